Background: an optimization exercise with open tools, aiming at small area and a short achievable clock period. Do not read the settings as production practice. RTL that was checked went through simulation tests only; none was proved equivalent to the original. Runs are listed by start time; runs that overlapped did not see each other's results, and the first one shown may already differ from the original design. Not every run is shown, and edits may drop behaviour that the tests do not exercise. The RTL of run 1 was laid out without a check of its function. Power figures rest on the tool's default switching activity, not on a simulated workload.

==> design/flow/design.v <==
`timescale 1ns / 1ps
module TNS_encoder_12(
    input wire [11 - 1 : 0] datain,     
    input wire clock,
    output reg [11:0] codeout
    );  
    wire [11:0] code_wire;
    reg [3:0] r_bit;     
    wire [11 - 1 : 0] r04_b;
    wire [10 - 1 : 0] r04_c;
    wire [9 - 1 : 0] r03;
    wire [8 - 1 : 0] r03_b;
    wire [7 - 1 : 0] r03_c;
    wire [6 - 1 : 0] r02;
    wire [5 - 1 : 0] r02_b;
    wire [4 - 1 : 0] r02_c;
    wire [3 - 1 : 0] r01;
    wire [2 - 1 : 0] r01_b;
    wire [1 - 1 : 0] r01_c;
    assign r04_b = (code_wire[11] == 0) ? (datain) : (datain - 1029);
    assign r04_c = (code_wire[10] == 0) ? (r04_b) : (r04_b - 686);
    assign r03 = (code_wire[9] == 0) ? (r04_c) : (r04_c - 343);
    assign r03_b = (code_wire[8] == 0) ? (r03) : (r03 - 147);
    assign r03_c = (code_wire[7] == 0) ? (r03_b) : (r03_b - 98);
    assign r02 = (code_wire[6] == 0) ? (r03_c) : (r03_c - 49);
    assign r02_b = (code_wire[5] == 0) ? (r02) : (r02 - 21);
    assign r02_c = (code_wire[4] == 0) ? (r02_b) : (r02_b - 14);
    assign r01 = (code_wire[3] == 0) ? (r02_c) : (r02_c - 7);
    assign r01_b = (code_wire[2] == 0) ? (r01) : (r01 - 3);
    assign r01_c = (code_wire[1] == 0) ? (r01_b) : (r01_b - 2);
    assign code_wire[11] = (datain < 1029) ? (0) : ( (datain >= (1029 + 343)) ? (1) : (r_bit[3]) );
    assign code_wire[10] = (r04_b < 686) ? (0) : (1);
    assign code_wire[9] = (r04_c < 343) ? (0) : (1);
    assign code_wire[8] = (r03 < 147) ? (0) : ( (r03 >= (147 + 49)) ? (1) : (r_bit[2]) );
    assign code_wire[7] = (r03_b < 98) ? (0) : (1);
    assign code_wire[6] = (r03_c < 49) ? (0) : (1);
    assign code_wire[5] = (r02 < 21) ? (0) : ( (r02 >= (21 + 7)) ? (1) : (r_bit[1]) );
    assign code_wire[4] = (r02_b < 14) ? (0) : (1);
    assign code_wire[3] = (r02_c < 7) ? (0) : (1);
    assign code_wire[2] = (r01 < 3) ? (0) : ( (r01 >= (3 + 1)) ? (1) : (r_bit[0]) );
    assign code_wire[1] = (r01_b < 2) ? (0) : (1);
    assign code_wire[0] = r01_c;
    always @(posedge clock) begin
      codeout <= code_wire;
      r_bit[3] <= code_wire[11];
      r_bit[2] <= code_wire[8];
      r_bit[1] <= code_wire[5];
      r_bit[0] <= code_wire[2];
    end
endmodule
module encoder_3c1s_18x18(datain, clock, codeout);
    input wire [219:0] datain;
    input wire clock;
    output wire [239:0] codeout;
    TNS_encoder_12 ecoder01( .datain(datain[10:0]), .clock(clock), .codeout(codeout[11:0]) );
    TNS_encoder_12 ecoder02( .datain(datain[21:11]), .clock(clock), .codeout(codeout[23:12]) );
    TNS_encoder_12 ecoder03( .datain(datain[32:22]), .clock(clock), .codeout(codeout[35:24]) );
    TNS_encoder_12 ecoder04( .datain(datain[43:33]), .clock(clock), .codeout(codeout[47:36]) );
    TNS_encoder_12 ecoder05( .datain(datain[54:44]), .clock(clock), .codeout(codeout[59:48]) );
    TNS_encoder_12 ecoder06( .datain(datain[65:55]), .clock(clock), .codeout(codeout[71:60]) );
    TNS_encoder_12 ecoder07( .datain(datain[76:66]), .clock(clock), .codeout(codeout[83:72]) );
    TNS_encoder_12 ecoder08( .datain(datain[87:77]), .clock(clock), .codeout(codeout[95:84]) );
    TNS_encoder_12 ecoder09( .datain(datain[98:88]), .clock(clock), .codeout(codeout[107:96]) );
    TNS_encoder_12 ecoder10( .datain(datain[109:99]), .clock(clock), .codeout(codeout[119:108]) );
    TNS_encoder_12 ecoder11( .datain(datain[120:110]), .clock(clock), .codeout(codeout[131:120]) );
    TNS_encoder_12 ecoder12( .datain(datain[131:121]), .clock(clock), .codeout(codeout[143:132]) );
    TNS_encoder_12 ecoder13( .datain(datain[142:132]), .clock(clock), .codeout(codeout[155:144]) );
    TNS_encoder_12 ecoder14( .datain(datain[153:143]), .clock(clock), .codeout(codeout[167:156]) );
    TNS_encoder_12 ecoder15( .datain(datain[164:154]), .clock(clock), .codeout(codeout[179:168]) );
    TNS_encoder_12 ecoder16( .datain(datain[175:165]), .clock(clock), .codeout(codeout[191:180]) );
    TNS_encoder_12 ecoder17( .datain(datain[186:176]), .clock(clock), .codeout(codeout[203:192]) );
    TNS_encoder_12 ecoder18( .datain(datain[197:187]), .clock(clock), .codeout(codeout[215:204]) );
    TNS_encoder_12 ecoder19( .datain(datain[208:198]), .clock(clock), .codeout(codeout[227:216]) );
    TNS_encoder_12 ecoder20( .datain(datain[219:209]), .clock(clock), .codeout(codeout[239:228]) );
endmodule
==> design/flow/run.sh <==
#!/bin/bash
# synth_recipe.tcl (not shown) runs the flow's synth.tcl, then flattens the netlist and writes it again
# the make line also repeats each setting of config.mk as NAME=value (left out here)
make -C /OpenROAD-flow-scripts/flow DESIGN_CONFIG=/design/flow/config.mk WORK_HOME=/design/flow/orfs CLKGATE_MAP_FILE= SYNTH_SCRIPT=/design/flow/synth_recipe.tcl finish
==> design/flow/config.mk <==
export PLATFORM = sky130hd
export DESIGN_NAME = encoder_3c1s_18x18
export DESIGN_NICKNAME = encoder_3c1s_18x18
export VERILOG_FILES = /design/flow/design.v
export SDC_FILE = /design/flow/constraint.sdc
export NUM_CORES = 4
export LEC_CHECK = 0
export CAP_MARGIN = 20
export CORE_MARGIN = 2
export CORE_UTILIZATION = 40
export SLEW_MARGIN = 20
==> design/flow/constraint.sdc <==
create_clock -name core_clock -period 12.0 [get_ports {clock}]
set_input_delay 2.4000 -clock core_clock [delete_from_list [all_inputs] [get_ports {clock}]]
set_output_delay 2.4000 -clock core_clock [all_outputs]
set_load 0.01 [all_outputs]
==> flow_summary.ini, run 1 <==
[clocking]
htreeDepth = 2
cts.sinks = 240
path_clk_slew_ns = 0.05
root_buffer = clkbuf_16
cts.path.max_buffers = 3
worstSkewPairLatency_ns = 0.63
cts_buffers = 41
cts_tree = done

[timing]
tightest_slew_ns = 1.17
max_freq_mhz = 85.8
slew_headroom_pct = 21.1
drv_slew = 0
finalHoldViolations = 0
setup_viol = 0
rsz0062_at_grt = yes
fin_worst_skew_ns = 0.0319
period_minus_slack_ns = 11.65
min_period_over_period_pct = 97.1

[worst_setup_path]
reg2regPathDepth = 44
worstPathArrival_ns = 12.13
cp_max_fo = 5
rr_endpoint = ecoder06.codeout[1]
slowest_stage = a2111o_1
cpPeakStageDelay_ns = 0.52
r2r_setup_slack_ns = 2.09
required_ns = 12.47
cpMostUsedCell = ha_1
worstSetupPathType = primary input to register
cp-end-kind = register
start_kind = primary input
rr_startpoint = ecoder06.codeout[11]

[synthesis]
synth_edf_count = 0
yosysWarnings = 1
ys.flop_type = dfxtp_1
synth_nets = 8921
ys_seq_area_share_pct = 8.02
synth-seq-cells = 240
synth_cell_types = 146
syn_area_um2 = 59900
syn_area_per_cell_um2 = 7.06
syn_inst = 8491
async_reset_ff_share_pct = 0

[cells_and_area]
final_util_pct = 58.6
final_cells = 12900
area_growth_pct = 46.0
layout.nets = 11300
final_cell_mix = buf_4 (2,123), nand2_1 (621), nor2_1 (576), a21oi_1 (442), o21ai_0 (426)
layout-drive-gt1-share_pct = 30.7
final_common_cell = buf_4

[placement]
hpwl_um = 169000
routabilityCongestion = 0.931
io_buffers = 460
dp.cells = 12700

[drt]
viasPerCell = 5.95
ant_nets = 0
wl_um = 210000
drcViolationCount = 0
num_vias = 76500
drtPass1Iterations = 6
drt_iter0_drc = 4668
routedWlPerCell_um = 16.4

[grt]
grt_usage_pct = 25.4
grt-ovfl-total = 0
grt_pass1_wl_um = 342000
grt_max_degree = 17
antenna_found_initial = 8
grt_pass1_vias = 71700

[floorplan]
die_y_um = 391
dieArea_um2 = 153000
die-width_um = 391
pin_count = 461
initial_core_util_pct = 40.2
rows = 142
core-area_um2 = 149000

[worst_hold_path]
holdCritStartpoint = ecoder14.codeout[2]
holdPathEnd = ecoder14.codeout[2]
hold_path_depth = 2
hold_path.class = register to register

[outcome]
outcome = finished clean

[run]
maxCapViolCount = 0
[layer usage]
metal | track usage (%) | up-vias | routed length, um
li1 | - | 38100 | -
met1 | 32.8 | 36300 | 95300
met2 | 44.4 | 1768 | 100000
met3 | 3.72 | 224 | 10500
met4 | 5.76 | 0 | 4180
met5 | 0 | - | 0
[what timing repair did]
item,CTS,global route
gates resized for setup,0,380
endpoints found under the setup margin,0,68
buffers inserted,0,122
hold buffers,0,0
[worst max-delay path, delay by kind of cell]
| family | cells | cell delay, ns |
|---|---|---|
| AO/OA/AOI/OAI | 19 | 4.64 |
| adder cells (fa/ha/maj) | 6 | 1.25 |
| AND/OR/NAND/NOR | 11 | 2.13 |
| buffers and inverters | 5 | 0.91 |
| XOR/XNOR | 2 | 0.28 |
| multiplexers | 2 | 0.48 |
[cells in the mapped netlist (156+ instances only)]
cell	n	area, um2
nand2_1	638	2390
nor2_1	604	2270
a21oi_1	489	2450
o21ai_0	478	2390
inv_1	420	1580
xnor2_1	378	3310
nor3_1	343	1720
nand3_1	303	1520
dfxtp_1	240	4800
mux2i_1	220	2200
ha_1	209	2620
o211ai_1	187	1400
a211oi_1	170	1280
or3_1	168	1050
o21a_1	160	1200
a31oi_1	158	988
mux2_2	156	1760
[area by class of cell]
type	instances	area (um2)
antenna	8	20.0
sequential	240	4800
fill	13900	61700
timing repair buffer	2593	20800
clock inverter	26	459
inverter	445	1690
tap	1944	2430
multi-input combinational	7553	56200
clock buffer	48	1090
[metrics by stage]
step	cell area, um2	TNS (ns)	worst slack [ns]	hold WS, ns
final	87500	0	0.347	0.497
after global routing	87500	-1.63	-0.166	0.519
after CTS	84800	0	0.140	0.500
after detailed placement	83300	-9.59	-0.493	0.482
after global placement	83300	-3.39	-0.372	0.474
after floorplan	62400	-1.47	-0.429	0.487
[kinds of logic after synthesis]
family	share of synthesized area (%)
buffers and inverters	4.63
AND/OR/NAND/NOR	27.9
multiplexers	6.73
flip-flops	8.02
XOR/XNOR	8.24
adder cells (fa/ha/maj)	4.36
AO/OA/AOI/OAI	40.1
[worst max path at each step]
stage	from	to	slack [ns]	cells after the start
floorplan	datain[15]	ecoder02.codeout[1]	-0.43	57
global placement	datain[55]	ecoder06.codeout[1]	-0.37	47
detailed placement	datain[15]	ecoder02.codeout[1]	-0.49	55
CTS	datain[55]	ecoder06.codeout[1]	0.14	47
global route	datain[79]	ecoder08.codeout[1]	-0.17	58
finish	datain[55]	ecoder06.codeout[1]	0.35	45
Power of run 1 is not shown: default switching activity piles up to over one toggle a cycle in this logic, so the estimate is an artifact.
==> inputs of run 2 (changes only) <==
==> design/flow/design.v (replaced) <==
module TNS_encoder_12(
    input wire [10:0] datain,
    input wire clock,
    output reg [11:0] codeout
    );
    wire [11:0] code_wire;
    TNS_core core(.datain(datain), .r_bit({codeout[11], codeout[8], codeout[5], codeout[2]}), .code_wire(code_wire));
    always @(posedge clock) codeout <= code_wire;
endmodule
module TNS_core(datain, r_bit, code_wire);
  input [10:0] datain;
  input [3:0] r_bit;
  output [11:0] code_wire;
  wire n_new_n100;
  wire n_new_n101;
  wire n_new_n102;
  wire n_new_n103;
  wire n_new_n104;
  wire n_new_n105;
  wire n_new_n106;
  wire n_new_n107;
  wire n_new_n108;
  wire n_new_n109;
  wire n_new_n110;
  wire n_new_n111;
  wire n_new_n112;
  wire n_new_n113;
  wire n_new_n114;
  wire n_new_n115;
  wire n_new_n116;
  wire n_new_n117;
  wire n_new_n118;
  wire n_new_n119;
  wire n_new_n120;
  wire n_new_n121;
  wire n_new_n122;
  wire n_new_n123;
  wire n_new_n124;
  wire n_new_n125;
  wire n_new_n126;
  wire n_new_n127;
  wire n_new_n128;
  wire n_new_n129;
  wire n_new_n130;
  wire n_new_n131;
  wire n_new_n132;
  wire n_new_n133;
  wire n_new_n134;
  wire n_new_n135;
  wire n_new_n136;
  wire n_new_n137;
  wire n_new_n138;
  wire n_new_n139;
  wire n_new_n140;
  wire n_new_n141;
  wire n_new_n142;
  wire n_new_n143;
  wire n_new_n144;
  wire n_new_n145;
  wire n_new_n146;
  wire n_new_n147;
  wire n_new_n148;
  wire n_new_n149;
  wire n_new_n150;
  wire n_new_n151;
  wire n_new_n152;
  wire n_new_n153;
  wire n_new_n154;
  wire n_new_n155;
  wire n_new_n156;
  wire n_new_n157;
  wire n_new_n158;
  wire n_new_n159;
  wire n_new_n160;
  wire n_new_n161;
  wire n_new_n162;
  wire n_new_n163;
  wire n_new_n164;
  wire n_new_n165;
  wire n_new_n166;
  wire n_new_n167;
  wire n_new_n168;
  wire n_new_n169;
  wire n_new_n170;
  wire n_new_n171;
  wire n_new_n172;
  wire n_new_n173;
  wire n_new_n174;
  wire n_new_n175;
  wire n_new_n176;
  wire n_new_n177;
  wire n_new_n178;
  wire n_new_n179;
  wire n_new_n180;
  wire n_new_n181;
  wire n_new_n182;
  wire n_new_n183;
  wire n_new_n184;
  wire n_new_n185;
  wire n_new_n186;
  wire n_new_n187;
  wire n_new_n188;
  wire n_new_n189;
  wire n_new_n190;
  wire n_new_n191;
  wire n_new_n192;
  wire n_new_n193;
  wire n_new_n194;
  wire n_new_n195;
  wire n_new_n196;
  wire n_new_n197;
  wire n_new_n198;
  wire n_new_n199;
  wire n_new_n201;
  wire n_new_n202;
  wire n_new_n203;
  wire n_new_n204;
  wire n_new_n205;
  wire n_new_n206;
  wire n_new_n207;
  wire n_new_n208;
  wire n_new_n209;
  wire n_new_n210;
  wire n_new_n211;
  wire n_new_n212;
  wire n_new_n213;
  wire n_new_n214;
  wire n_new_n216;
  wire n_new_n217;
  wire n_new_n218;
  wire n_new_n219;
  wire n_new_n220;
  wire n_new_n221;
  wire n_new_n222;
  wire n_new_n223;
  wire n_new_n224;
  wire n_new_n225;
  wire n_new_n226;
  wire n_new_n227;
  wire n_new_n228;
  wire n_new_n229;
  wire n_new_n230;
  wire n_new_n231;
  wire n_new_n233;
  wire n_new_n234;
  wire n_new_n235;
  wire n_new_n236;
  wire n_new_n237;
  wire n_new_n238;
  wire n_new_n239;
  wire n_new_n240;
  wire n_new_n241;
  wire n_new_n242;
  wire n_new_n243;
  wire n_new_n244;
  wire n_new_n245;
  wire n_new_n246;
  wire n_new_n247;
  wire n_new_n248;
  wire n_new_n249;
  wire n_new_n250;
  wire n_new_n251;
  wire n_new_n252;
  wire n_new_n253;
  wire n_new_n254;
  wire n_new_n255;
  wire n_new_n256;
  wire n_new_n257;
  wire n_new_n258;
  wire n_new_n259;
  wire n_new_n260;
  wire n_new_n261;
  wire n_new_n262;
  wire n_new_n263;
  wire n_new_n264;
  wire n_new_n265;
  wire n_new_n266;
  wire n_new_n267;
  wire n_new_n268;
  wire n_new_n269;
  wire n_new_n270;
  wire n_new_n271;
  wire n_new_n272;
  wire n_new_n273;
  wire n_new_n274;
  wire n_new_n275;
  wire n_new_n276;
  wire n_new_n277;
  wire n_new_n278;
  wire n_new_n279;
  wire n_new_n28;
  wire n_new_n280;
  wire n_new_n281;
  wire n_new_n282;
  wire n_new_n283;
  wire n_new_n284;
  wire n_new_n285;
  wire n_new_n286;
  wire n_new_n287;
  wire n_new_n288;
  wire n_new_n289;
  wire n_new_n29;
  wire n_new_n290;
  wire n_new_n291;
  wire n_new_n292;
  wire n_new_n293;
  wire n_new_n294;
  wire n_new_n295;
  wire n_new_n296;
  wire n_new_n297;
  wire n_new_n298;
  wire n_new_n299;
  wire n_new_n30;
  wire n_new_n300;
  wire n_new_n301;
  wire n_new_n302;
  wire n_new_n303;
  wire n_new_n304;
  wire n_new_n305;
  wire n_new_n306;
  wire n_new_n307;
  wire n_new_n308;
  wire n_new_n309;
  wire n_new_n31;
  wire n_new_n310;
  wire n_new_n311;
  wire n_new_n312;
  wire n_new_n313;
  wire n_new_n314;
  wire n_new_n315;
  wire n_new_n316;
  wire n_new_n317;
  wire n_new_n318;
  wire n_new_n319;
  wire n_new_n32;
  wire n_new_n320;
  wire n_new_n321;
  wire n_new_n322;
  wire n_new_n323;
  wire n_new_n324;
  wire n_new_n325;
  wire n_new_n326;
  wire n_new_n327;
  wire n_new_n328;
  wire n_new_n329;
  wire n_new_n33;
  wire n_new_n330;
  wire n_new_n331;
  wire n_new_n332;
  wire n_new_n333;
  wire n_new_n334;
  wire n_new_n335;
  wire n_new_n336;
  wire n_new_n337;
  wire n_new_n338;
  wire n_new_n339;
  wire n_new_n34;
  wire n_new_n340;
  wire n_new_n341;
  wire n_new_n342;
  wire n_new_n343;
  wire n_new_n344;
  wire n_new_n345;
  wire n_new_n346;
  wire n_new_n347;
  wire n_new_n348;
  wire n_new_n349;
  wire n_new_n35;
  wire n_new_n350;
  wire n_new_n351;
  wire n_new_n352;
  wire n_new_n353;
  wire n_new_n354;
  wire n_new_n355;
  wire n_new_n356;
  wire n_new_n357;
  wire n_new_n358;
  wire n_new_n359;
  wire n_new_n36;
  wire n_new_n360;
  wire n_new_n361;
  wire n_new_n362;
  wire n_new_n363;
  wire n_new_n364;
  wire n_new_n365;
  wire n_new_n366;
  wire n_new_n367;
  wire n_new_n368;
  wire n_new_n369;
  wire n_new_n37;
  wire n_new_n370;
  wire n_new_n371;
  wire n_new_n372;
  wire n_new_n373;
  wire n_new_n374;
  wire n_new_n375;
  wire n_new_n377;
  wire n_new_n378;
  wire n_new_n379;
  wire n_new_n38;
  wire n_new_n380;
  wire n_new_n381;
  wire n_new_n382;
  wire n_new_n383;
  wire n_new_n384;
  wire n_new_n385;
  wire n_new_n386;
  wire n_new_n387;
  wire n_new_n388;
  wire n_new_n389;
  wire n_new_n39;
  wire n_new_n390;
  wire n_new_n391;
  wire n_new_n392;
  wire n_new_n393;
  wire n_new_n394;
  wire n_new_n395;
  wire n_new_n396;
  wire n_new_n397;
  wire n_new_n398;
  wire n_new_n399;
  wire n_new_n40;
  wire n_new_n401;
  wire n_new_n402;
  wire n_new_n403;
  wire n_new_n404;
  wire n_new_n405;
  wire n_new_n406;
  wire n_new_n407;
  wire n_new_n408;
  wire n_new_n409;
  wire n_new_n41;
  wire n_new_n410;
  wire n_new_n411;
  wire n_new_n412;
  wire n_new_n414;
  wire n_new_n415;
  wire n_new_n416;
  wire n_new_n417;
  wire n_new_n418;
  wire n_new_n419;
  wire n_new_n42;
  wire n_new_n420;
  wire n_new_n421;
  wire n_new_n422;
  wire n_new_n423;
  wire n_new_n424;
  wire n_new_n425;
  wire n_new_n426;
  wire n_new_n427;
  wire n_new_n428;
  wire n_new_n429;
  wire n_new_n43;
  wire n_new_n430;
  wire n_new_n431;
  wire n_new_n432;
  wire n_new_n433;
  wire n_new_n434;
  wire n_new_n435;
  wire n_new_n436;
  wire n_new_n437;
  wire n_new_n438;
  wire n_new_n439;
  wire n_new_n44;
  wire n_new_n440;
  wire n_new_n441;
  wire n_new_n442;
  wire n_new_n443;
  wire n_new_n444;
  wire n_new_n445;
  wire n_new_n446;
  wire n_new_n447;
  wire n_new_n448;
  wire n_new_n449;
  wire n_new_n45;
  wire n_new_n450;
  wire n_new_n451;
  wire n_new_n452;
  wire n_new_n453;
  wire n_new_n454;
  wire n_new_n455;
  wire n_new_n456;
  wire n_new_n457;
  wire n_new_n458;
  wire n_new_n459;
  wire n_new_n46;
  wire n_new_n460;
  wire n_new_n461;
  wire n_new_n462;
  wire n_new_n463;
  wire n_new_n464;
  wire n_new_n465;
  wire n_new_n466;
  wire n_new_n467;
  wire n_new_n468;
  wire n_new_n469;
  wire n_new_n47;
  wire n_new_n470;
  wire n_new_n471;
  wire n_new_n472;
  wire n_new_n473;
  wire n_new_n474;
  wire n_new_n475;
  wire n_new_n476;
  wire n_new_n477;
  wire n_new_n478;
  wire n_new_n48;
  wire n_new_n480;
  wire n_new_n481;
  wire n_new_n482;
  wire n_new_n483;
  wire n_new_n484;
  wire n_new_n485;
  wire n_new_n486;
  wire n_new_n488;
  wire n_new_n489;
  wire n_new_n49;
  wire n_new_n490;
  wire n_new_n491;
  wire n_new_n492;
  wire n_new_n493;
  wire n_new_n495;
  wire n_new_n496;
  wire n_new_n497;
  wire n_new_n498;
  wire n_new_n499;
  wire n_new_n50;
  wire n_new_n500;
  wire n_new_n501;
  wire n_new_n502;
  wire n_new_n503;
  wire n_new_n504;
  wire n_new_n505;
  wire n_new_n506;
  wire n_new_n507;
  wire n_new_n508;
  wire n_new_n509;
  wire n_new_n51;
  wire n_new_n510;
  wire n_new_n511;
  wire n_new_n512;
  wire n_new_n513;
  wire n_new_n514;
  wire n_new_n515;
  wire n_new_n516;
  wire n_new_n517;
  wire n_new_n518;
  wire n_new_n519;
  wire n_new_n52;
  wire n_new_n520;
  wire n_new_n521;
  wire n_new_n522;
  wire n_new_n523;
  wire n_new_n524;
  wire n_new_n525;
  wire n_new_n526;
  wire n_new_n527;
  wire n_new_n528;
  wire n_new_n529;
  wire n_new_n53;
  wire n_new_n530;
  wire n_new_n531;
  wire n_new_n532;
  wire n_new_n533;
  wire n_new_n534;
  wire n_new_n535;
  wire n_new_n536;
  wire n_new_n538;
  wire n_new_n539;
  wire n_new_n54;
  wire n_new_n540;
  wire n_new_n541;
  wire n_new_n542;
  wire n_new_n543;
  wire n_new_n544;
  wire n_new_n545;
  wire n_new_n546;
  wire n_new_n547;
  wire n_new_n549;
  wire n_new_n55;
  wire n_new_n550;
  wire n_new_n551;
  wire n_new_n552;
  wire n_new_n553;
  wire n_new_n56;
  wire n_new_n57;
  wire n_new_n58;
  wire n_new_n59;
  wire n_new_n60;
  wire n_new_n61;
  wire n_new_n62;
  wire n_new_n63;
  wire n_new_n64;
  wire n_new_n65;
  wire n_new_n66;
  wire n_new_n67;
  wire n_new_n68;
  wire n_new_n69;
  wire n_new_n70;
  wire n_new_n71;
  wire n_new_n72;
  wire n_new_n73;
  wire n_new_n74;
  wire n_new_n75;
  wire n_new_n76;
  wire n_new_n77;
  wire n_new_n78;
  wire n_new_n79;
  wire n_new_n80;
  wire n_new_n81;
  wire n_new_n82;
  wire n_new_n83;
  wire n_new_n84;
  wire n_new_n85;
  wire n_new_n86;
  wire n_new_n87;
  wire n_new_n88;
  wire n_new_n89;
  wire n_new_n90;
  wire n_new_n91;
  wire n_new_n92;
  wire n_new_n93;
  wire n_new_n94;
  wire n_new_n95;
  wire n_new_n96;
  wire n_new_n97;
  wire n_new_n98;
  wire n_new_n99;
  assign n_new_n28 = (~datain[9] & datain[10]);
  assign n_new_n29 = (~datain[6] & n_new_n28);
  assign n_new_n30 = (datain[7] & n_new_n29);
  assign n_new_n31 = (~datain[5] & datain[6]);
  assign n_new_n32 = (~datain[7] & ~datain[10]);
  assign n_new_n33 = (datain[9] & ~n_new_n32);
  assign n_new_n34 = (n_new_n31 & n_new_n33);
  assign n_new_n35 = (~n_new_n30 & ~n_new_n34);
  assign n_new_n36 = (datain[8] & ~n_new_n35);
  assign n_new_n37 = (~datain[6] & datain[9]);
  assign n_new_n38 = (datain[6] & ~datain[9]);
  assign n_new_n39 = (~n_new_n37 & ~n_new_n38);
  assign n_new_n40 = (~datain[8] & ~datain[10]);
  assign n_new_n41 = (~datain[7] & n_new_n40);
  assign n_new_n42 = (datain[8] & ~n_new_n32);
  assign n_new_n43 = (~datain[5] & ~n_new_n42);
  assign n_new_n44 = (~n_new_n41 & ~n_new_n43);
  assign n_new_n45 = (~n_new_n39 & ~n_new_n44);
  assign n_new_n46 = (~n_new_n36 & ~n_new_n45);
  assign n_new_n47 = (datain[6] & datain[9]);
  assign n_new_n48 = (datain[8] & datain[10]);
  assign n_new_n49 = (datain[7] & n_new_n48);
  assign n_new_n50 = (~n_new_n41 & ~n_new_n49);
  assign n_new_n51 = (n_new_n47 & n_new_n50);
  assign n_new_n52 = (~datain[6] & ~datain[9]);
  assign n_new_n53 = (datain[7] & datain[10]);
  assign n_new_n54 = (~datain[8] & ~n_new_n53);
  assign n_new_n55 = (n_new_n52 & ~n_new_n54);
  assign n_new_n56 = (~n_new_n51 & ~n_new_n55);
  assign n_new_n57 = (datain[5] & ~n_new_n56);
  assign n_new_n58 = (n_new_n46 & ~n_new_n57);
  assign n_new_n59 = (datain[2] & datain[3]);
  assign n_new_n60 = (~datain[2] & ~datain[3]);
  assign n_new_n61 = (datain[0] & ~n_new_n60);
  assign n_new_n62 = (~n_new_n59 & ~n_new_n61);
  assign n_new_n63 = (datain[4] & n_new_n62);
  assign n_new_n64 = (~datain[4] & ~n_new_n62);
  assign n_new_n65 = (~n_new_n63 & ~n_new_n64);
  assign n_new_n66 = (datain[1] & n_new_n65);
  assign n_new_n67 = (datain[0] & datain[3]);
  assign n_new_n68 = (~datain[4] & n_new_n67);
  assign n_new_n69 = (~n_new_n63 & ~n_new_n68);
  assign n_new_n70 = (~datain[1] & ~n_new_n69);
  assign n_new_n71 = (~n_new_n66 & ~n_new_n70);
  assign n_new_n72 = (~datain[5] & ~datain[8]);
  assign n_new_n73 = (~n_new_n47 & n_new_n72);
  assign n_new_n74 = (~n_new_n52 & ~n_new_n73);
  assign n_new_n75 = (datain[7] & ~datain[10]);
  assign n_new_n76 = (~n_new_n74 & n_new_n75);
  assign n_new_n77 = (~datain[7] & datain[10]);
  assign n_new_n78 = (~n_new_n74 & n_new_n77);
  assign n_new_n79 = (~n_new_n76 & ~n_new_n78);
  assign n_new_n80 = (datain[9] & ~datain[10]);
  assign n_new_n81 = (datain[6] & n_new_n80);
  assign n_new_n82 = (~datain[7] & n_new_n81);
  assign n_new_n83 = (datain[5] & ~datain[6]);
  assign n_new_n84 = (~n_new_n31 & ~n_new_n83);
  assign n_new_n85 = (datain[9] & ~n_new_n84);
  assign n_new_n86 = (datain[5] & datain[6]);
  assign n_new_n87 = (datain[8] & datain[9]);
  assign n_new_n88 = (n_new_n86 & ~n_new_n87);
  assign n_new_n89 = (~n_new_n85 & ~n_new_n88);
  assign n_new_n90 = (n_new_n53 & ~n_new_n89);
  assign n_new_n91 = (~n_new_n82 & ~n_new_n90);
  assign n_new_n92 = (n_new_n79 & n_new_n91);
  assign n_new_n93 = (datain[5] & n_new_n32);
  assign n_new_n94 = (~datain[5] & n_new_n53);
  assign n_new_n95 = (~n_new_n93 & ~n_new_n94);
  assign n_new_n96 = (datain[8] & ~n_new_n52);
  assign n_new_n97 = (~n_new_n95 & n_new_n96);
  assign n_new_n98 = (n_new_n92 & ~n_new_n97);
  assign n_new_n99 = (n_new_n71 & n_new_n98);
  assign n_new_n100 = (~n_new_n71 & ~n_new_n98);
  assign n_new_n101 = (~datain[1] & ~datain[4]);
  assign n_new_n102 = (n_new_n67 & ~n_new_n101);
  assign n_new_n103 = (datain[1] & datain[4]);
  assign n_new_n104 = (~datain[0] & ~datain[3]);
  assign n_new_n105 = (n_new_n103 & n_new_n104);
  assign n_new_n106 = (~n_new_n102 & ~n_new_n105);
  assign n_new_n107 = (datain[2] & ~n_new_n106);
  assign n_new_n108 = (datain[2] & ~n_new_n101);
  assign n_new_n109 = (datain[0] & ~datain[3]);
  assign n_new_n110 = (~datain[0] & datain[3]);
  assign n_new_n111 = (~n_new_n109 & ~n_new_n110);
  assign n_new_n112 = (~n_new_n108 & ~n_new_n111);
  assign n_new_n113 = (~n_new_n107 & ~n_new_n112);
  assign n_new_n114 = (~n_new_n58 & ~n_new_n113);
  assign n_new_n115 = (~n_new_n100 & ~n_new_n114);
  assign n_new_n116 = (~n_new_n99 & ~n_new_n115);
  assign n_new_n117 = (n_new_n52 & ~n_new_n53);
  assign n_new_n118 = (~n_new_n32 & ~n_new_n117);
  assign n_new_n119 = (datain[8] & ~n_new_n118);
  assign n_new_n120 = (~datain[8] & datain[10]);
  assign n_new_n121 = (datain[7] & n_new_n120);
  assign n_new_n122 = (~n_new_n119 & ~n_new_n121);
  assign n_new_n123 = (~datain[5] & n_new_n122);
  assign n_new_n124 = (~datain[6] & datain[7]);
  assign n_new_n125 = (datain[6] & ~datain[7]);
  assign n_new_n126 = (~n_new_n124 & ~n_new_n125);
  assign n_new_n127 = (datain[10] & ~n_new_n126);
  assign n_new_n128 = (datain[9] & datain[10]);
  assign n_new_n129 = (datain[6] & datain[7]);
  assign n_new_n130 = (~n_new_n128 & n_new_n129);
  assign n_new_n131 = (~n_new_n127 & ~n_new_n130);
  assign n_new_n132 = (datain[8] & n_new_n131);
  assign n_new_n133 = (~datain[8] & n_new_n118);
  assign n_new_n134 = (~n_new_n132 & ~n_new_n133);
  assign n_new_n135 = (datain[5] & ~n_new_n134);
  assign n_new_n136 = (~n_new_n123 & ~n_new_n135);
  assign n_new_n137 = (~datain[6] & datain[8]);
  assign n_new_n138 = (datain[5] & n_new_n137);
  assign n_new_n139 = (datain[6] & ~datain[8]);
  assign n_new_n140 = (~datain[5] & n_new_n139);
  assign n_new_n141 = (~n_new_n138 & ~n_new_n140);
  assign n_new_n142 = (n_new_n33 & ~n_new_n141);
  assign n_new_n143 = (~n_new_n136 & ~n_new_n142);
  assign n_new_n144 = (~n_new_n103 & n_new_n104);
  assign n_new_n145 = (~n_new_n101 & ~n_new_n144);
  assign n_new_n146 = (datain[2] & ~n_new_n145);
  assign n_new_n147 = (~n_new_n102 & ~n_new_n103);
  assign n_new_n148 = (~datain[2] & ~n_new_n147);
  assign n_new_n149 = (~n_new_n146 & ~n_new_n148);
  assign n_new_n150 = (~n_new_n143 & ~n_new_n149);
  assign n_new_n151 = (n_new_n143 & n_new_n149);
  assign n_new_n152 = (~n_new_n150 & ~n_new_n151);
  assign n_new_n153 = (~n_new_n116 & ~n_new_n152);
  assign n_new_n154 = (n_new_n116 & n_new_n152);
  assign n_new_n155 = (~n_new_n153 & ~n_new_n154);
  assign n_new_n156 = (n_new_n58 & n_new_n113);
  assign n_new_n157 = (~n_new_n99 & ~n_new_n156);
  assign n_new_n158 = (~n_new_n100 & ~n_new_n157);
  assign n_new_n159 = (~n_new_n151 & ~n_new_n158);
  assign n_new_n160 = (~n_new_n150 & ~n_new_n159);
  assign n_new_n161 = (~n_new_n155 & ~n_new_n160);
  assign n_new_n162 = (n_new_n155 & n_new_n160);
  assign n_new_n163 = (~n_new_n161 & ~n_new_n162);
  assign n_new_n164 = (~n_new_n99 & ~n_new_n100);
  assign n_new_n165 = (~n_new_n113 & ~n_new_n164);
  assign n_new_n166 = (~n_new_n163 & n_new_n165);
  assign n_new_n167 = (n_new_n155 & ~n_new_n160);
  assign n_new_n168 = (n_new_n113 & ~n_new_n164);
  assign n_new_n169 = (n_new_n167 & n_new_n168);
  assign n_new_n170 = (~n_new_n166 & ~n_new_n169);
  assign n_new_n171 = (~n_new_n155 & n_new_n160);
  assign n_new_n172 = (n_new_n113 & n_new_n171);
  assign n_new_n173 = (n_new_n170 & ~n_new_n172);
  assign n_new_n174 = (n_new_n160 & ~n_new_n164);
  assign n_new_n175 = (n_new_n113 & n_new_n155);
  assign n_new_n176 = (n_new_n160 & n_new_n175);
  assign n_new_n177 = (~n_new_n174 & ~n_new_n176);
  assign n_new_n178 = (~n_new_n155 & ~n_new_n164);
  assign n_new_n179 = (~n_new_n113 & ~n_new_n160);
  assign n_new_n180 = (~n_new_n178 & ~n_new_n179);
  assign n_new_n181 = (n_new_n177 & n_new_n180);
  assign n_new_n182 = (r_bit[0] & n_new_n181);
  assign n_new_n183 = (n_new_n173 & ~n_new_n182);
  assign n_new_n184 = (n_new_n58 & ~n_new_n183);
  assign n_new_n185 = (~n_new_n113 & n_new_n164);
  assign n_new_n186 = (n_new_n167 & n_new_n185);
  assign n_new_n187 = (~n_new_n184 & ~n_new_n186);
  assign n_new_n188 = (~n_new_n167 & ~n_new_n178);
  assign n_new_n189 = (r_bit[0] & ~n_new_n188);
  assign n_new_n190 = (~n_new_n171 & ~n_new_n189);
  assign n_new_n191 = (~n_new_n113 & ~n_new_n190);
  assign n_new_n192 = (n_new_n113 & n_new_n160);
  assign n_new_n193 = (r_bit[0] & n_new_n192);
  assign n_new_n194 = (~n_new_n167 & ~n_new_n193);
  assign n_new_n195 = (n_new_n164 & ~n_new_n194);
  assign n_new_n196 = (~n_new_n163 & n_new_n168);
  assign n_new_n197 = (~n_new_n195 & ~n_new_n196);
  assign n_new_n198 = (~n_new_n191 & n_new_n197);
  assign n_new_n199 = (~n_new_n58 & ~n_new_n198);
  assign code_wire[0] = (n_new_n187 & ~n_new_n199);
  assign n_new_n201 = (~n_new_n164 & ~n_new_n179);
  assign n_new_n202 = (~n_new_n58 & ~n_new_n201);
  assign n_new_n203 = (n_new_n164 & ~n_new_n192);
  assign n_new_n204 = (~n_new_n202 & ~n_new_n203);
  assign n_new_n205 = (r_bit[0] & ~n_new_n204);
  assign n_new_n206 = (n_new_n113 & ~n_new_n167);
  assign n_new_n207 = (~n_new_n171 & ~n_new_n206);
  assign n_new_n208 = (n_new_n58 & ~n_new_n207);
  assign n_new_n209 = (~n_new_n172 & ~n_new_n208);
  assign n_new_n210 = (~n_new_n164 & n_new_n209);
  assign n_new_n211 = (~n_new_n58 & ~n_new_n192);
  assign n_new_n212 = (~n_new_n179 & ~n_new_n211);
  assign n_new_n213 = (n_new_n164 & n_new_n212);
  assign n_new_n214 = (~n_new_n210 & ~n_new_n213);
  assign code_wire[1] = (~n_new_n205 & ~n_new_n214);
  assign n_new_n216 = (n_new_n113 & n_new_n167);
  assign n_new_n217 = (~n_new_n113 & ~n_new_n155);
  assign n_new_n218 = (~n_new_n216 & ~n_new_n217);
  assign n_new_n219 = (~n_new_n58 & ~n_new_n218);
  assign n_new_n220 = (~n_new_n186 & ~n_new_n219);
  assign n_new_n221 = (n_new_n164 & ~n_new_n220);
  assign n_new_n222 = (n_new_n58 & ~n_new_n113);
  assign n_new_n223 = (~n_new_n58 & n_new_n113);
  assign n_new_n224 = (~n_new_n222 & ~n_new_n223);
  assign n_new_n225 = (r_bit[0] & ~n_new_n160);
  assign n_new_n226 = (n_new_n224 & ~n_new_n225);
  assign n_new_n227 = (~n_new_n114 & ~n_new_n164);
  assign n_new_n228 = (~r_bit[0] & n_new_n160);
  assign n_new_n229 = (~n_new_n227 & ~n_new_n228);
  assign n_new_n230 = (~n_new_n226 & n_new_n229);
  assign n_new_n231 = (~n_new_n155 & ~n_new_n230);
  assign code_wire[2] = (~n_new_n221 & ~n_new_n231);
  assign n_new_n233 = (~datain[7] & datain[9]);
  assign n_new_n234 = (~datain[10] & ~n_new_n233);
  assign n_new_n235 = (n_new_n72 & ~n_new_n234);
  assign n_new_n236 = (datain[7] & n_new_n80);
  assign n_new_n237 = (datain[7] & ~datain[9]);
  assign n_new_n238 = (datain[10] & ~n_new_n237);
  assign n_new_n239 = (datain[5] & ~n_new_n238);
  assign n_new_n240 = (~n_new_n236 & ~n_new_n239);
  assign n_new_n241 = (datain[8] & ~n_new_n240);
  assign n_new_n242 = (~n_new_n235 & ~n_new_n241);
  assign n_new_n243 = (~datain[6] & ~n_new_n242);
  assign n_new_n244 = (datain[8] & ~n_new_n128);
  assign n_new_n245 = (~datain[7] & ~n_new_n244);
  assign n_new_n246 = (~n_new_n120 & ~n_new_n245);
  assign n_new_n247 = (n_new_n86 & ~n_new_n246);
  assign n_new_n248 = (datain[7] & n_new_n40);
  assign n_new_n249 = (datain[8] & n_new_n128);
  assign n_new_n250 = (~n_new_n248 & ~n_new_n249);
  assign n_new_n251 = (~datain[9] & ~datain[10]);
  assign n_new_n252 = (~datain[8] & ~n_new_n251);
  assign n_new_n253 = (~datain[7] & ~n_new_n252);
  assign n_new_n254 = (n_new_n250 & ~n_new_n253);
  assign n_new_n255 = (n_new_n31 & ~n_new_n254);
  assign n_new_n256 = (~n_new_n247 & ~n_new_n255);
  assign n_new_n257 = (~datain[8] & n_new_n28);
  assign n_new_n258 = (~datain[7] & n_new_n257);
  assign n_new_n259 = (datain[5] & n_new_n258);
  assign n_new_n260 = (n_new_n256 & ~n_new_n259);
  assign n_new_n261 = (~n_new_n243 & n_new_n260);
  assign n_new_n262 = (datain[4] & ~n_new_n59);
  assign n_new_n263 = (datain[1] & n_new_n59);
  assign n_new_n264 = (~datain[4] & n_new_n263);
  assign n_new_n265 = (~n_new_n262 & ~n_new_n264);
  assign n_new_n266 = (~n_new_n261 & ~n_new_n265);
  assign n_new_n267 = (n_new_n261 & n_new_n265);
  assign n_new_n268 = (~n_new_n266 & ~n_new_n267);
  assign n_new_n269 = (datain[5] & ~datain[7]);
  assign n_new_n270 = (n_new_n29 & n_new_n269);
  assign n_new_n271 = (datain[7] & datain[8]);
  assign n_new_n272 = (~datain[6] & n_new_n271);
  assign n_new_n273 = (datain[7] & datain[9]);
  assign n_new_n274 = (~datain[7] & ~datain[9]);
  assign n_new_n275 = (~n_new_n273 & ~n_new_n274);
  assign n_new_n276 = (datain[6] & ~n_new_n275);
  assign n_new_n277 = (~n_new_n272 & ~n_new_n276);
  assign n_new_n278 = (datain[10] & ~n_new_n277);
  assign n_new_n279 = (datain[8] & ~datain[9]);
  assign n_new_n280 = (~datain[8] & n_new_n233);
  assign n_new_n281 = (~n_new_n279 & ~n_new_n280);
  assign n_new_n282 = (~datain[10] & ~n_new_n281);
  assign n_new_n283 = (~n_new_n278 & ~n_new_n282);
  assign n_new_n284 = (~datain[5] & ~n_new_n283);
  assign n_new_n285 = (datain[6] & n_new_n251);
  assign n_new_n286 = (datain[5] & datain[9]);
  assign n_new_n287 = (~datain[10] & ~n_new_n129);
  assign n_new_n288 = (n_new_n286 & ~n_new_n287);
  assign n_new_n289 = (~n_new_n285 & ~n_new_n288);
  assign n_new_n290 = (datain[8] & ~n_new_n289);
  assign n_new_n291 = (~datain[6] & ~datain[10]);
  assign n_new_n292 = (~n_new_n87 & n_new_n291);
  assign n_new_n293 = (datain[5] & n_new_n292);
  assign n_new_n294 = (~n_new_n257 & ~n_new_n293);
  assign n_new_n295 = (datain[7] & ~n_new_n294);
  assign n_new_n296 = (~n_new_n290 & ~n_new_n295);
  assign n_new_n297 = (~n_new_n284 & n_new_n296);
  assign n_new_n298 = (~n_new_n270 & n_new_n297);
  assign n_new_n299 = (datain[3] & ~n_new_n108);
  assign n_new_n300 = (datain[0] & ~n_new_n101);
  assign n_new_n301 = (~n_new_n103 & ~n_new_n300);
  assign n_new_n302 = (datain[2] & ~n_new_n301);
  assign n_new_n303 = (~datain[3] & n_new_n302);
  assign n_new_n304 = (~n_new_n299 & ~n_new_n303);
  assign n_new_n305 = (~n_new_n298 & ~n_new_n304);
  assign n_new_n306 = (n_new_n298 & n_new_n304);
  assign n_new_n307 = (~n_new_n160 & ~n_new_n306);
  assign n_new_n308 = (~n_new_n305 & ~n_new_n307);
  assign n_new_n309 = (~n_new_n268 & n_new_n308);
  assign n_new_n310 = (n_new_n268 & ~n_new_n308);
  assign n_new_n311 = (~r_bit[1] & ~n_new_n310);
  assign n_new_n312 = (~n_new_n309 & ~n_new_n311);
  assign n_new_n313 = (~n_new_n298 & n_new_n304);
  assign n_new_n314 = (n_new_n298 & ~n_new_n304);
  assign n_new_n315 = (~n_new_n313 & ~n_new_n314);
  assign n_new_n316 = (~n_new_n160 & ~n_new_n315);
  assign n_new_n317 = (n_new_n160 & n_new_n315);
  assign n_new_n318 = (~n_new_n316 & ~n_new_n317);
  assign n_new_n319 = (~n_new_n59 & n_new_n261);
  assign n_new_n320 = (datain[4] & ~n_new_n319);
  assign n_new_n321 = (~datain[5] & n_new_n87);
  assign n_new_n322 = (~datain[7] & n_new_n321);
  assign n_new_n323 = (~datain[9] & n_new_n125);
  assign n_new_n324 = (datain[7] & n_new_n128);
  assign n_new_n325 = (~n_new_n323 & ~n_new_n324);
  assign n_new_n326 = (~datain[8] & ~n_new_n325);
  assign n_new_n327 = (~datain[9] & n_new_n129);
  assign n_new_n328 = (~n_new_n120 & n_new_n327);
  assign n_new_n329 = (~n_new_n326 & ~n_new_n328);
  assign n_new_n330 = (datain[5] & ~n_new_n329);
  assign n_new_n331 = (~n_new_n322 & ~n_new_n330);
  assign n_new_n332 = (~datain[5] & datain[7]);
  assign n_new_n333 = (~datain[8] & ~datain[9]);
  assign n_new_n334 = (n_new_n332 & n_new_n333);
  assign n_new_n335 = (datain[8] & ~datain[10]);
  assign n_new_n336 = (datain[7] & ~n_new_n335);
  assign n_new_n337 = (~datain[5] & ~n_new_n336);
  assign n_new_n338 = (~datain[7] & n_new_n335);
  assign n_new_n339 = (~n_new_n337 & ~n_new_n338);
  assign n_new_n340 = (datain[9] & ~n_new_n339);
  assign n_new_n341 = (~n_new_n334 & ~n_new_n340);
  assign n_new_n342 = (datain[6] & n_new_n341);
  assign n_new_n343 = (~datain[5] & ~datain[7]);
  assign n_new_n344 = (n_new_n120 & n_new_n343);
  assign n_new_n345 = (~n_new_n269 & ~n_new_n332);
  assign n_new_n346 = (~n_new_n120 & ~n_new_n345);
  assign n_new_n347 = (~n_new_n344 & ~n_new_n346);
  assign n_new_n348 = (~datain[9] & ~n_new_n347);
  assign n_new_n349 = (~datain[5] & ~n_new_n120);
  assign n_new_n350 = (n_new_n273 & ~n_new_n349);
  assign n_new_n351 = (~n_new_n348 & ~n_new_n350);
  assign n_new_n352 = (~datain[6] & n_new_n351);
  assign n_new_n353 = (~n_new_n342 & ~n_new_n352);
  assign n_new_n354 = (n_new_n331 & ~n_new_n353);
  assign n_new_n355 = (~n_new_n261 & n_new_n263);
  assign n_new_n356 = (n_new_n354 & ~n_new_n355);
  assign n_new_n357 = (~n_new_n320 & n_new_n356);
  assign n_new_n358 = (n_new_n318 & n_new_n357);
  assign n_new_n359 = (~n_new_n318 & ~n_new_n354);
  assign n_new_n360 = (~n_new_n358 & ~n_new_n359);
  assign n_new_n361 = (~n_new_n312 & ~n_new_n360);
  assign n_new_n362 = (n_new_n268 & n_new_n354);
  assign n_new_n363 = (~n_new_n318 & n_new_n362);
  assign n_new_n364 = (~n_new_n308 & n_new_n363);
  assign n_new_n365 = (~n_new_n320 & ~n_new_n355);
  assign n_new_n366 = (n_new_n268 & ~n_new_n354);
  assign n_new_n367 = (~n_new_n365 & n_new_n366);
  assign n_new_n368 = (n_new_n318 & n_new_n367);
  assign n_new_n369 = (~n_new_n354 & n_new_n365);
  assign n_new_n370 = (~n_new_n318 & n_new_n369);
  assign n_new_n371 = (n_new_n354 & ~n_new_n365);
  assign n_new_n372 = (~n_new_n318 & n_new_n371);
  assign n_new_n373 = (~n_new_n370 & ~n_new_n372);
  assign n_new_n374 = (~n_new_n368 & n_new_n373);
  assign n_new_n375 = (~n_new_n364 & n_new_n374);
  assign code_wire[3] = ~((~n_new_n361 & n_new_n375));
  assign n_new_n377 = (n_new_n309 & n_new_n365);
  assign n_new_n378 = (n_new_n354 & n_new_n377);
  assign n_new_n379 = (~n_new_n354 & ~n_new_n365);
  assign n_new_n380 = (~n_new_n318 & n_new_n379);
  assign n_new_n381 = (~n_new_n358 & ~n_new_n380);
  assign n_new_n382 = (r_bit[1] & ~n_new_n381);
  assign n_new_n383 = (~n_new_n310 & n_new_n382);
  assign n_new_n384 = (~n_new_n364 & ~n_new_n383);
  assign n_new_n385 = (~n_new_n378 & n_new_n384);
  assign n_new_n386 = (n_new_n268 & ~n_new_n357);
  assign n_new_n387 = (n_new_n318 & n_new_n386);
  assign n_new_n388 = (n_new_n308 & n_new_n387);
  assign n_new_n389 = (~n_new_n268 & ~n_new_n357);
  assign n_new_n390 = (n_new_n318 & n_new_n389);
  assign n_new_n391 = (~n_new_n308 & n_new_n390);
  assign n_new_n392 = (~n_new_n388 & ~n_new_n391);
  assign n_new_n393 = (n_new_n268 & n_new_n365);
  assign n_new_n394 = (~n_new_n318 & n_new_n393);
  assign n_new_n395 = (~n_new_n308 & n_new_n394);
  assign n_new_n396 = (~n_new_n268 & ~n_new_n318);
  assign n_new_n397 = (n_new_n308 & n_new_n396);
  assign n_new_n398 = (~n_new_n395 & ~n_new_n397);
  assign n_new_n399 = (n_new_n392 & n_new_n398);
  assign code_wire[4] = (n_new_n385 & n_new_n399);
  assign n_new_n401 = (~n_new_n369 & ~n_new_n371);
  assign n_new_n402 = (n_new_n310 & ~n_new_n401);
  assign n_new_n403 = (~n_new_n357 & ~n_new_n380);
  assign n_new_n404 = (~r_bit[1] & ~n_new_n403);
  assign n_new_n405 = (~n_new_n318 & n_new_n357);
  assign n_new_n406 = (~n_new_n404 & ~n_new_n405);
  assign n_new_n407 = (~n_new_n310 & ~n_new_n406);
  assign n_new_n408 = (n_new_n309 & n_new_n401);
  assign n_new_n409 = (n_new_n318 & ~n_new_n401);
  assign n_new_n410 = (~n_new_n309 & n_new_n409);
  assign n_new_n411 = (~n_new_n408 & ~n_new_n410);
  assign n_new_n412 = (~n_new_n407 & n_new_n411);
  assign code_wire[5] = (~n_new_n402 & n_new_n412);
  assign n_new_n414 = (~n_new_n139 & n_new_n273);
  assign n_new_n415 = (~datain[6] & datain[10]);
  assign n_new_n416 = (~datain[8] & ~n_new_n415);
  assign n_new_n417 = (~datain[5] & ~n_new_n416);
  assign n_new_n418 = (~n_new_n137 & ~n_new_n417);
  assign n_new_n419 = (n_new_n274 & ~n_new_n418);
  assign n_new_n420 = (~n_new_n414 & ~n_new_n419);
  assign n_new_n421 = (datain[9] & n_new_n125);
  assign n_new_n422 = (~n_new_n37 & ~n_new_n327);
  assign n_new_n423 = (datain[5] & ~n_new_n422);
  assign n_new_n424 = (~n_new_n421 & ~n_new_n423);
  assign n_new_n425 = (~datain[8] & ~n_new_n424);
  assign n_new_n426 = (n_new_n420 & ~n_new_n425);
  assign n_new_n427 = (~datain[9] & n_new_n83);
  assign n_new_n428 = (datain[6] & n_new_n321);
  assign n_new_n429 = (~n_new_n427 & ~n_new_n428);
  assign n_new_n430 = (datain[7] & ~n_new_n429);
  assign n_new_n431 = (~datain[5] & n_new_n333);
  assign n_new_n432 = (~datain[8] & n_new_n80);
  assign n_new_n433 = (~datain[7] & ~n_new_n279);
  assign n_new_n434 = (~n_new_n432 & ~n_new_n433);
  assign n_new_n435 = (datain[5] & ~n_new_n434);
  assign n_new_n436 = (~n_new_n431 & ~n_new_n435);
  assign n_new_n437 = (datain[6] & n_new_n436);
  assign n_new_n438 = (datain[5] & ~n_new_n279);
  assign n_new_n439 = (~datain[8] & n_new_n128);
  assign n_new_n440 = (~datain[7] & ~n_new_n333);
  assign n_new_n441 = (~n_new_n439 & ~n_new_n440);
  assign n_new_n442 = (~datain[5] & n_new_n441);
  assign n_new_n443 = (~n_new_n438 & ~n_new_n442);
  assign n_new_n444 = (~datain[6] & ~n_new_n443);
  assign n_new_n445 = (~n_new_n437 & ~n_new_n444);
  assign n_new_n446 = (~n_new_n430 & ~n_new_n445);
  assign n_new_n447 = (n_new_n268 & ~n_new_n306);
  assign n_new_n448 = (~n_new_n150 & ~n_new_n447);
  assign n_new_n449 = (~n_new_n159 & n_new_n448);
  assign n_new_n450 = (~n_new_n268 & ~n_new_n305);
  assign n_new_n451 = (~n_new_n357 & ~n_new_n450);
  assign n_new_n452 = (~n_new_n449 & n_new_n451);
  assign n_new_n453 = (~n_new_n379 & ~n_new_n452);
  assign n_new_n454 = (n_new_n446 & n_new_n453);
  assign n_new_n455 = (~datain[9] & n_new_n269);
  assign n_new_n456 = (n_new_n273 & ~n_new_n291);
  assign n_new_n457 = (~datain[5] & n_new_n456);
  assign n_new_n458 = (~n_new_n455 & ~n_new_n457);
  assign n_new_n459 = (datain[5] & ~n_new_n124);
  assign n_new_n460 = (~n_new_n125 & ~n_new_n459);
  assign n_new_n461 = (~datain[8] & ~n_new_n460);
  assign n_new_n462 = (n_new_n458 & ~n_new_n461);
  assign n_new_n463 = (~datain[7] & n_new_n251);
  assign n_new_n464 = (datain[8] & ~n_new_n269);
  assign n_new_n465 = (~n_new_n463 & ~n_new_n464);
  assign n_new_n466 = (~datain[6] & ~n_new_n465);
  assign n_new_n467 = (n_new_n462 & ~n_new_n466);
  assign n_new_n468 = (r_bit[2] & n_new_n467);
  assign n_new_n469 = (~n_new_n446 & ~n_new_n453);
  assign n_new_n470 = (n_new_n468 & ~n_new_n469);
  assign n_new_n471 = (~n_new_n467 & n_new_n469);
  assign n_new_n472 = (~n_new_n470 & ~n_new_n471);
  assign n_new_n473 = (~n_new_n454 & n_new_n472);
  assign n_new_n474 = (n_new_n426 & ~n_new_n473);
  assign n_new_n475 = (n_new_n446 & ~n_new_n453);
  assign n_new_n476 = (~n_new_n446 & n_new_n453);
  assign n_new_n477 = (~n_new_n475 & ~n_new_n476);
  assign n_new_n478 = (~n_new_n426 & ~n_new_n477);
  assign code_wire[6] = (~n_new_n474 & ~n_new_n478);
  assign n_new_n480 = (~r_bit[2] & n_new_n426);
  assign n_new_n481 = (~n_new_n469 & n_new_n480);
  assign n_new_n482 = (~n_new_n454 & ~n_new_n481);
  assign n_new_n483 = (n_new_n467 & n_new_n482);
  assign n_new_n484 = (~n_new_n426 & ~n_new_n454);
  assign n_new_n485 = (~n_new_n469 & ~n_new_n484);
  assign n_new_n486 = (~n_new_n467 & n_new_n485);
  assign code_wire[7] = (~n_new_n483 & ~n_new_n486);
  assign n_new_n488 = (r_bit[2] & n_new_n426);
  assign n_new_n489 = (~n_new_n454 & n_new_n488);
  assign n_new_n490 = (~n_new_n469 & ~n_new_n489);
  assign n_new_n491 = (n_new_n467 & ~n_new_n490);
  assign n_new_n492 = (~n_new_n454 & n_new_n467);
  assign n_new_n493 = (~n_new_n426 & ~n_new_n492);
  assign code_wire[8] = ~((~n_new_n491 & ~n_new_n493));
  assign n_new_n495 = (~datain[8] & ~n_new_n129);
  assign n_new_n496 = (datain[9] & ~n_new_n495);
  assign n_new_n497 = (~datain[10] & ~n_new_n496);
  assign n_new_n498 = (r_bit[3] & ~n_new_n497);
  assign n_new_n499 = (~datain[6] & n_new_n128);
  assign n_new_n500 = (~n_new_n251 & ~n_new_n499);
  assign n_new_n501 = (~datain[8] & n_new_n500);
  assign n_new_n502 = (datain[7] & n_new_n28);
  assign n_new_n503 = (~n_new_n80 & ~n_new_n502);
  assign n_new_n504 = (datain[8] & n_new_n503);
  assign n_new_n505 = (~n_new_n501 & ~n_new_n504);
  assign n_new_n506 = (datain[5] & datain[8]);
  assign n_new_n507 = (n_new_n28 & n_new_n506);
  assign n_new_n508 = (~n_new_n248 & ~n_new_n507);
  assign n_new_n509 = (datain[6] & ~n_new_n508);
  assign n_new_n510 = (~n_new_n505 & ~n_new_n509);
  assign n_new_n511 = (~datain[6] & n_new_n333);
  assign n_new_n512 = (~n_new_n335 & ~n_new_n511);
  assign n_new_n513 = (~datain[5] & ~n_new_n512);
  assign n_new_n514 = (~datain[6] & n_new_n335);
  assign n_new_n515 = (~n_new_n439 & ~n_new_n514);
  assign n_new_n516 = (~n_new_n513 & n_new_n515);
  assign n_new_n517 = (~datain[7] & ~n_new_n516);
  assign n_new_n518 = (n_new_n510 & ~n_new_n517);
  assign n_new_n519 = (~n_new_n426 & n_new_n467);
  assign n_new_n520 = (~n_new_n453 & n_new_n519);
  assign n_new_n521 = (~n_new_n518 & n_new_n520);
  assign n_new_n522 = (~datain[7] & ~n_new_n86);
  assign n_new_n523 = (datain[8] & ~n_new_n522);
  assign n_new_n524 = (~datain[9] & ~n_new_n523);
  assign n_new_n525 = (datain[10] & ~n_new_n524);
  assign n_new_n526 = (~n_new_n520 & ~n_new_n525);
  assign n_new_n527 = (~n_new_n521 & ~n_new_n526);
  assign n_new_n528 = (n_new_n498 & ~n_new_n527);
  assign n_new_n529 = (n_new_n518 & n_new_n525);
  assign n_new_n530 = (n_new_n497 & n_new_n518);
  assign n_new_n531 = (~n_new_n525 & ~n_new_n530);
  assign n_new_n532 = (n_new_n520 & ~n_new_n531);
  assign n_new_n533 = (~n_new_n518 & ~n_new_n525);
  assign n_new_n534 = (~n_new_n520 & n_new_n533);
  assign n_new_n535 = (~n_new_n532 & ~n_new_n534);
  assign n_new_n536 = (~n_new_n529 & n_new_n535);
  assign code_wire[9] = (~n_new_n528 & n_new_n536);
  assign n_new_n538 = (~r_bit[3] & ~n_new_n527);
  assign n_new_n539 = (~n_new_n497 & n_new_n538);
  assign n_new_n540 = (~n_new_n497 & ~n_new_n525);
  assign n_new_n541 = (~n_new_n518 & n_new_n540);
  assign n_new_n542 = (~n_new_n520 & n_new_n541);
  assign n_new_n543 = (n_new_n520 & n_new_n525);
  assign n_new_n544 = (~n_new_n542 & ~n_new_n543);
  assign n_new_n545 = (n_new_n520 & n_new_n530);
  assign n_new_n546 = (~n_new_n529 & ~n_new_n545);
  assign n_new_n547 = (n_new_n544 & n_new_n546);
  assign code_wire[10] = ~((~n_new_n539 & n_new_n547));
  assign n_new_n549 = (~n_new_n518 & ~n_new_n520);
  assign n_new_n550 = (n_new_n518 & n_new_n520);
  assign n_new_n551 = (~r_bit[3] & ~n_new_n550);
  assign n_new_n552 = (~n_new_n549 & ~n_new_n551);
  assign n_new_n553 = (~n_new_n497 & n_new_n552);
  assign code_wire[11] = ~((~n_new_n525 & ~n_new_n553));
endmodule
module encoder_3c1s_18x18(datain, clock, codeout);
    input wire [219:0] datain;
    input wire clock;
    output wire [239:0] codeout;
    TNS_encoder_12 ecoder01( .datain(datain[10:0]), .clock(clock), .codeout(codeout[11:0]) );
    TNS_encoder_12 ecoder02( .datain(datain[21:11]), .clock(clock), .codeout(codeout[23:12]) );
    TNS_encoder_12 ecoder03( .datain(datain[32:22]), .clock(clock), .codeout(codeout[35:24]) );
    TNS_encoder_12 ecoder04( .datain(datain[43:33]), .clock(clock), .codeout(codeout[47:36]) );
    TNS_encoder_12 ecoder05( .datain(datain[54:44]), .clock(clock), .codeout(codeout[59:48]) );
    TNS_encoder_12 ecoder06( .datain(datain[65:55]), .clock(clock), .codeout(codeout[71:60]) );
    TNS_encoder_12 ecoder07( .datain(datain[76:66]), .clock(clock), .codeout(codeout[83:72]) );
    TNS_encoder_12 ecoder08( .datain(datain[87:77]), .clock(clock), .codeout(codeout[95:84]) );
    TNS_encoder_12 ecoder09( .datain(datain[98:88]), .clock(clock), .codeout(codeout[107:96]) );
    TNS_encoder_12 ecoder10( .datain(datain[109:99]), .clock(clock), .codeout(codeout[119:108]) );
    TNS_encoder_12 ecoder11( .datain(datain[120:110]), .clock(clock), .codeout(codeout[131:120]) );
    TNS_encoder_12 ecoder12( .datain(datain[131:121]), .clock(clock), .codeout(codeout[143:132]) );
    TNS_encoder_12 ecoder13( .datain(datain[142:132]), .clock(clock), .codeout(codeout[155:144]) );
    TNS_encoder_12 ecoder14( .datain(datain[153:143]), .clock(clock), .codeout(codeout[167:156]) );
    TNS_encoder_12 ecoder15( .datain(datain[164:154]), .clock(clock), .codeout(codeout[179:168]) );
    TNS_encoder_12 ecoder16( .datain(datain[175:165]), .clock(clock), .codeout(codeout[191:180]) );
    TNS_encoder_12 ecoder17( .datain(datain[186:176]), .clock(clock), .codeout(codeout[203:192]) );
    TNS_encoder_12 ecoder18( .datain(datain[197:187]), .clock(clock), .codeout(codeout[215:204]) );
    TNS_encoder_12 ecoder19( .datain(datain[208:198]), .clock(clock), .codeout(codeout[227:216]) );
    TNS_encoder_12 ecoder20( .datain(datain[219:209]), .clock(clock), .codeout(codeout[239:228]) );
endmodule
==> design/flow/flow/run.sh (new file) <==
#!/bin/bash
# Own layout flow: the standard synthesis, then the combinational logic between the
# registers is re-mapped with a stronger ABC script (registers, their names and cell types are
# kept as the standard synthesis made them), then the standard layout from floorplan on.
set -euo pipefail
W=$(pwd)
R=$W/orfs/results/$FLOW_PLATFORM/encoder_3c1s_18x18/base
YOSYS=yosys
[ -x "$FLOW_HOME/../tools/install/yosys/bin/yosys" ] && YOSYS=$FLOW_HOME/../tools/install/yosys/bin/yosys
LIB=$FLOW_HOME/platforms/$FLOW_PLATFORM/lib/sky130_fd_sc_hd__tt_025C_1v80.lib

bash standard.sh synth > std_synth.log 2>&1
cp $R/1_2_yosys.v $W/std_1_2_yosys.v

DU=""
for c in $(sed -n '/^export DONT_USE_CELLS/,/^$/p' $FLOW_HOME/platforms/$FLOW_PLATFORM/config.mk | grep -o 'sky130_fd_sc_hd__[a-z0-9_]*'); do
  DU="$DU -dont_use $c"
done
cat > $W/resyn.ys <<EOT
read_liberty -ignore_miss_func $LIB
blackbox sky130_fd_sc_hd__dfxtp_1
read_verilog $W/std_1_2_yosys.v
hierarchy -top $FLOW_TOP
flatten
opt -purge
abc -script $W/flow/resyn.abc -liberty $LIB $DU -D 12000
opt_clean -purge
hilomap -singleton -hicell sky130_fd_sc_hd__conb_1 HI -locell sky130_fd_sc_hd__conb_1 LO
splitnets
opt_clean -purge
rename -hide w:* x:* %d
stat -liberty $LIB
write_verilog -noattr -nohex -nodec $W/resyn_1_2_yosys.v
EOT
$YOSYS -s $W/resyn.ys > resyn.log 2>&1

# use the re-mapped netlist only if it keeps every register (name and cell type)
regs() { grep -E '^\s*sky130_fd_sc_hd__df' "$1" | awk '{print $1, $2}' | sort; }
if [ -s $W/resyn_1_2_yosys.v ] && [ "$(regs $W/std_1_2_yosys.v)" == "$(regs $W/resyn_1_2_yosys.v)" ]; then
  echo "using re-mapped netlist" > resyn_choice.log
  cp $W/resyn_1_2_yosys.v $R/1_2_yosys.v
  touch $R/1_2_yosys.v
else
  echo "registers differ; keeping the standard netlist" > resyn_choice.log
fi
bash standard.sh > layout.log 2>&1
==> design/flow/flow/resyn.abc (new file) <==
strash; dc2; dch -f; if -K 6 -a; mfs2; strash; dc2; dch -f; if -K 6 -a; mfs2; strash; dc2; dch -f; map; topo; stime -c; buffer -c; upsize -c; dnsize -c
==> design/flow/standard.sh (new file) <==
#!/bin/bash
# synth_recipe.tcl (not shown) runs the flow's synth.tcl, then flattens the netlist and writes it again
# the make line also repeats each setting of config.mk as NAME=value (left out here)
make -C /OpenROAD-flow-scripts/flow DESIGN_CONFIG=/design/flow/config.mk WORK_HOME=/design/flow/orfs CLKGATE_MAP_FILE= SYNTH_SCRIPT=/design/flow/synth_recipe.tcl "${@:-finish}"
removed: design/flow/run.sh
==> flow_summary.ini, run 2 <==
[timing]
worst_slack_ns = 6.69
period_minus_slack_ns = 5.31
slew_headroom_pct = 36.4
rsz0062_at_grt = no
max_freq_mhz = 188
drv_slew = 0
setup_viol = 0
fin_worst_skew_ns = 0.00780
tightest_slew_ns = 0.951
finalHoldViolations = 0
min_period_over_period_pct = 44.2
final.setup.tns_ns = 0

[cells_and_area]
layout-drive-gt1-share_pct = 6.77
final_cell_mix = nand2_1 (1,493), nor2_1 (822), inv_1 (674), o21ai_0 (492), a21oi_1 (490)
area_growth_pct = 19.6
fillCellCount = 9228
multi_input_area_um2 = 27600
layout.nets = 7012
final_common_cell = nand2_1
register_area_um2 = 4800
final_cells = 7999
final_util_pct = 48.4

[worst_setup_path]
cpMostUsedCell = nand3_1
worstPathArrival_ns = 5.81
cp_num_buf_inv = 2
cp_max_fo = 20
cp-startpoint = datain[127]
cp-end-kind = register
slowest_stage = clkdlybuf4s50_1
rr_startpoint = ecoder12.codeout[5]
crit_family = buffers and inverters
cpPeakStageDelay_ns = 1.01
start_kind = primary input
crit_chain = clkdlybuf4s50_1 > inv_1 > nand2_1 > nand3_1 > a21oi_1 > nor2_1 > nand2_1 > nand3_1 > nand3_1 > nand3_1 > nand3_2 > nand3_2 > nand2_2 > a41oi_2 > o211a_1
required_ns = 12.51
worstSetupPathType = primary input to register

[drt]
drt_iter0_drc = 4426
ant_nets = 0
drcViolationCount = 0
num_vias = 46900
wl_um = 126000
drtPass1Iterations = 8
routedWlPerCell_um = 15.7
viasPerCell = 5.86

[synthesis]
synth_nets = 6568
yosysWarnings = 1
syn_area_per_cell_um2 = 5.64
syn_inst = 6347
syn_area_um2 = 35800

[run]
maxCapViolCount = 0

[clocking]
cts.path.max_buffers = 3
root_buffer = clkbuf_16
path_clk_slew_ns = 0.06
htreeDepth = 2
cts.sinks = 240
cts_buffers = 37
ctsResizeCount = 0
postCtsSetupBuffers = 0
worstSkewPairLatency_ns = 0.61
ctsHoldBuffers = 0
cts_tree = done

[grt]
grt_usage_pct = 25.6
antenna_found_initial = 17
grt-ovfl-total = 0
grt_pass1_vias = 41100
grt_pass1_wl_um = 201000
grt_max_degree = 27

[floorplan]
core-area_um2 = 88500
die-width_um = 303
rows = 109
pin_count = 461
dieArea_um2 = 91900
initial_core_util_pct = 40.4
die_y_um = 303

[worst_hold_path]
hold_path.class = register to register
holdCritStartpoint = ecoder12.codeout[8]

[placement]
place_ws_ns = 6.10
dp.cells = 7917
hpwl_um = 97100
io_buffers = 460
routabilityCongestion = 0.984

[power]
p_leak_nw = 19.4
p_per_area_nw_per_um2 = 135
ir_drop_uv = 137

[outcome]
outcome = finished clean
-- run 2: worst reg2reg max path, cell delays in order (launching register included) --
cell and delay, ns:
dfxtp_1 0.33, inv_1 0.06, a31oi_1 0.24, o21ai_1 0.13
and3_1 0.17, o22ai_1 0.14, nand2_1 0.06
-- run 2: layout make-up --
class                      instances  share of cell area, %
antenna                           14                 0.0818
clock buffer                      46                   2.48
clock inverter                    22                  0.587
inverter                         777                   6.96
multi-input combinational       5274                   64.5
sequential                       240                   11.2
tap                             1165                   3.40
timing repair buffer             461                   10.8
-- run 2: path summary, 6_finish.rpt --
kind | end | slack [ns] | cells after the start
min reg2reg | ecoder12.codeout[8] | 0.53 | 2
max reg2reg | ecoder12.codeout[3] | 10.76 | 6
min | ecoder12.codeout[8] | 0.53 | 2
max | ecoder12.codeout[9] | 6.69 | 15
-- run 2: power by group --
group | internal [mW] | total [mW] | leakage [nW] | switching, mW
Sequential | 1.11 | 1.30 | 2.02 | 0.191
Clock | 0.719 | 1.19 | 0.632 | 0.475
Combinational | 1.34 | 3.27 | 16.8 | 1.93
-- run 2: per-stage QoR --
step	total power, mW	cell area, um2	hold slack (ns)
floorplan	3.25	35800	0.507
global placement	4.55	41500	0.504
detailed placement	4.55	41500	0.511
CTS	5.79	42800	0.527
global route	6.22	42800	0.551
finish	5.77	42800	0.527
-- run 2: layer usage --
metal | up-vias | GRT usage, % | part of all wire (%)
met5 | - | 0 | 0.061
met4 | 12 | 10.8 | 4.0
met3 | 312 | 5.58 | 9.0
met2 | 2122 | 41.1 | 45
met1 | 21000 | 33.1 | 42
li1 | 23500 | - | -
==> inputs of run 3 (changes only) <==
--- a/design/flow/flow/run.sh
+++ b/design/flow/flow/run.sh
@@ -45,2 +45,3 @@
 fi
+export BUFFER_PORTS_ARGS="-buffer_cell sky130_fd_sc_hd__buf_2"
 bash standard.sh > layout.log 2>&1
==> flow_summary.ini, run 3 <==
[outcome]
outcome = finished clean

[cells_and_area]
layout.nets = 7010
final_common_cell = nand2_1
area_growth_pct = 12.8
layout-drive-gt1-share_pct = 13.4
register_area_um2 = 4800
multi_input_area_um2 = 27600
final_cell_mix = nand2_1 (1,493), nor2_1 (822), inv_1 (674), o21ai_0 (492), a21oi_1 (490)
fillCellCount = 9438

[synthesis]
syn_inst = 6347
synth_nets = 6568
syn_area_per_cell_um2 = 5.64
yosysWarnings = 1
syn_area_um2 = 35800

[drt]
drtPass1Iterations = 7
viasPerCell = 5.86
num_vias = 46800
routedWlPerCell_um = 15.3
ant_nets = 0
drt_iter0_drc = 5098
drcViolationCount = 0
wl_um = 122000

[clocking]
path_clk_slew_ns = 0.06
postCtsSetupBuffers = 0
worstSkewPairLatency_ns = 0.60
root_buffer = clkbuf_16
cts.path.max_buffers = 3
cts.sinks = 240
ctsHoldBuffers = 0
ctsResizeCount = 0
cts_buffers = 35
cts_tree = done
htreeDepth = 2

[timing]
setup_viol = 0
worst_slack_ns = 7.39
final.setup.tns_ns = 0
rsz0062_at_grt = no
finalHoldViolations = 0
fin_worst_skew_ns = 0.0190
period_minus_slack_ns = 4.61
slew_headroom_pct = 47.7
max_freq_mhz = 217
min_period_over_period_pct = 38.4
tightest_slew_ns = 0.783
drv_slew = 0

[grt]
grt_pass1_wl_um = 196000
grt_usage_pct = 24.8
grt_max_degree = 27
antenna_found_initial = 27
grt_pass1_vias = 40800
grt-ovfl-total = 0

[power]
ir_drop_uv = 116
p_leak_nw = 19.4
p_per_area_nw_per_um2 = 131

[worst_setup_path]
rr_startpoint = ecoder12.codeout[5]
worstSetupPathType = primary input to register
required_ns = 12.47
r2r_setup_slack_ns = 10.75
rr_endpoint = ecoder12.codeout[3]
reg2regPathDepth = 6
cp_max_fo = 26
cp-end-kind = register
worstPathArrival_ns = 5.08
start_kind = primary input

[placement]
hpwl_um = 95000
place_ws_ns = 6.91
routabilityCongestion = 0.994
io_buffers = 460

[floorplan]
core-area_um2 = 88500
die_y_um = 303
rows = 109
dieArea_um2 = 91900
die-width_um = 303
pin_count = 461
initial_core_util_pct = 40.4

[worst_hold_path]
hold_path_depth = 2
hold_path.class = register to register
holdPathEnd = ecoder12.codeout[8]
holdCritStartpoint = ecoder12.codeout[8]

[run]
maxCapViolCount = 0
[run 3: cell type report]
type	instances	area share, %
sequential	240	11.9
tap	1165	3.61
inverter	777	7.38
antenna	19	0.118
timing repair buffer	461	5.72
clock buffer	42	2.33
multi-input combinational	5274	68.4
clock inverter	19	0.505
[run 3: worst max path at each step]
stage                 from             endpoint
6_report       datain[152]  ecoder14.codeout[9]
2_1_floorplan  datain[176]  ecoder17.codeout[6]
5_1_grt        datain[152]  ecoder14.codeout[9]
3_5_place_dp   datain[152]  ecoder14.codeout[9]
4_1_cts        datain[152]  ecoder14.codeout[9]
3_3_place_gp    datain[18]  ecoder02.codeout[6]
[run 3: worst max-delay path, cell delays in order]
cell and delay (ns):
buf_2 0.36, inv_1 0.21, a21oi_1 0.19, o21ai_0 0.15
nand3_1 0.20, nand2_1 0.11, a31oi_2 0.45, o22ai_1 0.24
o21ai_2 0.31, a41oi_1 0.20, a21oi_1 0.20, a21oi_1 0.05
[run 3: report_power, final]
part / switching, mW / internal, mW
Combinational: 1.91 / 1.02
Sequential: 0.185 / 1.11
Clock: 0.440 / 0.627
Total: 2.54 / 2.75
[run 3: routing by layer]
metal,global-route usage (%),share of wire [%],vias up
li1,-,-,23500
met1,31.9,43,21000
met2,40.3,45,2044
met3,4.82,8.5,342
met4,10.5,3.9,20
met5,0,0.098,-
[run 3: metrics by stage]
step / std cells / hold WS (ns) / total power, mW / instance area [um2] / utilization (%)
2_1_floorplan: 6347 / 0.507 / 3.25 / 35800 / -
3_3_place_gp: 7917 / 0.496 / 4.20 / 39200 / 44.2
3_5_place_dp: 7917 / 0.499 / 4.20 / 39200 / 44.2
4_1_cts: 7978 / 0.507 / 5.32 / 40300 / 45.5
5_1_grt: 7994 / 0.561 / 5.75 / 40300 / 45.6
6_report: 7997 / 0.508 / 5.29 / 40400 / 45.6
==> inputs of run 4 (changes only) <==
==> design/flow/design.v (replaced) <==
module TNS_encoder_12(
    input wire [10:0] datain,
    input wire clock,
    output reg [11:0] codeout
    );
    wire [11:0] code_wire;
    TNS_core core(.datain(datain), .r_bit({codeout[11], codeout[8], codeout[5], codeout[2]}), .code_wire(code_wire));
    always @(posedge clock) codeout <= code_wire;
endmodule
module TNS_core(datain, r_bit, code_wire);
  input [10:0] datain;
  input [3:0] r_bit;
  output [11:0] code_wire;
  wire n_new_n100;
  wire n_new_n101;
  wire n_new_n102;
  wire n_new_n103;
  wire n_new_n104;
  wire n_new_n105;
  wire n_new_n106;
  wire n_new_n107;
  wire n_new_n108;
  wire n_new_n109;
  wire n_new_n110;
  wire n_new_n111;
  wire n_new_n112;
  wire n_new_n113;
  wire n_new_n114;
  wire n_new_n115;
  wire n_new_n117;
  wire n_new_n118;
  wire n_new_n119;
  wire n_new_n121;
  wire n_new_n122;
  wire n_new_n124;
  wire n_new_n125;
  wire n_new_n126;
  wire n_new_n127;
  wire n_new_n128;
  wire n_new_n129;
  wire n_new_n130;
  wire n_new_n131;
  wire n_new_n132;
  wire n_new_n133;
  wire n_new_n134;
  wire n_new_n135;
  wire n_new_n136;
  wire n_new_n137;
  wire n_new_n138;
  wire n_new_n139;
  wire n_new_n140;
  wire n_new_n141;
  wire n_new_n142;
  wire n_new_n143;
  wire n_new_n144;
  wire n_new_n145;
  wire n_new_n146;
  wire n_new_n147;
  wire n_new_n148;
  wire n_new_n149;
  wire n_new_n150;
  wire n_new_n151;
  wire n_new_n152;
  wire n_new_n153;
  wire n_new_n154;
  wire n_new_n155;
  wire n_new_n156;
  wire n_new_n157;
  wire n_new_n158;
  wire n_new_n159;
  wire n_new_n160;
  wire n_new_n161;
  wire n_new_n162;
  wire n_new_n163;
  wire n_new_n164;
  wire n_new_n165;
  wire n_new_n166;
  wire n_new_n167;
  wire n_new_n168;
  wire n_new_n169;
  wire n_new_n170;
  wire n_new_n171;
  wire n_new_n172;
  wire n_new_n173;
  wire n_new_n174;
  wire n_new_n175;
  wire n_new_n176;
  wire n_new_n177;
  wire n_new_n178;
  wire n_new_n179;
  wire n_new_n180;
  wire n_new_n181;
  wire n_new_n182;
  wire n_new_n183;
  wire n_new_n184;
  wire n_new_n185;
  wire n_new_n186;
  wire n_new_n187;
  wire n_new_n188;
  wire n_new_n189;
  wire n_new_n190;
  wire n_new_n191;
  wire n_new_n192;
  wire n_new_n193;
  wire n_new_n194;
  wire n_new_n195;
  wire n_new_n196;
  wire n_new_n197;
  wire n_new_n198;
  wire n_new_n199;
  wire n_new_n200;
  wire n_new_n201;
  wire n_new_n202;
  wire n_new_n203;
  wire n_new_n204;
  wire n_new_n205;
  wire n_new_n206;
  wire n_new_n207;
  wire n_new_n208;
  wire n_new_n209;
  wire n_new_n210;
  wire n_new_n211;
  wire n_new_n212;
  wire n_new_n213;
  wire n_new_n214;
  wire n_new_n215;
  wire n_new_n216;
  wire n_new_n217;
  wire n_new_n218;
  wire n_new_n219;
  wire n_new_n220;
  wire n_new_n221;
  wire n_new_n222;
  wire n_new_n223;
  wire n_new_n225;
  wire n_new_n226;
  wire n_new_n227;
  wire n_new_n228;
  wire n_new_n229;
  wire n_new_n230;
  wire n_new_n232;
  wire n_new_n233;
  wire n_new_n235;
  wire n_new_n236;
  wire n_new_n237;
  wire n_new_n238;
  wire n_new_n239;
  wire n_new_n240;
  wire n_new_n241;
  wire n_new_n242;
  wire n_new_n243;
  wire n_new_n244;
  wire n_new_n245;
  wire n_new_n246;
  wire n_new_n247;
  wire n_new_n248;
  wire n_new_n249;
  wire n_new_n250;
  wire n_new_n251;
  wire n_new_n252;
  wire n_new_n253;
  wire n_new_n254;
  wire n_new_n255;
  wire n_new_n256;
  wire n_new_n257;
  wire n_new_n258;
  wire n_new_n259;
  wire n_new_n260;
  wire n_new_n261;
  wire n_new_n262;
  wire n_new_n263;
  wire n_new_n264;
  wire n_new_n265;
  wire n_new_n266;
  wire n_new_n267;
  wire n_new_n268;
  wire n_new_n269;
  wire n_new_n271;
  wire n_new_n272;
  wire n_new_n273;
  wire n_new_n274;
  wire n_new_n276;
  wire n_new_n277;
  wire n_new_n278;
  wire n_new_n28;
  wire n_new_n280;
  wire n_new_n281;
  wire n_new_n282;
  wire n_new_n283;
  wire n_new_n284;
  wire n_new_n285;
  wire n_new_n286;
  wire n_new_n287;
  wire n_new_n288;
  wire n_new_n29;
  wire n_new_n290;
  wire n_new_n291;
  wire n_new_n292;
  wire n_new_n293;
  wire n_new_n295;
  wire n_new_n30;
  wire n_new_n31;
  wire n_new_n32;
  wire n_new_n33;
  wire n_new_n34;
  wire n_new_n35;
  wire n_new_n36;
  wire n_new_n37;
  wire n_new_n38;
  wire n_new_n39;
  wire n_new_n40;
  wire n_new_n41;
  wire n_new_n42;
  wire n_new_n43;
  wire n_new_n44;
  wire n_new_n45;
  wire n_new_n46;
  wire n_new_n47;
  wire n_new_n48;
  wire n_new_n49;
  wire n_new_n50;
  wire n_new_n51;
  wire n_new_n52;
  wire n_new_n53;
  wire n_new_n54;
  wire n_new_n55;
  wire n_new_n56;
  wire n_new_n57;
  wire n_new_n58;
  wire n_new_n59;
  wire n_new_n60;
  wire n_new_n61;
  wire n_new_n62;
  wire n_new_n63;
  wire n_new_n64;
  wire n_new_n65;
  wire n_new_n66;
  wire n_new_n67;
  wire n_new_n68;
  wire n_new_n69;
  wire n_new_n70;
  wire n_new_n71;
  wire n_new_n72;
  wire n_new_n73;
  wire n_new_n74;
  wire n_new_n75;
  wire n_new_n76;
  wire n_new_n77;
  wire n_new_n78;
  wire n_new_n79;
  wire n_new_n80;
  wire n_new_n81;
  wire n_new_n82;
  wire n_new_n83;
  wire n_new_n84;
  wire n_new_n85;
  wire n_new_n86;
  wire n_new_n87;
  wire n_new_n88;
  wire n_new_n89;
  wire n_new_n90;
  wire n_new_n91;
  wire n_new_n92;
  wire n_new_n93;
  wire n_new_n94;
  wire n_new_n95;
  wire n_new_n96;
  wire n_new_n97;
  wire n_new_n98;
  wire n_new_n99;
  assign n_new_n28 = (datain[5] & datain[8]);
  assign n_new_n29 = (datain[7] & datain[10]);
  assign n_new_n30 = (~datain[7] & ~datain[10]);
  assign n_new_n31 = (~datain[6] & ~datain[9]);
  assign n_new_n32 = (~n_new_n30 & ~n_new_n31);
  assign n_new_n33 = (~n_new_n29 & ~n_new_n32);
  assign n_new_n34 = (~n_new_n28 & n_new_n33);
  assign n_new_n35 = (~datain[5] & ~datain[8]);
  assign n_new_n36 = (n_new_n31 & ~n_new_n35);
  assign n_new_n37 = (~n_new_n34 & n_new_n36);
  assign n_new_n38 = (datain[6] & datain[8]);
  assign n_new_n39 = (datain[5] & datain[7]);
  assign n_new_n40 = (datain[9] & ~n_new_n39);
  assign n_new_n41 = (n_new_n38 & n_new_n40);
  assign n_new_n42 = (datain[6] & datain[10]);
  assign n_new_n43 = (datain[5] & ~datain[8]);
  assign n_new_n44 = (n_new_n42 & ~n_new_n43);
  assign n_new_n45 = (~n_new_n41 & n_new_n44);
  assign n_new_n46 = (datain[6] & datain[9]);
  assign n_new_n47 = (~n_new_n30 & ~n_new_n35);
  assign n_new_n48 = (~n_new_n28 & ~n_new_n47);
  assign n_new_n49 = (n_new_n46 & ~n_new_n48);
  assign n_new_n50 = (~n_new_n45 & n_new_n49);
  assign n_new_n51 = (~n_new_n31 & ~n_new_n46);
  assign n_new_n52 = (n_new_n48 & n_new_n51);
  assign n_new_n53 = (~n_new_n50 & ~n_new_n52);
  assign n_new_n54 = (~n_new_n37 & n_new_n53);
  assign n_new_n55 = (~datain[1] & ~datain[4]);
  assign n_new_n56 = (datain[2] & ~n_new_n55);
  assign n_new_n57 = (~datain[3] & ~n_new_n56);
  assign n_new_n58 = (datain[1] & datain[4]);
  assign n_new_n59 = (~datain[0] & ~datain[3]);
  assign n_new_n60 = (~n_new_n58 & n_new_n59);
  assign n_new_n61 = (datain[3] & n_new_n56);
  assign n_new_n62 = (~n_new_n60 & ~n_new_n61);
  assign n_new_n63 = (~n_new_n57 & n_new_n62);
  assign n_new_n64 = (~datain[0] & ~n_new_n63);
  assign n_new_n65 = (datain[0] & ~n_new_n57);
  assign n_new_n66 = (~n_new_n61 & n_new_n65);
  assign n_new_n67 = (~n_new_n64 & ~n_new_n66);
  assign n_new_n68 = (~n_new_n54 & n_new_n67);
  assign n_new_n69 = (n_new_n54 & ~n_new_n67);
  assign n_new_n70 = (~n_new_n68 & ~n_new_n69);
  assign n_new_n71 = (datain[5] & datain[9]);
  assign n_new_n72 = (n_new_n38 & n_new_n71);
  assign n_new_n73 = (n_new_n29 & ~n_new_n72);
  assign n_new_n74 = (~n_new_n30 & ~n_new_n73);
  assign n_new_n75 = (~n_new_n31 & ~n_new_n52);
  assign n_new_n76 = (n_new_n74 & ~n_new_n75);
  assign n_new_n77 = (~n_new_n30 & n_new_n35);
  assign n_new_n78 = (~n_new_n76 & n_new_n77);
  assign n_new_n79 = (n_new_n29 & n_new_n46);
  assign n_new_n80 = (n_new_n28 & ~n_new_n79);
  assign n_new_n81 = (~n_new_n33 & n_new_n80);
  assign n_new_n82 = (n_new_n34 & ~n_new_n35);
  assign n_new_n83 = (~n_new_n81 & ~n_new_n82);
  assign n_new_n84 = (~n_new_n78 & n_new_n83);
  assign n_new_n85 = (n_new_n56 & ~n_new_n60);
  assign n_new_n86 = (~n_new_n61 & ~n_new_n65);
  assign n_new_n87 = (~n_new_n55 & ~n_new_n58);
  assign n_new_n88 = (~n_new_n86 & n_new_n87);
  assign n_new_n89 = (~datain[2] & ~n_new_n58);
  assign n_new_n90 = (~n_new_n88 & n_new_n89);
  assign n_new_n91 = (~n_new_n85 & ~n_new_n90);
  assign n_new_n92 = (n_new_n84 & ~n_new_n91);
  assign n_new_n93 = (~n_new_n74 & n_new_n75);
  assign n_new_n94 = (~n_new_n76 & ~n_new_n93);
  assign n_new_n95 = (n_new_n86 & ~n_new_n87);
  assign n_new_n96 = (~n_new_n88 & ~n_new_n95);
  assign n_new_n97 = (~n_new_n94 & n_new_n96);
  assign n_new_n98 = (~n_new_n84 & n_new_n91);
  assign n_new_n99 = (n_new_n94 & ~n_new_n96);
  assign n_new_n100 = (~n_new_n69 & ~n_new_n99);
  assign n_new_n101 = (~n_new_n98 & ~n_new_n100);
  assign n_new_n102 = (~n_new_n97 & n_new_n101);
  assign n_new_n103 = (~n_new_n68 & n_new_n92);
  assign n_new_n104 = (~n_new_n69 & ~n_new_n103);
  assign n_new_n105 = (~n_new_n99 & n_new_n104);
  assign n_new_n106 = (~n_new_n68 & n_new_n99);
  assign n_new_n107 = (r_bit[0] & ~n_new_n106);
  assign n_new_n108 = (~n_new_n97 & ~n_new_n107);
  assign n_new_n109 = (~n_new_n105 & n_new_n108);
  assign n_new_n110 = (~n_new_n102 & ~n_new_n109);
  assign n_new_n111 = (n_new_n92 & ~n_new_n110);
  assign n_new_n112 = (n_new_n98 & ~n_new_n109);
  assign n_new_n113 = (~n_new_n111 & ~n_new_n112);
  assign n_new_n114 = (n_new_n70 & ~n_new_n113);
  assign n_new_n115 = (~n_new_n70 & n_new_n113);
  assign code_wire[0] = ~((~n_new_n114 & ~n_new_n115));
  assign n_new_n117 = (n_new_n97 & ~n_new_n101);
  assign n_new_n118 = (n_new_n99 & ~n_new_n104);
  assign n_new_n119 = (~n_new_n110 & ~n_new_n118);
  assign code_wire[1] = ~((~n_new_n117 & ~n_new_n119));
  assign n_new_n121 = (~n_new_n92 & ~n_new_n102);
  assign n_new_n122 = (~n_new_n111 & ~n_new_n121);
  assign code_wire[2] = ~((~n_new_n112 & ~n_new_n122));
  assign n_new_n124 = (datain[7] & datain[8]);
  assign n_new_n125 = (datain[5] & ~datain[6]);
  assign n_new_n126 = (~datain[5] & datain[6]);
  assign n_new_n127 = (~n_new_n125 & ~n_new_n126);
  assign n_new_n128 = (~datain[7] & n_new_n127);
  assign n_new_n129 = (~n_new_n124 & ~n_new_n128);
  assign n_new_n130 = (~datain[9] & n_new_n129);
  assign n_new_n131 = (datain[6] & ~datain[9]);
  assign n_new_n132 = (~datain[5] & ~n_new_n131);
  assign n_new_n133 = (datain[7] & n_new_n132);
  assign n_new_n134 = (~n_new_n52 & n_new_n133);
  assign n_new_n135 = (~n_new_n130 & ~n_new_n134);
  assign n_new_n136 = (datain[10] & ~n_new_n135);
  assign n_new_n137 = (datain[8] & ~n_new_n40);
  assign n_new_n138 = (~n_new_n125 & n_new_n137);
  assign n_new_n139 = (datain[8] & datain[9]);
  assign n_new_n140 = (datain[7] & n_new_n125);
  assign n_new_n141 = (~n_new_n139 & n_new_n140);
  assign n_new_n142 = (~n_new_n138 & ~n_new_n141);
  assign n_new_n143 = (~datain[10] & ~n_new_n142);
  assign n_new_n144 = (~datain[10] & ~n_new_n35);
  assign n_new_n145 = (~n_new_n28 & ~n_new_n30);
  assign n_new_n146 = (datain[9] & ~n_new_n145);
  assign n_new_n147 = (~n_new_n144 & n_new_n146);
  assign n_new_n148 = (~n_new_n143 & ~n_new_n147);
  assign n_new_n149 = (~n_new_n136 & n_new_n148);
  assign n_new_n150 = (~n_new_n63 & n_new_n149);
  assign n_new_n151 = (n_new_n63 & ~n_new_n149);
  assign n_new_n152 = (~n_new_n150 & ~n_new_n151);
  assign n_new_n153 = (~n_new_n121 & ~n_new_n152);
  assign n_new_n154 = (~n_new_n61 & ~n_new_n151);
  assign n_new_n155 = (~datain[4] & n_new_n154);
  assign n_new_n156 = (datain[4] & ~n_new_n154);
  assign n_new_n157 = (~n_new_n155 & ~n_new_n156);
  assign n_new_n158 = (~datain[5] & ~datain[7]);
  assign n_new_n159 = (~datain[6] & ~datain[10]);
  assign n_new_n160 = (~n_new_n82 & n_new_n159);
  assign n_new_n161 = (n_new_n52 & n_new_n160);
  assign n_new_n162 = (datain[7] & ~datain[9]);
  assign n_new_n163 = (~datain[6] & ~datain[8]);
  assign n_new_n164 = (datain[10] & n_new_n163);
  assign n_new_n165 = (~n_new_n38 & ~n_new_n164);
  assign n_new_n166 = (~datain[7] & ~n_new_n165);
  assign n_new_n167 = (~n_new_n162 & ~n_new_n166);
  assign n_new_n168 = (n_new_n35 & ~n_new_n167);
  assign n_new_n169 = (~datain[7] & datain[9]);
  assign n_new_n170 = (~n_new_n39 & ~n_new_n169);
  assign n_new_n171 = (~n_new_n158 & ~n_new_n162);
  assign n_new_n172 = (n_new_n170 & n_new_n171);
  assign n_new_n173 = (n_new_n38 & ~n_new_n172);
  assign n_new_n174 = (~n_new_n28 & ~n_new_n141);
  assign n_new_n175 = (~n_new_n137 & ~n_new_n174);
  assign n_new_n176 = (~n_new_n173 & ~n_new_n175);
  assign n_new_n177 = (~n_new_n168 & n_new_n176);
  assign n_new_n178 = (~n_new_n161 & n_new_n177);
  assign n_new_n179 = (n_new_n158 & ~n_new_n178);
  assign n_new_n180 = (datain[8] & n_new_n160);
  assign n_new_n181 = (~n_new_n43 & ~n_new_n141);
  assign n_new_n182 = (~n_new_n129 & ~n_new_n181);
  assign n_new_n183 = (~datain[8] & ~n_new_n159);
  assign n_new_n184 = (n_new_n170 & n_new_n183);
  assign n_new_n185 = (~n_new_n42 & ~n_new_n184);
  assign n_new_n186 = (~n_new_n45 & ~n_new_n185);
  assign n_new_n187 = (~n_new_n182 & ~n_new_n186);
  assign n_new_n188 = (~n_new_n180 & n_new_n187);
  assign n_new_n189 = (~n_new_n179 & n_new_n188);
  assign n_new_n190 = (~n_new_n157 & ~n_new_n189);
  assign n_new_n191 = (n_new_n157 & n_new_n189);
  assign n_new_n192 = (~n_new_n190 & ~n_new_n191);
  assign n_new_n193 = (~n_new_n153 & ~n_new_n192);
  assign n_new_n194 = (n_new_n121 & n_new_n152);
  assign n_new_n195 = (~r_bit[1] & ~n_new_n194);
  assign n_new_n196 = (n_new_n193 & ~n_new_n195);
  assign n_new_n197 = (~n_new_n155 & ~n_new_n191);
  assign n_new_n198 = (datain[5] & ~n_new_n166);
  assign n_new_n199 = (~n_new_n168 & ~n_new_n198);
  assign n_new_n200 = (~datain[8] & n_new_n29);
  assign n_new_n201 = (~n_new_n126 & n_new_n200);
  assign n_new_n202 = (~n_new_n140 & ~n_new_n201);
  assign n_new_n203 = (~datain[9] & n_new_n202);
  assign n_new_n204 = (~n_new_n199 & n_new_n203);
  assign n_new_n205 = (datain[9] & ~n_new_n202);
  assign n_new_n206 = (~datain[10] & n_new_n41);
  assign n_new_n207 = (~n_new_n162 & ~n_new_n169);
  assign n_new_n208 = (n_new_n132 & ~n_new_n163);
  assign n_new_n209 = (~n_new_n207 & n_new_n208);
  assign n_new_n210 = (~n_new_n206 & ~n_new_n209);
  assign n_new_n211 = (~n_new_n205 & n_new_n210);
  assign n_new_n212 = (~n_new_n204 & n_new_n211);
  assign n_new_n213 = (~n_new_n197 & n_new_n212);
  assign n_new_n214 = (~n_new_n196 & n_new_n213);
  assign n_new_n215 = (~r_bit[1] & ~n_new_n193);
  assign n_new_n216 = (n_new_n192 & ~n_new_n194);
  assign n_new_n217 = (n_new_n197 & ~n_new_n212);
  assign n_new_n218 = (~n_new_n216 & n_new_n217);
  assign n_new_n219 = (~n_new_n215 & n_new_n218);
  assign n_new_n220 = (~n_new_n214 & ~n_new_n219);
  assign n_new_n221 = (~n_new_n153 & ~n_new_n194);
  assign n_new_n222 = (~n_new_n220 & n_new_n221);
  assign n_new_n223 = (n_new_n220 & ~n_new_n221);
  assign code_wire[3] = ~((~n_new_n222 & ~n_new_n223));
  assign n_new_n225 = (n_new_n214 & ~n_new_n216);
  assign n_new_n226 = (~n_new_n220 & ~n_new_n225);
  assign n_new_n227 = (n_new_n193 & ~n_new_n213);
  assign n_new_n228 = (n_new_n153 & n_new_n192);
  assign n_new_n229 = (~n_new_n196 & ~n_new_n228);
  assign n_new_n230 = (~n_new_n227 & n_new_n229);
  assign code_wire[4] = (~n_new_n226 & n_new_n230);
  assign n_new_n232 = (~n_new_n217 & ~n_new_n227);
  assign n_new_n233 = (~n_new_n214 & n_new_n232);
  assign code_wire[5] = ~((~n_new_n219 & ~n_new_n233));
  assign n_new_n235 = (~datain[6] & ~datain[7]);
  assign n_new_n236 = (~n_new_n71 & n_new_n235);
  assign n_new_n237 = (datain[5] & n_new_n46);
  assign n_new_n238 = (~n_new_n29 & n_new_n237);
  assign n_new_n239 = (~n_new_n236 & ~n_new_n238);
  assign n_new_n240 = (~datain[8] & ~datain[9]);
  assign n_new_n241 = (~n_new_n124 & ~n_new_n240);
  assign n_new_n242 = (~n_new_n239 & n_new_n241);
  assign n_new_n243 = (n_new_n51 & n_new_n184);
  assign n_new_n244 = (~datain[8] & datain[9]);
  assign n_new_n245 = (datain[7] & ~n_new_n244);
  assign n_new_n246 = (~n_new_n51 & ~n_new_n127);
  assign n_new_n247 = (n_new_n245 & n_new_n246);
  assign n_new_n248 = (~n_new_n243 & ~n_new_n247);
  assign n_new_n249 = (~n_new_n242 & n_new_n248);
  assign n_new_n250 = (n_new_n232 & n_new_n249);
  assign n_new_n251 = (~n_new_n232 & ~n_new_n249);
  assign n_new_n252 = (~n_new_n250 & ~n_new_n251);
  assign n_new_n253 = (~datain[9] & ~n_new_n125);
  assign n_new_n254 = (~n_new_n140 & ~n_new_n253);
  assign n_new_n255 = (~n_new_n245 & ~n_new_n254);
  assign n_new_n256 = (~n_new_n232 & n_new_n255);
  assign n_new_n257 = (datain[6] & ~datain[7]);
  assign n_new_n258 = (~datain[6] & datain[7]);
  assign n_new_n259 = (~datain[8] & ~n_new_n258);
  assign n_new_n260 = (~n_new_n257 & ~n_new_n259);
  assign n_new_n261 = (n_new_n207 & n_new_n260);
  assign n_new_n262 = (~n_new_n207 & ~n_new_n260);
  assign n_new_n263 = (~n_new_n261 & ~n_new_n262);
  assign n_new_n264 = (n_new_n178 & n_new_n263);
  assign n_new_n265 = (~n_new_n256 & ~n_new_n264);
  assign n_new_n266 = (r_bit[2] & ~n_new_n250);
  assign n_new_n267 = (~n_new_n178 & ~n_new_n207);
  assign n_new_n268 = (~n_new_n251 & n_new_n267);
  assign n_new_n269 = (~n_new_n266 & n_new_n268);
  assign code_wire[8] = (n_new_n265 & ~n_new_n269);
  assign n_new_n271 = (~n_new_n252 & ~code_wire[8]);
  assign n_new_n272 = (~n_new_n250 & code_wire[8]);
  assign n_new_n273 = (~n_new_n256 & ~n_new_n272);
  assign n_new_n274 = (~n_new_n251 & ~n_new_n273);
  assign code_wire[6] = (~n_new_n271 & ~n_new_n274);
  assign n_new_n276 = (~n_new_n251 & n_new_n273);
  assign n_new_n277 = (n_new_n178 & ~n_new_n276);
  assign n_new_n278 = (~n_new_n178 & n_new_n273);
  assign code_wire[7] = ~((~n_new_n277 & ~n_new_n278));
  assign n_new_n280 = (~datain[7] & n_new_n265);
  assign n_new_n281 = (datain[10] & ~r_bit[3]);
  assign n_new_n282 = (~n_new_n280 & n_new_n281);
  assign n_new_n283 = (n_new_n240 & ~n_new_n282);
  assign n_new_n284 = (datain[8] & ~n_new_n281);
  assign n_new_n285 = (n_new_n280 & n_new_n284);
  assign n_new_n286 = (~datain[8] & n_new_n265);
  assign n_new_n287 = (datain[9] & ~n_new_n286);
  assign n_new_n288 = (~n_new_n285 & ~n_new_n287);
  assign code_wire[9] = (~n_new_n283 & n_new_n288);
  assign n_new_n290 = (~datain[8] & n_new_n281);
  assign n_new_n291 = (~n_new_n280 & ~n_new_n290);
  assign n_new_n292 = (~n_new_n244 & ~n_new_n284);
  assign n_new_n293 = (~n_new_n291 & n_new_n292);
  assign code_wire[10] = ~((~n_new_n287 & ~n_new_n293));
  assign n_new_n295 = (~datain[9] & n_new_n293);
  assign code_wire[11] = (datain[10] & ~n_new_n295);
endmodule
module encoder_3c1s_18x18(datain, clock, codeout);
    input wire [219:0] datain;
    input wire clock;
    output wire [239:0] codeout;
    TNS_encoder_12 ecoder01( .datain(datain[10:0]), .clock(clock), .codeout(codeout[11:0]) );
    TNS_encoder_12 ecoder02( .datain(datain[21:11]), .clock(clock), .codeout(codeout[23:12]) );
    TNS_encoder_12 ecoder03( .datain(datain[32:22]), .clock(clock), .codeout(codeout[35:24]) );
    TNS_encoder_12 ecoder04( .datain(datain[43:33]), .clock(clock), .codeout(codeout[47:36]) );
    TNS_encoder_12 ecoder05( .datain(datain[54:44]), .clock(clock), .codeout(codeout[59:48]) );
    TNS_encoder_12 ecoder06( .datain(datain[65:55]), .clock(clock), .codeout(codeout[71:60]) );
    TNS_encoder_12 ecoder07( .datain(datain[76:66]), .clock(clock), .codeout(codeout[83:72]) );
    TNS_encoder_12 ecoder08( .datain(datain[87:77]), .clock(clock), .codeout(codeout[95:84]) );
    TNS_encoder_12 ecoder09( .datain(datain[98:88]), .clock(clock), .codeout(codeout[107:96]) );
    TNS_encoder_12 ecoder10( .datain(datain[109:99]), .clock(clock), .codeout(codeout[119:108]) );
    TNS_encoder_12 ecoder11( .datain(datain[120:110]), .clock(clock), .codeout(codeout[131:120]) );
    TNS_encoder_12 ecoder12( .datain(datain[131:121]), .clock(clock), .codeout(codeout[143:132]) );
    TNS_encoder_12 ecoder13( .datain(datain[142:132]), .clock(clock), .codeout(codeout[155:144]) );
    TNS_encoder_12 ecoder14( .datain(datain[153:143]), .clock(clock), .codeout(codeout[167:156]) );
    TNS_encoder_12 ecoder15( .datain(datain[164:154]), .clock(clock), .codeout(codeout[179:168]) );
    TNS_encoder_12 ecoder16( .datain(datain[175:165]), .clock(clock), .codeout(codeout[191:180]) );
    TNS_encoder_12 ecoder17( .datain(datain[186:176]), .clock(clock), .codeout(codeout[203:192]) );
    TNS_encoder_12 ecoder18( .datain(datain[197:187]), .clock(clock), .codeout(codeout[215:204]) );
    TNS_encoder_12 ecoder19( .datain(datain[208:198]), .clock(clock), .codeout(codeout[227:216]) );
    TNS_encoder_12 ecoder20( .datain(datain[219:209]), .clock(clock), .codeout(codeout[239:228]) );
endmodule
==> design/flow/flow/run.sh (replaced) <==
#!/bin/bash
# Own layout flow. The standard synthesis runs first, for reference. Then our own synthesis of
# the same RTL: Yosys's generic synthesis (no fsm/share passes, flattened) without its adder
# extraction, and a light ABC mapping that keeps the structure of the logic as the RTL gives it.
# Its registers are renamed to the standard synthesis's names (paired by the port each drives,
# same cell types), and it replaces the standard netlist if that pairing succeeds. Then the standard flow's
# standard layout runs from floorplan on, with buf_2 cells as the port buffers.
set -euo pipefail
W=$(pwd)
R=$W/orfs/results/$FLOW_PLATFORM/encoder_3c1s_18x18/base
YOSYS=yosys
[ -x "$FLOW_HOME/../tools/install/yosys/bin/yosys" ] && YOSYS=$FLOW_HOME/../tools/install/yosys/bin/yosys
LIB=$FLOW_HOME/platforms/$FLOW_PLATFORM/lib/sky130_fd_sc_hd__tt_025C_1v80.lib

bash standard.sh synth > std_synth.log 2>&1
cp $R/1_2_yosys.v $W/std_1_2_yosys.v

DU=""
for c in $(sed -n '/^export DONT_USE_CELLS/,/^$/p' $FLOW_HOME/platforms/$FLOW_PLATFORM/config.mk | grep -o 'sky130_fd_sc_hd__[a-z0-9_]*'); do
  DU="$DU -dont_use $c"
done
cat > $W/own_synth.ys <<EOT
read_verilog -sv $FLOW_DESIGN
synth -flatten -nofsm -noshare -noabc -top $FLOW_TOP
opt -purge
dfflibmap -liberty $LIB $DU
opt
abc -script $W/flow/map.abc -liberty $LIB $DU -D 12000
opt_clean -purge
hilomap -singleton -hicell sky130_fd_sc_hd__conb_1 HI -locell sky130_fd_sc_hd__conb_1 LO
splitnets
opt_clean -purge
rename -hide w:* x:* %d
stat -liberty $LIB
write_verilog -noattr -nohex -nodec $W/own_1_2_yosys.v
EOT
if $YOSYS -s $W/own_synth.ys > own_synth.log 2>&1 && \
   python3 $W/flow/regnames.py $W/std_1_2_yosys.v $W/own_1_2_yosys.v $W/own_named_1_2_yosys.v > regnames.log 2>&1; then
  echo "using own synthesis" > synth_choice.log
  cp $W/own_named_1_2_yosys.v $R/1_2_yosys.v
  touch $R/1_2_yosys.v
else
  echo "own synthesis failed or registers differ; keeping the standard netlist" > synth_choice.log
fi
export BUFFER_PORTS_ARGS="-buffer_cell sky130_fd_sc_hd__buf_2"
bash standard.sh > layout.log 2>&1
==> design/flow/flow/map.abc (new file) <==
strash; dch -f; map; topo; stime -c; buffer -c; upsize -c; dnsize -c
==> design/flow/flow/regnames.py (new file) <==
"""Give the registers of our own synthesis netlist the names the standard synthesis gave them,
pairing them by the net each register drives. Exits 1 if the registers cannot be paired one to one
with the same cell types."""
import re, sys
std_path, own_path, out_path = sys.argv[1:4]
pat = re.compile(r'^\s*(sky130_fd_sc_hd__df\w+)\s+(\\\S+|\S+)\s*\((.*?)\);', re.S | re.M)
def regs(text):
    d = {}
    for m in pat.finditer(text):
        q = re.search(r'\.Q\(\s*(\\\S+\s|[^()\s]+)\s*\)', m.group(3))
        if not q:
            sys.exit('no Q pin on %s' % m.group(2))
        d[q.group(1).strip()] = (m.group(1), m.group(2), m.start(2), m.end(2))
    return d
std = open(std_path).read()
own = open(own_path).read()
rs, ro = regs(std), regs(own)
if set(rs) != set(ro) or len(rs) != len(ro):
    sys.exit('register Q nets differ: %d std, %d own' % (len(rs), len(ro)))
edits = []
for q, (cell, name, a, b) in ro.items():
    scell, sname = rs[q][0], rs[q][1]
    if scell != cell:
        sys.exit('cell type differs for %s: %s vs %s' % (q, scell, cell))
    if not sname.startswith('\\'):
        sys.exit('unexpected std name %s' % sname)
    edits.append((a, b, sname + ' '))
for a, b, s in sorted(edits, reverse=True):
    own = own[:a] + s + own[b:]
open(out_path, 'w').write(own)
print('renamed %d registers' % len(edits))
removed: design/flow/flow/resyn.abc
==> flow_summary.ini, run 4 <==
[floorplan]
dieArea_um2 = 77100
die-width_um = 278
die_y_um = 278
rows = 100
pin_count = 461
initial_core_util_pct = 40.3
core-area_um2 = 74300

[cells_and_area]
layout-drive-gt1-share_pct = 22.2
area_growth_pct = 15.7
final_cell_mix = nand2_1 (1,174), inv_1 (487), buf_2 (460), nor2_1 (432), nand3_1 (392)
final_common_cell = nand2_1
layout.nets = 5541
fillCellCount = 7928
multi_input_area_um2 = 22800
register_area_um2 = 4800

[worst_setup_path]
start_kind = primary input
worstPathArrival_ns = 4.83
worstSetupPathType = primary input to register
required_ns = 12.41
cp_max_fo = 16
cp-end-kind = register

[power]
ir_drop_uv = 104
swShare_pct = 44.0
power_mw = 4.59
p_leak_nw = 17.8
p_per_area_nw_per_um2 = 132
p_int_mw = 2.57
clock_power_share_pct = 23.7
p_switching_mw = 2.02
p_seq_share_pct = 26.2
power_frac_comb_pct = 50.1

[timing]
rsz0062_at_grt = no
period_minus_slack_ns = 4.42
max_freq_mhz = 226
fin_worst_skew_ns = 0.0237
tightest_slew_ns = 0.450
finalHoldViolations = 0
min_period_over_period_pct = 36.8
final.setup.tns_ns = 0
drv_slew = 0
setup_viol = 0
slew_headroom_pct = 70.0

[drt]
drt_iter0_drc = 2663
ant_nets = 0
viasPerCell = 5.54
wl_um = 96000
drcViolationCount = 0
num_vias = 35100
drtPass1Iterations = 6
routedWlPerCell_um = 15.2

[run]
maxCapViolCount = 0

[clocking]
path_clk_slew_ns = 0.06
cts.sinks = 240
cts_tree = done
cts_buffers = 36
root_buffer = clkbuf_16
htreeDepth = 2
ctsResizeCount = 0
ctsHoldBuffers = 0
worstSkewPairLatency_ns = 0.56
postCtsSetupBuffers = 0
cts.path.max_buffers = 3

[outcome]
outcome = finished clean

[synthesis]
yosysWarnings = 1
syn_inst = 4826
syn_area_per_cell_um2 = 6.21
synth_nets = 5047
syn_area_um2 = 30000

[grt]
grt_usage_pct = 23.8
antenna_found_initial = 25
grt_max_degree = 20
grt_pass1_vias = 32100
grt-ovfl-total = 0
grt_pass1_wl_um = 157000

[placement]
io_buffers = 460
hpwl_um = 76900
routabilityCongestion = 0.961

[worst_hold_path]
hold_path.class = register to register
==> run 4: cell type report <==
cell class	instances	area share, %
Multi-Input combinational cell	4004	65.8
Antenna cell	21	0.152
Timing Repair Buffer	460	6.64
Sequential cell	240	13.9
Clock buffer	46	2.85
Tap cell	969	3.50
Inverter	578	6.68
Clock inverter	17	0.552
==> run 4: worst paths after layout <==
check | start | end | slack [ns] | depth (start not counted)
worst min-delay path | ecoder11.codeout[11] | ecoder11.codeout[9] | 0.54 | 3
worst min register to register | ecoder11.codeout[11] | ecoder11.codeout[9] | 0.54 | 3
worst max-delay path | datain[30] | ecoder03.codeout[7] | 7.58 | 15
worst max register to register | ecoder10.codeout[5] | ecoder10.codeout[4] | 10.86 | 5
==> run 4: worst max-delay path: stages <==
cell,delay (ns)
buf_2,0.34
nand2_2,0.12
nand4_2,0.12
a21boi_1,0.23
o22ai_1,0.14
o21bai_2,0.29
nand3_1,0.21
o21ai_2,0.12
nand2_1,0.10
nand3_2,0.13
nand3_1,0.14
nand2_1,0.12
nand3_2,0.10
a31oi_1,0.15
o21ai_0,0.12
==> run 4: per-layer routing <==
metal | routed length (um) | GRT usage [%]
met2 | 44000 | 39.3
met1 | 41500 | 29.9
met5 | 85 | 0
met4 | 3480 | 9.98
met3 | 6950 | 4.94
==> run 4: power groups by stage <==
stage	combinational (mW)	clock (mW)	sequential [mW]
after global placement	2.28	0	1.22
final	2.30	1.09	1.20
after global routing	2.57	1.16	1.23
after floorplan	1.39	0	1.33
after CTS	2.30	1.13	1.20
after detailed placement	2.29	0	1.22
==> run 4: per-stage QoR <==
step	cells	utilization [%]	hold WS (ns)	setup WS [ns]	area, um2
global placement	6251	45.0	0.533	7.07	33400
global route	6328	46.6	0.583	7.28	34700
CTS	6314	46.6	0.545	7.64	34600
detailed placement	6251	45.0	0.539	7.05	33400
floorplan	4826	-	0.580	7.85	30000
finish	6335	46.7	0.544	7.58	34700
==> inputs of run 5 (changes only) <==
--- a/design/flow/flow/run.sh
+++ b/design/flow/flow/run.sh
@@ -45,2 +45,4 @@
 export BUFFER_PORTS_ARGS="-buffer_cell sky130_fd_sc_hd__buf_2"
+# ask the repair steps for more setup slack than the constraints need, to shorten the period
+export SETUP_SLACK_MARGIN=7.6
 bash standard.sh > layout.log 2>&1
==> flow_summary.ini, run 5 <==
[timing]
final.setup.tns_ns = 0
slew_headroom_pct = 70.9
finalHoldViolations = 0
drv_slew = 0
period_minus_slack_ns = 4.23
setup_viol = 0
min_period_over_period_pct = 35.3
tightest_slew_ns = 0.436
timing.hold.ws_ns = 0.544
fin_worst_skew_ns = 0.0250
rsz0062_at_grt = no
max_freq_mhz = 236

[power]
ir_drop_uv = 106
p_leak_nw = 18.1
power_mw = 4.63
p_per_area_nw_per_um2 = 130

[drt]
ant_nets = 0
viasPerCell = 5.56
wl_um = 96600
routedWlPerCell_um = 15.2
drt_iter0_drc = 2512
drtPass1Iterations = 6
drcViolationCount = 0
num_vias = 35300

[clocking]
cts.sinks = 240
cts_buffers = 36
root_buffer = clkbuf_16
path_clk_slew_ns = 0.06
worstSkewPairLatency_ns = 0.56
htreeDepth = 2
ctsHoldBuffers = 0
cts.path.max_buffers = 3
cts_tree = done

[worst_setup_path]
cp-end-kind = register
worstSetupPathType = primary input to register
start_kind = primary input
required_ns = 12.47
cp_max_fo = 12
worstPathArrival_ns = 4.70

[run]
maxCapViolCount = 0

[placement]
hpwl_um = 76900
post_dp_cell_area_um2 = 33400
routabilityCongestion = 0.961
io_buffers = 460

[grt]
grt_max_degree = 20
grt_pass1_wl_um = 157000
grt_pass1_vias = 32100
grt-ovfl-total = 0
antenna_found_initial = 19
grt_usage_pct = 23.8

[floorplan]
dieArea_um2 = 77100
core-area_um2 = 74300
die_y_um = 278
die-width_um = 278
rows = 100
initial_core_util_pct = 40.3
pin_count = 461

[cells_and_area]
final_cell_mix = nand2_1 (1,167), inv_1 (485), nor2_1 (420), nand3_1 (377), buf_2 (357)
final_util_pct = 47.9
layout.nets = 5553
final_common_cell = nand2_1
layout-drive-gt1-share_pct = 24.2
area_growth_pct = 18.7
final_area_um2 = 35600

[synthesis]
syn_area_per_cell_um2 = 6.21
yosysWarnings = 1
synth_nets = 5047
syn_inst = 4826
syn_area_um2 = 30000

[worst_hold_path]
hold_path.class = register to register

[outcome]
outcome = finished clean
[run 5: cell types whose count changed in the layout (fill, tap and decap cells not counted), sizes merged]
cell,delta
clkinvlp,+1
diode,-5
buf,-41
inv,-1
clkbuf,+53
[run 5: stage by stage]
step	instances	worst slack, ns
floorplan	4826	7.85
global placement	6251	7.07
detailed placement	6251	7.05
CTS	6314	7.64
global route	6338	7.59
finish	6342	7.77
[run 5: worst paths after layout]
| kind | startpoint | endpoint | cells past startpoint | slack [ns] |
|---|---|---|---|---|
| setup / recovery | datain[64] | ecoder06.codeout[9] | 14 | 7.77 |
| hold / removal | ecoder11.codeout[11] | ecoder11.codeout[9] | 3 | 0.54 |
| setup reg to reg | ecoder05.codeout[5] | ecoder05.codeout[4] | 5 | 10.86 |
| hold reg to reg | ecoder11.codeout[11] | ecoder11.codeout[9] | 3 | 0.54 |
[run 5: repair_timing]
item                                    CTS  global route
setup buffers                             0            12
resized for setup                         0           281
endpoints found under the setup margin    0           150
[run 5: cell type report]
class	instances	area, um2
repair buffers	472	2720
flip-flops and latches	240	4800
inverters	578	2320
fillers	7864	38700
well taps	969	1210
diodes	16	40.0
multi-input cells	4004	23300
clock inverters	17	191
clock buffers	46	990
[run 5: worst max-delay path: stages]
cell and delay [ns]:
clkbuf_4 0.23, nand2_2 0.08, nand4_2 0.10, a21boi_1 0.19
o22ai_1 0.12, o21bai_2 0.28, a21oi_1 0.14, o22ai_2 0.20
nand2_1 0.11, nand3_2 0.12, nand2_4 0.08, a21oi_4 0.26
o21ai_1 0.13, a211oi_2 0.25
[run 5: per-layer routing]
metal  vias up  share of wire (%)  GRT usage (%)  wire length [um]
met3       205                7.4           4.94              7190
met1     15900                 43           29.9             41400
met5         -              0.036              0                35
met2      1148                 46           39.3             44300
met4         6                3.7           9.98              3580
li1      18100                  -              -                 -
[run 5: power breakdown]
part	internal, mW	switching (mW)
sequential	1.08	0.121
clock	0.651	0.434
combinational	0.864	1.48
total	2.60	2.04
==> inputs of run 6 (changes only) <==
--- a/design/flow/flow/run.sh
+++ b/design/flow/flow/run.sh
@@ -46,3 +46,3 @@
 # ask the repair steps for more setup slack than the constraints need, to shorten the period
-export SETUP_SLACK_MARGIN=7.6
+export SETUP_SLACK_MARGIN=8.2
 bash standard.sh > layout.log 2>&1
==> flow_summary.ini, run 6 <==
[floorplan]
rows = 100
initial_core_util_pct = 40.3
core-area_um2 = 74300
die_y_um = 278
pin_count = 461
dieArea_um2 = 77100
die-width_um = 278

[drt]
drt_iter0_drc = 3418
drtPass1Iterations = 6
num_vias = 41200
drcViolationCount = 0
ant_nets = 0
viasPerCell = 5.85
routedWlPerCell_um = 18.0
wl_um = 127000

[power]
p_leak_nw = 24.6
power_mw = 6.06
p_per_area_nw_per_um2 = 117
ir_drop_uv = 118

[worst_setup_path]
cp_max_fo = 19
cpPeakStageDelay_ns = 0.27
rr_startpoint = ecoder18.codeout[2]
worstSetupPathType = primary input to register
start_kind = primary input
required_ns = 12.52
crit_chain = buf_16 > inv_4 > a21oi_4 > a21oi_2 > a21oi_2 > nand3_2 > nand3_2 > nand4_1 > o21ai_2 > nand2_2 > nand3_4 > nand2_4 > a21oi_4 > nand2_2 > o21ai_2 > a31o_1
slowest_stage = a21oi_4
worstPathArrival_ns = 4.62
reg2regPathDepth = 5
rr_endpoint = ecoder18.codeout[0]
r2r_setup_slack_ns = 10.78
cp-end-kind = register

[run]
maxCapViolCount = 0

[worst_hold_path]
holdPathEnd = ecoder11.codeout[9]
hold_path.class = register to register
hold_path_depth = 3
holdCritStartpoint = ecoder11.codeout[11]

[clocking]
cts_tree = done
worstSkewPairLatency_ns = 0.58
cts_buffers = 37
root_buffer = clkbuf_16
path_clk_slew_ns = 0.05
cts.path.max_buffers = 3
ctsHoldBuffers = 0
cts.sinks = 240
htreeDepth = 2

[grt]
grt-ovfl-total = 0
grt_pass1_vias = 37200
antenna_found_initial = 7
grt_max_degree = 20
grt_usage_pct = 27.6
grt_pass1_wl_um = 181000

[timing]
finalHoldViolations = 0
rsz0062_at_grt = yes
min_period_over_period_pct = 34.2
final.setup.tns_ns = 0
setup_viol = 0
max_freq_mhz = 244
tightest_slew_ns = 0.489
drv_slew = 0
slew_headroom_pct = 67.4
period_minus_slack_ns = 4.10
fin_worst_skew_ns = 0.0228

[synthesis]
syn_area_per_cell_um2 = 6.21
synth_nets = 5047
syn_area_um2 = 30000
yosysWarnings = 1
syn_inst = 4826

[placement]
hpwl_um = 78100
io_buffers = 460
routabilityCongestion = 0.963

[outcome]
outcome = finished clean

[cells_and_area]
final_cell_mix = nand2_1 (745), buf_4 (602), inv_1 (449), nand2_2 (415), nor2_1 (344)
layout-drive-gt1-share_pct = 52.5
final_common_cell = nand2_1
area_growth_pct = 72.6
layout.nets = 6266
## run 6: timing repair
action | 4_1_cts | 5_1_grt
gates resized for setup | 1291 | 925
buffers inserted | 412 | 262
pin swaps | 573 | 682
gates cloned | 32 | 18
endpoints found under the setup margin | 205 | 221
## run 6: worst max-delay path by stage
stage                           start                    to  slack, ns  cells past startpoint
after floorplan            datain[32]  ecoder03.codeout[10]       7.87                     14
after global placement     datain[63]   ecoder06.codeout[7]       7.07                     15
after detailed placement  datain[206]  ecoder19.codeout[11]       7.08                     16
after CTS                  datain[84]   ecoder08.codeout[3]       8.06                     14
after global routing       datain[52]  ecoder05.codeout[11]       7.78                     16
final                      datain[52]  ecoder05.codeout[10]       7.90                     16
## run 6: area by class of cell
class,instances,area (um2)
Multi-Input combinational cell,4004,30600
Fill cell,5647,22600
Timing Repair Buffer,1184,11100
Sequential cell,240,4800
Inverter,578,2670
Tap cell,969,1210
Clock buffer,47,1070
Clock inverter,20,275
Antenna cell,6,15.0
## run 6: through the flow
step	setup WS [ns]	instances	instance area [um2]	hold WS (ns)	util, %
6_report	7.90	7048	51700	0.554	69.6
5_1_grt	7.78	7044	51700	0.585	69.6
4_1_cts	8.06	6762	45300	0.545	61.0
3_5_place_dp	7.08	6251	34900	0.539	47.0
3_3_place_gp	7.07	6251	34900	0.530	47.0
2_1_floorplan	7.87	4826	31500	0.580	-
## run 6: critical path, delay by kind of cell
kind / cells / cell delay, ns
and+or+nand+nor: 7 / 0.83
buffers and inverters: 2 / 0.21
AOI/OAI and AO/OA: 7 / 1.18
## run 6: per-layer routing
metal | routed length [um] | track usage [%] | vias up | part of all wire, %
met1 | 49000 | 33.5 | 19400 | 39
met5 | 0 | 0 | - | 0
met2 | 62100 | 47.4 | 1810 | 49
met4 | 6790 | 12.9 | 0 | 5.4
met3 | 9090 | 4.62 | 500 | 7.2
li1 | - | - | 19600 | -
## run 6: report_power, final
group          switching, mW  internal [mW]  total [mW]
registers              0.168           1.08        1.25
clock network          0.459          0.759        1.22
logic                   2.01           1.58        3.59
==> inputs of run 7 (changes only) <==
--- a/design/flow/config.mk
+++ b/design/flow/config.mk
@@ -9,3 +9,3 @@
 export CORE_MARGIN = 2
-export CORE_UTILIZATION = 40
+export CORE_UTILIZATION = 65
 export SLEW_MARGIN = 20
==> flow_summary.ini, run 7 <==
[synthesis]
synth_nets = 5047
syn_inst = 4826
syn_area_per_cell_um2 = 6.21
yosysWarnings = 1
syn_area_um2 = 30000

[placement]
dp.cells = 5882
hpwl_um = 73100
routabilityCongestion = 1.04
io_buffers = 460

[clocking]
ctsResizeCount = 1298
htreeDepth = 1
postCtsSetupBuffers = 411
ctsHoldBuffers = 0
cts_buffers = 31
cts.path.max_buffers = 3
root_buffer = clkbuf_16

[outcome]
stop_stage = clock tree synthesis
tool.error = [ERROR DPL-0033] detailed placement checks failed during check placement.
outcome = stopped before the end

[floorplan]
pin_count = 461
die_y_um = 219
initial_core_util_pct = 65.9
rows = 78
die-width_um = 219
-- run 7: per-stage QoR --
stage	instance area, um2	worst slack (ns)	hold WS (ns)	utilization [%]
2_1_floorplan	31500	7.87	0.580	-
3_3_place_gp	34500	7.11	0.539	75.8
3_5_place_dp	34500	7.08	0.545	75.8
-- run 7: worst min-delay path by stage --
| stage | from | to | slack (ns) | cells after the start |
|---|---|---|---|---|
| floorplan | ecoder06.codeout[11] | ecoder06.codeout[9] | 0.58 | 3 |
| global placement | ecoder06.codeout[11] | ecoder06.codeout[9] | 0.54 | 3 |
| detailed placement | ecoder11.codeout[11] | ecoder11.codeout[9] | 0.54 | 3 |
==> inputs of run 8 (changes only) <==
--- a/design/flow/flow/run.sh
+++ b/design/flow/flow/run.sh
@@ -46,3 +46,3 @@
 # ask the repair steps for more setup slack than the constraints need, to shorten the period
-export SETUP_SLACK_MARGIN=8.2
+export SETUP_SLACK_MARGIN=7.6
 bash standard.sh > layout.log 2>&1
--- a/design/flow/config.mk
+++ b/design/flow/config.mk
@@ -9,3 +9,3 @@
 export CORE_MARGIN = 2
-export CORE_UTILIZATION = 65
+export CORE_UTILIZATION = 55
 export SLEW_MARGIN = 20
==> flow_summary.ini, run 8 <==
[floorplan]
pin_count = 461
rows = 85
die-width_um = 237
initial_core_util_pct = 55.7
core-area_um2 = 53800
die_y_um = 237
dieArea_um2 = 56400

[worst_hold_path]
holdCritStartpoint = ecoder06.codeout[11]
hold_path.class = register to register

[clocking]
cts.sinks = 240
worstSkewPairLatency_ns = 0.56
cts_tree = done
htreeDepth = 2
root_buffer = clkbuf_16
cts_buffers = 35
cts.path.max_buffers = 3
path_clk_slew_ns = 0.06

[worst_setup_path]
cp-end-kind = register
required_ns = 12.44
cp_num_buf_inv = 2
cpMostUsedCell = nand3_1
rr_startpoint = ecoder17.codeout[5]
worstSetupPathType = primary input to register
cp-startpoint = datain[95]
crit_chain = clkbuf_4 > inv_4 > nand2_1 > nand2_1 > nand4_2 > nand3_1 > nand3_1 > nand3_1 > nand4_1 > nand3b_1 > nand2_1 > nand3_2 > nand2_4 > nand2_2 > nand3_2 > nand3_1 > nand3_1 > o21ai_0
rr_endpoint = ecoder17.codeout[3]
cp_max_fo = 11
cp.depth = 18
crit_family = simple AND/OR/NAND/NOR gates
critPathCapture = ecoder09.codeout[7]
worstPathArrival_ns = 4.69
slowest_stage = nand3b_1
cpPeakStageDelay_ns = 0.24
reg2regPathDepth = 4
r2r_setup_slack_ns = 10.71
start_kind = primary input

[cells_and_area]
final_common_cell = nand2_1
area_growth_pct = 17.3
final_cell_mix = nand2_1 (1,164), inv_1 (486), nor2_1 (424), nand3_1 (381), buf_2 (360)
layout.nets = 5556
layout-drive-gt1-share_pct = 24.0

[power]
power_mw = 4.62
p_per_area_nw_per_um2 = 132
p_leak_nw = 18.1
ir_drop_uv = 125

[timing]
slew_headroom_pct = 73.9
min_period_over_period_pct = 35.4
finalHoldViolations = 0
fin_worst_skew_ns = 0.0135
rsz0062_at_grt = yes
drv_slew = 0
worst_slack_ns = 7.75
period_minus_slack_ns = 4.25
max_freq_mhz = 235
tightest_slew_ns = 0.392
setup_viol = 0
final.setup.tns_ns = 0

[grt]
grt_max_degree = 20
antenna_found_initial = 25
grt_pass1_wl_um = 150000
grt-ovfl-total = 0
grt_pass1_vias = 31600
grt_usage_pct = 31.1

[placement]
place_ws_ns = 7.08
routabilityCongestion = 0.972
hpwl_um = 73100
io_buffers = 460

[synthesis]
syn_inst = 4826
synth_nets = 5047
syn_area_per_cell_um2 = 6.21
yosysWarnings = 1
syn_area_um2 = 30000

[drt]
viasPerCell = 5.88
drcViolationCount = 0
drtPass1Iterations = 8
drt_iter0_drc = 3087
wl_um = 92900
ant_nets = 0
num_vias = 35800
routedWlPerCell_um = 15.3

[run]
maxCapViolCount = 0

[outcome]
outcome = finished clean
==> run 8: cell type report <==
type / count / area, um2
antenna: 24 / 60.1
clock buffer: 41 / 971
clock inverter: 18 / 210
fill: 5105 / 18700
inverter: 578 / 2320
multi-input combinational: 4004 / 23200
sequential: 240 / 4800
tap: 696 / 871
timing repair buffer: 476 / 2720
==> run 8: power by group <==
group / leakage [nW] / switching, mW / internal (mW)
Combinational: 15.5 / 1.48 / 0.864
Sequential: 2.02 / 0.124 / 1.08
Clock: 0.572 / 0.413 / 0.663
Total: 18.1 / 2.02 / 2.61
==> run 8: worst min path at each step <==
stage                                     end  slack, ns  cells after the start
after floorplan           ecoder03.codeout[9]       0.58                      3
after global placement    ecoder17.codeout[9]       0.52                      3
after detailed placement  ecoder06.codeout[9]       0.53                      3
after CTS                 ecoder06.codeout[9]       0.54                      3
after global routing      ecoder06.codeout[9]       0.57                      3
final                     ecoder06.codeout[9]       0.53                      3
==> run 8: worst register-to-register path, cell delays in order, from the launching register on <==
cell,delay [ns]
dfxtp_1,0.35
o21ai_1,0.17
nor2b_1,0.27
nor2_2,0.07
xnor2_1,0.30
==> run 8: metrics by stage <==
stage                     hold slack, ns  instance area (um2)  std cells  utilization [%]
after CTS                          0.541                34300       6037             63.7
after detailed placement           0.534                33100       5978             61.5
after floorplan                    0.580                30000       4826                -
after global routing               0.573                35100       6068             65.3
final                              0.530                35200       6077             65.3
after global placement             0.524                33100       5978             61.5
==> run 8: timing repair <==
action | CTS | global route
setup buffers | 0 | 16
gates resized for setup | 0 | 241
endpoints found under the setup margin | 0 | 146
hold buffers | 0 | 0
==> run 8: metal layers <==
layer | up-vias | part of all wire [%] | global-route usage, %
met4 | 8 | 3.8 | 13.1
met2 | 1414 | 46 | 51.2
met5 | - | 0.054 | 0
met3 | 230 | 8.2 | 6.41
li1 | 18000 | - | -
met1 | 16100 | 42 | 39.3
==> inputs of run 9 (changes only) <==
==> design/flow/design.v (replaced) <==
module TNS_encoder_12(
    input wire [10:0] datain,
    input wire clock,
    output reg [11:0] codeout
    );
    wire [11:0] code_wire;
    TNS_core core(.datain(datain), .r_bit({codeout[11], codeout[8], codeout[5], codeout[2]}), .code_wire(code_wire));
    always @(posedge clock) codeout <= code_wire;
endmodule
module TNS_core(datain, r_bit, code_wire);
  input [10:0] datain;
  input [3:0] r_bit;
  output [11:0] code_wire;
  wire n_new_n100;
  wire n_new_n101;
  wire n_new_n102;
  wire n_new_n103;
  wire n_new_n104;
  wire n_new_n106;
  wire n_new_n107;
  wire n_new_n108;
  wire n_new_n109;
  wire n_new_n110;
  wire n_new_n112;
  wire n_new_n113;
  wire n_new_n114;
  wire n_new_n116;
  wire n_new_n117;
  wire n_new_n118;
  wire n_new_n119;
  wire n_new_n120;
  wire n_new_n121;
  wire n_new_n122;
  wire n_new_n123;
  wire n_new_n124;
  wire n_new_n125;
  wire n_new_n126;
  wire n_new_n127;
  wire n_new_n128;
  wire n_new_n129;
  wire n_new_n130;
  wire n_new_n131;
  wire n_new_n132;
  wire n_new_n133;
  wire n_new_n134;
  wire n_new_n135;
  wire n_new_n136;
  wire n_new_n137;
  wire n_new_n138;
  wire n_new_n139;
  wire n_new_n140;
  wire n_new_n141;
  wire n_new_n142;
  wire n_new_n143;
  wire n_new_n144;
  wire n_new_n145;
  wire n_new_n146;
  wire n_new_n147;
  wire n_new_n148;
  wire n_new_n149;
  wire n_new_n150;
  wire n_new_n151;
  wire n_new_n152;
  wire n_new_n153;
  wire n_new_n154;
  wire n_new_n155;
  wire n_new_n156;
  wire n_new_n157;
  wire n_new_n158;
  wire n_new_n159;
  wire n_new_n160;
  wire n_new_n161;
  wire n_new_n162;
  wire n_new_n163;
  wire n_new_n164;
  wire n_new_n165;
  wire n_new_n166;
  wire n_new_n167;
  wire n_new_n168;
  wire n_new_n169;
  wire n_new_n170;
  wire n_new_n171;
  wire n_new_n172;
  wire n_new_n173;
  wire n_new_n174;
  wire n_new_n175;
  wire n_new_n176;
  wire n_new_n177;
  wire n_new_n178;
  wire n_new_n179;
  wire n_new_n180;
  wire n_new_n181;
  wire n_new_n182;
  wire n_new_n183;
  wire n_new_n184;
  wire n_new_n185;
  wire n_new_n186;
  wire n_new_n187;
  wire n_new_n188;
  wire n_new_n189;
  wire n_new_n190;
  wire n_new_n191;
  wire n_new_n192;
  wire n_new_n193;
  wire n_new_n194;
  wire n_new_n195;
  wire n_new_n196;
  wire n_new_n197;
  wire n_new_n198;
  wire n_new_n199;
  wire n_new_n200;
  wire n_new_n201;
  wire n_new_n202;
  wire n_new_n203;
  wire n_new_n204;
  wire n_new_n205;
  wire n_new_n206;
  wire n_new_n207;
  wire n_new_n208;
  wire n_new_n209;
  wire n_new_n210;
  wire n_new_n211;
  wire n_new_n212;
  wire n_new_n213;
  wire n_new_n214;
  wire n_new_n215;
  wire n_new_n216;
  wire n_new_n217;
  wire n_new_n218;
  wire n_new_n219;
  wire n_new_n221;
  wire n_new_n222;
  wire n_new_n224;
  wire n_new_n225;
  wire n_new_n227;
  wire n_new_n228;
  wire n_new_n229;
  wire n_new_n230;
  wire n_new_n231;
  wire n_new_n232;
  wire n_new_n233;
  wire n_new_n234;
  wire n_new_n235;
  wire n_new_n236;
  wire n_new_n237;
  wire n_new_n238;
  wire n_new_n239;
  wire n_new_n240;
  wire n_new_n241;
  wire n_new_n242;
  wire n_new_n243;
  wire n_new_n244;
  wire n_new_n245;
  wire n_new_n246;
  wire n_new_n247;
  wire n_new_n248;
  wire n_new_n249;
  wire n_new_n250;
  wire n_new_n251;
  wire n_new_n252;
  wire n_new_n253;
  wire n_new_n254;
  wire n_new_n255;
  wire n_new_n256;
  wire n_new_n257;
  wire n_new_n258;
  wire n_new_n259;
  wire n_new_n260;
  wire n_new_n261;
  wire n_new_n262;
  wire n_new_n263;
  wire n_new_n264;
  wire n_new_n266;
  wire n_new_n267;
  wire n_new_n268;
  wire n_new_n270;
  wire n_new_n272;
  wire n_new_n273;
  wire n_new_n274;
  wire n_new_n275;
  wire n_new_n276;
  wire n_new_n277;
  wire n_new_n278;
  wire n_new_n279;
  wire n_new_n28;
  wire n_new_n280;
  wire n_new_n282;
  wire n_new_n284;
  wire n_new_n29;
  wire n_new_n30;
  wire n_new_n31;
  wire n_new_n32;
  wire n_new_n33;
  wire n_new_n34;
  wire n_new_n35;
  wire n_new_n36;
  wire n_new_n37;
  wire n_new_n38;
  wire n_new_n39;
  wire n_new_n40;
  wire n_new_n41;
  wire n_new_n42;
  wire n_new_n43;
  wire n_new_n44;
  wire n_new_n45;
  wire n_new_n46;
  wire n_new_n47;
  wire n_new_n48;
  wire n_new_n49;
  wire n_new_n50;
  wire n_new_n51;
  wire n_new_n52;
  wire n_new_n53;
  wire n_new_n54;
  wire n_new_n55;
  wire n_new_n56;
  wire n_new_n57;
  wire n_new_n58;
  wire n_new_n59;
  wire n_new_n60;
  wire n_new_n61;
  wire n_new_n62;
  wire n_new_n63;
  wire n_new_n64;
  wire n_new_n65;
  wire n_new_n66;
  wire n_new_n67;
  wire n_new_n68;
  wire n_new_n69;
  wire n_new_n70;
  wire n_new_n71;
  wire n_new_n72;
  wire n_new_n73;
  wire n_new_n74;
  wire n_new_n75;
  wire n_new_n76;
  wire n_new_n77;
  wire n_new_n78;
  wire n_new_n79;
  wire n_new_n80;
  wire n_new_n81;
  wire n_new_n82;
  wire n_new_n83;
  wire n_new_n84;
  wire n_new_n85;
  wire n_new_n86;
  wire n_new_n87;
  wire n_new_n88;
  wire n_new_n89;
  wire n_new_n90;
  wire n_new_n91;
  wire n_new_n92;
  wire n_new_n93;
  wire n_new_n94;
  wire n_new_n95;
  wire n_new_n96;
  wire n_new_n97;
  wire n_new_n98;
  wire n_new_n99;
  assign n_new_n28 = (datain[1] & datain[4]);
  assign n_new_n29 = (~datain[1] & ~datain[4]);
  assign n_new_n30 = (~n_new_n28 & ~n_new_n29);
  assign n_new_n31 = (~datain[0] & ~datain[3]);
  assign n_new_n32 = (datain[0] & datain[3]);
  assign n_new_n33 = (datain[2] & ~n_new_n29);
  assign n_new_n34 = (~n_new_n32 & ~n_new_n33);
  assign n_new_n35 = (~n_new_n31 & ~n_new_n34);
  assign n_new_n36 = (n_new_n30 & n_new_n35);
  assign n_new_n37 = (~n_new_n28 & ~n_new_n36);
  assign n_new_n38 = (datain[2] & ~n_new_n37);
  assign n_new_n39 = (~n_new_n31 & ~n_new_n32);
  assign n_new_n40 = (~n_new_n38 & n_new_n39);
  assign n_new_n41 = (n_new_n38 & ~n_new_n39);
  assign n_new_n42 = (~n_new_n40 & ~n_new_n41);
  assign n_new_n43 = (datain[7] & datain[10]);
  assign n_new_n44 = (datain[6] & datain[9]);
  assign n_new_n45 = (~datain[5] & ~datain[8]);
  assign n_new_n46 = (~datain[6] & ~datain[9]);
  assign n_new_n47 = (~n_new_n45 & ~n_new_n46);
  assign n_new_n48 = (~n_new_n44 & ~n_new_n47);
  assign n_new_n49 = (n_new_n43 & ~n_new_n48);
  assign n_new_n50 = (datain[5] & datain[8]);
  assign n_new_n51 = (~n_new_n45 & ~n_new_n50);
  assign n_new_n52 = (~datain[7] & ~datain[10]);
  assign n_new_n53 = (~n_new_n48 & ~n_new_n52);
  assign n_new_n54 = (~n_new_n43 & ~n_new_n53);
  assign n_new_n55 = (n_new_n51 & n_new_n54);
  assign n_new_n56 = (~n_new_n45 & ~n_new_n55);
  assign n_new_n57 = (n_new_n43 & n_new_n50);
  assign n_new_n58 = (n_new_n56 & ~n_new_n57);
  assign n_new_n59 = (datain[9] & ~n_new_n58);
  assign n_new_n60 = (~datain[9] & n_new_n56);
  assign n_new_n61 = (~n_new_n59 & ~n_new_n60);
  assign n_new_n62 = (~n_new_n49 & ~n_new_n61);
  assign n_new_n63 = (~datain[6] & ~n_new_n62);
  assign n_new_n64 = (datain[6] & ~n_new_n61);
  assign n_new_n65 = (~n_new_n63 & ~n_new_n64);
  assign n_new_n66 = (n_new_n42 & ~n_new_n65);
  assign n_new_n67 = (~n_new_n42 & n_new_n65);
  assign n_new_n68 = (~n_new_n66 & ~n_new_n67);
  assign n_new_n69 = (~datain[2] & n_new_n37);
  assign n_new_n70 = (~n_new_n38 & ~n_new_n69);
  assign n_new_n71 = (datain[8] & ~n_new_n43);
  assign n_new_n72 = (n_new_n44 & n_new_n50);
  assign n_new_n73 = (~n_new_n71 & n_new_n72);
  assign n_new_n74 = (~n_new_n51 & ~n_new_n73);
  assign n_new_n75 = (~n_new_n54 & n_new_n74);
  assign n_new_n76 = (~n_new_n55 & ~n_new_n75);
  assign n_new_n77 = (~n_new_n70 & n_new_n76);
  assign n_new_n78 = (n_new_n70 & ~n_new_n76);
  assign n_new_n79 = (n_new_n49 & ~n_new_n72);
  assign n_new_n80 = (~n_new_n46 & n_new_n50);
  assign n_new_n81 = (~n_new_n44 & n_new_n52);
  assign n_new_n82 = (~n_new_n80 & n_new_n81);
  assign n_new_n83 = (n_new_n54 & ~n_new_n82);
  assign n_new_n84 = (~n_new_n79 & ~n_new_n83);
  assign n_new_n85 = (~n_new_n30 & ~n_new_n35);
  assign n_new_n86 = (~n_new_n36 & ~n_new_n85);
  assign n_new_n87 = (n_new_n84 & ~n_new_n86);
  assign n_new_n88 = (~n_new_n66 & ~n_new_n87);
  assign n_new_n89 = (~n_new_n78 & ~n_new_n88);
  assign n_new_n90 = (~n_new_n84 & n_new_n86);
  assign n_new_n91 = (n_new_n89 & ~n_new_n90);
  assign n_new_n92 = (n_new_n77 & n_new_n91);
  assign n_new_n93 = (r_bit[0] & n_new_n67);
  assign n_new_n94 = (n_new_n87 & ~n_new_n93);
  assign n_new_n95 = (n_new_n78 & ~n_new_n94);
  assign n_new_n96 = (~n_new_n92 & ~n_new_n95);
  assign n_new_n97 = (~n_new_n68 & n_new_n96);
  assign n_new_n98 = (~n_new_n89 & ~n_new_n90);
  assign n_new_n99 = (~n_new_n67 & n_new_n77);
  assign n_new_n100 = (~n_new_n66 & ~n_new_n99);
  assign n_new_n101 = (~r_bit[0] & ~n_new_n100);
  assign n_new_n102 = (n_new_n98 & n_new_n101);
  assign n_new_n103 = (n_new_n68 & ~n_new_n96);
  assign n_new_n104 = (~n_new_n102 & ~n_new_n103);
  assign code_wire[0] = ~((~n_new_n97 & n_new_n104));
  assign n_new_n106 = (n_new_n89 & n_new_n90);
  assign n_new_n107 = (~n_new_n94 & ~n_new_n106);
  assign n_new_n108 = (~n_new_n100 & ~n_new_n107);
  assign n_new_n109 = (n_new_n98 & ~n_new_n101);
  assign n_new_n110 = (n_new_n107 & n_new_n109);
  assign code_wire[1] = (~n_new_n108 & ~n_new_n110);
  assign n_new_n112 = (~n_new_n77 & ~n_new_n91);
  assign n_new_n113 = (~n_new_n95 & n_new_n112);
  assign n_new_n114 = (~n_new_n92 & ~n_new_n102);
  assign code_wire[2] = (~n_new_n113 & n_new_n114);
  assign n_new_n116 = (~datain[8] & datain[10]);
  assign n_new_n117 = (n_new_n46 & n_new_n116);
  assign n_new_n118 = (datain[6] & n_new_n51);
  assign n_new_n119 = (~n_new_n117 & ~n_new_n118);
  assign n_new_n120 = (~datain[7] & ~n_new_n119);
  assign n_new_n121 = (~datain[7] & datain[9]);
  assign n_new_n122 = (~datain[10] & ~n_new_n121);
  assign n_new_n123 = (datain[5] & datain[7]);
  assign n_new_n124 = (~datain[8] & ~n_new_n123);
  assign n_new_n125 = (n_new_n122 & n_new_n124);
  assign n_new_n126 = (~datain[5] & datain[6]);
  assign n_new_n127 = (n_new_n116 & ~n_new_n126);
  assign n_new_n128 = (~n_new_n125 & ~n_new_n127);
  assign n_new_n129 = (datain[6] & ~n_new_n128);
  assign n_new_n130 = (~n_new_n120 & ~n_new_n129);
  assign n_new_n131 = (n_new_n46 & n_new_n123);
  assign n_new_n132 = (datain[10] & n_new_n44);
  assign n_new_n133 = (~n_new_n123 & n_new_n132);
  assign n_new_n134 = (~n_new_n131 & ~n_new_n133);
  assign n_new_n135 = (datain[8] & ~n_new_n134);
  assign n_new_n136 = (datain[8] & ~datain[10]);
  assign n_new_n137 = (datain[7] & datain[9]);
  assign n_new_n138 = (~datain[5] & ~n_new_n137);
  assign n_new_n139 = (n_new_n136 & ~n_new_n138);
  assign n_new_n140 = (n_new_n45 & ~n_new_n122);
  assign n_new_n141 = (~n_new_n139 & ~n_new_n140);
  assign n_new_n142 = (~datain[6] & ~n_new_n141);
  assign n_new_n143 = (~n_new_n135 & ~n_new_n142);
  assign n_new_n144 = (n_new_n130 & n_new_n143);
  assign n_new_n145 = (datain[4] & ~n_new_n144);
  assign n_new_n146 = (~datain[3] & ~n_new_n38);
  assign n_new_n147 = (datain[3] & n_new_n38);
  assign n_new_n148 = (~n_new_n146 & ~n_new_n147);
  assign n_new_n149 = (~datain[6] & datain[8]);
  assign n_new_n150 = (datain[6] & ~datain[8]);
  assign n_new_n151 = (n_new_n123 & ~n_new_n150);
  assign n_new_n152 = (~n_new_n149 & n_new_n151);
  assign n_new_n153 = (~n_new_n140 & ~n_new_n152);
  assign n_new_n154 = (~datain[10] & ~n_new_n153);
  assign n_new_n155 = (~n_new_n71 & ~n_new_n116);
  assign n_new_n156 = (datain[5] & ~datain[6]);
  assign n_new_n157 = (~datain[10] & ~n_new_n156);
  assign n_new_n158 = (~datain[7] & ~n_new_n126);
  assign n_new_n159 = (~n_new_n157 & n_new_n158);
  assign n_new_n160 = (~datain[9] & ~n_new_n159);
  assign n_new_n161 = (~n_new_n155 & n_new_n160);
  assign n_new_n162 = (datain[9] & n_new_n126);
  assign n_new_n163 = (datain[8] & datain[9]);
  assign n_new_n164 = (~n_new_n46 & ~n_new_n163);
  assign n_new_n165 = (~n_new_n162 & n_new_n164);
  assign n_new_n166 = (~datain[5] & ~datain[7]);
  assign n_new_n167 = (~n_new_n131 & ~n_new_n166);
  assign n_new_n168 = (~n_new_n165 & n_new_n167);
  assign n_new_n169 = (datain[10] & n_new_n168);
  assign n_new_n170 = (~n_new_n161 & ~n_new_n169);
  assign n_new_n171 = (~n_new_n154 & n_new_n170);
  assign n_new_n172 = (n_new_n148 & n_new_n171);
  assign n_new_n173 = (~n_new_n146 & ~n_new_n172);
  assign n_new_n174 = (~datain[4] & n_new_n144);
  assign n_new_n175 = (~n_new_n145 & ~n_new_n174);
  assign n_new_n176 = (n_new_n173 & n_new_n175);
  assign n_new_n177 = (~n_new_n145 & ~n_new_n176);
  assign n_new_n178 = (~n_new_n44 & ~n_new_n163);
  assign n_new_n179 = (~n_new_n117 & n_new_n178);
  assign n_new_n180 = (n_new_n166 & ~n_new_n179);
  assign n_new_n181 = (~n_new_n127 & ~n_new_n156);
  assign n_new_n182 = (n_new_n137 & ~n_new_n181);
  assign n_new_n183 = (datain[7] & ~datain[9]);
  assign n_new_n184 = (datain[6] & n_new_n183);
  assign n_new_n185 = (~n_new_n51 & n_new_n184);
  assign n_new_n186 = (~n_new_n182 & ~n_new_n185);
  assign n_new_n187 = (~n_new_n180 & n_new_n186);
  assign n_new_n188 = (n_new_n168 & n_new_n179);
  assign n_new_n189 = (n_new_n44 & ~n_new_n152);
  assign n_new_n190 = (n_new_n136 & n_new_n189);
  assign n_new_n191 = (~datain[8] & ~datain[9]);
  assign n_new_n192 = (datain[6] & ~n_new_n43);
  assign n_new_n193 = (n_new_n191 & n_new_n192);
  assign n_new_n194 = (datain[5] & n_new_n193);
  assign n_new_n195 = (~n_new_n190 & ~n_new_n194);
  assign n_new_n196 = (~n_new_n188 & n_new_n195);
  assign n_new_n197 = (n_new_n187 & n_new_n196);
  assign n_new_n198 = (n_new_n177 & n_new_n197);
  assign n_new_n199 = (~n_new_n173 & ~n_new_n175);
  assign n_new_n200 = (~n_new_n176 & ~n_new_n199);
  assign n_new_n201 = (~n_new_n148 & ~n_new_n171);
  assign n_new_n202 = (~n_new_n172 & ~n_new_n201);
  assign n_new_n203 = (~n_new_n112 & n_new_n202);
  assign n_new_n204 = (n_new_n200 & ~n_new_n203);
  assign n_new_n205 = (n_new_n112 & ~n_new_n202);
  assign n_new_n206 = (n_new_n198 & ~n_new_n205);
  assign n_new_n207 = (n_new_n204 & ~n_new_n206);
  assign n_new_n208 = (~r_bit[1] & ~n_new_n207);
  assign n_new_n209 = (~n_new_n177 & ~n_new_n197);
  assign n_new_n210 = (~n_new_n204 & ~n_new_n209);
  assign n_new_n211 = (~n_new_n208 & ~n_new_n210);
  assign n_new_n212 = (n_new_n198 & ~n_new_n211);
  assign n_new_n213 = (~n_new_n200 & ~n_new_n205);
  assign n_new_n214 = (n_new_n209 & ~n_new_n213);
  assign n_new_n215 = (~n_new_n208 & n_new_n214);
  assign n_new_n216 = (~n_new_n212 & ~n_new_n215);
  assign n_new_n217 = (~n_new_n203 & ~n_new_n205);
  assign n_new_n218 = (n_new_n216 & n_new_n217);
  assign n_new_n219 = (~n_new_n216 & ~n_new_n217);
  assign code_wire[3] = (~n_new_n218 & ~n_new_n219);
  assign n_new_n221 = (~n_new_n211 & ~n_new_n213);
  assign n_new_n222 = (~n_new_n200 & n_new_n218);
  assign code_wire[4] = ~((~n_new_n221 & ~n_new_n222));
  assign n_new_n224 = (~n_new_n198 & ~n_new_n210);
  assign n_new_n225 = (~n_new_n215 & n_new_n224);
  assign code_wire[5] = (~n_new_n212 & ~n_new_n225);
  assign n_new_n227 = (n_new_n187 & n_new_n189);
  assign n_new_n228 = (n_new_n186 & ~n_new_n193);
  assign n_new_n229 = (~n_new_n123 & ~n_new_n228);
  assign n_new_n230 = (~datain[6] & datain[7]);
  assign n_new_n231 = (~datain[8] & ~n_new_n230);
  assign n_new_n232 = (~datain[5] & datain[7]);
  assign n_new_n233 = (n_new_n46 & ~n_new_n232);
  assign n_new_n234 = (~n_new_n231 & n_new_n233);
  assign n_new_n235 = (~datain[6] & datain[9]);
  assign n_new_n236 = (n_new_n166 & n_new_n235);
  assign n_new_n237 = (~n_new_n234 & ~n_new_n236);
  assign n_new_n238 = (~n_new_n229 & n_new_n237);
  assign n_new_n239 = (~n_new_n227 & n_new_n238);
  assign n_new_n240 = (~n_new_n224 & n_new_n239);
  assign n_new_n241 = (~datain[5] & ~n_new_n231);
  assign n_new_n242 = (~n_new_n239 & n_new_n241);
  assign n_new_n243 = (datain[8] & n_new_n230);
  assign n_new_n244 = (~n_new_n125 & ~n_new_n150);
  assign n_new_n245 = (~n_new_n232 & ~n_new_n244);
  assign n_new_n246 = (datain[5] & ~datain[7]);
  assign n_new_n247 = (~n_new_n163 & n_new_n246);
  assign n_new_n248 = (~n_new_n245 & ~n_new_n247);
  assign n_new_n249 = (~n_new_n243 & n_new_n248);
  assign n_new_n250 = (~n_new_n242 & n_new_n249);
  assign n_new_n251 = (~n_new_n240 & n_new_n250);
  assign n_new_n252 = (n_new_n224 & ~n_new_n239);
  assign n_new_n253 = (~n_new_n121 & ~n_new_n183);
  assign n_new_n254 = (~r_bit[2] & ~n_new_n253);
  assign n_new_n255 = (~n_new_n252 & n_new_n254);
  assign n_new_n256 = (n_new_n251 & ~n_new_n255);
  assign n_new_n257 = (~n_new_n149 & ~n_new_n248);
  assign n_new_n258 = (n_new_n253 & n_new_n257);
  assign n_new_n259 = (~n_new_n253 & ~n_new_n257);
  assign n_new_n260 = (~n_new_n258 & ~n_new_n259);
  assign n_new_n261 = (~n_new_n256 & ~n_new_n260);
  assign n_new_n262 = (~n_new_n240 & ~n_new_n252);
  assign n_new_n263 = (~n_new_n261 & n_new_n262);
  assign n_new_n264 = (n_new_n261 & ~n_new_n262);
  assign code_wire[6] = (~n_new_n263 & ~n_new_n264);
  assign n_new_n266 = (~n_new_n240 & n_new_n260);
  assign n_new_n267 = (~n_new_n250 & ~n_new_n252);
  assign n_new_n268 = (~n_new_n266 & n_new_n267);
  assign code_wire[7] = (~n_new_n256 & ~n_new_n268);
  assign n_new_n270 = (n_new_n251 & n_new_n253);
  assign code_wire[8] = (~n_new_n261 & ~n_new_n270);
  assign n_new_n272 = (~n_new_n251 & ~n_new_n257);
  assign n_new_n273 = (~datain[7] & n_new_n272);
  assign n_new_n274 = (~n_new_n191 & ~n_new_n273);
  assign n_new_n275 = (datain[10] & ~r_bit[3]);
  assign n_new_n276 = (~n_new_n274 & ~n_new_n275);
  assign n_new_n277 = (~datain[8] & n_new_n273);
  assign n_new_n278 = (n_new_n137 & ~n_new_n272);
  assign n_new_n279 = (~n_new_n163 & ~n_new_n278);
  assign n_new_n280 = (~n_new_n277 & n_new_n279);
  assign code_wire[9] = (~n_new_n276 & n_new_n280);
  assign n_new_n282 = (~n_new_n274 & n_new_n275);
  assign code_wire[10] = ~((n_new_n280 & ~n_new_n282));
  assign n_new_n284 = (~datain[9] & code_wire[10]);
  assign code_wire[11] = (datain[10] & ~n_new_n284);
endmodule
module encoder_3c1s_18x18(datain, clock, codeout);
    input wire [219:0] datain;
    input wire clock;
    output wire [239:0] codeout;
    TNS_encoder_12 ecoder01( .datain(datain[10:0]), .clock(clock), .codeout(codeout[11:0]) );
    TNS_encoder_12 ecoder02( .datain(datain[21:11]), .clock(clock), .codeout(codeout[23:12]) );
    TNS_encoder_12 ecoder03( .datain(datain[32:22]), .clock(clock), .codeout(codeout[35:24]) );
    TNS_encoder_12 ecoder04( .datain(datain[43:33]), .clock(clock), .codeout(codeout[47:36]) );
    TNS_encoder_12 ecoder05( .datain(datain[54:44]), .clock(clock), .codeout(codeout[59:48]) );
    TNS_encoder_12 ecoder06( .datain(datain[65:55]), .clock(clock), .codeout(codeout[71:60]) );
    TNS_encoder_12 ecoder07( .datain(datain[76:66]), .clock(clock), .codeout(codeout[83:72]) );
    TNS_encoder_12 ecoder08( .datain(datain[87:77]), .clock(clock), .codeout(codeout[95:84]) );
    TNS_encoder_12 ecoder09( .datain(datain[98:88]), .clock(clock), .codeout(codeout[107:96]) );
    TNS_encoder_12 ecoder10( .datain(datain[109:99]), .clock(clock), .codeout(codeout[119:108]) );
    TNS_encoder_12 ecoder11( .datain(datain[120:110]), .clock(clock), .codeout(codeout[131:120]) );
    TNS_encoder_12 ecoder12( .datain(datain[131:121]), .clock(clock), .codeout(codeout[143:132]) );
    TNS_encoder_12 ecoder13( .datain(datain[142:132]), .clock(clock), .codeout(codeout[155:144]) );
    TNS_encoder_12 ecoder14( .datain(datain[153:143]), .clock(clock), .codeout(codeout[167:156]) );
    TNS_encoder_12 ecoder15( .datain(datain[164:154]), .clock(clock), .codeout(codeout[179:168]) );
    TNS_encoder_12 ecoder16( .datain(datain[175:165]), .clock(clock), .codeout(codeout[191:180]) );
    TNS_encoder_12 ecoder17( .datain(datain[186:176]), .clock(clock), .codeout(codeout[203:192]) );
    TNS_encoder_12 ecoder18( .datain(datain[197:187]), .clock(clock), .codeout(codeout[215:204]) );
    TNS_encoder_12 ecoder19( .datain(datain[208:198]), .clock(clock), .codeout(codeout[227:216]) );
    TNS_encoder_12 ecoder20( .datain(datain[219:209]), .clock(clock), .codeout(codeout[239:228]) );
endmodule
--- a/design/flow/config.mk
+++ b/design/flow/config.mk
@@ -9,3 +9,3 @@
 export CORE_MARGIN = 2
-export CORE_UTILIZATION = 55
+export CORE_UTILIZATION = 40
 export SLEW_MARGIN = 20
==> flow_summary.ini, run 9 <==
[clocking]
cts.path.max_buffers = 3
worstSkewPairLatency_ns = 0.56
ctsHoldBuffers = 0
path_clk_slew_ns = 0.06
cts.sinks = 240
cts_buffers = 37
htreeDepth = 2
root_buffer = clkbuf_16
cts_tree = done

[timing]
worst_slack_ns = 7.68
tightest_slew_ns = 0.754
setup_viol = 0
final.setup.tns_ns = 0
slew_headroom_pct = 48.9
min_period_over_period_pct = 36.0
max_freq_mhz = 231
drv_slew = 0
fin_worst_skew_ns = 0.0171
period_minus_slack_ns = 4.32
rsz0062_at_grt = yes
finalHoldViolations = 0
timing.hold.ws_ns = 0.567

[floorplan]
die-width_um = 269
rows = 97
core-area_um2 = 69900
pin_count = 461
initial_core_util_pct = 40.3
die_y_um = 269
dieArea_um2 = 72600

[power]
power_mw = 4.92
ir_drop_uv = 106
p_per_area_nw_per_um2 = 140
p_leak_nw = 16.8

[drt]
wl_um = 90000
drtPass1Iterations = 8
num_vias = 33700
ant_nets = 0
routedWlPerCell_um = 14.9
drt_iter0_drc = 2559
viasPerCell = 5.58
drcViolationCount = 0

[worst_setup_path]
worstSetupPathType = primary input to register
start_kind = primary input
worstPathArrival_ns = 4.77
cp_max_fo = 7
cp-end-kind = register
crit_chain = buf_2 > clkinv_2 > nand2_1 > o211ai_1 > nand3_1 > o211ai_2 > o21ai_0 > nand2_1 > nand2_1 > o21bai_2 > a21oi_4 > nor2_1 > nor2_2 > a21oi_1 > xor2_1
crit_family = compound AO/OA/AOI/OAI gates
required_ns = 12.45
cpPeakStageDelay_ns = 0.35
slowest_stage = o211ai_2
cp_num_buf_inv = 2
r2r_setup_slack_ns = 10.78
cpMostUsedCell = nand2_1

[grt]
grt_pass1_vias = 29800
grt-ovfl-total = 0
grt_pass1_wl_um = 143000
grt_usage_pct = 22.8
grt_max_degree = 18
antenna_found_initial = 17

[synthesis]
syn_area_um2 = 28200
syn_inst = 4500
yosysWarnings = 1
syn_area_per_cell_um2 = 6.26
synth_nets = 4721

[run]
maxCapViolCount = 0

[cells_and_area]
layout-drive-gt1-share_pct = 25.5
layout.nets = 5285
area_growth_pct = 24.8
final_area_um2 = 35200
final_cells = 6038
final_util_pct = 50.3
final_common_cell = nand2_1
final_cell_mix = nand2_1 (1,006), nor2_1 (490), inv_1 (407), buf_2 (382), nand3_1 (313)

[worst_hold_path]
hold_path.class = register to register

[placement]
routabilityCongestion = 0.961
io_buffers = 460
post_dp_cell_area_um2 = 31500
dp.cells = 5880
hpwl_um = 70100
place_ws_ns = 7.04

[outcome]
outcome = finished clean
==> run 9: per-layer routing <==
metal  track usage [%]  vias up  routed length (um)
li1                  -    17100                   -
met1              29.2    15200               38700
met2              37.9     1176               41600
met3              5.30      190                6800
met4              7.09       22                2660
met5                 0        -                 147
==> run 9: worst register-to-register path: stages (launching register included) <==
cell and delay (ns):
dfxtp_1 0.36, nand2_1 0.09, nand3_1 0.08, nand3_1 0.12
nand2_1 0.07, o21ai_0 0.37
==> run 9: final cells by class <==
class / count / area (um2)
diodes: 5 / 12.5
clock buffers: 44 / 992
clock inverters: 24 / 370
fillers: 7116 / 34700
inverters: 563 / 2240
multi-input cells: 3677 / 22400
flip-flops and latches: 240 / 4800
well taps: 940 / 1180
repair buffers: 545 / 3210
==> run 9: final timing paths <==
check / to / start / cells after the start
setup reg to reg: ecoder05.codeout[0] / ecoder05.codeout[2] / 5
hold / removal: ecoder03.codeout[7] / ecoder03.codeout[8] / 3
setup / recovery: ecoder20.codeout[6] / datain[214] / 15
hold reg to reg: ecoder03.codeout[7] / ecoder03.codeout[8] / 3
==> run 9: power by group <==
group | internal (mW) | leakage [nW] | switching, mW
Combinational | 0.970 | 14.1 | 1.50
Clock | 0.769 | 0.653 | 0.453
Sequential | 1.09 | 2.02 | 0.137
==> run 9: repair_timing <==
item | in CTS | in global routing
gates resized for setup | 0 | 452
setup buffers | 0 | 85
setup endpoints to repair | 0 | 142
==> inputs of run 10 (changes only) <==
==> design/flow/design.v: back to that of run 4 <==
--- a/design/flow/config.mk
+++ b/design/flow/config.mk
@@ -10,2 +10,3 @@
 export CORE_UTILIZATION = 40
+export CTS_BUF_LIST = sky130_fd_sc_hd__clkbuf_4 sky130_fd_sc_hd__clkbuf_8
 export SLEW_MARGIN = 20
==> flow_summary.ini, run 10 <==
[synthesis]
yosysWarnings = 1
syn_area_um2 = 30000
syn_inst = 4826
syn_area_per_cell_um2 = 6.21
synth_nets = 5047

[floorplan]
rows = 100
initial_core_util_pct = 40.3
die-width_um = 278
die_y_um = 278
dieArea_um2 = 77100
pin_count = 461
core-area_um2 = 74300

[worst_setup_path]
cp.depth = 14
cp-end-kind = register
worstSetupPathType = primary input to register
slowest_stage = a211oi_1
crit_family = compound AO/OA/AOI/OAI gates
r2r_setup_slack_ns = 10.86
required_ns = 12.53
reg2regPathDepth = 5
crit_chain = clkbuf_4 > nand2_2 > nand4_2 > a21boi_1 > o22ai_1 > o21bai_2 > a21oi_1 > o22ai_2 > nand2_1 > nand3_2 > nand2_4 > a21oi_4 > o21ai_1 > a211oi_1
cpPeakStageDelay_ns = 0.33
start_kind = primary input
worstPathArrival_ns = 4.77
cp_max_fo = 16
cp_num_buf_inv = 1

[outcome]
outcome = finished clean

[drt]
wl_um = 96000
drtPass1Iterations = 6
drt_iter0_drc = 2635
drcViolationCount = 0
routedWlPerCell_um = 15.1
viasPerCell = 5.55
num_vias = 35300
ant_nets = 0

[timing]
rsz0062_at_grt = yes
slew_headroom_pct = 69.8
finalHoldViolations = 0
max_freq_mhz = 236
drv_slew = 0
setup_viol = 0
final.setup.tns_ns = 0
tightest_slew_ns = 0.453
fin_worst_skew_ns = 0.0130
period_minus_slack_ns = 4.24
min_period_over_period_pct = 35.3

[cells_and_area]
area_growth_pct = 16.2
layout-drive-gt1-share_pct = 22.9
final_cells = 6360
layout.nets = 5559
final_cell_mix = nand2_1 (1,173), inv_1 (487), nor2_1 (432), buf_2 (404), nand3_1 (392)
final_common_cell = nand2_1

[clocking]
cts.sinks = 240
postCtsSetupBuffers = 0
ctsHoldBuffers = 0
worstSkewPairLatency_ns = 0.65
root_buffer = clkbuf_8
ctsResizeCount = 0
htreeDepth = 2
path_clk_slew_ns = 0.05
cts.path.max_buffers = 3
cts_buffers = 54
cts_tree = done

[power]
p_seq_share_pct = 26.6
ir_drop_uv = 80.0
power_frac_comb_pct = 51.2
p_int_mw = 2.50
swShare_pct = 44.5
p_switching_mw = 2.01
clock_power_share_pct = 22.2
p_per_area_nw_per_um2 = 130
p_leak_nw = 17.9

[grt]
grt_pass1_wl_um = 157000
grt_max_degree = 20
antenna_found_initial = 23
grt_usage_pct = 23.7
grt_pass1_vias = 32100
grt-ovfl-total = 0

[placement]
io_buffers = 460
dp.cells = 6251
routabilityCongestion = 0.961
hpwl_um = 76900

[worst_hold_path]
hold_path_depth = 3
hold_path.class = register to register

[run]
maxCapViolCount = 0
[run 10: metal layers]
layer | wire (um) | part of all wire [%] | track usage, %
met1 | 41300 | 43 | 29.7
met2 | 44100 | 46 | 39.0
met3 | 7170 | 7.5 | 5.31
met4 | 3400 | 3.5 | 10.1
met5 | 56 | 0.058 | 0
[run 10: area by class of cell]
type                       instances  area, um2
antenna                           18       45.0
clock buffer                      76       1010
clock inverter                    15        140
fill                            7937      39500
inverter                         578       2320
multi-input combinational       4004      22900
sequential                       240       4800
tap                              969       1210
timing repair buffer             460       2440
[run 10: power by group through the flow]
| stage | Clock, mW | Combinational, mW | Sequential [mW] |
|---|---|---|---|
| floorplan | 0 | 1.39 | 1.33 |
| global placement | 0 | 2.28 | 1.22 |
| detailed placement | 0 | 2.29 | 1.22 |
| CTS | 1.05 | 2.30 | 1.20 |
| global route | 1.08 | 2.57 | 1.23 |
| finish | 1.00 | 2.31 | 1.20 |
[run 10: worst reg2reg max path: stages, from the launching register on]
cell and delay [ns]:
dfxtp_1 0.32, o21ai_1 0.16, nor2b_1 0.28, nor2_2 0.07, a21oi_1 0.12, nor2_1 0.05
[run 10: path summary, 6_finish.rpt]
kind	start	end
max	datain[63]	ecoder06.codeout[9]
min	ecoder11.codeout[11]	ecoder11.codeout[9]
max reg2reg	ecoder18.codeout[5]	ecoder18.codeout[4]
min reg2reg	ecoder11.codeout[11]	ecoder11.codeout[9]
[run 10: metrics by stage]
| stage | setup slack (ns) | util (%) | hold slack, ns | instance area [um2] | power (mW) |
|---|---|---|---|---|---|
| finish | 7.76 | 46.9 | 0.545 | 34800 | 4.51 |
| global route | 7.56 | 46.9 | 0.582 | 34800 | 4.88 |
| CTS | 7.76 | 46.5 | 0.544 | 34600 | 4.55 |
| detailed placement | 7.05 | 45.0 | 0.539 | 33400 | 3.51 |
| global placement | 7.07 | 45.0 | 0.533 | 33400 | 3.50 |
| floorplan | 7.85 | - | 0.580 | 30000 | 2.72 |
==> inputs of run 11 (changes only) <==
==> design/flow/design.v: back to that of run 9 <==
--- a/design/flow/flow/run.sh
+++ b/design/flow/flow/run.sh
@@ -6,3 +6,4 @@
 # same cell types), and it replaces the standard netlist if that pairing succeeds. Then the standard flow's
-# standard layout runs from floorplan on, with buf_2 cells as the port buffers.
+# standard layout runs from floorplan on, with buf_2 cells as the port buffers (the output
+# ones become buf_1 after global placement) and a setup margin for the repair steps.
 set -euo pipefail
@@ -47,2 +48,3 @@
 export SETUP_SLACK_MARGIN=7.6
+export POST_GLOBAL_PLACE_TCL=$W/flow/post_gpl.tcl
 bash standard.sh > layout.log 2>&1
==> design/flow/flow/post_gpl.tcl (new file) <==
# Runs after global placement (POST_GLOBAL_PLACE_TCL). The output ports have setup slack to
# spare, so their port buffers become the smallest buffer; detailed placement legalizes later.
set n 0
foreach inst [get_cells output*] {
  if { [get_property $inst ref_name] == "sky130_fd_sc_hd__buf_2" } {
    replace_cell $inst sky130_fd_sc_hd__buf_1
    incr n
  }
}
puts "post_gpl: $n output port buffers set to sky130_fd_sc_hd__buf_1"
==> flow_summary.ini, run 11 <==
[timing]
final.setup.tns_ns = 0
slew_headroom_pct = 56.2
min_period_over_period_pct = 35.7
rsz0062_at_grt = yes
tightest_slew_ns = 0.649
drv_slew = 0
period_minus_slack_ns = 4.28
max_freq_mhz = 234
finalHoldViolations = 0
fin_worst_skew_ns = 0.0145
setup_viol = 0

[floorplan]
die_y_um = 269
die-width_um = 269
dieArea_um2 = 72600
initial_core_util_pct = 40.3
core-area_um2 = 69900
rows = 97
pin_count = 461

[clocking]
cts.sinks = 240
path_clk_slew_ns = 0.06
cts_buffers = 52
root_buffer = clkbuf_8
cts.path.max_buffers = 3
worstSkewPairLatency_ns = 0.65
htreeDepth = 2
cts_tree = done
ctsHoldBuffers = 0

[cells_and_area]
layout-drive-gt1-share_pct = 17.7
area_growth_pct = 17.6
layout.nets = 5238
final_common_cell = nand2_1
final_cell_mix = nand2_1 (1,030), nor2_1 (500), inv_1 (412), nand3_1 (317)
final_cells = 6009

[power]
power_mw = 4.60
ir_drop_uv = 105
p_per_area_nw_per_um2 = 139
p_leak_nw = 15.5

[drt]
met3_length_um = 7170
dr_wl_met2_um = 40200
top_layer = met5
ant_nets = 0
num_vias = 33400
wl_um = 88700
drtPass1Iterations = 7
viasPerCell = 5.55
wl_met1_um = 38300
routedWlPerCell_um = 14.8
drt_iter0_drc = 2664
drcViolationCount = 0

[run]
maxCapViolCount = 0

[grt]
antenna_found_initial = 21
grt-ovfl-total = 0
grt_pass1_wl_um = 144000
grt_max_degree = 18
grt_pass1_vias = 29900
grt_usage_pct = 22.9

[synthesis]
syn_inst = 4500
syn_area_um2 = 28200
synth_nets = 4721
syn_area_per_cell_um2 = 6.26
yosysWarnings = 1

[worst_setup_path]
cp_max_fo = 13
slowest_stage = o31ai_1
worstPathArrival_ns = 4.85
crit_chain = buf_2 > inv_2 > a21oi_1 > nor2_1 > o31ai_1 > nand3_1 > nand2_1 > o2111ai_1 > nand2_1 > o21bai_4 > a21oi_4 > o21bai_2 > nand2_1 > a21oi_1 > o211ai_1 > a21oi_1
cp-end-kind = register
cpPeakStageDelay_ns = 0.35
start_kind = primary input
required_ns = 12.57
rr_startpoint = ecoder05.codeout[2]
worstSetupPathType = primary input to register
reg2regPathDepth = 6
rr_endpoint = ecoder05.codeout[0]
r2r_setup_slack_ns = 10.78

[outcome]
outcome = finished clean

[worst_hold_path]
hold_path.class = register to register
holdCritStartpoint = ecoder03.codeout[8]
hold_path_depth = 3
holdPathEnd = ecoder03.codeout[7]

[placement]
hpwl_um = 70100
io_buffers = 460
dp.cells = 5880
==> run 11: per-layer routing <==
metal	track usage (%)	vias up
li1	-	17000
met1	29.1	14800
met4	8.26	24
met5	0	-
met2	37.5	1279
met3	5.65	208
==> run 11: critical path: cells and delay by family <==
| kind | cells | cell delay (ns) |
|---|---|---|
| AO/OA/AOI/OAI | 9 | 1.62 |
| AND/OR/NAND/NOR | 5 | 0.56 |
| buffers and inverters | 2 | 0.26 |
==> run 11: worst max path at each step <==
stage	from	to	slack, ns	cells past startpoint
after floorplan	datain[204]	ecoder19.codeout[6]	7.72	12
after global placement	datain[96]	ecoder09.codeout[11]	7.05	16
after detailed placement	datain[96]	ecoder09.codeout[11]	7.05	16
after CTS	datain[96]	ecoder09.codeout[11]	7.74	16
after global routing	datain[53]	ecoder05.codeout[11]	7.53	17
final	datain[29]	ecoder03.codeout[11]	7.72	16
==> run 11: metrics by stage <==
| step | util, % | hold slack (ns) | setup WS (ns) | cell area (um2) |
|---|---|---|---|---|
| after global placement | 45.1 | 0.561 | 7.05 | 31500 |
| final | 47.4 | 0.569 | 7.72 | 33200 |
| after global routing | 47.4 | 0.613 | 7.53 | 33200 |
| after floorplan | - | 0.606 | 7.72 | 28200 |
| after detailed placement | 44.7 | 0.561 | 7.05 | 31200 |
| after CTS | 46.4 | 0.572 | 7.74 | 32500 |
==> run 11: cell type report <==
type                    instances  area (um2)
diodes                         10        25.0
clock buffers                  77         985
clock inverters                19         270
fillers                      7400       36800
inverters                     563        2160
multi-input cells            3677       21400
flip-flops and latches        240        4800
well taps                     940        1180
repair buffers                483        2320
==> run 11: timing repair <==
| item | in CTS | in global routing |
|---|---|---|
| resized for setup | 0 | 139 |
| hold endpoints to repair | 0 | 0 |
| setup endpoints to repair | 0 | 72 |
| setup buffers | 0 | 23 |
==> run 11: report_power, final <==
part	internal, mW	leakage, nW	total [mW]	switching [mW]
Clock	0.675	0.668	1.11	0.434
Sequential	1.09	2.02	1.24	0.145
Combinational	0.810	12.9	2.26	1.45
==> inputs of run 12 (changes only) <==
--- a/design/flow/flow/run.sh
+++ b/design/flow/flow/run.sh
@@ -6,4 +6,3 @@
 # same cell types), and it replaces the standard netlist if that pairing succeeds. Then the standard flow's
-# standard layout runs from floorplan on, with buf_2 cells as the port buffers (the output
-# ones become buf_1 after global placement) and a setup margin for the repair steps.
+# standard layout runs from floorplan on, with buf_2 cells as the port buffers.
 set -euo pipefail
@@ -48,3 +47,2 @@
 export SETUP_SLACK_MARGIN=7.6
-export POST_GLOBAL_PLACE_TCL=$W/flow/post_gpl.tcl
 bash standard.sh > layout.log 2>&1
removed: design/flow/flow/post_gpl.tcl
==> flow_summary.ini, run 12 <==
[worst_setup_path]
crit_family = compound AO/OA/AOI/OAI gates
cp-end-kind = register
worstSetupPathType = primary input to register
required_ns = 12.60
cpPeakStageDelay_ns = 0.33
start_kind = primary input
worstPathArrival_ns = 4.85
crit_chain = buf_2 > inv_2 > o211ai_1 > nand3_1 > o211ai_2 > o21ai_0 > nand2_1 > nand2_1 > o21bai_2 > a21oi_2 > o21bai_2 > a31oi_1 > o211ai_1 > a21oi_1
cp_max_fo = 13
cp_num_buf_inv = 2
slowest_stage = o211ai_2

[drt]
num_vias = 33400
drtPass1Iterations = 7
routedWlPerCell_um = 14.8
drt_iter0_drc = 2532
wl_um = 88600
ant_nets = 0
drcViolationCount = 0
viasPerCell = 5.56

[timing]
tightest_slew_ns = 0.680
fin_worst_skew_ns = 0.0258
rsz0062_at_grt = yes
final.setup.tns_ns = 0
finalHoldViolations = 0
max_freq_mhz = 235
worst_slack_ns = 7.75
period_minus_slack_ns = 4.25
drv_slew = 0
setup_viol = 0
min_period_over_period_pct = 35.4
slew_headroom_pct = 54.1

[synthesis]
synth_nets = 4721
syn_area_per_cell_um2 = 6.26
yosysWarnings = 1
syn_area_um2 = 28200
syn_inst = 4500

[power]
p_leak_nw = 16.2
p_seq_share_pct = 26.6
clock_power_share_pct = 23.2
p_per_area_nw_per_um2 = 139
ir_drop_uv = 103
power_frac_comb_pct = 50.2
power_mw = 4.63
swShare_pct = 43.6
p_int_mw = 2.61
p_switching_mw = 2.02

[floorplan]
die_y_um = 269
rows = 97
pin_count = 461
core-area_um2 = 69900
die-width_um = 269
initial_core_util_pct = 40.3
dieArea_um2 = 72600

[cells_and_area]
register_area_um2 = 4800
area_growth_pct = 18.3
multi_input_area_um2 = 21400
fillCellCount = 7304
layout.nets = 5239
final_cell_mix = nand2_1 (1,033), nor2_1 (498), inv_1 (411), buf_2 (406), nand3_1 (317)
final_cells = 6006
final_util_pct = 47.7
final_common_cell = nand2_1
layout-drive-gt1-share_pct = 22.3

[grt]
antenna_found_initial = 21
grt_pass1_wl_um = 144000
busiest_layer = met2
met3_usage_pct = 5.58
grt_pass1_vias = 29900
grt-ovfl-total = 0
grt_usage_pct = 23.0
grt_max_degree = 18
grtUsageMet2_pct = 38.1
met1_usage_pct = 29.1

[placement]
dp.cells = 5880
hpwl_um = 70100
place_ws_ns = 7.04
routabilityCongestion = 0.961
io_buffers = 460

[clocking]
cts_buffers = 53
cts_tree = done
worstSkewPairLatency_ns = 0.67
cts.sinks = 240
htreeDepth = 2
path_clk_slew_ns = 0.06
ctsHoldBuffers = 0
cts.path.max_buffers = 3
root_buffer = clkbuf_8

[outcome]
outcome = finished clean

[worst_hold_path]
hold_path.class = register to register

[run]
maxCapViolCount = 0
run 12: cell count changes in the layout (fill, tap and decap cells not counted), moves of 4 or more:
cell	change
buf_2	+241
o21ai_0	+4
buf_1	-240
nor2_2	+4
run 12: through the flow:
| step | area (um2) | hold slack, ns |
|---|---|---|
| after CTS | 32700 | 0.568 |
| final | 33400 | 0.566 |
| after global placement | 31500 | 0.561 |
| after floorplan | 28200 | 0.606 |
| after global routing | 33400 | 0.600 |
| after detailed placement | 31500 | 0.559 |
run 12: layer usage:
layer	up-vias	share of wire, %
met5	-	0.16
met4	22	3.0
met3	207	7.7
met2	1193	46
met1	14900	44
li1	17000	-
run 12: final timing paths:
kind              cells after the start  slack, ns                start              endpoint
setup / recovery                     14       7.75          datain[218]  ecoder20.codeout[11]
hold / removal                        3       0.57  ecoder03.codeout[8]   ecoder03.codeout[7]
setup reg to reg                      6      10.79  ecoder05.codeout[2]   ecoder05.codeout[0]
hold reg to reg                       3       0.57  ecoder03.codeout[8]   ecoder03.codeout[7]
run 12: worst min-delay path, stage by stage (launching register included):
cell     delay, ns
dfxtp_1       0.32
nor2_1        0.04
nand2_1       0.09
a32oi_1       0.06
run 12: layout make-up:
class                      instances  area share, %
timing repair buffer             483           7.84
tap                              940           3.53
clock buffer                      78           2.99
inverter                         563           6.47
clock inverter                    16          0.623
sequential                       240           14.4
multi-input combinational       3677           64.1
antenna                            9         0.0675
run 12: power groups by stage:
stage / logic (mW) / registers (mW) / clock network (mW)
2_1_floorplan: 1.42 / 1.35 / 0
3_3_place_gp: 2.28 / 1.25 / 0
3_5_place_dp: 2.28 / 1.24 / 0
4_1_cts: 2.29 / 1.23 / 1.12
5_1_grt: 2.59 / 1.26 / 1.15
6_report: 2.33 / 1.23 / 1.08
run 12: timing repair:
action                                  in CTS  in global routing
endpoints found under the setup margin       0                 65
gates resized for setup                      0                119
buffers inserted                             0                 23
==> inputs of run 13 (changes only) <==
--- a/design/flow/flow/run.sh
+++ b/design/flow/flow/run.sh
@@ -6,3 +6,4 @@
 # same cell types), and it replaces the standard netlist if that pairing succeeds. Then the standard flow's
-# standard layout runs from floorplan on, with buf_2 cells as the port buffers.
+# standard layout runs from floorplan on, with buf_2 cells as the port buffers (the output
+# ones become buf_1 after global placement) and a setup margin for the repair steps.
 set -euo pipefail
@@ -47,2 +48,3 @@
 export SETUP_SLACK_MARGIN=7.6
+export POST_GLOBAL_PLACE_TCL=$W/flow/post_gpl.tcl
 bash standard.sh > layout.log 2>&1
==> design/flow/flow/post_gpl.tcl (new file) <==
# Runs after global placement (POST_GLOBAL_PLACE_TCL). The output ports have setup slack to
# spare, so their port buffers become the smallest buffer; detailed placement legalizes later.
set n 0
foreach inst [get_cells output*] {
  if { [get_property $inst ref_name] == "sky130_fd_sc_hd__buf_2" } {
    replace_cell $inst sky130_fd_sc_hd__buf_1
    incr n
  }
}
puts "post_gpl: $n output port buffers set to sky130_fd_sc_hd__buf_1"
--- a/design/flow/config.mk
+++ b/design/flow/config.mk
@@ -10,3 +10,3 @@
 export CORE_UTILIZATION = 40
-export CTS_BUF_LIST = sky130_fd_sc_hd__clkbuf_4 sky130_fd_sc_hd__clkbuf_8
+export CTS_BUF_LIST = sky130_fd_sc_hd__clkbuf_2 sky130_fd_sc_hd__clkbuf_4
 export SLEW_MARGIN = 20
==> flow_summary.ini, run 13 <==
[clocking]
cts.sinks = 240
root_buffer = clkbuf_4
cts.path.max_buffers = 3
ctsHoldBuffers = 0
htreeDepth = 3
cts_tree = done
cts_buffers = 80
worstSkewPairLatency_ns = 0.84
path_clk_slew_ns = 0.06

[run]
maxCapViolCount = 0

[synthesis]
yosysWarnings = 1
syn_area_per_cell_um2 = 6.26
syn_inst = 4500
synth_nets = 4721
syn_area_um2 = 28200

[drt]
drt_iter0_drc = 2578
drtPass1Iterations = 7
wl_um = 88100
num_vias = 33400
routedWlPerCell_um = 14.6
drcViolationCount = 0
viasPerCell = 5.53
ant_nets = 0

[floorplan]
die_y_um = 269
pin_count = 461
core-area_um2 = 69900
dieArea_um2 = 72600
rows = 97
initial_core_util_pct = 40.3
die-width_um = 269

[grt]
grt_max_degree = 18
grt_pass1_wl_um = 144000
grt-ovfl-total = 0
grt_usage_pct = 23.0
antenna_found_initial = 23
grt_pass1_vias = 30100

[worst_setup_path]
cpPeakStageDelay_ns = 0.25
cp_max_fo = 14
cp-end-kind = register
worstSetupPathType = primary input to register
slowest_stage = buf_2
worstPathArrival_ns = 4.92
required_ns = 12.75
crit_chain = buf_2 > inv_2 > nand2_1 > nand3_1 > nand4_1 > o211ai_1 > o211ai_1 > nand4_1 > nand2_2 > a31oi_4 > o21bai_4 > a21oi_4 > o21bai_2 > nand2_1 > a21oi_1 > o211ai_1 > a21oi_1
start_kind = primary input
cpMostUsedCell = o211ai_1

[worst_hold_path]
hold_path.class = register to register

[cells_and_area]
layout.nets = 5243
layout-drive-gt1-share_pct = 16.4
final_area_um2 = 32300
multi_input_area_um2 = 21100
register_area_um2 = 4800
final_cell_mix = nand2_1 (1,042), nor2_1 (502), inv_1 (414), nand3_1 (317), o21ai_0 (247)
fillCellCount = 7505
final_common_cell = nand2_1
area_growth_pct = 14.6

[power]
p_leak_nw = 15.3
p_int_mw = 2.34
p_seq_share_pct = 28.4
p_switching_mw = 2.02
swShare_pct = 46.3
ir_drop_uv = 109
p_per_area_nw_per_um2 = 135
power_frac_comb_pct = 50.7
power_mw = 4.35
clock_power_share_pct = 20.9

[timing]
period_minus_slack_ns = 4.17
min_period_over_period_pct = 34.7
max_freq_mhz = 240
finalHoldViolations = 0
final.setup.tns_ns = 0
fin_worst_skew_ns = 0.0387
setup_viol = 0
slew_headroom_pct = 48.3
tightest_slew_ns = 0.765
rsz0062_at_grt = yes
drv_slew = 0

[placement]
io_buffers = 460
hpwl_um = 70100
post_dp_cell_area_um2 = 31200

[outcome]
outcome = finished clean
[run 13: area by class of cell]
class / count / area share [%]
antenna: 18 / 0.139
clock inverter: 46 / 0.813
clock buffer: 102 / 2.37
inverter: 563 / 6.65
timing repair buffer: 460 / 6.24
sequential: 240 / 14.9
multi-input combinational: 3677 / 65.3
tap: 940 / 3.64
[run 13: worst paths after layout]
kind	startpoint	end	slack, ns	depth (start not counted)
setup / recovery	datain[149]	ecoder14.codeout[11]	7.83	17
hold / removal	ecoder03.codeout[8]	ecoder03.codeout[7]	0.55	3
setup reg to reg	ecoder05.codeout[2]	ecoder05.codeout[0]	10.80	6
hold reg to reg	ecoder03.codeout[8]	ecoder03.codeout[7]	0.55	3
[run 13: worst max-delay path: cells and delay by family]
family / cells / cell delay (ns)
AOI/OAI and AO/OA: 9 / 1.23
and+or+nand+nor: 6 / 0.90
buffers and inverters: 2 / 0.37
[run 13: stage by stage]
step	util (%)	cells	hold WS, ns	setup WS, ns
after floorplan	-	4500	0.606	7.72
after global placement	45.1	5880	0.561	7.05
after detailed placement	44.7	5880	0.561	7.05
after CTS	46.1	6028	0.557	7.95
after global routing	46.2	6042	0.607	7.59
final	46.2	6046	0.553	7.83
[run 13: power groups by stage]
stage | registers [mW] | clock network, mW | logic (mW)
after floorplan | 1.35 | 0 | 1.42
after global placement | 1.25 | 0 | 2.28
after detailed placement | 1.25 | 0 | 2.20
after CTS | 1.24 | 0.962 | 2.21
after global routing | 1.26 | 1.01 | 2.47
final | 1.24 | 0.908 | 2.21
[run 13: metal layers]
| layer | vias to the layer above | GRT usage [%] | part of all wire [%] |
|---|---|---|---|
| met5 | - | 0 | 0.18 |
| met4 | 22 | 8.36 | 3.0 |
| met3 | 204 | 6.13 | 8.2 |
| met2 | 1265 | 37.6 | 45 |
| met1 | 14800 | 29.0 | 43 |
| li1 | 17100 | - | - |
[run 13: timing repair]
action | in CTS | in global routing
gates resized for setup | 0 | 5
buffers inserted | 0 | 0
endpoints found under the setup margin | 0 | 3
endpoints found under the hold margin | 0 | 0
==> inputs of run 14 (changes only) <==
--- a/design/flow/flow/run.sh
+++ b/design/flow/flow/run.sh
@@ -47,4 +47,6 @@
 # ask the repair steps for more setup slack than the constraints need, to shorten the period
-export SETUP_SLACK_MARGIN=7.6
+export SETUP_SLACK_MARGIN=7.4
 export POST_GLOBAL_PLACE_TCL=$W/flow/post_gpl.tcl
+# clock tree as the standard flow builds it, with the buffers of config.mk and no dummy loads
+export CTS_ARGS="-sink_clustering_enable -repair_clock_nets -dont_use_dummy_load -buf_list {sky130_fd_sc_hd__clkbuf_2 sky130_fd_sc_hd__clkbuf_4}"
 bash standard.sh > layout.log 2>&1
==> flow_summary.ini, run 14 <==
[floorplan]
initial_core_util_pct = 40.3
pin_count = 461
dieArea_um2 = 72600
core-area_um2 = 69900
die-width_um = 269
die_y_um = 269
rows = 97

[drt]
drcViolationCount = 0
num_vias = 33300
routedWlPerCell_um = 14.7
wl_um = 87700
viasPerCell = 5.57
drt_iter0_drc = 2575
ant_nets = 0
drtPass1Iterations = 9

[timing]
final.setup.tns_ns = 0
max_freq_mhz = 237
slew_headroom_pct = 48.8
finalHoldViolations = 0
rsz0062_at_grt = no
fin_worst_skew_ns = 0.0517
drv_slew = 0
min_period_over_period_pct = 35.1
timing.hold.ws_ns = 0.552
period_minus_slack_ns = 4.21
tightest_slew_ns = 0.758
setup_viol = 0

[clocking]
postCtsSetupBuffers = 0
ctsHoldBuffers = 0
htreeDepth = 3
cts.path.max_buffers = 3
worstSkewPairLatency_ns = 0.83
root_buffer = clkbuf_4
cts.sinks = 240
path_clk_slew_ns = 0.06
cts_tree = done
ctsResizeCount = 0
cts_buffers = 80

[cells_and_area]
final_cell_mix = nand2_1 (1,042), nor2_1 (502), inv_1 (414), nand3_1 (317), o21ai_0 (247)
final_cells = 5973
final_util_pct = 45.6
area_growth_pct = 13.0
layout.nets = 5243
fillCellCount = 7515
layout-drive-gt1-share_pct = 16.0
final_common_cell = nand2_1

[power]
power_frac_comb_pct = 53.6
ir_drop_uv = 98.5
p_seq_share_pct = 30.1
swShare_pct = 47.2
p_leak_nw = 15.0
p_per_area_nw_per_um2 = 129
clock_power_share_pct = 16.3
p_int_mw = 2.17
p_switching_mw = 1.94

[placement]
dp.cells = 5880
hpwl_um = 70100
io_buffers = 460

[synthesis]
syn_inst = 4500
synth_nets = 4721
syn_area_um2 = 28200
yosysWarnings = 1
syn_area_per_cell_um2 = 6.26

[worst_setup_path]
required_ns = 12.71
worstSetupPathType = primary input to register
cp_max_fo = 15
cp-end-kind = register
worstPathArrival_ns = 4.92
start_kind = primary input

[grt]
grt_max_degree = 18
grt_pass1_vias = 30000
grt_pass1_wl_um = 143000
antenna_found_initial = 22
grt_usage_pct = 23.0
grt-ovfl-total = 0

[run]
maxCapViolCount = 0

[outcome]
outcome = finished clean

[worst_hold_path]
hold_path.class = register to register
## run 14: stage by stage
step / worst slack [ns] / total power, mW / area, um2
6_report: 7.79 / 4.12 / 31800
5_1_grt: 7.52 / 4.49 / 31800
4_1_cts: 7.91 / 4.17 / 31800
3_5_place_dp: 7.05 / 3.45 / 31200
3_3_place_gp: 7.05 / 3.52 / 31500
2_1_floorplan: 7.72 / 2.77 / 28200
## run 14: routing by layer
layer	vias to the layer above	routed length, um	global-route usage, %	share of wire [%]
met4	22	2950	9.46	3.4
li1	17000	-	-	-
met1	14700	37600	28.9	43
met2	1358	39400	37.3	45
met3	219	7630	5.91	8.7
met5	-	151	0	0.17
## run 14: worst paths after layout
check | start | endpoint | slack (ns) | cells past startpoint
worst min-delay path | ecoder03.codeout[8] | ecoder03.codeout[7] | 0.55 | 3
worst min register to register | ecoder03.codeout[8] | ecoder03.codeout[7] | 0.55 | 3
worst max register to register | ecoder05.codeout[2] | ecoder05.codeout[0] | 10.79 | 6
worst max-delay path | datain[204] | ecoder19.codeout[11] | 7.79 | 15
## run 14: layout make-up
class                   instances  area [um2]  share of cell area (%)
inverters                     563        2150                    6.75
flip-flops and latches        240        4800                    15.1
multi-input cells            3677       21100                    66.2
clock buffers                  80         601                    1.89
repair buffers                460        2000                    6.29
well taps                     940        1180                    3.69
diodes                         13        32.5                   0.102
## run 14: power by group through the flow
| stage | Combinational (mW) | Sequential (mW) | Clock [mW] |
|---|---|---|---|
| finish | 2.21 | 1.24 | 0.671 |
| global route | 2.47 | 1.26 | 0.757 |
| CTS | 2.21 | 1.24 | 0.719 |
| detailed placement | 2.20 | 1.25 | 0 |
| global placement | 2.28 | 1.25 | 0 |
| floorplan | 1.42 | 1.35 | 0 |
## run 14: critical path: stages
cell,delay [ns]
buf_2,0.25
inv_2,0.11
nand2_1,0.18
nand3_1,0.13
a31oi_1,0.25
o211ai_1,0.17
nand4_1,0.17
nand2_2,0.11
a31oi_4,0.23
o21bai_4,0.10
a21oi_4,0.18
o21bai_2,0.10
a31oi_1,0.23
o211ai_1,0.14
a21oi_1,0.16
==> inputs of run 15 (changes only) <==
--- a/design/flow/flow/run.sh
+++ b/design/flow/flow/run.sh
@@ -47,3 +47,3 @@
 # ask the repair steps for more setup slack than the constraints need, to shorten the period
-export SETUP_SLACK_MARGIN=7.4
+export SETUP_SLACK_MARGIN=7.8
 export POST_GLOBAL_PLACE_TCL=$W/flow/post_gpl.tcl
==> flow_summary.ini, run 15 <==
[timing]
drv_slew = 0
slew_headroom_pct = 53.7
timing.hold.ws_ns = 0.572
finalHoldViolations = 0
tightest_slew_ns = 0.683
rsz0062_at_grt = yes
fin_worst_skew_ns = 0.0551
final.setup.tns_ns = 0
max_freq_mhz = 243
min_period_over_period_pct = 34.3
setup_viol = 0
period_minus_slack_ns = 4.11

[worst_setup_path]
slowest_stage = o21ai_1
required_ns = 12.65
rr_endpoint = ecoder17.codeout[0]
rr_startpoint = ecoder17.codeout[2]
reg2regPathDepth = 5
start_kind = primary input
worstSetupPathType = primary input to register
cp_max_fo = 15
worstPathArrival_ns = 4.76
cpPeakStageDelay_ns = 0.33
r2r_setup_slack_ns = 10.83
cp-end-kind = register
crit_chain = clkbuf_4 > nor2_4 > inv_1 > nand2_1 > o21ai_0 > o21ai_1 > nor2_1 > a31oi_4 > o21bai_4 > a21oi_4 > o21bai_2 > a31oi_1 > o211ai_1 > a21oi_1

[worst_hold_path]
hold_path.class = register to register
holdCritStartpoint = ecoder02.codeout[8]
holdPathEnd = ecoder02.codeout[7]
hold_path_depth = 3

[floorplan]
dieArea_um2 = 72600
die-width_um = 269
die_y_um = 269
pin_count = 461
rows = 97
initial_core_util_pct = 40.3
core-area_um2 = 69900

[synthesis]
synth_nets = 4721
syn_inst = 4500
syn_area_per_cell_um2 = 6.26
yosysWarnings = 1
syn_area_um2 = 28200

[grt]
antenna_found_initial = 28
met1_usage_pct = 28.8
busiest_layer = met2
met3_usage_pct = 4.75
grt_pass1_vias = 29900
grt_usage_pct = 22.8
grt_pass1_wl_um = 143000
grtUsageMet2_pct = 37.8
grt-ovfl-total = 0
grt_max_degree = 18

[drt]
routedWlPerCell_um = 14.6
drcViolationCount = 0
wl_um = 87900
num_vias = 33600
ant_nets = 0
drtPass1Iterations = 7
drt_iter0_drc = 2776
viasPerCell = 5.60

[clocking]
htreeDepth = 3
root_buffer = clkbuf_4
cts_buffers = 78
worstSkewPairLatency_ns = 0.76
cts.path.max_buffers = 3
path_clk_slew_ns = 0.05
ctsHoldBuffers = 0
cts.sinks = 240
cts_tree = done

[placement]
io_buffers = 460
hpwl_um = 69600

[cells_and_area]
layout-drive-gt1-share_pct = 18.7
final_common_cell = nand2_1
area_growth_pct = 16.5
layout.nets = 5272
fillCellCount = 7359
final_cell_mix = nand2_1 (1,021), nor2_1 (493), inv_1 (411), nand3_1 (314)

[power]
power_frac_comb_pct = 54.6
p_leak_nw = 15.3
clock_power_share_pct = 15.7
p_per_area_nw_per_um2 = 127
p_seq_share_pct = 29.7
ir_drop_uv = 88.7
swShare_pct = 47.2
p_switching_mw = 1.97
p_int_mw = 2.21

[run]
maxCapViolCount = 0

[outcome]
outcome = finished clean
[run 15: worst max path at each step]
stage | end | slack (ns) | cells after the start | startpoint
floorplan | ecoder02.codeout[6] | 7.74 | 12 | datain[21]
CTS | ecoder19.codeout[11] | 7.94 | 16 | datain[204]
finish | ecoder12.codeout[11] | 7.89 | 14 | datain[129]
detailed placement | ecoder19.codeout[11] | 7.02 | 16 | datain[204]
global placement | ecoder19.codeout[11] | 7.06 | 16 | datain[204]
global route | ecoder19.codeout[11] | 7.72 | 17 | datain[204]
[run 15: critical path: cells and delay by family]
kind                   cells  cell delay [ns]
buffers and inverters      2             0.31
and+or+nand+nor            3             0.46
AOI/OAI and AO/OA          9             1.59
[run 15: cell type report]
cell class | count | area [um2] | share of cell area [%]
Antenna cell | 18 | 45.0 | 0.137
Clock buffer | 78 | 586 | 1.78
Inverter | 563 | 2160 | 6.57
Multi-Input combinational cell | 3677 | 21700 | 66.1
Sequential cell | 240 | 4800 | 14.6
Tap cell | 940 | 1180 | 3.58
Timing Repair Buffer | 491 | 2370 | 7.21
[run 15: stage by stage]
stage / utilization (%) / std cells / instance area (um2) / power (mW) / worst slack (ns)
after floorplan: - / 4500 / 28500 / 2.79 / 7.74
after global placement: 45.5 / 5880 / 31800 / 3.55 / 7.06
after detailed placement: 45.0 / 5880 / 31500 / 3.48 / 7.02
after CTS: 45.9 / 5958 / 32100 / 4.18 / 7.94
after global routing: 47.0 / 6006 / 32800 / 4.56 / 7.72
final: 47.0 / 6007 / 32800 / 4.18 / 7.89
[run 15: what timing repair did]
action                                  in CTS  in global routing
endpoints found under the setup margin       0                 73
buffers inserted                             0                 31
resized for setup                            0                136
[run 15: routing by layer]
metal  up-vias  part of all wire (%)  wire [um]
li1      17100                     -          -
met1     15000                    43      37500
met2      1294                    46      40400
met3       204                   8.1       7080
met4        10                   3.3       2860
met5         -                 0.064         56
[run 15: power groups by stage]
stage,logic (mW),clock network [mW],registers [mW]
detailed placement,2.22,0,1.26
floorplan,1.44,0,1.35
finish,2.28,0.657,1.24
CTS,2.23,0.711,1.24
global placement,2.30,0,1.25
global route,2.55,0.744,1.27
==> inputs of run 16 (changes only) <==
--- a/design/flow/flow/run.sh
+++ b/design/flow/flow/run.sh
@@ -47,3 +47,3 @@
 # ask the repair steps for more setup slack than the constraints need, to shorten the period
-export SETUP_SLACK_MARGIN=7.8
+export SETUP_SLACK_MARGIN=7.6
 export POST_GLOBAL_PLACE_TCL=$W/flow/post_gpl.tcl
==> flow_summary.ini, run 16 <==
[cells_and_area]
layout.nets = 5243
layout-drive-gt1-share_pct = 16.0
multi_input_area_um2 = 21100
area_growth_pct = 13.0
final_cells = 5973
final_cell_mix = nand2_1 (1,042), nor2_1 (502), inv_1 (414), nand3_1 (317), o21ai_0 (247)
final_common_cell = nand2_1
register_area_um2 = 4800
fillCellCount = 7513

[synthesis]
syn_area_um2 = 28200
synth_nets = 4721
syn_inst = 4500
syn_area_per_cell_um2 = 6.26
yosysWarnings = 1

[grt]
grt_pass1_vias = 30000
grt_pass1_wl_um = 143000
grt_max_degree = 18
antenna_found_initial = 22
grt-ovfl-total = 0
grt_usage_pct = 23.0

[worst_setup_path]
worstPathArrival_ns = 4.91
required_ns = 12.71
cp-end-kind = register
start_kind = primary input
cp_max_fo = 15
worstSetupPathType = primary input to register

[timing]
rsz0062_at_grt = yes
min_period_over_period_pct = 35.0
tightest_slew_ns = 0.758
setup_viol = 0
final.setup.tns_ns = 0
worst_slack_ns = 7.79
slew_headroom_pct = 48.8
fin_worst_skew_ns = 0.0516
finalHoldViolations = 0
drv_slew = 0
max_freq_mhz = 238
period_minus_slack_ns = 4.21

[power]
p_per_area_nw_per_um2 = 129
swShare_pct = 47.2
power_mw = 4.12
p_seq_share_pct = 30.1
ir_drop_uv = 98.5
p_int_mw = 2.17
p_switching_mw = 1.94
p_leak_nw = 15.0
clock_power_share_pct = 16.3
power_frac_comb_pct = 53.6

[floorplan]
die-width_um = 269
dieArea_um2 = 72600
core-area_um2 = 69900
die_y_um = 269
pin_count = 461
rows = 97
initial_core_util_pct = 40.3

[placement]
place_ws_ns = 7.05
io_buffers = 460
hpwl_um = 70100
dp.cells = 5880

[drt]
drt_iter0_drc = 2572
drcViolationCount = 0
drtPass1Iterations = 10
wl_um = 87700
num_vias = 33300
routedWlPerCell_um = 14.7
viasPerCell = 5.57
ant_nets = 0

[clocking]
path_clk_slew_ns = 0.06
worstSkewPairLatency_ns = 0.83
postCtsSetupBuffers = 0
cts.sinks = 240
cts_tree = done
cts.path.max_buffers = 3
root_buffer = clkbuf_4
htreeDepth = 3
ctsHoldBuffers = 0
cts_buffers = 80

[run]
maxCapViolCount = 0

[worst_hold_path]
hold_path.class = register to register

[outcome]
outcome = finished clean
==> run 16: layer usage <==
metal / up-vias / GRT usage (%) / part of all wire (%) / wire length (um)
met2: 1312 / 37.3 / 45 / 39300
met3: 223 / 5.91 / 8.6 / 7530
met5: - / 0 / 0.17 / 151
met4: 22 / 9.46 / 3.4 / 2990
li1: 17000 / - / - / -
met1: 14700 / 28.9 / 43 / 37800
==> run 16: power by group through the flow <==
stage / clock (mW) / combinational [mW] / sequential, mW
2_1_floorplan: 0 / 1.42 / 1.35
3_3_place_gp: 0 / 2.28 / 1.25
3_5_place_dp: 0 / 2.20 / 1.25
4_1_cts: 0.719 / 2.21 / 1.24
5_1_grt: 0.757 / 2.47 / 1.26
6_report: 0.670 / 2.21 / 1.24
==> run 16: path summary, 6_finish.rpt <==
kind | to | cells after the start | slack [ns] | from
min reg2reg | ecoder03.codeout[7] | 3 | 0.55 | ecoder03.codeout[8]
max reg2reg | ecoder05.codeout[0] | 6 | 10.79 | ecoder05.codeout[2]
min | ecoder03.codeout[7] | 3 | 0.55 | ecoder03.codeout[8]
max | ecoder19.codeout[11] | 15 | 7.79 | datain[204]
==> run 16: worst max-delay path: stages <==
cell and delay (ns):
buf_2 0.26, inv_2 0.11, nand2_1 0.19, nand3_1 0.13, a31oi_1 0.24, o211ai_1 0.17, nand4_1 0.17, nand2_2 0.11
a31oi_4 0.23, o21bai_4 0.10, a21oi_4 0.18, o21bai_2 0.10, a31oi_1 0.23, o211ai_1 0.14, a21oi_1 0.16
==> run 16: repair_timing <==
item | CTS | global route
resized for setup | 0 | 6
endpoints found under the setup margin | 0 | 4
endpoints found under the hold margin | 0 | 0
==> run 16: final cells by class <==
cell class / count / area share [%]
Multi-Input combinational cell: 3677 / 66.2
Tap cell: 940 / 3.69
Antenna cell: 13 / 0.102
Sequential cell: 240 / 15.1
Inverter: 563 / 6.75
Clock buffer: 80 / 1.88
Timing Repair Buffer: 460 / 6.33
==> run 16: through the flow <==
stage	utilization (%)	instance area (um2)	hold slack, ns
floorplan	-	28200	0.606
global placement	45.1	31500	0.561
detailed placement	44.7	31200	0.561
CTS	45.5	31800	0.555
global route	45.6	31900	0.601
finish	45.6	31900	0.552
==> inputs of run 17 (changes only) <==
--- a/design/flow/config.mk
+++ b/design/flow/config.mk
@@ -11,2 +11,3 @@
 export CTS_BUF_LIST = sky130_fd_sc_hd__clkbuf_2 sky130_fd_sc_hd__clkbuf_4
+export PLACE_DENSITY = 0.8
 export SLEW_MARGIN = 20
==> flow_summary.ini, run 17 <==
[outcome]
outcome = finished clean

[timing]
final.setup.tns_ns = 0
slew_headroom_pct = 53.0
rsz0062_at_grt = yes
period_minus_slack_ns = 4.24
min_period_over_period_pct = 35.3
timing.hold.ws_ns = 0.567
drv_slew = 0
tightest_slew_ns = 0.693
finalHoldViolations = 0
worst_slack_ns = 7.76
setup_viol = 0
fin_worst_skew_ns = 0.0751
max_freq_mhz = 236

[power]
ir_drop_uv = 109
p_per_area_nw_per_um2 = 129
power_mw = 4.11
p_leak_nw = 15.0

[synthesis]
synth_nets = 4721
syn_area_per_cell_um2 = 6.26
syn_area_um2 = 28200
syn_inst = 4500
yosysWarnings = 1

[placement]
dp.cells = 5880
hpwl_um = 68300
place_ws_ns = 7.06
io_buffers = 460

[grt]
grt_max_degree = 18
met3_usage_pct = 4.90
grt_pass1_wl_um = 141000
grt-ovfl-total = 0
grt_usage_pct = 22.4
met1_usage_pct = 27.9
antenna_found_initial = 16
busiest_layer = met2
grtUsageMet2_pct = 37.4
grt_pass1_vias = 30500

[cells_and_area]
area_growth_pct = 13.0
layout.nets = 5241
register_area_um2 = 4800
final_cells = 5968
multi_input_area_um2 = 21100
layout-drive-gt1-share_pct = 16.0
final_common_cell = nand2_1
fillCellCount = 7301
final_cell_mix = nand2_1 (1,042), nor2_1 (502), inv_1 (414), nand3_1 (317), o21ai_0 (247)

[clocking]
cts.path.max_buffers = 3
root_buffer = clkbuf_4
postCtsSetupBuffers = 0
path_clk_slew_ns = 0.06
cts_buffers = 78
htreeDepth = 3
ctsResizeCount = 0
ctsHoldBuffers = 0
cts.sinks = 240
worstSkewPairLatency_ns = 0.79
cts_tree = done

[floorplan]
die-width_um = 269
pin_count = 461
dieArea_um2 = 72600
die_y_um = 269
core-area_um2 = 69900
rows = 97
initial_core_util_pct = 40.3

[worst_setup_path]
start_kind = primary input
cp_max_fo = 13
cp-end-kind = register
r2r_setup_slack_ns = 10.70
worstSetupPathType = primary input to register
worstPathArrival_ns = 4.90
required_ns = 12.67

[drt]
drcViolationCount = 0
drtPass1Iterations = 8
viasPerCell = 5.66
wl_um = 85400
drt_iter0_drc = 2633
routedWlPerCell_um = 14.3
num_vias = 33800
ant_nets = 0

[worst_hold_path]
hold_path.class = register to register

[run]
maxCapViolCount = 0
==> run 17: cell types whose count changed in the layout (fill, tap and decap cells not counted), sizes merged <==
cell and delta:
buf -2, diode -3
==> run 17: where the power goes <==
| part | internal [mW] | switching, mW |
|---|---|---|
| Sequential | 1.09 | 0.145 |
| Combinational | 0.782 | 1.44 |
| Clock | 0.291 | 0.358 |
==> run 17: path summary, 6_finish.rpt <==
check / start / endpoint / cells past startpoint
setup / recovery: datain[194] / ecoder18.codeout[11] / 16
hold / removal: ecoder04.codeout[11] / ecoder04.codeout[9] / 2
setup reg to reg: ecoder14.codeout[5] / ecoder14.codeout[4] / 5
hold reg to reg: ecoder04.codeout[11] / ecoder04.codeout[9] / 2
==> run 17: layout make-up <==
class | count | area share [%]
flip-flops and latches | 240 | 15.1
inverters | 563 | 6.75
diodes | 10 | 0.0786
multi-input cells | 3677 | 66.2
repair buffers | 460 | 6.35
clock buffers | 78 | 1.84
well taps | 940 | 3.69
==> run 17: metrics by stage <==
stage          util [%]  area [um2]
2_1_floorplan         -       28200
3_3_place_gp       45.1       31500
3_5_place_dp       44.7       31200
4_1_cts            45.5       31800
5_1_grt            45.6       31800
6_report           45.6       31900
==> run 17: worst max-delay path, stage by stage <==
cell	delay, ns
buf_2	0.16
inv_2	0.13
a21oi_1	0.20
nor2_1	0.09
o31ai_1	0.39
nand3_1	0.13
nand2_1	0.14
o2111ai_1	0.16
nand2_1	0.14
o21bai_4	0.15
a21oi_4	0.10
o21bai_2	0.16
nand2_1	0.07
a21oi_1	0.19
o211ai_1	0.14
a21oi_1	0.13
==> run 17: per-layer routing <==
| metal | vias to the layer above | routed length (um) | share of wire [%] |
|---|---|---|---|
| met5 | - | 69 | 0.081 |
| met4 | 10 | 2760 | 3.2 |
| met3 | 221 | 7110 | 8.3 |
| met2 | 1402 | 39200 | 46 |
| met1 | 15200 | 36200 | 42 |
| li1 | 17000 | - | - |
==> inputs of run 18 (changes only) <==
--- a/design/flow/flow/run.sh
+++ b/design/flow/flow/run.sh
@@ -50,3 +50,3 @@
 # clock tree as the standard flow builds it, with the buffers of config.mk and no dummy loads
-export CTS_ARGS="-sink_clustering_enable -repair_clock_nets -dont_use_dummy_load -buf_list {sky130_fd_sc_hd__clkbuf_2 sky130_fd_sc_hd__clkbuf_4}"
+export CTS_ARGS="-sink_clustering_enable -repair_clock_nets -dont_use_dummy_load -buf_list {sky130_fd_sc_hd__clkbuf_1 sky130_fd_sc_hd__clkbuf_2}"
 bash standard.sh > layout.log 2>&1
--- a/design/flow/config.mk
+++ b/design/flow/config.mk
@@ -10,4 +10,3 @@
 export CORE_UTILIZATION = 40
-export CTS_BUF_LIST = sky130_fd_sc_hd__clkbuf_2 sky130_fd_sc_hd__clkbuf_4
-export PLACE_DENSITY = 0.8
+export CTS_BUF_LIST = sky130_fd_sc_hd__clkbuf_1 sky130_fd_sc_hd__clkbuf_2
 export SLEW_MARGIN = 20
==> flow_summary.ini, run 18 <==
[worst_setup_path]
crit_family = flip-flops
cpPeakStageDelay_ns = 0.34
worstSetupPathType = register to primary output
cp-end-kind = primary output
crit_chain = buf_1
cp_max_fo = 2
start_kind = register
worstPathArrival_ns = 1.70
required_ns = 9.60
slowest_stage = dfxtp_1
cp_num_buf_inv = 1

[timing]
drv_slew = 0
setup_viol = 0
final.setup.tns_ns = 0
slew_headroom_pct = 48.8
rsz0062_at_grt = no
max_freq_mhz = 244
tightest_slew_ns = 0.758
finalHoldViolations = 0
timing.hold.ws_ns = 0.550
worst_slack_ns = 7.90
period_minus_slack_ns = 4.10
min_period_over_period_pct = 34.2
fin_worst_skew_ns = 0.0759

[cells_and_area]
layout-drive-gt1-share_pct = 16.0
area_growth_pct = 12.3
layout.nets = 5243
final_cells = 5973
final_cell_mix = nand2_1 (1,042), nor2_1 (502), inv_1 (414), nand3_1 (317), o21ai_0 (247)
final_area_um2 = 31600
final_util_pct = 45.3
final_common_cell = nand2_1

[drt]
viasPerCell = 5.57
drtPass1Iterations = 6
top_layer = met5
wl_um = 87900
routedWlPerCell_um = 14.7
dr_wl_met2_um = 39400
wl_met1_um = 38000
met3_length_um = 7280
ant_nets = 0
num_vias = 33300
drcViolationCount = 0
drt_iter0_drc = 2706

[floorplan]
initial_core_util_pct = 40.3
rows = 97
core-area_um2 = 69900
pin_count = 461
die-width_um = 269
die_y_um = 269
dieArea_um2 = 72600

[grt]
grt_usage_pct = 23.0
grt_max_degree = 18
grt_pass1_wl_um = 144000
antenna_found_initial = 22
grt-ovfl-total = 0
grt_pass1_vias = 30000

[synthesis]
yosysWarnings = 1
syn_inst = 4500
syn_area_um2 = 28200
syn_area_per_cell_um2 = 6.26
synth_nets = 4721

[placement]
place_ws_ns = 7.05
hpwl_um = 70100
io_buffers = 460
dp.cells = 5880
post_dp_cell_area_um2 = 31200

[clocking]
cts_tree = done
ctsResizeCount = 0
cts.sinks = 240
cts_buffers = 80
ctsHoldBuffers = 0
worstSkewPairLatency_ns = 1.05
postCtsSetupBuffers = 0
htreeDepth = 3
path_clk_slew_ns = 0.08
cts.path.max_buffers = 3
root_buffer = clkbuf_2

[worst_hold_path]
hold_path.class = register to register

[power]
power_mw = 3.99
ir_drop_uv = 101
p_leak_nw = 15.0
p_per_area_nw_per_um2 = 126

[run]
maxCapViolCount = 0

[outcome]
outcome = finished clean
run 18: final cells by class:
type	instances	area [um2]
well taps	940	1180
clock buffers	80	400
repair buffers	460	2000
fillers	7538	38300
inverters	563	2150
flip-flops and latches	240	4800
diodes	13	32.5
multi-input cells	3677	21100
run 18: path summary, 6_finish.rpt:
| kind | to | cells after the start | slack [ns] | from |
|---|---|---|---|---|
| hold reg to reg | ecoder03.codeout[7] | 3 | 0.55 | ecoder03.codeout[8] |
| setup reg to reg | ecoder05.codeout[0] | 6 | 10.79 | ecoder05.codeout[2] |
| hold / removal | ecoder03.codeout[7] | 3 | 0.55 | ecoder03.codeout[8] |
| setup / recovery | codeout[53] | 1 | 7.90 | ecoder05.codeout[5] |
run 18: where the power goes:
part | internal, mW | total, mW | switching [mW]
clock | 0.172 | 0.547 | 0.375
combinational | 0.780 | 2.21 | 1.43
sequential | 1.09 | 1.24 | 0.146
total | 2.04 | 3.99 | 1.95
run 18: per-layer routing:
| metal | up-vias | GRT usage (%) |
|---|---|---|
| li1 | 17000 | - |
| met1 | 14800 | 28.9 |
| met2 | 1255 | 37.5 |
| met3 | 220 | 5.84 |
| met4 | 20 | 9.23 |
| met5 | - | 0 |
==> inputs of run 19 (changes only) <==
--- a/design/flow/flow/run.sh
+++ b/design/flow/flow/run.sh
@@ -49,4 +49,4 @@
 export POST_GLOBAL_PLACE_TCL=$W/flow/post_gpl.tcl
-# clock tree as the standard flow builds it, with the buffers of config.mk and no dummy loads
-export CTS_ARGS="-sink_clustering_enable -repair_clock_nets -dont_use_dummy_load -buf_list {sky130_fd_sc_hd__clkbuf_1 sky130_fd_sc_hd__clkbuf_2}"
+# clock tree as the standard flow builds it (its own buffer choice), without dummy loads
+export CTS_ARGS="-sink_clustering_enable -repair_clock_nets -dont_use_dummy_load"
 bash standard.sh > layout.log 2>&1
--- a/design/flow/config.mk
+++ b/design/flow/config.mk
@@ -10,3 +10,2 @@
 export CORE_UTILIZATION = 40
-export CTS_BUF_LIST = sky130_fd_sc_hd__clkbuf_1 sky130_fd_sc_hd__clkbuf_2
 export SLEW_MARGIN = 20
==> flow_summary.ini, run 19 <==
[outcome]
outcome = finished clean

[cells_and_area]
final_cell_mix = nand2_1 (990), nor2_1 (493), inv_1 (405), nand3_1 (309)
layout.nets = 5279
layout-drive-gt1-share_pct = 20.9
final_common_cell = nand2_1
final_area_um2 = 34700
area_growth_pct = 23.0

[timing]
slew_headroom_pct = 61.9
tightest_slew_ns = 0.563
finalHoldViolations = 0
rsz0062_at_grt = yes
timing.hold.ws_ns = 0.579
period_minus_slack_ns = 4.33
min_period_over_period_pct = 36.1
final.setup.tns_ns = 0
setup_viol = 0
max_freq_mhz = 231
drv_slew = 0
fin_worst_skew_ns = 0.0286

[floorplan]
initial_core_util_pct = 40.3
rows = 97
die-width_um = 269
pin_count = 461
core-area_um2 = 69900
dieArea_um2 = 72600
die_y_um = 269

[drt]
ant_nets = 0
drtPass1Iterations = 8
num_vias = 33600
viasPerCell = 5.61
drt_iter0_drc = 2667
wl_um = 90800
drcViolationCount = 0
routedWlPerCell_um = 15.1

[grt]
grt-ovfl-total = 0
grt_usage_pct = 22.8
grt_max_degree = 18
grt_pass1_vias = 29700
antenna_found_initial = 14
grt_pass1_wl_um = 143000

[run]
maxCapViolCount = 0

[clocking]
worstSkewPairLatency_ns = 0.56
path_clk_slew_ns = 0.06
htreeDepth = 2
root_buffer = clkbuf_16
cts_buffers = 37
cts_tree = done
cts.sinks = 240
cts.path.max_buffers = 3

[worst_setup_path]
cp-end-kind = register
start_kind = primary input
reg2regPathDepth = 6
worstSetupPathType = primary input to register
worstPathArrival_ns = 4.79
cp_max_fo = 14
required_ns = 12.47

[synthesis]
syn_area_um2 = 28200
yosysWarnings = 1
syn_area_per_cell_um2 = 6.26
synth_nets = 4721
syn_inst = 4500

[worst_hold_path]
hold_path.class = register to register
hold_path_depth = 3

[placement]
post_dp_cell_area_um2 = 31200
io_buffers = 460
hpwl_um = 70100

[power]
p_leak_nw = 15.9
p_per_area_nw_per_um2 = 132
ir_drop_uv = 122
run 19: report_power, final:
group	switching, mW	leakage [nW]	internal [mW]
combinational	1.51	13.4	0.891
sequential	0.145	2.02	1.09
clock	0.390	0.456	0.537
total	2.04	15.9	2.52
run 19: path summary, 6_finish.rpt:
kind | to | startpoint | slack, ns
setup reg to reg | ecoder05.codeout[0] | ecoder05.codeout[2] | 10.78
hold reg to reg | ecoder02.codeout[7] | ecoder02.codeout[8] | 0.58
hold / removal | ecoder02.codeout[7] | ecoder02.codeout[8] | 0.58
setup / recovery | ecoder11.codeout[11] | datain[118] | 7.67
run 19: layer usage:
| layer | global-route usage, % | up-vias | wire length, um |
|---|---|---|---|
| met1 | 29.2 | 15100 | 38800 |
| met2 | 38.3 | 1224 | 42500 |
| met5 | 0 | - | 147 |
| met3 | 4.92 | 185 | 6700 |
| met4 | 7.00 | 22 | 2650 |
| li1 | - | 17100 | - |
run 19: worst max-delay path, cell delays in order:
cell and delay (ns):
clkbuf_4 0.20, nor2_4 0.16, nand2_1 0.10, nand3_1 0.14, a31oi_1 0.15, o211ai_1 0.28
nand4_1 0.19, nand2_2 0.16, a31oi_4 0.12, o21bai_4 0.18, a21oi_4 0.10, o21bai_4 0.14
nand2_1 0.08, a21oi_2 0.14, o211ai_1 0.12, a21oi_1 0.13
run 19: timing repair:
action,CTS,global route
setup endpoints to repair,1,154
hold buffers,0,0
buffers inserted,0,79
pin swaps,0,154
resized for setup,1,547
endpoints found under the hold margin,0,0
run 19: layout make-up:
| class | count | area (um2) |
|---|---|---|
| Antenna cell | 3 | 7.51 |
| Timing Repair Buffer | 539 | 2950 |
| Inverter | 563 | 2310 |
| Tap cell | 940 | 1180 |
| Clock buffer | 37 | 926 |
| Fill cell | 7243 | 35200 |
| Sequential cell | 240 | 4800 |
| Multi-Input combinational cell | 3677 | 22500 |
run 19: stage by stage:
stage               setup WS, ns  util [%]  power [mW]  instances
detailed placement          7.05      44.7        3.45       5880
CTS                         7.62      46.0        4.42       5917
finish                      7.67      49.6        4.57       5999
global route                7.53      49.6        4.92       5997
global placement            7.05      45.1        3.52       5880
floorplan                   7.72         -        2.77       4500
==> inputs of run 20 (changes only) <==
--- a/design/flow/flow/run.sh
+++ b/design/flow/flow/run.sh
@@ -49,4 +49,2 @@
 export POST_GLOBAL_PLACE_TCL=$W/flow/post_gpl.tcl
-# clock tree as the standard flow builds it (its own buffer choice), without dummy loads
-export CTS_ARGS="-sink_clustering_enable -repair_clock_nets -dont_use_dummy_load"
 bash standard.sh > layout.log 2>&1
==> flow_summary.ini, run 20 <==
[synthesis]
synth_nets = 4721
syn_area_per_cell_um2 = 6.26
yosysWarnings = 1
syn_inst = 4500
syn_area_um2 = 28200

[clocking]
cts.path.max_buffers = 3
path_clk_slew_ns = 0.06
cts_buffers = 37
cts.sinks = 240
cts_tree = done
root_buffer = clkbuf_16
htreeDepth = 2
worstSkewPairLatency_ns = 0.56
ctsHoldBuffers = 0

[drt]
viasPerCell = 5.61
drtPass1Iterations = 6
drcViolationCount = 0
ant_nets = 0
routedWlPerCell_um = 15.0
num_vias = 33800
drt_iter0_drc = 2675
wl_um = 90700

[timing]
timing.hold.ws_ns = 0.566
drv_slew = 0
tightest_slew_ns = 0.573
period_minus_slack_ns = 4.32
finalHoldViolations = 0
max_freq_mhz = 232
min_period_over_period_pct = 36.0
slew_headroom_pct = 61.2
final.setup.tns_ns = 0
rsz0062_at_grt = yes
fin_worst_skew_ns = 0.0151
setup_viol = 0

[worst_setup_path]
cpPeakStageDelay_ns = 0.26
cp-end-kind = register
required_ns = 12.44
start_kind = primary input
worstPathArrival_ns = 4.76
cp_num_buf_inv = 1
slowest_stage = a31oi_1
cp_max_fo = 15
crit_chain = buf_4 > nand2_2 > nand2_1 > nand3_1 > a31oi_1 > o211ai_1 > nand4_1 > nand2_2 > a31oi_4 > o21bai_4 > a21oi_4 > nor2_1 > nor2_2 > a21oi_1 > xor2_1
worstSetupPathType = primary input to register
cpMostUsedCell = nand2_2
crit_family = compound AO/OA/AOI/OAI gates

[placement]
post_dp_cell_area_um2 = 31200
io_buffers = 460
hpwl_um = 70100

[power]
p_switching_mw = 2.10
p_leak_nw = 16.0
ir_drop_uv = 136
power_frac_comb_pct = 49.3
p_per_area_nw_per_um2 = 139
p_seq_share_pct = 25.6
swShare_pct = 43.4
p_int_mw = 2.74
clock_power_share_pct = 25.1

[cells_and_area]
final_area_um2 = 34800
area_growth_pct = 23.4
fillCellCount = 7236
layout.nets = 5281
final_cell_mix = nand2_1 (1,001), nor2_1 (496), inv_1 (409), nand3_1 (313)
layout-drive-gt1-share_pct = 20.5
final_common_cell = nand2_1

[grt]
antenna_found_initial = 14
grt_pass1_vias = 29800
grt_max_degree = 18
grt_pass1_wl_um = 144000
grt-ovfl-total = 0
grt_usage_pct = 22.9

[floorplan]
dieArea_um2 = 72600
initial_core_util_pct = 40.3
die-width_um = 269
pin_count = 461
die_y_um = 269
rows = 97
core-area_um2 = 69900

[outcome]
outcome = finished clean

[run]
maxCapViolCount = 0

[worst_hold_path]
hold_path.class = register to register
[run 20: power groups by stage]
stage	registers [mW]	clock network, mW	logic [mW]
2_1_floorplan	1.35	0	1.42
6_report	1.24	1.21	2.38
3_3_place_gp	1.25	0	2.28
4_1_cts	1.24	1.25	2.21
5_1_grt	1.26	1.28	2.65
3_5_place_dp	1.25	0	2.20
[run 20: metrics by stage]
stage	util, %	cells	total power, mW	setup slack, ns
after global placement	45.1	5880	3.52	7.05
after global routing	49.7	6030	5.19	7.52
after floorplan	-	4500	2.77	7.72
final	49.7	6032	4.83	7.68
after detailed placement	44.7	5880	3.45	7.05
after CTS	46.6	5948	4.70	7.62
[run 20: per-layer routing]
layer | vias to the layer above | routed length (um) | global-route usage (%) | share of wire [%]
met3 | 217 | 6650 | 4.92 | 7.3
li1 | 17100 | - | - | -
met1 | 15200 | 38900 | 29.2 | 43
met5 | - | 149 | 0 | 0.16
met4 | 22 | 2740 | 7.13 | 3.0
met2 | 1282 | 42300 | 38.4 | 47
[run 20: path summary, 6_finish.rpt]
kind,start,end,slack [ns],cells after the start
max,datain[116],ecoder11.codeout[6],7.68,15
max reg2reg,ecoder17.codeout[2],ecoder17.codeout[0],10.72,5
min reg2reg,ecoder03.codeout[8],ecoder03.codeout[7],0.57,3
min,ecoder03.codeout[8],ecoder03.codeout[7],0.57,3
[run 20: what timing repair did]
action	4_1_cts	5_1_grt
endpoints found under the setup margin	0	146
gates resized for setup	0	455
setup buffers	0	81
[run 20: final cells by class]
class / instances / area [um2] / share of cell area, %
multi-input cells: 3677 / 22300 / 64.1
flip-flops and latches: 240 / 4800 / 13.8
inverters: 563 / 2270 / 6.54
clock inverters: 18 / 260 / 0.748
clock buffers: 50 / 1080 / 3.10
repair buffers: 541 / 2900 / 8.33
diodes: 3 / 7.51 / 0.0216
well taps: 940 / 1180 / 3.38
[run 20: tightest hold or removal path: cells and delay by family (launching register included)]
family | cells | cell delay [ns]
DFF | 1 | 0.32
and+or+nand+nor | 2 | 0.13
AOI/OAI and AO/OA | 1 | 0.06
==> inputs of run 21 (changes only) <==
--- a/design/flow/flow/run.sh
+++ b/design/flow/flow/run.sh
@@ -7,3 +7,3 @@
 # standard layout runs from floorplan on, with buf_2 cells as the port buffers (the output
-# ones become buf_1 after global placement) and a setup margin for the repair steps.
+# ones become buf_1 after global placement).
 set -euo pipefail
@@ -46,4 +46,2 @@
 export BUFFER_PORTS_ARGS="-buffer_cell sky130_fd_sc_hd__buf_2"
-# ask the repair steps for more setup slack than the constraints need, to shorten the period
-export SETUP_SLACK_MARGIN=7.6
 export POST_GLOBAL_PLACE_TCL=$W/flow/post_gpl.tcl
==> flow_summary.ini, run 21 <==
[outcome]
outcome = finished clean

[worst_setup_path]
cp_max_fo = 14
rr_endpoint = ecoder05.codeout[0]
cp-end-kind = register
worstSetupPathType = primary input to register
rr_startpoint = ecoder05.codeout[2]
reg2regPathDepth = 6
worstPathArrival_ns = 4.90
required_ns = 12.48
start_kind = primary input
r2r_setup_slack_ns = 10.78

[placement]
dp.cells = 5880
hpwl_um = 70100
io_buffers = 460

[run]
maxCapViolCount = 0

[drt]
drcViolationCount = 0
met3_length_um = 6740
drtPass1Iterations = 8
dr_wl_met2_um = 40000
drt_iter0_drc = 2737
wl_um = 87600
top_layer = met5
num_vias = 33100
routedWlPerCell_um = 14.7
viasPerCell = 5.55
ant_nets = 0
wl_met1_um = 38300

[grt]
grt_max_degree = 18
grt-ovfl-total = 0
grt_pass1_wl_um = 144000
antenna_found_initial = 19
grt_pass1_vias = 29800
grt_usage_pct = 22.9

[cells_and_area]
final_util_pct = 46.6
fillCellCount = 7402
layout-drive-gt1-share_pct = 15.7
layout.nets = 5200
final_common_cell = nand2_1
final_cells = 5957
area_growth_pct = 15.6
final_cell_mix = nand2_1 (1,042), nor2_1 (502), inv_1 (414), nand3_1 (317), o21ai_0 (247)

[clocking]
ctsResizeCount = 0
path_clk_slew_ns = 0.05
cts_tree = done
ctsHoldBuffers = 0
htreeDepth = 2
worstSkewPairLatency_ns = 0.56
root_buffer = clkbuf_16
postCtsSetupBuffers = 0
cts.sinks = 240
cts_buffers = 37
cts.path.max_buffers = 3

[floorplan]
die_y_um = 269
pin_count = 461
dieArea_um2 = 72600
core-area_um2 = 69900
initial_core_util_pct = 40.3
die-width_um = 269
rows = 97

[timing]
finalHoldViolations = 0
setup_viol = 0
max_freq_mhz = 226
drv_slew = 0
slew_headroom_pct = 49.5
timing.hold.ws_ns = 0.564
final.setup.tns_ns = 0
tightest_slew_ns = 0.747
rsz0062_at_grt = no
min_period_over_period_pct = 36.8
period_minus_slack_ns = 4.42
fin_worst_skew_ns = 0.0139

[synthesis]
syn_inst = 4500
synth_nets = 4721
syn_area_per_cell_um2 = 6.26
yosysWarnings = 1
syn_area_um2 = 28200

[power]
ir_drop_uv = 135
p_leak_nw = 15.3
p_per_area_nw_per_um2 = 143
power_mw = 4.65

[worst_hold_path]
hold_path.class = register to register
holdCritStartpoint = ecoder03.codeout[8]
hold_path_depth = 3
holdPathEnd = ecoder03.codeout[7]
[run 21: worst max path at each step]
stage,start,end,slack [ns]
finish,datain[149],ecoder14.codeout[11],7.58
CTS,datain[96],ecoder09.codeout[11],7.62
global placement,datain[96],ecoder09.codeout[11],7.05
floorplan,datain[204],ecoder19.codeout[6],7.72
detailed placement,datain[96],ecoder09.codeout[11],7.05
global route,datain[50],ecoder05.codeout[11],7.26
[run 21: layer usage]
layer | GRT usage [%] | vias to the layer above
li1 | - | 16900
met1 | 29.2 | 14700
met2 | 38.4 | 1265
met3 | 4.92 | 176
met4 | 7.13 | 22
met5 | 0 | -
[run 21: through the flow]
| step | worst slack, ns | cell area, um2 |
|---|---|---|
| global route | 7.26 | 32600 |
| CTS | 7.62 | 32600 |
| floorplan | 7.72 | 28200 |
| global placement | 7.05 | 31500 |
| finish | 7.58 | 32600 |
| detailed placement | 7.05 | 31200 |
[run 21: layout make-up]
| class | instances | area (um2) | share of cell area [%] |
|---|---|---|---|
| multi-input combinational | 3677 | 21100 | 64.7 |
| sequential | 240 | 4800 | 14.7 |
| inverter | 563 | 2150 | 6.60 |
| timing repair buffer | 460 | 2000 | 6.15 |
| tap | 940 | 1180 | 3.61 |
| clock buffer | 50 | 1080 | 3.31 |
| clock inverter | 18 | 260 | 0.799 |
| antenna | 9 | 22.5 | 0.0691 |
[run 21: worst max-delay path: stages]
cell and delay, ns:
buf_2 0.25, inv_2 0.12, nand2_1 0.19, nand2_1 0.09, nor2_1 0.14, o21a_1 0.14, a21oi_1 0.06, nand3b_1 0.30
a31oi_4 0.30, o21bai_4 0.09, a21oi_4 0.21, o21bai_2 0.10, a31oi_1 0.22, o211ai_1 0.14, a21oi_1 0.14
[run 21: power by group]
| group | internal, mW | switching [mW] | total (mW) |
|---|---|---|---|
| registers | 1.09 | 0.145 | 1.24 |
| logic | 0.780 | 1.43 | 2.21 |
| clock network | 0.760 | 0.447 | 1.21 |
==> inputs of run 22 (changes only) <==
--- a/design/flow/flow/run.sh
+++ b/design/flow/flow/run.sh
@@ -7,3 +7,3 @@
 # standard layout runs from floorplan on, with buf_2 cells as the port buffers (the output
-# ones become buf_1 after global placement).
+# ones become buf_1 after global placement) and a setup margin for the repair steps.
 set -euo pipefail
@@ -46,2 +46,4 @@
 export BUFFER_PORTS_ARGS="-buffer_cell sky130_fd_sc_hd__buf_2"
+# ask the repair steps for more setup slack than the constraints need, to shorten the period
+export SETUP_SLACK_MARGIN=7.45
 export POST_GLOBAL_PLACE_TCL=$W/flow/post_gpl.tcl
==> flow_summary.ini, run 22 <==
[placement]
place_ws_ns = 7.05
hpwl_um = 70100
io_buffers = 460
dp.cells = 5880

[power]
p_per_area_nw_per_um2 = 142
p_switching_mw = 2.03
p_seq_share_pct = 26.5
power_frac_comb_pct = 47.7
power_mw = 4.68
p_leak_nw = 15.4
swShare_pct = 43.4
ir_drop_uv = 135
p_int_mw = 2.65
clock_power_share_pct = 25.8

[cells_and_area]
multi_input_area_um2 = 21200
area_growth_pct = 16.7
layout.nets = 5212
layout-drive-gt1-share_pct = 16.3
final_common_cell = nand2_1
final_cell_mix = nand2_1 (1,035), nor2_1 (501), inv_1 (413), nand3_1 (317), o21ai_0 (244)
register_area_um2 = 4800
final_cells = 5967
fillCellCount = 7384

[worst_setup_path]
cp_max_fo = 15
cpPeakStageDelay_ns = 0.32
rr_endpoint = ecoder17.codeout[0]
rr_startpoint = ecoder17.codeout[2]
crit_chain = clkbuf_4 > inv_2 > nand2_1 > a31oi_1 > a22oi_1 > nand3b_1 > a31oi_4 > o21bai_4 > a21oi_4 > o21bai_2 > a31oi_1 > o211ai_1 > a21oi_1
cp_num_buf_inv = 2
worstSetupPathType = primary input to register
cp-startpoint = datain[94]
start_kind = primary input
r2r_setup_slack_ns = 10.79
slowest_stage = nand3b_1
required_ns = 12.48
reg2regPathDepth = 5
cpMostUsedCell = a31oi_1
cp-end-kind = register
crit_family = compound AO/OA/AOI/OAI gates
worstPathArrival_ns = 4.84

[floorplan]
die-width_um = 269
pin_count = 461
die_y_um = 269
core-area_um2 = 69900
initial_core_util_pct = 40.3
dieArea_um2 = 72600
rows = 97

[clocking]
worstSkewPairLatency_ns = 0.56
cts_buffers = 37
cts.path.max_buffers = 3
path_clk_slew_ns = 0.05
cts.sinks = 240
ctsHoldBuffers = 0
htreeDepth = 2
root_buffer = clkbuf_16
cts_tree = done

[grt]
antenna_found_initial = 18
grt_max_degree = 18
grt-ovfl-total = 0
grt_usage_pct = 22.9
grt_pass1_wl_um = 144000
grt_pass1_vias = 29800

[timing]
final.setup.tns_ns = 0
drv_slew = 0
timing.hold.ws_ns = 0.563
period_minus_slack_ns = 4.36
finalHoldViolations = 0
setup_viol = 0
fin_worst_skew_ns = 0.0141
rsz0062_at_grt = yes
slew_headroom_pct = 55.7
min_period_over_period_pct = 36.3
worst_slack_ns = 7.64
max_freq_mhz = 230
tightest_slew_ns = 0.654

[drt]
ant_nets = 0
drt_iter0_drc = 2774
drtPass1Iterations = 7
routedWlPerCell_um = 14.8
num_vias = 33200
drcViolationCount = 0
wl_um = 88100
viasPerCell = 5.56

[synthesis]
syn_area_per_cell_um2 = 6.26
synth_nets = 4721
syn_inst = 4500
syn_area_um2 = 28200
yosysWarnings = 1

[worst_hold_path]
hold_path_depth = 3
holdPathEnd = ecoder03.codeout[7]
hold_path.class = register to register
holdCritStartpoint = ecoder03.codeout[8]

[run]
maxCapViolCount = 0

[outcome]
outcome = finished clean
## run 22: how the worst max path moves through the flow
stage,end,slack [ns],depth (start not counted)
finish,ecoder09.codeout[11],7.64,13
global route,ecoder05.codeout[11],7.41,17
CTS,ecoder09.codeout[11],7.62,16
detailed placement,ecoder09.codeout[11],7.05,16
global placement,ecoder09.codeout[11],7.05,16
floorplan,ecoder19.codeout[6],7.72,12
## run 22: what timing repair did
action,CTS,global route
resized for setup,0,74
buffers inserted,0,12
endpoints found under the setup margin,0,43
## run 22: worst reg2reg max path: cells and delay by family (launching register included)
family / cells / cell delay, ns
flip-flops: 1 / 0.35
AO/OA/AOI/OAI: 3 / 0.55
AND/OR/NAND/NOR: 2 / 0.20
## run 22: metrics by stage
step | util [%] | cell area [um2]
floorplan | - | 28200
global placement | 45.1 | 31500
detailed placement | 44.7 | 31200
CTS | 46.6 | 32600
global route | 47.1 | 32900
finish | 47.1 | 32900
## run 22: cell type report
cell class	instances	share of cell area [%]
Timing Repair Buffer	472	6.69
Clock buffer	50	3.27
Multi-Input combinational cell	3677	64.5
Clock inverter	18	0.791
Tap cell	940	3.57
Inverter	563	6.54
Antenna cell	7	0.0532
Sequential cell	240	14.6
## run 22: power by group through the flow
stage                     registers, mW  clock network (mW)  logic (mW)
final                              1.24                1.21        2.23
after detailed placement           1.25                   0        2.20
after floorplan                    1.35                   0        1.42
after global routing               1.26                1.28        2.50
after CTS                          1.24                1.25        2.21
after global placement             1.25                   0        2.28
## run 22: metal layers
layer / vias up / global-route usage, % / share of wire, % / wire length, um
met1: 14700 / 29.2 / 44 / 38400
met4: 24 / 7.13 / 2.9 / 2510
met2: 1286 / 38.4 / 46 / 40300
li1: 16900 / - / - / -
met5: - / 0 / 0.18 / 163
met3: 187 / 4.92 / 7.7 / 6790

## what the ideal ports hide
How much do the figures lean on ideal ports? The routed layouts below were timed once more, with nothing changed but the port constraints. Step 1 assumes that a clkbuf_16 drives the clock port and a buf_2 every other input. Step 2 moves the port delays by t, midway between the first and last clock arrival at a register: inputs arrive t later, outputs are due t later. That takes back most of the time a late clock gives input paths. a / b / c = no drivers / after step 1 / after step 2; a / b = the first two.
| run | shift t [ns] | setup WS [ns] | worst register clock-pin slew, ns |
|---|---|---|---|
| run 1 | 0.688 | 0.347 / 0.388 / -0.300 | 0.07 / 0.07 |
| run 2 | 0.677 | 6.695 / 6.727 / 6.050 | 0.06 / 0.06 |
| run 3 | 0.654 | 7.389 / 7.426 / 6.772 | 0.07 / 0.07 |
| run 4 | 0.616 | 7.579 / 7.594 / 6.978 | 0.06 / 0.06 |
| run 5 | 0.614 | 7.767 / 7.772 / 7.158 | 0.07 / 0.07 |
| run 6 | 0.635 | 7.900 / 7.782 / 7.148 | 0.07 / 0.07 |
| run 8 | 0.613 | 7.751 / 7.775 / 7.162 | 0.06 / 0.06 |
| run 9 | 0.622 | 7.677 / 7.691 / 7.069 | 0.07 / 0.07 |
| run 10 | 0.711 | 7.760 / 7.768 / 7.057 | 0.06 / 0.06 |
| run 11 | 0.705 | 7.718 / 7.746 / 7.041 | 0.07 / 0.07 |
| run 12 | 0.716 | 7.750 / 7.752 / 7.036 | 0.07 / 0.07 |
| run 13 | 0.873 | 7.831 / 7.820 / 6.947 | 0.07 / 0.07 |
| run 14 | 0.841 | 7.788 / 7.789 / 6.948 | 0.07 / 0.07 |
| run 15 | 0.805 | 7.888 / 7.912 / 7.107 | 0.07 / 0.07 |
| run 16 | 0.841 | 7.795 / 7.788 / 6.947 | 0.07 / 0.07 |
| run 17 | 0.811 | 7.764 / 7.801 / 6.989 | 0.07 / 0.07 |
| run 18 | 1.041 | 7.900 / 7.839 / 6.938 | 0.10 / 0.10 |
| run 19 | 0.611 | 7.672 / 7.695 / 7.084 | 0.06 / 0.06 |
| run 20 | 0.621 | 7.682 / 7.716 / 7.095 | 0.06 / 0.06 |
| run 21 | 0.619 | 7.582 / 7.557 / 6.938 | 0.06 / 0.06 |
| run 22 | 0.619 | 7.643 / 7.615 / 6.996 | 0.06 / 0.06 |
Met with ideal ports but missed after step 2: setup timing in run 1. For run 18, which loses most, drivers alone change the setup slack by -0.061 ns; drivers and shift together by -0.962 ns.
